This design comes from an exercise in tuning for small area on the open sky130 flow, not from production work. Where RTL was checked, it was by simulation tests only, not by an equivalence proof against the original. Order is by start time. A run may have started before the one above it ended, and the first run may already hold edits. The series may have gaps, and a smaller design here may also do less where the tests do not look. Function not checked in runs 7 and 8: the RTL went through the layout flow alone. No driver is modelled on the clock port, so clocking that relies on it looks cheaper here than on a real chip. Power figures rest on the tool's default switching activity, not on a simulated workload.

**flow/run.sh**
```bash
#!/bin/bash
# synth_recipe.tcl (not shown) runs the flow's synth.tcl, then flattens the netlist and writes it again
# the make line also repeats each setting of config.mk as NAME=value (left out here)
make -C /OpenROAD-flow-scripts/flow DESIGN_CONFIG=/design/flow/config.mk WORK_HOME=/design/flow/orfs CLKGATE_MAP_FILE= SYNTH_SCRIPT=/design/flow/synth_recipe.tcl finish
```
**flow/design.v**
```verilog
`timescale 1 ps / 1 ps
module OFDM_Symbol_Sync #(
    THRESHOLD=100,
    OFDM_SYMBOL_LENGTH=64
) (
		output  reg        sample_clock_reset,  
		input  wire        clock_clk,              
        input  wire        reset_reset,
		input  wire signed [31:0] asi_in0_data,            
		input  wire        asi_in0_valid,           
		output reg  [31:0] aso_out0_data,           
		output reg         aso_out0_valid,          
		output reg         aso_out0_endofpacket,    
		output reg         aso_out0_startofpacket,  
		output  reg        pre_sampling             
	);
    wire signed [15:0] asiReal;
    wire signed [15:0] asiImag;
    reg signed [31:0]tMA32;
    reg signed [31:0]tMA32C2;
    reg signed [31:0]tMA32Accu;
    reg signed [31:0]tMA32C2Accu;
    reg signed [5:0]tMA32Index;
    reg signed [5:0]tMA32C2Index;
    reg signed [31:0]tMA4;
    reg signed [31:0]tMA4C2;
    reg signed [31:0]tMA4Accu;
    reg signed [31:0]tMA4C2Accu;
    reg signed [5:0]tMA4Index;
    reg signed [5:0]tMA4C2Index;
    reg signed [31:0]tMADifference;
    reg signed [31:0]tMAC2Difference;
    reg [15:0]tMA32Settd;
    reg [15:0]tMA32C2Settd;
    reg [10:0]tIDLECounter;
    reg tSlackState;
    reg tSlackStateC2;
    reg tAccuFlag;
    reg tAccuFlagC2;
    reg [1:0]tInnerState;
    reg tPacketState;
    reg [15:0]tDataCounter;
    wire signed [31:0]tSyncChannelData;
    wire signed [31:0]tSyncChannelDataC2;
    assign tSyncChannelData={{16{asi_in0_data[15]}},asi_in0_data[15:0]};
    assign tSyncChannelDataC2={{16{asi_in0_data[31]}},asi_in0_data[31:16]};
    assign asiReal=asi_in0_data[31:16];
    assign asiImag=asi_in0_data[15:0];
    always @ (posedge clock_clk or posedge reset_reset)begin
        if(reset_reset) begin
            tMA32<=0;
            tMA32C2<=0;
            tMA32Accu<=0;
            tMA32C2Accu<=0;
            tMA32Index<=0;
            tMA32C2Index<=0;
            tMA4<=0;
            tMA4C2<=0;
            tMA4Accu<=0;
            tMA4C2Accu<=0;
            tMA4Index<=0;
            tMA4C2Index<=0;
            tAccuFlag<=0;
            tAccuFlagC2<=0;
            tMA32Settd<=0;
            tMA32C2Settd<=0;
            tMADifference=0;
            tMAC2Difference=0;
            pre_sampling<=1;
            tPacketState<=0;
            tDataCounter<=0;
            tInnerState<=0;
            tIDLECounter<=0;
            tSlackState<=0;
            sample_clock_reset<=0;
            aso_out0_data=0;
            aso_out0_valid<=0;
            aso_out0_endofpacket<=0;
            aso_out0_startofpacket<=0;
        end
        else begin
            case (tInnerState)
                0:begin 
                    if(asi_in0_valid)begin
                        if(tMA4Index==1)begin
                            tMA4<=(tMA4Accu>>>1);
                            tMA4Accu<=tSyncChannelData;
                            tMA4Index<=0;
                            tMADifference=(tMA32-tMA4)>0?(tMA32-tMA4):(tMA4-tMA32);
                            if(tMADifference>THRESHOLD&&tMA32Settd==1)begin
                                pre_sampling<=0;
                                tInnerState<=1;
                                aso_out0_valid<=1;
                                aso_out0_startofpacket<=1;
                            end
                        end else begin
                            tMA4Accu<=tMA4Accu+tSyncChannelData;
                            tMA4Index<=tMA4Index+1;
                        end
                        if (tMA32Index==31)begin
                            tAccuFlag<=1;
                            tMA32<=(tMA32Accu>>>5);
                            tMA32Index<=0;
                            tMA32Accu<=0;
                            tMA32Settd<=1;
                        end else begin
                            tMA32Accu<=tMA32Accu+tSyncChannelData;
                            tMA32Index<=tMA32Index+1;
                        end
                        if(tMA4C2Index==1)begin
                            tMA4C2<=(tMA4C2Accu>>>1);
                            tMA4C2Accu<=tSyncChannelDataC2;
                            tMA4C2Index<=0;
                            tMAC2Difference=(tMA32C2-tMA4C2)>0?(tMA32C2-tMA4C2):(tMA4C2-tMA32C2);
                            if(tMAC2Difference>THRESHOLD&&tMA32C2Settd==1)begin
                                pre_sampling<=0;
                                tInnerState<=1;
                                aso_out0_valid<=1;
                                aso_out0_startofpacket<=1;
                            end
                        end else begin
                            tMA4C2Accu<=tMA4C2Accu+tSyncChannelDataC2;
                            tMA4C2Index<=tMA4C2Index+1;
                        end
                        if (tMA32C2Index==31)begin
                            tAccuFlagC2<=1;
                            tMA32C2<=(tMA32C2Accu>>>5);
                            tMA32C2Index<=0;
                            tMA32C2Accu<=0;
                            tMA32C2Settd<=1;
                        end else begin
                            tMA32C2Accu<=tMA32C2Accu+tSyncChannelDataC2;
                            tMA32C2Index<=tMA32C2Index+1;
                        end
                    end
                end
                1:begin
                    if(aso_out0_valid) begin
                        aso_out0_valid<=0;
                    end
                    else begin
                        if(asi_in0_valid)
                            aso_out0_valid<=1;
                    end
                    if(aso_out0_startofpacket)
                        aso_out0_startofpacket<=0;
                    if(asi_in0_valid)begin
                        if(!tPacketState)begin
                            aso_out0_startofpacket<=1;
                            tPacketState<=1;
                        end
                        aso_out0_data={{16'b0-asiReal},{16'b0-asiImag}};
                        if(tDataCounter==OFDM_SYMBOL_LENGTH-1)begin
                            aso_out0_endofpacket<=1;
                            tDataCounter<=tDataCounter+1;
                        end
                        else if(tDataCounter==OFDM_SYMBOL_LENGTH)begin
                            aso_out0_endofpacket<=0;
                            aso_out0_valid<=0;
                            tPacketState<=0;
                            tMA32<=0;
                            tMA32C2<=0;
                            tMA32Accu<=0;
                            tMA32C2Accu<=0;
                            tMA32Index<=0;
                            tMA32C2Index<=0;
                            tMA4<=0;
                            tMA4C2<=0;
                            tMA4Accu<=0;
                            tMA4C2Accu<=0;
                            tMA4Index<=0;
                            tMA4C2Index<=0;
                            tAccuFlag<=0;
                            tAccuFlagC2<=0;
                            tMA32Settd<=0;
                            tMA32C2Settd<=0;
                            tMADifference=0;
                            tMAC2Difference=0;
                            pre_sampling<=1;
                            tPacketState<=0;
                            tDataCounter<=0;
                            tInnerState<=2;
                            tSlackState<=0;
                            tIDLECounter<=0;
                        end
                        else begin
                            tDataCounter<=tDataCounter+1;
                        end
                    end
                end
                2:begin
                    if(tIDLECounter<512)
                        tIDLECounter<=tIDLECounter+1;
                    else
                        tInnerState<=0;
                end
            endcase
        end
    end
endmodule
```
**flow/constraint.sdc**
```tcl
create_clock -name core_clock -period 5.5 [get_ports {clock_clk}]
set_input_delay 1.1000 -clock core_clock [delete_from_list [all_inputs] [get_ports {clock_clk}]]
set_output_delay 1.1000 -clock core_clock [all_outputs]
set_load 0.01 [all_outputs]
```
**flow/config.mk**
```make
export PLATFORM = sky130hd
export DESIGN_NAME = OFDM_Symbol_Sync
export DESIGN_NICKNAME = OFDM_Symbol_Sync
export VERILOG_FILES = /design/flow/design.v
export SDC_FILE = /design/flow/constraint.sdc
export NUM_CORES = 4
export LEC_CHECK = 0
export CAP_MARGIN = 20
export CORE_MARGIN = 2
export CORE_UTILIZATION = 40
export PLACE_DENSITY = 0.6
export SLEW_MARGIN = 20
```
==> run_results.csv, run 1 <==
group,metric,value,unit
final_layout,syn_to_final_growth,11.6,%
final_layout,drive_gt1_share,5.52,%
final_layout,fill_cells,6718,
flow_run,drv_cap,0,
logic_synthesis,synth.top_cells.by_count,"nand2_1 (386), dfrtp_1 (335), o21ai_0 (307), ha_1 (263), a21oi_1 (261)",
timing,slew_headroom,33.3,%
timing,fin_ws,288,ps
logic_synthesis,synth_area_leaders,"dfrtp_1 (31%), ha_1 (12%), o21ai_0 (5.7%)",
timing,slew_violations,0,
timing,worst_clock_skew,37.8,ps
critical_path,setup.worst_path.start_class,"flip-flop",
logic_synthesis,ys_seq_area_share,30.9,%
logic_synthesis,synthFlopType,"dfrtp_1",
placement,gp_congestion,0.955,
timing,worst_slew_pin_slew,997,ps
critical_path,slowest_delay,550,ps
power,peakVddDrop,292,uV
clock_tree,tritoncts,"built",
logic_synthesis,synthAdderAreaFrac,12.7,%
drt,viasPerCell,5.68,
clock_tree,cts-root-buf,"clkbuf_16",
drt,drt_iter0_drc,1799,
placement,place_hpwl,56.6,mm
placement,detailedPlace.worstSlack,82.7,ps
clock_tree,cts-resized-gates,0,
floorplan,core_area,67300,um^2
timing,finalCritPeriodShare,94.8,%
logic_synthesis,syn-num-nets,3599,
timing,max_freq,0.192,GHz
logic_synthesis,synth_top_family_by_area,"compound AO/OA/AOI/OAI gates",
logic_synthesis,synth.most_common_cell,"nand2_1",
timing,hold_viol,0,
drt,num_vias,24000,
worst_hold_path,hold_class,"reg -> reg",
timing,rsz0062_at_grt,"no",
logic_synthesis,synthArstFlopShare,100,%
grt,grt_pass1_wl,124,mm
floorplan,die-area,70100,um^2
floorplan,start_util,40.4,%
critical_path,worst_path_max_delay_cell,"or4_4",
drt,firstDrtPassIters,5,
logic_synthesis,synth_compound_area_share,26.5,%
critical_path,path_delay_family,"compound AO/OA/AOI/OAI gates",
final_layout,num_antenna_cells,0,
floorplan,pin_count,72,
clock_tree,cts.clk_slew.worst_paths,60,ps
clock_tree,post-cts-setup-buffer-count,0,
critical_path,end_kind,"flip-flop",
grt,grt_usage,21.4,%
timing,final-setup-viol-count,0,
clock_tree,cts-buffers-inserted,39,
logic_synthesis,yosys_register_bits,336,
logic_synthesis,synth-edff-count,0,
grt,grt_pass1_vias,22700,
critical_path,required,5950,ps
logic_synthesis,yosys.area.top_type,"dfrtp_1",
clock_tree,clock_latency,560,ps
critical_path,worstPathCellList,"inv_1, ha_1, nor2b_1, o31a_4, a211oi_4, a21oi_2, or3_1, a2111oi_2, nand4_1, or4_4, o21ai_2, mux4_2, a32oi_1, mux2i_1, o31a_1, o21a_4, a31o_1",
logic_synthesis,yosys_warnings,1,
logic_synthesis,synthMuxAreaShare,1.16,%
placement,io_buffers,70,
critical_path,setup.worst_path.class,"reg -> reg",
logic_synthesis,synth_cells,3293,
timing,period_minus_slack,5210,ps
placement,placed_cell_area,29000,um^2
power,power.leakage,0.0138,uW
grt,antenna_found_initial,0,
grt,grt_max_degree,149,
grt,overflow,0,
logic_synthesis,yosys.area_share.simple,17.5,%
floorplan,fp.dieH,265,um
status,status,"complete, no violations",
clock_tree,cts.sinks,336,
logic_synthesis,synthesis.area,27200,um^2
drt,wl_per_cell,17.9,um
critical_path,critPathBufInv,1,
logic_synthesis,synth_cell_types,94,
floorplan,die_width,265,um
final_layout,nNetsFinal,3631,
critical_path,arrival,5660,ps
clock_tree,cts_hold_buf,0,
power,power.density,734,nW/um^2
logic_synthesis,syn_avg_cell_area,8.25,um^2
drt,drt_wl_total,75.5,mm
logic_synthesis,synthXorXnorAreaFrac,6.54,%
floorplan,std_cell_rows,95,
clock_tree,h-tree-depth,2,
logic_synthesis,synth.top_cell.area_share,30.8,%
final_layout,finalInstanceArea,30300,um^2
drt,drc_errors,0,
clock_tree,cts_buffer_depth,3,
drt,antenna_left,0,
final_layout,final_cells,4227,
placement,place_inst,4157,
timing,hold_slack,472,ps
critical_path,crit_fanout,6,
-- logic make-up (layout without fill, tap and decap cells) --
family,after synthesis,in the layout
compound gates,1105,1105
simple gates,1014,1014
flops,336,336
buf+inv,334,395
fa+ha+maj,271,271
xor+xnor,203,203
mux,29,29
other cells,1,1
-- power by group --
group | internal, uW | switching (uW) | leakage (uW)
registers | 3530 | 1100 | 0.00422
clock network | 1640 | 1110 | 0.000647
logic | 6150 | 8730 | 0.00896
-- per-stage QoR --
| stage | setup TNS (ps) | power (uW) | utilization, % |
|---|---|---|---|
| 2_1_floorplan | -30070 | 15500 | - |
| 3_3_place_gp | 0 | 19200 | 43.1 |
| 3_5_place_dp | 0 | 19300 | 43.1 |
| 4_1_cts | 0 | 22200 | 45.1 |
| 5_1_grt | 0 | 24300 | 45.1 |
| 6_report | 0 | 22300 | 45.1 |
-- worst min-delay path: cells and delay by family (launching register included) --
family,cells,cell delay (ps)
flip-flops,1,370
buffers and inverters,1,60
AO/OA/AOI/OAI,1,50
-- flip-flops by register name, summed over array words and instances (netlist names), 6 cells and up --
signal	count
tIDLECounter	11
tMA32C2	27
tMA32	27
tMA32C2Index	6
tMA32C2Accu	32
aso_out0_data	32
tMA4	31
tMA32Accu	32
tMA4C2Index	6
tDataCounter	16
tMA4C2	31
tMA32Index	6
tMA4Accu	32
tMA4C2Accu	32
tMA4Index	6
-- cell type report --
cell class              count  area [um^2]  share of cell area, %
inverters                 192          724                   2.39
clock inverters            17          246                  0.813
well taps                 873         1090                   3.60
repair buffers            133         1200                   3.96
clock buffers              53         1090                   3.59
multi-input cells        2623        17600                   57.9
flip-flops and latches    336         8410                   27.7
-- final timing paths --
kind                              startpoint               end  slack, ps  depth (start not counted)
worst max-delay path                tMA32[1]    tInnerState[1]        290                         17
worst min-delay path            pre_sampling      pre_sampling        470                          2
worst max register to register      tMA32[1]    tInnerState[1]        290                         17
worst min register to register  pre_sampling      pre_sampling        470                          2
max in group asynchronous        reset_reset        tMA4C2[26]       3300                          3
min in group asynchronous        reset_reset  aso_out0_data[5]        970                          2
-- layout by cell type, fill, tap and decap left out, types with 15 or more instances in the layout --
cell             netlist  routed
a211oi_1              21      20
a21o_1                92      92
a21oi_1              261     258
a22o_1               123     123
a31oi_1               29      28
and2_1                20      20
and3_1                22      22
buf_4                  1      60
clkbuf_16              0      40
clkdlybuf4s50_1        0      68
dfrtp_1              335     335
ha_1                 263     263
inv_1                191     190
mux2i_1               19      19
nand2_1              386     383
nand2b_1              36      36
nand3_1               78      77
nand4_1               45      45
nor2_1               210     209
nor2b_1               32      32
nor3_1                72      72
nor4_1                26      24
o211ai_1              18      18
o21a_1                48      48
o21ai_0              307     307
o21ai_1               18      15
o21bai_1              33      33
o31ai_1               20      20
or3_1                 23      23
or4_1                 16      16
xnor2_1               94      94
xor2_1               109     109
-- metal layers --
metal | global-route usage [%] | vias up | wire length (um)
met5 | 0 | - | 0
li1 | - | 12000 | -
met1 | 31.4 | 11500 | 37700
met2 | 34.8 | 479 | 34000
met4 | 3.66 | 0 | 1050
met3 | 1.99 | 84 | 2730
==> run 2: changes to the inputs <==
==> flow/design.v (replaced) <==
`timescale 1 ps / 1 ps
module OFDM_Symbol_Sync #(
    THRESHOLD=100,
    OFDM_SYMBOL_LENGTH=64
) (
    output wire        sample_clock_reset,
    input  wire        clock_clk,
    input  wire        reset_reset,
    input  wire signed [31:0] asi_in0_data,
    input  wire        asi_in0_valid,
    output reg  [31:0] aso_out0_data,
    output reg         aso_out0_valid,
    output wire        aso_out0_endofpacket,
    output reg         aso_out0_startofpacket,
    output wire        pre_sampling
);
    wire signed [15:0] sI = asi_in0_data[15:0];
    wire signed [15:0] sR = asi_in0_data[31:16];
    wire v = asi_in0_valid;
    reg st_pkt, st_idle;
    wire st_srch = ~st_pkt & ~st_idle;
    reg [9:0] cnt;
    wire [4:0] idx = cnt[4:0];
    wire idx31 = &idx;
    wire idx0  = ~|idx;
    wire settd = cnt[5];
    reg signed [20:0] accR, accI;    
    reg signed [15:0] m32R, m32I;    
    reg signed [15:0] p4R, p4I;      
    reg flag;                         
    wire signed [15:0] mR = idx31 ? accR[20:5] : m32R;
    wire signed [15:0] mI = idx31 ? accI[20:5] : m32I;
    wire signed [16:0] dR = mR - p4R;
    wire signed [16:0] dI = mI - p4I;
    wire bigR = (dR > 17'sd100) | (dR < -17'sd100);
    wire bigI = (dI > 17'sd100) | (dI < -17'sd100);
    wire detect = st_srch & v & idx[0] & flag & settd;
    wire signed [16:0] pairR = p4R + sR;
    wire signed [16:0] pairI = p4I + sI;
    always @(posedge clock_clk) begin
        if (v) begin
            accR <= (idx0 ? 21'sd0 : accR) + sR;
            accI <= (idx0 ? 21'sd0 : accI) + sI;
            p4R  <= idx[0] ? sR : pairR[16:1];
            p4I  <= idx[0] ? sI : pairI[16:1];
        end
        if (idx31) begin
            m32R <= accR[20:5];
            m32I <= accI[20:5];
        end
        if (v & idx[0])
            flag <= bigR | bigI;
    end
    wire pkt_end  = st_pkt & v & cnt[6];
    wire idle_end = st_idle & cnt[9];
    wire cnt_clr  = detect | pkt_end | idle_end;
    wire cnt_inc  = v | st_idle;
    wire c5 = cnt_inc & idx31;
    always @(posedge clock_clk or posedge reset_reset) begin
        if (reset_reset) begin
            st_pkt <= 1'b0;
            st_idle <= 1'b0;
            cnt <= 10'd0;
            aso_out0_data <= 32'd0;
            aso_out0_valid <= 1'b0;
            aso_out0_startofpacket <= 1'b0;
        end else begin
            if (cnt_clr)
                cnt <= 10'd0;
            else if (st_srch) begin
                cnt[4:0] <= idx + {4'd0, cnt_inc};
                cnt[5] <= cnt[5] | c5;
            end else
                cnt <= cnt + {9'd0, cnt_inc};
            if (detect) st_pkt <= 1'b1;
            else if (pkt_end) st_pkt <= 1'b0;
            if (pkt_end) st_idle <= 1'b1;
            else if (idle_end) st_idle <= 1'b0;
            if (st_pkt & v)
                aso_out0_data <= {16'd0 - asi_in0_data[31:16], 16'd0 - asi_in0_data[15:0]};
            aso_out0_valid <= detect | (st_pkt & ~aso_out0_valid & v & ~cnt[6]);
            aso_out0_startofpacket <= detect | (st_pkt & v & ~|cnt[6:0]);
        end
    end
    assign aso_out0_endofpacket = st_pkt & cnt[6];
    assign pre_sampling = ~st_pkt;
    assign sample_clock_reset = 1'b0;
endmodule
==> run 2 against run 1 <==
Effect of this change:
- via count decreased by 63%
- critical path type unchanged
- still clean
- clock power shrank 57%
- sequential power down 63%
- register-to-register slack improved by 720 ps
- cell area down 58%
- utilization rose by 1.4 points
- count of clock-buffer cells in the layout is 31 lower
- sequential cell count down 183
- combinational power is 79% lower
- setup slack gained 720 ps
==> run_results.csv, run 2 <==
group,metric,value,unit
timing,max_freq,0.222,GHz
timing,finalCritPeriodShare,81.8,%
clock_tree,cts_buffer_depth,2,
floorplan,pin_count,72,
logic_synthesis,synth.most_common_cell,"nand2_1",
critical_path,reg2regPathDepth,14,
drt,firstDrtPassIters,5,
floorplan,fp.dieH,171,um
logic_synthesis,synth_cells,1192,
clock_tree,clock_latency,430,ps
floorplan,std_cell_rows,61,
status,status,"complete, no violations",
clock_tree,cts.sinks,153,
drt,drc_errors,0,
grt,grt_pass1_wl,44.4,mm
clock_tree,cts.clk_slew.worst_paths,60,ps
power,pwr-share-comb,52.2,%
logic_synthesis,ys_seq_area_share,36.3,%
timing,hold_viol,0,
final_layout,reg.largest.list,"aso_out0_data: 32 flops, accI: 21 flops, accR: 21 flops",
clock_tree,cts-buffers-inserted,17,
floorplan,die_width,171,um
logic_synthesis,yosys_register_bits,153,
logic_synthesis,yosys_warnings,1,
final_layout,layout_common_cells,"nand2_1 (107), ha_1 (106), o21ai_0 (87)",
timing,rsz0062_at_grt,"no",
final_layout,largest_reg_flops,32,
final_layout,num_antenna_cells,0,
power,swShare,38.6,%
power,p_switching,2340,uW
timing,final-setup-viol-count,0,
clock_tree,h-tree-depth,4,
logic_synthesis,synthArstFlopShare,30.1,%
critical_path,setup.worst_path.start,"cnt[2]",
logic_synthesis,yosys.area.top_type,"edfxtp_1",
placement,place_hpwl,20.4,mm
final_layout,fill_cells,2700,
drt,num_vias,8857,
logic_synthesis,synthFlopType,"edfxtp_1",
critical_path,reg2reg_setup_slack,1000,ps
logic_synthesis,synth-edff-count,75,
timing,slew_headroom,51.1,%
final_layout,nNetsFinal,1409,
timing,period_minus_slack,4500,ps
critical_path,r2r_start,"cnt[2]",
worst_hold_path,min_from,"m32I[0]",
timing,fin_ws,1000,ps
logic_synthesis,syn-num-nets,1339,
placement,gp_congestion,0.878,
timing,worst_slew_pin_slew,732,ps
critical_path,critPathCapture,"flag",
flow_run,drv_cap,0,
clock_tree,cts_hold_buf,0,
timing,worst_clock_skew,9.78,ps
worst_hold_path,hold_class,"reg -> reg",
critical_path,required,5660,ps
final_layout,final_common_cell,"nand2_1",
timing,slew_violations,0,
grt,grt_pass1_vias,8550,
grt,antenna_found_initial,0,
drt,wl_per_cell,16.4,um
logic_synthesis,synth_area_leaders,"edfxtp_1 (20%), ha_1 (12%), dfrtp_1 (10%)",
power,internal-power,3720,uW
critical_path,worstReg2RegEnd,"flag",
floorplan,die-area,29200,um^2
logic_synthesis,synth_cell_types,79,
power,power.density,471,nW/um^2
final_layout,max_flop_register,"aso_out0_data",
critical_path,arrival,4660,ps
critical_path,end_kind,"flip-flop",
grt,grt_max_degree,66,
critical_path,setup.worst_path.class,"reg -> reg",
critical_path,setup.worst_path.start_class,"flip-flop",
power,power.leakage,0.00537,uW
power,power,6060,uW
grt,overflow,0,
floorplan,start_util,40.3,%
logic_synthesis,syn_avg_cell_area,9.34,um^2
final_layout,syn_to_final_growth,15.4,%
drt,viasPerCell,5.36,
clock_tree,tritoncts,"built",
clock_tree,post-cts-setup-buffer-count,0,
placement,detailedPlace.worstSlack,778,ps
logic_synthesis,synth.top_cells.by_count,"nand2_1 (108), ha_1 (106), o21ai_0 (87), edfxtp_1 (75), inv_1 (74)",
drt,drt_iter0_drc,512,
floorplan,core_area,27600,um^2
critical_path,crit_fanout,18,
clock_tree,cts-resized-gates,0,
grt,grt_usage,19.3,%
logic_synthesis,synth.top_cell.area_share,20.2,%
clock_tree,cts-root-buf,"clkbuf_16",
logic_synthesis,synthesis.area,11100,um^2
timing,setup_tns,0,ps
placement,io_buffers,70,
final_layout,drive_gt1_share,7.76,%
drt,drt_wl_total,27.0,mm
drt,antenna_left,0,
power,clockPowerShare,19.5,%
power,peakVddDrop,189,uV
power,p_seq_share,28.3,%
run 2: cell count changes in the layout (fill, tap and decap cells not counted), sizes merged, moves of 65 or more:
| cell | before | now |
|---|---|---|
| dfrtp | 335 | 46 |
| nand2 | 386 | 108 |
| a21o | 92 | 15 |
| o21ai | 325 | 89 |
| edfxtp | 0 | 75 |
| inv | 191 | 75 |
| a22o | 123 | 0 |
| a21oi | 263 | 51 |
| nor2 | 210 | 66 |
| xor2 | 109 | 44 |
| ha | 263 | 106 |
run 2: metrics by stage:
stage          utilization, %  hold slack (ps)  cells  instance area (um^2)
2_1_floorplan               -              435   1192                 11100
3_3_place_gp             44.4              453   1621                 12300
3_5_place_dp             44.4              456   1621                 12300
4_1_cts                  46.5              465   1653                 12900
5_1_grt                  46.5              493   1653                 12900
6_report                 46.5              465   1653                 12900
run 2: cell type report:
cell class              instances  area (um^2)  share of cell area [%]
clock inverters                10         88.8                   0.691
repair buffers                 81          781                    6.07
inverters                      74          278                    2.16
well taps                     378          473                    3.68
multi-input cells             935         6690                    52.1
clock buffers                  22          497                    3.86
flip-flops and latches        153         4050                    31.5
run 2: layer usage:
metal  global-route usage, %  vias up  share of wire (%)
li1                        -     4466                  -
met1                    27.5     4204                 50
met2                    30.3      171                 44
met3                    3.42       16                4.1
met4                    4.72        0                1.2
met5                       0        -                  0
run 2: kinds of logic after synthesis:
family          count (synthesis)  synth area share, %
compound gates                271                 16.3
xor+xnor                      109                 8.57
fa+ha+maj                     112                 13.0
buf+inv                       104                 3.62
flops                         153                 36.3
mux                            40                 3.98
other cells                     1               0.0337
simple gates                  402                 18.2
run 2: worst min-delay path by stage:
stage                      to  slack [ps]  cells past startpoint
2_1_floorplan         m32I[0]         430                      2
3_3_place_gp          m32I[0]         450                      2
3_5_place_dp   aso_out0_valid         460                      1
6_report              m32I[0]         460                      2
4_1_cts        aso_out0_valid         470                      1
5_1_grt               m32R[6]         490                      1
run 2: power by group through the flow:
stage | sequential (uW) | combinational [uW] | clock, uW
floorplan | 1690 | 2530 | 0
global placement | 1740 | 3070 | 0
detailed placement | 1740 | 3120 | 0
CTS | 1720 | 3150 | 1210
global route | 1750 | 3570 | 1250
finish | 1720 | 3160 | 1180
run 2: critical path, cell delays in order (launching register included):
cell and delay (ps):
dfrtp_1 440, nand3_1 100, or2_2 440, buf_4 280
mux2_2 380, ha_1 270, nor2b_1 130, o21a_1 190
o21ai_0 350, a211oi_1 180, or4_1 490, a222oi_1 380
nand4_1 140, nor4_1 350, o211ai_2 120
==> run 3: changes to the inputs <==
==> flow/design.v (replaced) <==
`timescale 1 ps / 1 ps
module OFDM_Symbol_Sync #(
    THRESHOLD=100,
    OFDM_SYMBOL_LENGTH=64
) (
    output wire        sample_clock_reset,
    input  wire        clock_clk,
    input  wire        reset_reset,
    input  wire signed [31:0] asi_in0_data,
    input  wire        asi_in0_valid,
    output reg  [31:0] aso_out0_data,
    output reg         aso_out0_valid,
    output wire        aso_out0_endofpacket,
    output reg         aso_out0_startofpacket,
    output wire        pre_sampling
);
    wire [15:0] sI = asi_in0_data[15:0];
    wire [15:0] sR = asi_in0_data[31:16];
    wire v = asi_in0_valid;
    reg st_pkt, st_idle;
    wire st_srch = ~st_pkt & ~st_idle;
    reg [9:0] cnt;
    wire [4:0] idx = cnt[4:0];
    wire idx31 = &idx;
    wire idx0  = ~|idx;
    wire settd = cnt[5];
    reg [20:0] accR, accI;    
    reg [15:0] m32R, m32I;    
    reg [15:0] p4R, p4I;      
    reg flag;                 
    wire [20:0] aR = accR & {21{~idx0}};
    wire [20:0] aI = accI & {21{~idx0}};
    wire [20:0] bR = {{5{sR[15]}}, sR};
    wire [20:0] bI = {{5{sI[15]}}, sI};
    wire [21:0] caR, caI;
    wire [20:0] sumaR, sumaI;
    assign caR[0] = 1'b0;
    assign caI[0] = 1'b0;
    genvar k;
    generate for (k = 0; k < 21; k = k + 1) begin : g_acc
        assign sumaR[k]  = aR[k] ^ bR[k] ^ caR[k];
        assign caR[k+1]  = (aR[k] & bR[k]) | (caR[k] & (aR[k] ^ bR[k]));
        assign sumaI[k]  = aI[k] ^ bI[k] ^ caI[k];
        assign caI[k+1]  = (aI[k] & bI[k]) | (caI[k] & (aI[k] ^ bI[k]));
    end endgenerate
    wire [16:0] cpR, cpI;
    wire [16:0] sumpR, sumpI;
    assign cpR[0] = 1'b0;
    assign cpI[0] = 1'b0;
    generate for (k = 0; k < 16; k = k + 1) begin : g_pair
        assign sumpR[k]  = p4R[k] ^ sR[k] ^ cpR[k];
        assign cpR[k+1]  = (p4R[k] & sR[k]) | (cpR[k] & (p4R[k] ^ sR[k]));
        assign sumpI[k]  = p4I[k] ^ sI[k] ^ cpI[k];
        assign cpI[k+1]  = (p4I[k] & sI[k]) | (cpI[k] & (p4I[k] ^ sI[k]));
    end endgenerate
    assign sumpR[16] = p4R[15] ^ sR[15] ^ cpR[16];
    assign sumpI[16] = p4I[15] ^ sI[15] ^ cpI[16];
    wire [15:0] mR = idx31 ? accR[20:5] : m32R;
    wire [15:0] mI = idx31 ? accI[20:5] : m32I;
    wire [15:0] npR = ~p4R;
    wire [15:0] npI = ~p4I;
    wire [16:0] cdR, cdI;
    wire [16:0] dR, dI;
    assign cdR[0] = 1'b1;
    assign cdI[0] = 1'b1;
    generate for (k = 0; k < 16; k = k + 1) begin : g_diff
        assign dR[k]     = mR[k] ^ npR[k] ^ cdR[k];
        assign cdR[k+1]  = (mR[k] & npR[k]) | (cdR[k] & (mR[k] ^ npR[k]));
        assign dI[k]     = mI[k] ^ npI[k] ^ cdI[k];
        assign cdI[k+1]  = (mI[k] & npI[k]) | (cdI[k] & (mI[k] ^ npI[k]));
    end endgenerate
    assign dR[16] = mR[15] ^ npR[15] ^ cdR[16];
    assign dI[16] = mI[15] ^ npI[15] ^ cdI[16];
    wire [15:0] eR = dR[15:0] ^ {16{dR[16]}};
    wire [15:0] eI = dI[15:0] ^ {16{dI[16]}};
    wire bigR = (|eR[15:7]) | (eR[6] & eR[5] & (eR[4] | eR[3] | (eR[2] & (dR[16] | eR[1] | eR[0]))));
    wire bigI = (|eI[15:7]) | (eI[6] & eI[5] & (eI[4] | eI[3] | (eI[2] & (dI[16] | eI[1] | eI[0]))));
    wire detect = st_srch & v & idx[0] & flag & settd;
    always @(posedge clock_clk) begin
        if (v) begin
            accR <= sumaR;
            accI <= sumaI;
            p4R  <= idx[0] ? sR : sumpR[16:1];
            p4I  <= idx[0] ? sI : sumpI[16:1];
        end
        if (idx31) begin
            m32R <= accR[20:5];
            m32I <= accI[20:5];
        end
        if (v & idx[0])
            flag <= bigR | bigI;
    end
    wire pkt_end  = st_pkt & v & cnt[6];
    wire idle_end = st_idle & cnt[9];
    wire cnt_clr  = detect | pkt_end | idle_end;
    wire cnt_inc  = v | st_idle;
    wire [10:0] cc;
    assign cc[0] = cnt_inc;
    generate for (k = 0; k < 10; k = k + 1) begin : g_cnt
        assign cc[k+1] = cc[k] & cnt[k];
    end endgenerate
    wire [9:0] cnt_up = cnt ^ cc[9:0];
    wire [15:0] orR, orI;
    assign orR[0] = 1'b0;
    assign orI[0] = 1'b0;
    generate for (k = 1; k < 16; k = k + 1) begin : g_neg
        assign orR[k] = orR[k-1] | sR[k-1];
        assign orI[k] = orI[k-1] | sI[k-1];
    end endgenerate
    always @(posedge clock_clk or posedge reset_reset) begin
        if (reset_reset) begin
            st_pkt <= 1'b0;
            st_idle <= 1'b0;
            cnt <= 10'd0;
            aso_out0_data <= 32'd0;
            aso_out0_valid <= 1'b0;
            aso_out0_startofpacket <= 1'b0;
        end else begin
            if (cnt_clr)
                cnt <= 10'd0;
            else if (st_srch) begin
                cnt[4:0] <= cnt_up[4:0];
                cnt[5] <= cnt[5] | cc[5];
            end else
                cnt <= cnt_up;
            if (detect) st_pkt <= 1'b1;
            else if (pkt_end) st_pkt <= 1'b0;
            if (pkt_end) st_idle <= 1'b1;
            else if (idle_end) st_idle <= 1'b0;
            if (st_pkt & v)
                aso_out0_data <= {sR ^ orR, sI ^ orI};
            aso_out0_valid <= detect | (st_pkt & ~aso_out0_valid & v & ~cnt[6]);
            aso_out0_startofpacket <= detect | (st_pkt & v & ~|cnt[6:0]);
        end
    end
    assign aso_out0_endofpacket = st_pkt & cnt[6];
    assign pre_sampling = ~st_pkt;
    assign sample_clock_reset = 1'b0;
endmodule
==> run 3 against run 2 <==
Effect of this change:
- the layout now fails its checks (setup timing)
- sequential cell count did not move
- routed wire length fell by 35%
- cell area fell by 14%
- die area fell by 21%
- count of clock-buffer cells in the layout rose by 4
- sequential share of layout area rose by 4.9 points
- clock power barely moved
- clock skew fell by 1.2 ps
- utilization rose by 4.9 points
- global-route usage fell by 2.2 points
- largest cell class unchanged
- largest power group unchanged
==> run_results.csv, run 3 <==
group,metric,value,unit
worst_hold_path,hold_class,"reg -> reg",
grt,overflow,0,
logic_synthesis,syn_avg_cell_area,14.2,um^2
clock_tree,cts-root-buf,"clkbuf_16",
logic_synthesis,yosys.area.top_type,"edfxtp_1",
final_layout,fill_cells,1809,
grt,grt_pass1_vias,5734,
power,power.leakage,0.00476,uW
logic_synthesis,synthArstFlopShare,30.1,%
floorplan,pin_count,72,
floorplan,die_width,152,um
drt,antenna_left,0,
final_layout,syn_to_final_growth,27.2,%
final_layout,layout_common_cells,"fa_2 (86), inv_1 (81), mux2_2 (75), edfxtp_1 (75), clkdlybuf4s50_1 (63)",
logic_synthesis,synthFlopType,"edfxtp_1",
placement,place_hpwl,12.8,mm
grt,grt_usage,17.1,%
power,power,4910,uW
grt,grt_pass1_wl,29.6,mm
logic_synthesis,synth_area_leaders,"edfxtp_1 (26%), fa_1 (23%), dfrtp_1 (13%)",
drt,drc_errors,0,
final_layout,nNetsFinal,917,
logic_synthesis,synth.most_common_cell,"fa_1",
status,so_faults,"setup timing",
timing,worst_slew_pin_slew,933,ps
critical_path,setup.worst_path.class,"reg -> reg",
final_layout,finalCoreUtilization,51.4,%
placement,detailedPlace.worstSlack,-3440,ps
clock_tree,cts.clk_slew.worst_paths,60,ps
logic_synthesis,yosys_warnings,1,
timing,slew_headroom,37.7,%
drt,wl_per_cell,17.1,um
logic_synthesis,synth_cell_types,39,
final_layout,largest_reg_flops,32,
power,peakVddDrop,214,uV
timing,hold_slack,472,ps
logic_synthesis,synthesis.area,8740,um^2
logic_synthesis,syn-num-nets,793,
critical_path,slowest_delay,440,ps
logic_synthesis,synth-edff-count,75,
clock_tree,cts-buffers-inserted,17,
final_layout,final_common_cell,"fa_2",
placement,io_buffers,70,
timing,setup_tns,-33910,ps
timing,max_freq,0.123,GHz
critical_path,required,5670,ps
logic_synthesis,yosys_register_bits,153,
clock_tree,cts_buffer_depth,2,
timing,rsz0062_at_grt,"yes",
power,power.density,442,nW/um^2
logic_synthesis,ys_seq_area_share,46.3,%
logic_synthesis,synth.top_cells.by_count,"fa_1 (100), inv_1 (91), mux2_2 (76), edfxtp_1 (75), dfrtp_1 (46)",
drt,firstDrtPassIters,4,
grt,grt_max_degree,69,
final_layout,drive_gt1_share,36.7,%
placement,gp_congestion,0.749,
timing,finalCritPeriodShare,148,%
timing,fin_ws,-2660,ps
timing,slew_violations,0,
timing,final-setup-viol-count,27,
logic_synthesis,synth_cells,616,
drt,drt_wl_total,17.6,mm
floorplan,start_util,40.4,%
critical_path,arrival,8320,ps
floorplan,die-area,23000,um^2
critical_path,path_delay_family,"adder cells",
grt,antenna_found_initial,0,
clock_tree,clock_latency,430,ps
critical_path,end_kind,"flip-flop",
floorplan,std_cell_rows,54,
status,status,"failed layout checks",
drt,num_vias,4921,
logic_synthesis,synth.top_cell.area_share,25.8,%
critical_path,critPathBufInv,2,
timing,hold_viol,0,
drt,viasPerCell,4.76,
timing,worst_clock_skew,8.59,ps
timing,period_minus_slack,8160,ps
clock_tree,h-tree-depth,4,
drt,drt_iter0_drc,162,
final_layout,reg.largest.list,"aso_out0_data: 32 flops, accI: 21 flops, accR: 21 flops",
final_layout,max_flop_register,"aso_out0_data",
floorplan,core_area,21600,um^2
clock_tree,tritoncts,"built",
critical_path,cp_common_cell,"fa_2",
flow_run,drv_cap,0,
floorplan,fp.dieH,152,um
critical_path,crit_fanout,4,
clock_tree,cts.sinks,153,
final_layout,num_antenna_cells,0,
critical_path,worst_path_max_delay_cell,"dfrtp_2",
critical_path,setup.worst_path.start_class,"flip-flop",
==> run 3: worst reg2reg max path: stages (launching register included) <==
cell and delay (ps):
dfrtp_2 440, nor3_4 220, nand2_4 110, and2_4 180
ha_4 150, inv_2 50, fa_2 180, inv_2 40
fa_2 340, fa_2 340, fa_2 350, fa_2 350
fa_2 350, fa_2 340, fa_2 350, fa_2 350
fa_2 350, fa_2 360, fa_2 350, fa_2 350
fa_2 350, fa_2 350, fa_2 350, fa_2 350
fa_2 350, fa_2 340, xor2_1 150, xnor2_1 140
==> run 3: layout make-up <==
class	instances	area, um^2	share of cell area, %
timing repair buffer	121	1160	10.5
tap	280	350	3.15
clock inverter	6	60.1	0.541
multi-input combinational	356	4610	41.5
sequential	153	4050	36.4
inverter	91	350	3.15
clock buffer	26	531	4.77
==> run 3: what timing repair did <==
action	in CTS	in global routing
setup buffers	5	10
setup endpoints to repair	31	29
pin swaps	2	12
resized for setup	36	27
hold buffers	0	0
gates cloned	1	0
==> run 3: stage by stage <==
stage | instances | cell area, um^2
after floorplan | 616 | 9020
after global placement | 989 | 10300
after detailed placement | 989 | 10300
after CTS | 1027 | 11000
after global routing | 1033 | 11100
final | 1033 | 11100
==> run 3: worst paths after layout <==
check | start | cells after the start | to | slack (ps)
max | cnt[0] | 27 | accR[20] | -2660
min | aso_out0_valid | 1 | aso_out0_valid | 470
max reg2reg | cnt[0] | 27 | accR[20] | -2660
min reg2reg | aso_out0_valid | 1 | aso_out0_valid | 470
max in group asynchronous | reset_reset | 2 | cnt[0] | 3740
min in group asynchronous | reset_reset | 2 | aso_out0_data[6] | 1140
==> run 3: power breakdown <==
group / switching [uW] / internal, uW
sequential: 173 / 1670
clock: 464 / 709
combinational: 928 / 969
==> run 3: cell families after synthesis <==
kind of cell	after synthesis	share of synthesized area (%)
compound gates	20	1.49
xor+xnor	7	0.702
fa+ha+maj	142	28.9
buf+inv	107	4.70
flops	153	46.3
mux	92	11.6
other cells	1	0.0429
simple gates	94	6.23
==> run 3: metal layers <==
| metal | part of all wire (%) | track usage [%] |
|---|---|---|
| met4 | 1.4 | 4.72 |
| met2 | 51 | 29.5 |
| met5 | 0 | 0 |
| met3 | 3.0 | 3.68 |
| met1 | 44 | 21.9 |
==> run 4: changes to the inputs <==
==> flow/design.v (replaced) <==
`timescale 1 ps / 1 ps
module ofdm_ss_rca #(parameter W = 8) (
    input  wire [W-1:0] a,
    input  wire [W-1:0] b,
    input  wire         ci,
    output wire [W-1:0] s,
    output wire         co
);
    wire [W:0] c;
    assign c[0] = ci;
    genvar k;
    generate for (k = 0; k < W; k = k + 1) begin : g
        assign s[k]   = a[k] ^ b[k] ^ c[k];
        assign c[k+1] = (a[k] & b[k]) | (c[k] & (a[k] ^ b[k]));
    end endgenerate
    assign co = c[W];
endmodule
module ofdm_ss_chan (
    input  wire        clk,
    input  wire        v,           
    input  wire [15:0] s,           
    input  wire        first,       
    input  wire        last,        
    input  wire        odd,         
    output wire        big          
);
    reg  [4:0] accL;
    reg  [7:0] accM, accH;
    reg        c5, c13;
    wire [4:0] nL;
    wire [7:0] nM, nH;
    wire       n5, n13, nc_unused;
    wire       keep = ~first;
    ofdm_ss_rca #(5) uL (.a(accL & {5{keep}}), .b(s[4:0]),  .ci(1'b0),      .s(nL), .co(n5));
    ofdm_ss_rca #(8) uM (.a(accM & {8{keep}}), .b(s[12:5]), .ci(c5 & keep), .s(nM), .co(n13));
    ofdm_ss_rca #(8) uH (.a(accH & {8{keep}}), .b({{5{s[15]}}, s[15:13]}), .ci(c13 & keep),
                         .s(nH), .co(nc_unused));
    reg [15:0] m32;
    reg        cm0, cm8;
    reg  [16:0] p4;
    reg         pc;
    wire [16:0] pa = p4 & {17{~odd}};
    wire [16:0] pb = {s[15], s};
    wire [16:0] nP;
    wire        n9, np_unused;
    ofdm_ss_rca #(9) uP0 (.a(pa[8:0]),  .b(pb[8:0]),  .ci(1'b0), .s(nP[8:0]),  .co(n9));
    ofdm_ss_rca #(8) uP1 (.a(pa[16:9]), .b(pb[16:9]), .ci(1'b0), .s(nP[16:9]), .co(np_unused));
    always @(posedge clk) begin
        if (v) begin
            accL <= nL;
            accM <= nM;
            accH <= nH;
            c5   <= n5;
            c13  <= n13;
            p4   <= nP;
            pc   <= n9 & ~odd;
        end
        if (v & last) begin
            m32 <= {nH, nM};
            cm0 <= n5;
            cm8 <= n13;
        end
    end
    wire [15:0] X = m32;
    wire [15:0] Y = p4[16:1];
    wire [7:0]  lo;
    wire        cl;
    ofdm_ss_rca #(8) uD0 (.a(X[7:0]), .b(~Y[7:0]), .ci(cm0), .s(lo), .co(cl));
    wire [8:0]  dh;
    ofdm_ss_rca #(9) uD1 (.a({X[15], X[15:8]}), .b(~{Y[15], Y[15:8]}), .ci(cm8), .s(dh), .co());
    wire a1 = &dh[8:1];
    wire z1 = ~|dh[8:1];
    wire dm2 = a1 & ~dh[0];
    wire dm1 = a1 &  dh[0];
    wire d0  = z1 & ~dh[0];
    wire dp1 = z1 &  dh[0];
    wire hz  = (pc == cl) ? d0  : (pc ? dp1 : dm1);
    wire hm1 = (pc == cl) ? dm1 : (pc ? d0  : dm2);
    wire le99  = ~lo[7] & ~(lo[6] & lo[5] & (lo[4] | lo[3] | lo[2]));
    wire ge155 = lo[7] & (lo[6] | lo[5] | (lo[4] & lo[3] & (lo[2] | (lo[1] & lo[0]))));
    assign big = ~((hz & le99) | (hm1 & ge155));
endmodule
module OFDM_Symbol_Sync #(
    THRESHOLD=100,
    OFDM_SYMBOL_LENGTH=64
) (
    output wire        sample_clock_reset,
    input  wire        clock_clk,
    input  wire        reset_reset,
    input  wire signed [31:0] asi_in0_data,
    input  wire        asi_in0_valid,
    output reg  [31:0] aso_out0_data,
    output reg         aso_out0_valid,
    output wire        aso_out0_endofpacket,
    output reg         aso_out0_startofpacket,
    output wire        pre_sampling
);
    wire [15:0] sI = asi_in0_data[15:0];
    wire [15:0] sR = asi_in0_data[31:16];
    wire v = asi_in0_valid;
    reg st_pkt, st_idle;
    wire st_srch = ~st_pkt & ~st_idle;
    reg [9:0] cnt;
    wire [4:0] idx = cnt[4:0];
    wire settd = cnt[5];
    wire bigR, bigI;
    ofdm_ss_chan chR (.clk(clock_clk), .v(v), .s(sR), .first(idx == 5'd0),
                      .last(idx == 5'd30), .odd(idx[0]), .big(bigR));
    ofdm_ss_chan chI (.clk(clock_clk), .v(v), .s(sI), .first(idx == 5'd0),
                      .last(idx == 5'd30), .odd(idx[0]), .big(bigI));
    reg flag;
    always @(posedge clock_clk)
        if (v & idx[0])
            flag <= bigR | bigI;
    wire detect = st_srch & v & idx[0] & flag & settd;
    wire pkt_end  = st_pkt & v & cnt[6];
    wire idle_end = st_idle & cnt[9];
    wire cnt_clr  = detect | pkt_end | idle_end;
    wire cnt_inc  = v | st_idle;
    wire [10:0] cc;
    assign cc[0] = cnt_inc;
    genvar k;
    generate for (k = 0; k < 10; k = k + 1) begin : g_cnt
        assign cc[k+1] = cc[k] & cnt[k];
    end endgenerate
    wire [9:0] cnt_up = cnt ^ cc[9:0];
    wire [15:0] orR, orI;
    assign orR[0] = 1'b0;
    assign orI[0] = 1'b0;
    generate for (k = 1; k < 16; k = k + 1) begin : g_neg
        assign orR[k] = orR[k-1] | sR[k-1];
        assign orI[k] = orI[k-1] | sI[k-1];
    end endgenerate
    always @(posedge clock_clk or posedge reset_reset) begin
        if (reset_reset) begin
            st_pkt <= 1'b0;
            st_idle <= 1'b0;
            cnt <= 10'd0;
            aso_out0_data <= 32'd0;
            aso_out0_valid <= 1'b0;
            aso_out0_startofpacket <= 1'b0;
        end else begin
            if (cnt_clr)
                cnt <= 10'd0;
            else if (st_srch) begin
                cnt[4:0] <= cnt_up[4:0];
                cnt[5] <= cnt[5] | cc[5];
            end else
                cnt <= cnt_up;
            if (detect) st_pkt <= 1'b1;
            else if (pkt_end) st_pkt <= 1'b0;
            if (pkt_end) st_idle <= 1'b1;
            else if (idle_end) st_idle <= 1'b0;
            if (st_pkt & v)
                aso_out0_data <= {sR ^ orR, sI ^ orI};
            aso_out0_valid <= detect | (st_pkt & ~aso_out0_valid & v & ~cnt[6]);
            aso_out0_startofpacket <= detect | (st_pkt & v & ~|cnt[6:0]);
        end
    end
    assign aso_out0_endofpacket = st_pkt & cnt[6];
    assign pre_sampling = ~st_pkt;
    assign sample_clock_reset = 1'b0;
endmodule
==> run 4 against run 3 <==
Effect of this change:
- the run now finishes clean
- clock skew is 4.2 ps higher
- total power is 24% lower
- synthesized cell count is 5.8% higher
- routed wire length is 4.8% lower
- die area is 4.2% higher
- setup slack better by 3100 ps
- sequential share of layout area is 7.3 points higher
- non-clock buffer count is 43 lower
- global-route usage is 1.6 points lower
- combinational power is about 60% lower
- synthesized area is 4.3% higher
- fmax is 62% higher
- critical endpoint is now flag
- largest power group is now registers
==> run_results.csv, run 4 <==
group,metric,value,unit
status,status,"complete, no violations",
floorplan,core_area,22500,um^2
drt,firstDrtPassIters,4,
grt,use_met2,25.8,%
logic_synthesis,ys_seq_area_share,51.8,%
final_layout,layout_common_cells,"edfxtp_1 (119), inv_1 (118), fa_1 (98)",
clock_tree,cts.sinks,165,
timing,hold_slack,483,ps
timing,slew_headroom,43.0,%
clock_tree,clock_latency,430,ps
grt,overflow,0,
logic_synthesis,syn_avg_cell_area,14.0,um^2
drt,drt_wl_total,16.8,mm
critical_path,setup.worst_path.start_class,"flip-flop",
power,power.leakage,0.00468,uW
grt,grt-busiest-layer,"met2",
final_layout,finalCoreUtilization,48.0,%
logic_synthesis,synthArstFlopShare,27.9,%
critical_path,required,5660,ps
timing,rsz0062_at_grt,"no",
clock_tree,cts-buffers-inserted,17,
logic_synthesis,yosys.area.top_type,"edfxtp_1",
logic_synthesis,synth_area_leaders,"edfxtp_1 (39%), fa_1 (22%), dfrtp_1 (13%)",
final_layout,syn_to_final_growth,18.5,%
placement,io_buffers,70,
logic_synthesis,synth_compound_area_share,1.81,%
logic_synthesis,syn-num-nets,829,
placement,place_hpwl,12.4,mm
final_layout,multi_input_area,3880,um^2
grt,grt_max_degree,48,
logic_synthesis,synth.top_cell.area_share,39.2,%
clock_tree,cts.clk_slew.worst_paths,60,ps
timing,final-setup-viol-count,0,
clock_tree,cts-root-buf,"clkbuf_16",
critical_path,r2r_start,"chI.m32[8]",
critical_path,reg2reg_setup_slack,470,ps
logic_synthesis,synth_cells,652,
logic_synthesis,synth_top_family_by_area,"adder cells",
drt,wl_per_cell,16.2,um
floorplan,die-area,24000,um^2
final_layout,fill_cells,1951,
critical_path,worstReg2RegEnd,"flag",
final_layout,max_flop_register,"aso_out0_data",
logic_synthesis,synthAdderAreaFrac,27.6,%
final_layout,drive_gt1_share,7.21,%
final_layout,num_antenna_cells,0,
flow_run,drv_cap,0,
final_layout,final_common_cell,"edfxtp_1",
floorplan,start_util,40.5,%
grt,grt_pass1_wl,28.4,mm
timing,worst_slew_pin_slew,852,ps
clock_tree,cts-resized-gates,0,
final_layout,reg.largest.list,"aso_out0_data: 32 flops, chI.p4: 17 flops, chR.p4: 17 flops",
critical_path,reg2regPathDepth,16,
logic_synthesis,synthXorXnorAreaFrac,1.25,%
power,power.density,344,nW/um^2
timing,finalCritPeriodShare,91.5,%
logic_synthesis,yosys.area_share.simple,8.24,%
grt,use_met3,3.65,%
logic_synthesis,synth-edff-count,119,
logic_synthesis,synth_cell_types,47,
timing,period_minus_slack,5030,ps
drt,drc_errors,0,
timing,max_freq,0.199,GHz
timing,slew_violations,0,
clock_tree,tritoncts,"built",
logic_synthesis,synthesis.area,9110,um^2
clock_tree,post-cts-setup-buffer-count,0,
worst_hold_path,hold_class,"reg -> reg",
final_layout,nNetsFinal,913,
grt,grt_pass1_vias,5562,
logic_synthesis,yosys_register_bits,165,
clock_tree,cts_buffer_depth,2,
final_layout,regArea,4720,um^2
logic_synthesis,synthMuxAreaShare,3.57,%
logic_synthesis,synth.top_cells.by_count,"edfxtp_1 (119), inv_1 (119), fa_1 (98), dfrtp_1 (46), ha_1 (44)",
drt,antenna_left,0,
critical_path,arrival,5200,ps
floorplan,std_cell_rows,55,
drt,num_vias,4914,
floorplan,die_width,155,um
worst_hold_path,hold_end,"aso_out0_valid",
critical_path,setup.worst_path.class,"reg -> reg",
logic_synthesis,yosys_warnings,2,
clock_tree,cts_hold_buf,0,
placement,gp_congestion,0.756,
critical_path,crit_fanout,2,
timing,setup_tns,0,ps
logic_synthesis,synthFlopType,"edfxtp_1",
power,peakVddDrop,206,uV
critical_path,end_kind,"flip-flop",
floorplan,fp.dieH,155,um
clock_tree,h-tree-depth,4,
grt,gr-usage-met1,20.0,%
grt,antenna_found_initial,0,
floorplan,pin_count,72,
worst_hold_path,min_from,"aso_out0_valid",
timing,hold_viol,0,
worst_hold_path,holdPathStages,1,
drt,viasPerCell,4.75,
drt,drt_iter0_drc,250,
grt,grt_usage,15.5,%
final_layout,largest_reg_flops,32,
timing,worst_clock_skew,12.8,ps
==> run 4: changes by cell type after synthesis, moves of 6 or more <==
cell / delta
nor2b_1: +10
nor2_1: +28
mux2_2: -68
edfxtp_1: +44
inv_1: +28
dfxtp_1: -32
mux2_1: +20
nand2_1: +21
mux2i_1: -15
xnor2_1: +6
==> run 4: report_power, final <==
group          internal [uW]  total (uW)  switching (uW)
clock network            739        1230             490
logic                    334         761             427
registers               1680        1720            43.4
==> run 4: kinds of logic (layout without fill, tap and decap cells) <==
family | Yosys count | after routing
AO/OA/AOI/OAI | 23 | 23
buffers and inverters | 132 | 229
multiplexers | 29 | 29
other | 1 | 1
AND/OR/NAND/NOR | 147 | 147
adder cells (fa/ha/maj) | 142 | 142
flip-flops | 165 | 165
XOR/XNOR | 13 | 13
==> run 4: metal layers <==
layer	share of wire, %	up-vias
met5	0	-
met4	1.9	0
met3	2.6	23
met2	50	71
met1	45	2534
li1	-	2286
==> run 4: area by class of cell <==
cell class	count	area share, %
Inverter	119	4.15
Multi-Input combinational cell	355	35.9
Sequential cell	165	43.7
Tap cell	285	3.30
Clock inverter	11	1.39
Timing Repair Buffer	78	7.25
Clock buffer	21	4.26
==> run 4: how the worst max path moves through the flow <==
stage | start | endpoint | slack [ps] | cells past startpoint
final | chI.m32[8] | flag | 470 | 16
after global routing | chI.m32[8] | flag | 230 | 16
after CTS | chI.m32[8] | flag | 450 | 16
after detailed placement | asi_in0_data[16] | chR.pc | 340 | 13
after global placement | asi_in0_data[0] | chI.pc | 390 | 13
after floorplan | chR.m32[8] | flag | 790 | 16
==> run 4: metrics by stage <==
stage / cells / cell area [um^2] / power (uW) / worst slack, ps
after floorplan: 652 / 9110 / 2260 / 790
after global placement: 1002 / 10200 / 2470 / 389
after detailed placement: 1002 / 10200 / 2530 / 336
after CTS: 1034 / 10800 / 3770 / 450
after global routing: 1034 / 10800 / 3980 / 232
final: 1034 / 10800 / 3710 / 465
==> run 4: critical path: stages, from the launching register on <==
cell and delay, ps:
edfxtp_1 370, inv_1 80, fa_1 170, inv_1 50, fa_1 440, fa_1 460
fa_1 480, fa_1 460, fa_1 470, fa_1 430, inv_1 90, fa_1 410
nand4b_1 190, nor2_1 190, nand2_1 80, a22oi_1 270, o22ai_1 130
==> run 5: changes to the inputs <==
--- a/flow/design.v
+++ b/flow/design.v
@@ -31,30 +31,30 @@
     wire [7:0] nM, nH;
     wire       n5, n13, nc_unused;
     wire       keep = ~first;
-    ofdm_ss_rca #(5) uL (.a(accL & {5{keep}}), .b(s[4:0]),  .ci(1'b0),      .s(nL), .co(n5));
-    ofdm_ss_rca #(8) uM (.a(accM & {8{keep}}), .b(s[12:5]), .ci(c5 & keep), .s(nM), .co(n13));
-    ofdm_ss_rca #(8) uH (.a(accH & {8{keep}}), .b({{5{s[15]}}, s[15:13]}), .ci(c13 & keep),
+    wire [15:0] sv = s & {16{v}};
+    ofdm_ss_rca #(5) uL (.a(accL & {5{keep}}), .b(sv[4:0]),  .ci(1'b0),      .s(nL), .co(n5));
+    ofdm_ss_rca #(8) uM (.a(accM & {8{keep}}), .b(sv[12:5]), .ci(c5 & keep), .s(nM), .co(n13));
+    ofdm_ss_rca #(8) uH (.a(accH & {8{keep}}), .b({{5{sv[15]}}, sv[15:13]}), .ci(c13 & keep),
                          .s(nH), .co(nc_unused));
     reg [15:0] m32;
     reg        cm0, cm8;
     reg  [16:0] p4;
     reg         pc;
-    wire [16:0] pa = p4 & {17{~odd}};
-    wire [16:0] pb = {s[15], s};
+    wire [16:0] pa = p4 & {17{~(odd & v)}};
+    wire [16:0] pb = {sv[15], sv};
     wire [16:0] nP;
     wire        n9, np_unused;
     ofdm_ss_rca #(9) uP0 (.a(pa[8:0]),  .b(pb[8:0]),  .ci(1'b0), .s(nP[8:0]),  .co(n9));
     ofdm_ss_rca #(8) uP1 (.a(pa[16:9]), .b(pb[16:9]), .ci(1'b0), .s(nP[16:9]), .co(np_unused));
     always @(posedge clk) begin
-        if (v) begin
-            accL <= nL;
-            accM <= nM;
-            accH <= nH;
-            c5   <= n5;
-            c13  <= n13;
-            p4   <= nP;
-            pc   <= n9 & ~odd;
-        end
+        accL <= nL;
+        accM <= nM;
+        accH <= nH;
+        c5   <= n5;
+        c13  <= n13;
+        p4   <= nP;
+        if (v)
+            pc <= n9 & ~odd;
         if (v & last) begin
             m32 <= {nH, nM};
             cm0 <= n5;
--- a/flow/config.mk
+++ b/flow/config.mk
@@ -8,5 +8,6 @@
 export CAP_MARGIN = 20
 export CORE_MARGIN = 2
 export CORE_UTILIZATION = 40
+export CTS_BUF_LIST = sky130_fd_sc_hd__clkbuf_8
 export PLACE_DENSITY = 0.6
 export SLEW_MARGIN = 20
==> run 5 against run 4 <==
Effect of this change:
- global-route usage decreased by 0.15 points
- cell area decreased by 7.7%
- first-iteration DRC count shrank 29%
- register-to-register slack gained 30 ps
- cell count rose by 4.0%
- critical path type unchanged
- critical endpoint unchanged
- largest power group unchanged
==> run_results.csv, run 5 <==
group,metric,value,unit
worst_hold_path,hold_class,"reg -> reg",
timing,worst_slew_pin_slew,933,ps
clock_tree,h-tree-depth,4,
final_layout,nNetsFinal,964,
power,pwr-share-comb,34.4,%
timing,final-setup-viol-count,0,
power,swShare,32.6,%
clock_tree,cts-buffers-inserted,17,
timing,fin_ws,498,ps
logic_synthesis,yosys.area.top_type,"fa_1",
floorplan,fp.dieH,150,um
logic_synthesis,ys_seq_area_share,45.8,%
timing,slew_headroom,37.6,%
timing,worst_clock_skew,13.4,ps
drt,viasPerCell,4.44,
timing,max_freq,0.200,GHz
logic_synthesis,synth_cell_types,49,
critical_path,arrival,5210,ps
logic_synthesis,synthFlopType,"dfxtp_1",
placement,detailedPlace.worstSlack,137,ps
critical_path,setup.worst_path.start_class,"flip-flop",
final_layout,fill_cells,1927,
clock_tree,cts.clk_slew.worst_paths,90,ps
clock_tree,tritoncts,"built",
logic_synthesis,yosys_register_bits,165,
final_layout,drive_gt1_share,9.25,%
drt,wl_per_cell,14.2,um
floorplan,start_util,40.8,%
power,p_switching,1260,uW
placement,place_hpwl,11.6,mm
timing,finalCritPeriodShare,90.9,%
final_layout,final_common_cell,"inv_1",
floorplan,die_width,150,um
power,clockPowerShare,20.8,%
logic_synthesis,synth-edff-count,39,
clock_tree,cts_buffer_depth,2,
final_layout,max_flop_register,"aso_out0_data",
power,internal-power,2590,uW
critical_path,crit_fanout,2,
grt,grt_pass1_vias,5196,
final_layout,syn_to_final_growth,16.4,%
logic_synthesis,syn_avg_cell_area,12.1,um^2
timing,rsz0062_at_grt,"no",
logic_synthesis,synthesis.area,8570,um^2
drt,drt_iter0_drc,178,
floorplan,die-area,22600,um^2
critical_path,required,5710,ps
critical_path,setup.worst_path.class,"reg -> reg",
power,p_seq_share,44.8,%
clock_tree,post-cts-setup-buffer-count,0,
critical_path,end_kind,"flip-flop",
logic_synthesis,synth_area_leaders,"fa_1 (23%), dfxtp_1 (19%), edfxtp_1 (14%)",
logic_synthesis,syn-num-nets,884,
timing,period_minus_slack,5000,ps
grt,grt_pass1_wl,26.2,mm
power,power.density,386,nW/um^2
drt,antenna_left,0,
drt,firstDrtPassIters,4,
grt,antenna_found_initial,0,
logic_synthesis,synth.top_cells.by_count,"inv_1 (138), fa_1 (98), dfxtp_1 (80), nand2_1 (57), and2_1 (56)",
timing,hold_viol,0,
placement,io_buffers,70,
clock_tree,clock_latency,460,ps
clock_tree,cts.sinks,165,
status,status,"complete, no violations",
timing,slew_violations,0,
logic_synthesis,yosys_warnings,2,
final_layout,num_antenna_cells,0,
logic_synthesis,synth_cells,707,
placement,gp_congestion,0.759,
drt,num_vias,4775,
floorplan,std_cell_rows,53,
clock_tree,cts-root-buf,"clkbuf_8",
power,power.leakage,0.00471,uW
logic_synthesis,synth.most_common_cell,"inv_1",
timing,setup_tns,0,ps
grt,grt_max_degree,48,
final_layout,reg.largest.list,"aso_out0_data: 32 flops, chI.p4: 17 flops, chR.p4: 17 flops",
power,peakVddDrop,180,uV
clock_tree,cts_hold_buf,0,
logic_synthesis,synth.top_cell.area_share,22.9,%
floorplan,pin_count,72,
flow_run,drv_cap,0,
final_layout,largest_reg_flops,32,
drt,drt_wl_total,15.3,mm
critical_path,reg2reg_setup_slack,500,ps
grt,grt_usage,15.4,%
clock_tree,cts-resized-gates,0,
final_layout,layout_common_cells,"inv_1 (140), fa_1 (98), dfxtp_1 (80)",
logic_synthesis,synthArstFlopShare,27.9,%
grt,overflow,0,
drt,drc_errors,0,
floorplan,core_area,21000,um^2
[run 5: changes by cell type after synthesis, sizes merged, moves of 3 or more]
cell | before | now
edfxtp | 119 | 39
buf | 6 | 9
nor2b | 10 | 1
o21ai | 6 | 10
nand2b | 4 | 0
dfxtp | 0 | 80
inv | 119 | 139
and2 | 38 | 56
nand2 | 38 | 58
[run 5: layer usage]
metal  share of wire, %  GRT usage [%]  vias to the layer above  wire length [um]
met2                 47           23.3                       72              7190
met4               0.97           4.67                        0               148
met5                  0              0                        -                 0
li1                   -              -                     2343                 -
met3                3.2           3.85                       11               491
met1                 49           21.9                     2349              7440
[run 5: critical path, cell delays in order, from the launching register on]
cell      delay (ps)
edfxtp_1         360
inv_1             90
fa_1             170
inv_1             50
fa_1             440
fa_1             480
fa_1             470
fa_1             460
fa_1             460
fa_1             420
inv_1             90
fa_1             390
nand4b_1         180
nor2_1           180
o21ai_0          150
a211oi_2         270
o22ai_1          100
[run 5: cells by family (layout without fill, tap and decap cells)]
logic type	Yosys count	after routing	share of synthesized area, %
simple gates	172	172	10.3
mux	29	29	3.80
flops	165	165	45.8
other cells	1	1	0.0438
buf+inv	157	250	7.20
fa+ha+maj	142	142	29.3
xor+xnor	13	13	1.33
compound gates	28	28	2.28
[run 5: cell type report]
type,instances,area [um^2],area share (%)
Tap cell,275,344,3.45
Clock inverter,13,92.6,0.928
Clock buffer,19,262,2.62
Timing Repair Buffer,79,788,7.90
Inverter,139,522,5.23
Sequential cell,165,3920,39.3
Multi-Input combinational cell,385,4040,40.5
[run 5: per-stage QoR]
| stage | hold WS, ps | std cells | utilization (%) | power [uW] | cell area [um^2] |
|---|---|---|---|---|---|
| after CTS | 473 | 1074 | 47.3 | 3920 | 9940 |
| final | 479 | 1075 | 47.4 | 3850 | 9970 |
| after detailed placement | 454 | 1042 | 45.6 | 3100 | 9590 |
| after global routing | 480 | 1075 | 47.4 | 4230 | 9970 |
| after global placement | 454 | 1042 | 45.6 | 3050 | 9590 |
| after floorplan | 459 | 707 | - | 2750 | 8570 |
[run 5: power groups by stage]
stage	Combinational (uW)	Clock (uW)	Sequential, uW
after floorplan	1030	0	1720
after global placement	1310	0	1740
after detailed placement	1360	0	1750
after CTS	1360	833	1730
after global routing	1580	892	1760
final	1330	801	1720
[run 5: worst paths after layout]
path	from	endpoint	cells after the start
max	chR.m32[8]	flag	16
min	aso_out0_valid	aso_out0_valid	1
max reg2reg	chR.m32[8]	flag	16
min reg2reg	aso_out0_valid	aso_out0_valid	1
max in group asynchronous	reset_reset	aso_out0_data[19]	3
min in group asynchronous	reset_reset	aso_out0_data[3]	3
==> run 6: changes to the inputs <==
==> flow/flow/run.sh (new file) <==
#!/bin/bash
set -euo pipefail
export BUFFER_PORTS_ARGS="-buffer_cell sky130_fd_sc_hd__buf_1"
bash standard.sh > standard_flow.log 2>&1
==> flow/standard.sh (new file) <==
#!/bin/bash
# synth_recipe.tcl (not shown) runs the flow's synth.tcl, then flattens the netlist and writes it again
# the make line also repeats each setting of config.mk as NAME=value (left out here)
make -C /OpenROAD-flow-scripts/flow DESIGN_CONFIG=/design/flow/config.mk WORK_HOME=/design/flow/orfs CLKGATE_MAP_FILE= SYNTH_SCRIPT=/design/flow/synth_recipe.tcl "${@:-finish}"
removed: flow/run.sh
==> run 6 against run 5 <==
Effect of this change:
- still clean on timing, DRC and antenna
- clock skew grew 3.2 ps
- cell count about the same
- die area unchanged
- worst hold slack worse by 4.7 ps
- register-to-register slack improved by 120 ps
- cell area shrank 3.6%
- via count fell by 0.23%
- utilization fell by 1.7 points
==> run_results.csv, run 6 <==
group,metric,value,unit
timing,finalCritPeriodShare,88.8,%
critical_path,setup.worst_path.class,"reg -> reg",
logic_synthesis,synthXorXnorAreaFrac,1.33,%
critical_path,slowest_delay,470,ps
logic_synthesis,synth.most_common_cell,"inv_1",
clock_tree,cts-root-buf,"clkbuf_8",
clock_tree,post-cts-setup-buffer-count,0,
logic_synthesis,ys_seq_area_share,45.8,%
power,p_seq_share,43.1,%
critical_path,end_kind,"flip-flop",
timing,hold_viol,0,
floorplan,start_util,40.8,%
critical_path,reg2regPathDepth,16,
logic_synthesis,synthArstFlopShare,27.9,%
critical_path,worst_path_max_delay_cell,"fa_1",
power,swShare,32.1,%
flow_run,drv_cap,0,
clock_tree,tritoncts,"built",
final_layout,max_flop_register,"aso_out0_data",
critical_path,worstPathCellList,"inv_1, fa_1, inv_1, fa_1, fa_1, fa_1, fa_1, fa_1, fa_1, inv_1, fa_1, nand4b_1, nor2_1, o2111ai_1, a21oi_1, o22ai_1",
critical_path,required,5700,ps
clock_tree,cts_hold_buf,0,
worst_hold_path,hold_class,"reg -> reg",
logic_synthesis,synth_cells,707,
logic_synthesis,synth_top_family_by_area,"adder cells",
final_layout,nNetsFinal,963,
logic_synthesis,yosys.area.top_type,"fa_1",
logic_synthesis,syn_avg_cell_area,12.1,um^2
drt,firstDrtPassIters,4,
placement,placed_cell_area,9150,um^2
final_layout,syn_to_final_growth,12.1,%
grt,antenna_found_initial,0,
logic_synthesis,synthAdderAreaFrac,29.3,%
timing,final-setup-viol-count,0,
floorplan,die_width,150,um
timing,worst_clock_skew,16.6,ps
final_layout,num_antenna_cells,0,
clock_tree,cts-resized-gates,0,
final_layout,finalInstanceArea,9610,um^2
final_layout,layout_common_cells,"inv_1 (137), fa_1 (98), dfxtp_1 (80)",
critical_path,critPathBufInv,3,
critical_path,setup.worst_path.start_class,"flip-flop",
final_layout,reg.largest.list,"aso_out0_data: 32 flops, chI.p4: 17 flops, chR.p4: 17 flops",
floorplan,pin_count,72,
logic_synthesis,syn-num-nets,884,
critical_path,path_delay_family,"adder cells",
logic_synthesis,synthMuxAreaShare,3.80,%
power,pwr-share-comb,32.9,%
critical_path,cp_common_cell,"fa_1",
final_layout,drive_gt1_share,10.0,%
timing,period_minus_slack,4890,ps
final_layout,largest_reg_flops,32,
grt,grt_pass1_vias,5091,
power,peakVddDrop,198,uV
drt,drc_errors,0,
logic_synthesis,synthFlopType,"dfxtp_1",
placement,place_hpwl,11.1,mm
clock_tree,clock_latency,460,ps
grt,grt_pass1_wl,25.1,mm
placement,gp_congestion,0.732,
grt,grt_max_degree,48,
critical_path,crit_fanout,2,
clock_tree,cts-buffers-inserted,17,
drt,wl_per_cell,13.7,um
timing,max_freq,0.205,GHz
floorplan,die-area,22600,um^2
logic_synthesis,synthesis.area,8570,um^2
clock_tree,h-tree-depth,4,
drt,viasPerCell,4.44,
worst_hold_path,holdPathStages,1,
floorplan,core_area,21000,um^2
timing,rsz0062_at_grt,"no",
final_layout,fill_cells,1927,
logic_synthesis,synth.top_cell.area_share,22.9,%
power,power.density,415,nW/um^2
logic_synthesis,synth_area_leaders,"fa_1 (23%), dfxtp_1 (19%), edfxtp_1 (14%)",
grt,overflow,0,
timing,setup_tns,0,ps
critical_path,cp.depth,16,
drt,num_vias,4764,
clock_tree,cts.sinks,165,
logic_synthesis,yosys_register_bits,165,
timing,slew_headroom,37.6,%
power,p_switching,1280,uW
placement,io_buffers,70,
status,status,"complete, no violations",
grt,grt_usage,14.7,%
timing,slew_violations,0,
drt,drt_wl_total,14.7,mm
timing,worst_slew_pin_slew,933,ps
logic_synthesis,synth_compound_area_share,2.28,%
logic_synthesis,synth_cell_types,49,
floorplan,std_cell_rows,53,
final_layout,final_common_cell,"inv_1",
power,power.leakage,0.00457,uW
power,clockPowerShare,24.0,%
drt,drt_iter0_drc,137,
clock_tree,cts.clk_slew.worst_paths,90,ps
power,internal-power,2710,uW
logic_synthesis,synth.top_cells.by_count,"inv_1 (138), fa_1 (98), dfxtp_1 (80), nand2_1 (57), and2_1 (56)",
logic_synthesis,yosys.area_share.simple,10.3,%
logic_synthesis,yosys_warnings,2,
logic_synthesis,synth-edff-count,39,
critical_path,arrival,5090,ps
clock_tree,cts_buffer_depth,2,
floorplan,fp.dieH,150,um
drt,antenna_left,0,
run 6: changes by cell type in the layout (fill, tap and decap cells not counted), moves of 2 or more:
cell	previous run	this run
clkbuf_8	19	17
clkinv_1	3	0
clkdlybuf4s50_1	70	0
inv_1	140	137
inv_6	0	4
buf_1	0	69
bufinv_16	1	4
run 6: cell families after synthesis:
logic type,after synthesis
multiplexers,29
XOR/XNOR,13
AND/OR/NAND/NOR,172
other,1
adder cells (fa/ha/maj),142
buffers and inverters,157
AO/OA/AOI/OAI,28
flip-flops,165
run 6: layer usage:
| layer | GRT usage, % | routed length, um | vias to the layer above |
|---|---|---|---|
| met1 | 20.1 | 7060 | 2335 |
| met3 | 3.30 | 529 | 15 |
| li1 | - | - | 2333 |
| met5 | 0 | 0 | - |
| met2 | 23.0 | 6870 | 81 |
| met4 | 5.24 | 223 | 0 |
run 6: worst paths after layout:
check	start	end	slack (ps)
min in group asynchronous	reset_reset	aso_out0_data[3]	780
worst max-delay path	chI.m32[8]	flag	610
worst min-delay path	aso_out0_valid	aso_out0_valid	470
max in group asynchronous	reset_reset	aso_out0_data[26]	4270
worst max register to register	chI.m32[8]	flag	610
worst min register to register	aso_out0_valid	aso_out0_valid	470
run 6: area by class of cell:
class                           count  area, um^2  share of cell area, %
Multi-Input combinational cell    385        4040                   42.0
Clock inverter                     15         201                   2.10
Inverter                          139         522                   5.43
Sequential cell                   165        3920                   40.8
Tap cell                          275         344                   3.58
Timing Repair Buffer               78         344                   3.58
Clock buffer                       17         234                   2.43
run 6: power by group through the flow:
stage | Sequential (uW) | Combinational (uW) | Clock (uW)
floorplan | 1720 | 1030 | 0
global placement | 1740 | 1290 | 0
detailed placement | 1750 | 1340 | 0
CTS | 1720 | 1350 | 987
global route | 1750 | 1570 | 1040
finish | 1720 | 1310 | 958
run 6: per-stage QoR:
step	setup slack [ps]	total power [uW]	utilization (%)	hold slack (ps)	instances
floorplan	624	2750	-	459	707
global placement	515	3030	43.5	461	1041
detailed placement	402	3080	43.5	456	1041
global route	238	4370	45.7	500	1074
CTS	571	4060	45.6	475	1073
finish	614	3990	45.7	474	1074
==> run 7: changes to the inputs <==
--- a/flow/design.v
+++ b/flow/design.v
@@ -45,7 +45,8 @@
     wire [16:0] nP;
     wire        n9, np_unused;
     ofdm_ss_rca #(9) uP0 (.a(pa[8:0]),  .b(pb[8:0]),  .ci(1'b0), .s(nP[8:0]),  .co(n9));
-    ofdm_ss_rca #(8) uP1 (.a(pa[16:9]), .b(pb[16:9]), .ci(1'b0), .s(nP[16:9]), .co(np_unused));
+    ofdm_ss_rca #(8) uP1 (.a(pa[16:9]), .b(pb[16:9]), .ci(pc & ~(odd & v)), .s(nP[16:9]),
+                          .co(np_unused));
     always @(posedge clk) begin
         accL <= nL;
         accM <= nM;
@@ -53,8 +54,7 @@
         c5   <= n5;
         c13  <= n13;
         p4   <= nP;
-        if (v)
-            pc <= n9 & ~odd;
+        pc   <= n9;
         if (v & last) begin
             m32 <= {nH, nM};
             cm0 <= n5;
@@ -127,9 +127,11 @@
     wire [15:0] orR, orI;
     assign orR[0] = 1'b0;
     assign orI[0] = 1'b0;
-    generate for (k = 1; k < 16; k = k + 1) begin : g_neg
-        assign orR[k] = orR[k-1] | sR[k-1];
-        assign orI[k] = orI[k-1] | sI[k-1];
+    assign orR[1] = sR[0];
+    assign orI[1] = sI[0];
+    generate for (k = 2; k < 16; k = k + 1) begin : g_neg
+        assign orR[k] = orR[k-2] | sR[k-2] | sR[k-1];
+        assign orI[k] = orI[k-2] | sI[k-2] | sI[k-1];
     end endgenerate
     always @(posedge clock_clk or posedge reset_reset) begin
         if (reset_reset) begin
==> flow/flow/run.sh (replaced) <==
#!/bin/bash
set -euo pipefail
export SYNTH_ARGS="-noabc"
export BUFFER_PORTS_ARGS="-buffer_cell sky130_fd_sc_hd__buf_1"
bash standard.sh > standard_flow.log 2>&1
==> run 7 against run 6 <==
Effect of this change:
- still clean on timing, DRC and antenna
- via count down 2.0%
- clock power down 3.1%
- register-to-register slack lost 300 ps
- count of clock-buffer cells in the layout is 1 higher
- cell count shrank 5.2%
- global-route usage fell by 0.17 points
- fmax decreased by 5.8%
==> run_results.csv, run 7 <==
group,metric,value,unit
clock_tree,cts-buffers-inserted,17,
logic_synthesis,synth-edff-count,37,
drt,drt_wl_total,14.7,mm
worst_hold_path,hold_class,"reg -> reg",
clock_tree,post-cts-setup-buffer-count,0,
grt,grt_max_degree,47,
logic_synthesis,synth_cells,650,
clock_tree,cts-root-buf,"clkbuf_8",
critical_path,worst_path_max_delay_cell,"fa_1",
timing,worst_slew_pin_slew,862,ps
logic_synthesis,synth_cell_types,44,
final_layout,reg.largest.list,"aso_out0_data: 32 flops, chI.p4: 17 flops, chR.p4: 17 flops",
timing,worst_clock_skew,21.5,ps
status,status,"complete, no violations",
critical_path,end_kind,"flip-flop",
final_layout,largest_reg_flops,32,
logic_synthesis,yosys_register_bits,165,
clock_tree,clock_latency,460,ps
clock_tree,cts.sinks,165,
clock_tree,h-tree-depth,4,
placement,io_buffers,70,
drt,drt_iter0_drc,229,
placement,placed_cell_area,9090,um^2
drt,firstDrtPassIters,4,
critical_path,cp_common_cell,"fa_1",
grt,grt_pass1_vias,5244,
placement,place_hpwl,11.4,mm
clock_tree,tritoncts,"built",
timing,hold_viol,0,
timing,slew_violations,0,
grt,grt_usage,14.5,%
logic_synthesis,yosys_warnings,2,
worst_hold_path,min_from,"aso_out0_valid",
clock_tree,cts_hold_buf,0,
power,power.leakage,0.00428,uW
clock_tree,cts.clk_slew.worst_paths,100,ps
floorplan,start_util,40.5,%
critical_path,reg2reg_setup_slack,310,ps
final_layout,nNetsFinal,907,
floorplan,die_width,150,um
critical_path,setup.worst_path.start,"chI.m32[8]",
floorplan,die-area,22400,um^2
placement,place_inst,986,
final_layout,drive_gt1_share,9.96,%
logic_synthesis,synthFlopType,"dfxtp_1",
final_layout,finalInstanceArea,9520,um^2
drt,drc_errors,0,
logic_synthesis,synth.most_common_cell,"and2_1",
floorplan,pin_count,72,
floorplan,fp.dieH,150,um
final_layout,final_common_cell,"and2_1",
timing,hold_slack,469,ps
critical_path,required,5700,ps
final_layout,num_antenna_cells,0,
worst_hold_path,hold_end,"aso_out0_valid",
logic_synthesis,syn_avg_cell_area,13.1,um^2
timing,final-setup-viol-count,0,
timing,setup_tns,0,ps
logic_synthesis,synthArstFlopShare,27.9,%
timing,period_minus_slack,5190,ps
final_layout,fill_cells,1909,
critical_path,r2r_start,"chI.m32[8]",
floorplan,std_cell_rows,53,
critical_path,crit_fanout,2,
drt,antenna_left,0,
final_layout,syn_to_final_growth,12.2,%
logic_synthesis,synth.top_cells.by_count,"and2_1 (116), fa_1 (100), dfxtp_1 (82), inv_1 (75), dfrtp_1 (46)",
drt,num_vias,4670,
critical_path,setup.worst_path.class,"reg -> reg",
flow_run,drv_cap,0,
grt,overflow,0,
grt,antenna_found_initial,0,
critical_path,worstPathCellList,"inv_1, fa_1, fa_1, fa_1, fa_1, fa_1, fa_1, fa_1, inv_1, fa_1, nand4b_1, nor2_1, nand4_1, a211oi_1, o22ai_1",
critical_path,arrival,5380,ps
logic_synthesis,yosys.area.top_type,"fa_1",
timing,finalCritPeriodShare,94.3,%
power,peakVddDrop,170,uV
critical_path,path_delay_family,"adder cells",
critical_path,critPathBufInv,2,
logic_synthesis,synth.top_cell.area_share,23.6,%
critical_path,setup.worst_path.start_class,"flip-flop",
timing,slew_headroom,42.3,%
drt,viasPerCell,4.59,
final_layout,final_cells,1018,
clock_tree,cts-resized-gates,0,
drt,wl_per_cell,14.5,um
final_layout,layout_common_cells,"and2_1 (116), fa_1 (98), dfxtp_1 (82)",
placement,gp_congestion,0.760,
final_layout,max_flop_register,"aso_out0_data",
critical_path,worstReg2RegEnd,"flag",
clock_tree,cts_buffer_depth,2,
worst_hold_path,holdPathStages,1,
logic_synthesis,syn-num-nets,827,
logic_synthesis,ys_seq_area_share,46.0,%
critical_path,reg2regPathDepth,15,
logic_synthesis,synth_area_leaders,"fa_1 (24%), dfxtp_1 (19%), dfrtp_1 (14%)",
timing,max_freq,0.193,GHz
power,power.density,422,nW/um^2
timing,rsz0062_at_grt,"no",
critical_path,slowest_delay,470,ps
logic_synthesis,synthesis.area,8490,um^2
grt,grt_pass1_wl,25.2,mm
floorplan,core_area,21000,um^2
## run 7: cell types whose count changed in the layout (fill, tap and decap cells not counted), sizes merged, moves of 3 or more
cell / change
and2: +60
inv: -64
buf: +3
nor2: -27
clkinv: +3
nand2: -29
## run 7: area by class of cell
cell class	instances	area [um^2]	area share, %
repair buffers	80	338	3.55
multi-input cells	390	4230	44.4
flip-flops and latches	165	3900	41.0
inverters	76	287	3.01
clock inverters	14	175	1.84
clock buffers	18	248	2.60
well taps	275	344	3.61
## run 7: layer usage
layer | track usage [%] | vias up | share of wire, %
met5 | 0 | - | 0
met4 | 5.05 | 0 | 1.6
met3 | 3.32 | 19 | 3.5
met2 | 23.4 | 72 | 48
met1 | 19.4 | 2347 | 47
li1 | - | 2232 | -
## run 7: logic make-up (layout without fill, tap and decap cells)
group | count (synthesis) | in the layout | synth area share, %
AOI/OAI and AO/OA | 26 | 26 | 1.93
xor gates and xnor gates | 13 | 13 | 1.34
adders and majority gates | 142 | 142 | 29.8
buffers and inverters | 95 | 188 | 4.41
DFF | 165 | 165 | 46.0
muxes | 30 | 30 | 3.95
other | 1 | 1 | 0.0442
and+or+nand+nor | 178 | 178 | 12.5
## run 7: how the worst max path moves through the flow
stage | slack [ps] | depth (start not counted) | endpoint
2_1_floorplan | 20 | 12 | chI.p4[8]
3_3_place_gp | -70 | 12 | chI.p4[8]
3_5_place_dp | -130 | 12 | chI.p4[8]
4_1_cts | 210 | 15 | flag
5_1_grt | 10 | 15 | flag
6_report | 310 | 15 | flag
## run 7: metrics by stage
stage               setup WS, ps  total power, uW  util [%]
finish                       315             4020      45.4
global route                14.9             4370      45.4
CTS                          214             4080      45.4
detailed placement          -130             3130      43.4
global placement           -68.7             3040      43.4
floorplan                   19.3             2790         -
## run 7: power breakdown
group | switching (uW) | internal, uW
Sequential | 140 | 1640
Clock | 461 | 467
Combinational | 680 | 626
Total | 1280 | 2740
==> run 8: changes to the inputs <==
==> flow/flow/run.sh (replaced) <==
#!/bin/bash
set -euo pipefail
export SYNTH_ARGS="-noabc"
export BUFFER_PORTS_ARGS="-buffer_cell sky130_fd_sc_hd__buf_1"
export CTS_ARGS="-sink_clustering_enable -repair_clock_nets -dont_use_dummy_load -buf_list sky130_fd_sc_hd__clkbuf_8"
bash standard.sh > standard_flow.log 2>&1
==> run 8 against run 7 <==
Effect of this change:
- total power decreased by 6.9%
- sequential cell count unchanged
- non-clock buffer count unchanged
- synthesized area is the same
- die area did not move
- sequential share of layout area rose by 0.83 points
- critical endpoint unchanged
- global-route usage fell by 0.064 points
- still clean
- highest routed layer unchanged
==> run_results.csv, run 8 <==
group,metric,value,unit
critical_path,arrival,5400,ps
power,power.leakage,0.00419,uW
clock_tree,cts-root-buf,"clkbuf_8",
drt,firstDrtPassIters,4,
final_layout,num_antenna_cells,0,
clock_tree,h-tree-depth,4,
logic_synthesis,synth_cells,650,
timing,final-setup-viol-count,0,
final_layout,largest_reg_flops,32,
logic_synthesis,syn_avg_cell_area,13.1,um^2
status,status,"complete, no violations",
clock_tree,cts_hold_buf,0,
clock_tree,post-cts-setup-buffer-count,0,
drt,drt_wl_total,14.7,mm
final_layout,drive_gt1_share,8.10,%
critical_path,setup.worst_path.class,"reg -> reg",
logic_synthesis,synthArstFlopShare,27.9,%
logic_synthesis,synth-edff-count,37,
power,peakVddDrop,169,uV
timing,fin_ws,301,ps
placement,io_buffers,70,
logic_synthesis,synth.most_common_cell,"and2_1",
placement,detailedPlace.worstSlack,-130,ps
timing,rsz0062_at_grt,"no",
grt,antenna_found_initial,0,
timing,slew_headroom,41.7,%
drt,wl_per_cell,14.7,um
clock_tree,tritoncts,"built",
logic_synthesis,ys_seq_area_share,46.0,%
logic_synthesis,synth_area_leaders,"fa_1 (24%), dfxtp_1 (19%), dfrtp_1 (14%)",
drt,viasPerCell,4.63,
timing,worst_slew_pin_slew,871,ps
power,power,3740,uW
final_layout,layout_common_cells,"and2_1 (116), fa_1 (98), dfxtp_1 (82)",
flow_run,drv_cap,0,
final_layout,nNetsFinal,907,
final_layout,reg.largest.list,"aso_out0_data: 32 flops, chI.p4: 17 flops, chR.p4: 17 flops",
power,power.density,401,nW/um^2
timing,max_freq,0.192,GHz
power,p_switching,1200,uW
grt,grt_usage,14.5,%
logic_synthesis,syn-num-nets,827,
placement,gp_congestion,0.760,
clock_tree,cts.sinks,165,
logic_synthesis,yosys_warnings,2,
clock_tree,cts_buffer_depth,2,
power,p_seq_share,47.7,%
final_layout,final_common_cell,"and2_1",
floorplan,pin_count,72,
logic_synthesis,synth.top_cell.area_share,23.6,%
final_layout,fill_cells,1930,
grt,grt_pass1_vias,5216,
final_layout,regArea,3900,um^2
placement,place_hpwl,11.4,mm
logic_synthesis,yosys_register_bits,165,
timing,setup_tns,0,ps
logic_synthesis,yosys.area.top_type,"fa_1",
clock_tree,cts-buffers-inserted,17,
worst_hold_path,hold_class,"reg -> reg",
power,swShare,32.0,%
timing,slew_violations,0,
drt,drt_iter0_drc,223,
power,internal-power,2540,uW
final_layout,syn_to_final_growth,9.97,%
logic_synthesis,synthFlopType,"dfxtp_1",
critical_path,reg2regPathDepth,15,
grt,grt_pass1_wl,25.1,mm
logic_synthesis,synth_cell_types,44,
power,clockPowerShare,17.4,%
drt,antenna_left,0,
grt,grt_max_degree,47,
final_layout,multi_input_area,4230,um^2
floorplan,core_area,21000,um^2
timing,finalCritPeriodShare,94.5,%
floorplan,die-area,22400,um^2
clock_tree,clock_latency,460,ps
drt,num_vias,4643,
grt,overflow,0,
floorplan,std_cell_rows,53,
floorplan,fp.dieH,150,um
timing,worst_clock_skew,33.7,ps
critical_path,required,5700,ps
logic_synthesis,synth.top_cells.by_count,"and2_1 (116), fa_1 (100), dfxtp_1 (82), inv_1 (75), dfrtp_1 (46)",
final_layout,max_flop_register,"aso_out0_data",
timing,hold_viol,0,
logic_synthesis,synthesis.area,8490,um^2
power,pwr-share-comb,34.9,%
critical_path,crit_fanout,2,
critical_path,end_kind,"flip-flop",
floorplan,die_width,150,um
worst_hold_path,holdPathStages,1,
timing,period_minus_slack,5200,ps
critical_path,setup.worst_path.start_class,"flip-flop",
floorplan,start_util,40.5,%
clock_tree,cts.clk_slew.worst_paths,100,ps
drt,drc_errors,0,
run 8: timing repair:
| item | CTS | global route |
|---|---|---|
| endpoints found under the setup margin | 0 | 1 |
| gates resized for setup | 0 | 1 |
| hold endpoints to repair | 0 | 0 |
run 8: cell families (layout without fill, tap and decap cells):
kind of cell	count (synthesis)	count (layout)	synth area share (%)
AND/OR/NAND/NOR	178	178	12.5
buffers and inverters	95	173	4.41
AO/OA/AOI/OAI	26	26	1.93
flip-flops	165	165	46.0
adder cells (fa/ha/maj)	142	142	29.8
XOR/XNOR	13	13	1.34
other	1	1	0.0442
multiplexers	30	30	3.95
run 8: path summary, 6_finish.rpt:
check / from / to / slack, ps
worst max-delay path: chR.m32[8] / flag / 300
worst min-delay path: aso_out0_valid / aso_out0_valid / 470
worst max register to register: chR.m32[8] / flag / 300
worst min register to register: aso_out0_valid / aso_out0_valid / 470
max in group asynchronous: reset_reset / aso_out0_data[30] / 4200
min in group asynchronous: reset_reset / aso_out0_data[2] / 760
run 8: power groups by stage:
stage,registers [uW],clock network [uW],logic (uW)
finish,1790,651,1300
global route,1830,725,1540
CTS,1790,672,1340
detailed placement,1810,0,1320
global placement,1810,0,1230
floorplan,1770,0,1020
run 8: area by class of cell:
| cell class | count | share of cell area [%] |
|---|---|---|
| multi-input cells | 390 | 45.3 |
| flip-flops and latches | 165 | 41.8 |
| well taps | 275 | 3.69 |
| repair buffers | 80 | 3.62 |
| inverters | 76 | 3.07 |
| clock buffers | 17 | 2.51 |
run 8: worst max-delay path, stage by stage, from the launching register on:
cell,delay [ps]
edfxtp_1,340
inv_1,60
fa_1,430
fa_1,470
fa_1,460
fa_1,460
fa_1,460
fa_1,460
fa_1,430
inv_1,90
fa_1,420
nand4b_1,190
nor2_1,180
nand4_1,140
a211oi_2,230
o22ai_1,150
run 8: metrics by stage:
step | area, um^2 | hold slack [ps] | std cells | utilization (%)
global route | 9330 | 493 | 1003 | 44.5
finish | 9330 | 468 | 1003 | 44.5
floorplan | 8490 | 460 | 650 | -
CTS | 9330 | 465 | 1003 | 44.5
global placement | 9090 | 451 | 986 | 43.4
detailed placement | 9090 | 455 | 986 | 43.4
run 8: routing by layer:
metal | vias to the layer above | GRT usage (%) | part of all wire, %
met5 | - | 0 | 0
li1 | 2210 | - | -
met4 | 0 | 4.91 | 1.5
met3 | 17 | 3.41 | 3.5
met1 | 2347 | 19.5 | 47
met2 | 69 | 23.1 | 48
==> run 9: changes to the inputs <==
--- a/flow/design.v
+++ b/flow/design.v
@@ -22,6 +22,8 @@
     input  wire        first,       
     input  wire        last,        
     input  wire        odd,         
+    input  wire        count,       
+    output wire        c512,        
     output wire        big          
 );
     reg  [4:0] accL;
@@ -30,12 +32,13 @@
     wire [4:0] nL;
     wire [7:0] nM, nH;
     wire       n5, n13, nc_unused;
-    wire       keep = ~first;
+    wire       keep = ~first | count;
     wire [15:0] sv = s & {16{v}};
-    ofdm_ss_rca #(5) uL (.a(accL & {5{keep}}), .b(sv[4:0]),  .ci(1'b0),      .s(nL), .co(n5));
+    ofdm_ss_rca #(5) uL (.a(accL & {5{keep}}), .b(sv[4:0]),  .ci(count),     .s(nL), .co(n5));
     ofdm_ss_rca #(8) uM (.a(accM & {8{keep}}), .b(sv[12:5]), .ci(c5 & keep), .s(nM), .co(n13));
     ofdm_ss_rca #(8) uH (.a(accH & {8{keep}}), .b({{5{sv[15]}}, sv[15:13]}), .ci(c13 & keep),
                          .s(nH), .co(nc_unused));
+    assign c512 = (&accM[3:0]) & c5;
     reg [15:0] m32;
     reg        cm0, cm8;
     reg  [16:0] p4;
@@ -100,30 +103,32 @@
     wire v = asi_in0_valid;
     reg st_pkt, st_idle;
     wire st_srch = ~st_pkt & ~st_idle;
-    reg [9:0] cnt;
+    reg [6:0] cnt;
     wire [4:0] idx = cnt[4:0];
     wire settd = cnt[5];
-    wire bigR, bigI;
-    ofdm_ss_chan chR (.clk(clock_clk), .v(v), .s(sR), .first(idx == 5'd0),
-                      .last(idx == 5'd30), .odd(idx[0]), .big(bigR));
-    ofdm_ss_chan chI (.clk(clock_clk), .v(v), .s(sI), .first(idx == 5'd0),
-                      .last(idx == 5'd30), .odd(idx[0]), .big(bigI));
+    wire bigR, bigI, c512;
+    wire vs = v & st_srch;
+    ofdm_ss_chan chR (.clk(clock_clk), .v(vs), .s(sR), .first(idx == 5'd0),
+                      .last(idx == 5'd30), .odd(idx[0]), .count(st_idle), .c512(c512),
+                      .big(bigR));
+    ofdm_ss_chan chI (.clk(clock_clk), .v(vs), .s(sI), .first(idx == 5'd0),
+                      .last(idx == 5'd30), .odd(idx[0]), .count(1'b0), .c512(),
+                      .big(bigI));
     reg flag;
     always @(posedge clock_clk)
         if (v & idx[0])
             flag <= bigR | bigI;
     wire detect = st_srch & v & idx[0] & flag & settd;
     wire pkt_end  = st_pkt & v & cnt[6];
-    wire idle_end = st_idle & cnt[9];
+    wire idle_end = st_idle & c512;
     wire cnt_clr  = detect | pkt_end | idle_end;
-    wire cnt_inc  = v | st_idle;
-    wire [10:0] cc;
-    assign cc[0] = cnt_inc;
+    wire [7:0] cc;
+    assign cc[0] = v;
     genvar k;
-    generate for (k = 0; k < 10; k = k + 1) begin : g_cnt
+    generate for (k = 0; k < 7; k = k + 1) begin : g_cnt
         assign cc[k+1] = cc[k] & cnt[k];
     end endgenerate
-    wire [9:0] cnt_up = cnt ^ cc[9:0];
+    wire [6:0] cnt_up = cnt ^ cc[6:0];
     wire [15:0] orR, orI;
     assign orR[0] = 1'b0;
     assign orI[0] = 1'b0;
@@ -137,13 +142,13 @@
         if (reset_reset) begin
             st_pkt <= 1'b0;
             st_idle <= 1'b0;
-            cnt <= 10'd0;
+            cnt <= 7'd0;
             aso_out0_data <= 32'd0;
             aso_out0_valid <= 1'b0;
             aso_out0_startofpacket <= 1'b0;
         end else begin
             if (cnt_clr)
-                cnt <= 10'd0;
+                cnt <= 7'd0;
             else if (st_srch) begin
                 cnt[4:0] <= cnt_up[4:0];
                 cnt[5] <= cnt[5] | cc[5];
==> run 9 against run 8 <==
Effect of this change:
- still clean on timing, DRC and antenna
- via count fell by 1.3%
- critical path depth fell by 2
- combinational power increased by 65%
- synthesized cell count shrank 3.1%
- sequential share of layout area is 0.43 points lower
- count of clock-buffer cells in the layout did not move
- total power grew 30%
- fmax fell by 1.6%
- clock power down 0.8%
- sequential power up 16%
- die area shrank 2.0%
- critical path type unchanged
- critical endpoint unchanged
- highest routed layer unchanged
==> run_results.csv, run 9 <==
group,metric,value,unit
logic_synthesis,syn-num-nets,804,
timing,slew_headroom,39.0,%
placement,gp_congestion,0.782,
final_layout,multi_input_area,4170,um^2
final_layout,finalCoreUtilization,45.6,%
power,clockPowerShare,13.3,%
logic_synthesis,synth.top_cell.area_share,24.3,%
drt,drt_iter0_drc,177,
final_layout,final_common_cell,"and2_1",
floorplan,fp.dieH,148,um
clock_tree,cts.sinks,162,
drt,viasPerCell,4.64,
worst_hold_path,hold_class,"reg -> reg",
timing,hold_viol,0,
clock_tree,post-cts-setup-buffer-count,0,
logic_synthesis,syn_avg_cell_area,13.2,um^2
drt,num_vias,4583,
grt,grt_pass1_wl,26.7,mm
power,swShare,36.2,%
clock_tree,cts.clk_slew.worst_paths,90,ps
placement,place_hpwl,12.4,mm
critical_path,cp_common_cell,"fa_1",
drt,wl_per_cell,15.7,um
timing,max_freq,0.189,GHz
drt,drt_wl_total,15.5,mm
logic_synthesis,yosys_register_bits,162,
critical_path,worst_path_max_delay_cell,"fa_1",
logic_synthesis,synth_area_leaders,"fa_1 (24%), dfxtp_1 (20%), edfxtp_1 (13%)",
logic_synthesis,synthMuxAreaShare,3.91,%
power,power.density,526,nW/um^2
logic_synthesis,synth_compound_area_share,2.05,%
logic_synthesis,synth_cells,630,
final_layout,nNetsFinal,894,
power,power,4860,uW
clock_tree,cts_hold_buf,0,
logic_synthesis,synthesis.area,8310,um^2
timing,finalCritPeriodShare,96.1,%
final_layout,largest_reg_flops,32,
drt,antenna_left,0,
grt,overflow,0,
critical_path,crit_fanout,5,
floorplan,die_width,148,um
floorplan,std_cell_rows,52,
floorplan,core_area,20300,um^2
logic_synthesis,synth_top_family_by_area,"adder cells",
logic_synthesis,yosys_warnings,2,
final_layout,max_flop_register,"aso_out0_data",
critical_path,path_delay_family,"adder cells",
critical_path,worstPathCellList,"fa_1, fa_1, fa_1, fa_1, fa_1, fa_1, fa_1, fa_1, xnor2_1, nor2_1, o211ai_1, a211oi_1, o2bb2ai_1",
final_layout,reg.largest.list,"aso_out0_data: 32 flops, chI.p4: 17 flops, chR.p4: 17 flops",
critical_path,critPathBufInv,0,
final_layout,regArea,3830,um^2
drt,firstDrtPassIters,4,
grt,grt_max_degree,44,
logic_synthesis,synthXorXnorAreaFrac,1.37,%
timing,slew_violations,0,
power,pwr-share-comb,43.9,%
critical_path,setup.worst_path.class,"reg -> reg",
logic_synthesis,ys_seq_area_share,46.0,%
floorplan,die-area,22000,um^2
power,p_switching,1760,uW
timing,period_minus_slack,5280,ps
critical_path,setup.worst_path.start_class,"flip-flop",
timing,rsz0062_at_grt,"no",
logic_synthesis,synthArstFlopShare,26.5,%
timing,final-setup-viol-count,0,
placement,io_buffers,70,
grt,antenna_found_initial,0,
timing,worst_slew_pin_slew,913,ps
clock_tree,cts_buffer_depth,2,
drt,drc_errors,0,
logic_synthesis,synthFlopType,"dfxtp_1",
critical_path,slowest_delay,530,ps
logic_synthesis,yosys.area_share.simple,12.3,%
clock_tree,tritoncts,"built",
flow_run,drv_cap,0,
critical_path,required,5660,ps
logic_synthesis,synth.top_cells.by_count,"fa_1 (101), and2_1 (94), dfxtp_1 (82), inv_1 (74), dfrtp_1 (43)",
floorplan,start_util,41.0,%
final_layout,num_antenna_cells,0,
clock_tree,clock_latency,460,ps
clock_tree,cts-resized-gates,0,
logic_synthesis,synth-edff-count,37,
clock_tree,cts-root-buf,"clkbuf_8",
power,peakVddDrop,234,uV
clock_tree,h-tree-depth,4,
final_layout,layout_common_cells,"and2_1 (94), fa_1 (89), dfxtp_1 (82)",
final_layout,fill_cells,1873,
final_layout,syn_to_final_growth,11.2,%
logic_synthesis,synth_cell_types,44,
logic_synthesis,synth.most_common_cell,"fa_1",
grt,grt_pass1_vias,5305,
status,status,"complete, no violations",
final_layout,drive_gt1_share,11.1,%
floorplan,pin_count,72,
power,p_seq_share,42.8,%
grt,grt_usage,15.7,%
timing,worst_clock_skew,26.3,ps
clock_tree,cts-buffers-inserted,17,
power,power.leakage,0.00406,uW
logic_synthesis,yosys.area.top_type,"fa_1",
critical_path,arrival,5450,ps
logic_synthesis,synthAdderAreaFrac,30.0,%
critical_path,end_kind,"flip-flop",
power,internal-power,3100,uW
-- run 9: power by group through the flow --
stage               Combinational (uW)  Sequential (uW)  Clock, uW
floorplan                         1530             2080          0
global placement                  2020             2080          0
detailed placement                2180             2100          0
CTS                               2200             2090        670
global route                      2510             2140        715
finish                            2140             2080        646
-- run 9: kinds of logic (layout without fill, tap and decap cells) --
family                     Yosys count  count (layout)
DFF                                162             162
other                                1               1
AOI/OAI and AO/OA                   26              26
and+or+nand+nor                    170             170
xor gates and xnor gates            13              13
muxes                               29              29
buffers and inverters               90             178
adders and majority gates          139             139
-- run 9: final timing paths --
check / from / depth (start not counted) / slack [ps] / endpoint
worst max-delay path: chI.p4[1] / 13 / 220 / flag
worst min-delay path: aso_out0_valid / 1 / 490 / aso_out0_valid
worst max register to register: chI.p4[1] / 13 / 220 / flag
worst min register to register: aso_out0_valid / 1 / 490 / aso_out0_valid
max in group asynchronous: reset_reset / 2 / 4080 / cnt[5]
min in group asynchronous: reset_reset / 2 / 820 / aso_out0_data[1]
-- run 9: routing by layer --
| layer | up-vias | routed length, um | track usage (%) |
|---|---|---|---|
| met4 | 0 | 275 | 5.71 |
| met2 | 59 | 7570 | 25.8 |
| met5 | - | 0 | 0 |
| li1 | 2178 | - | - |
| met3 | 20 | 341 | 2.73 |
| met1 | 2326 | 7360 | 21.1 |
-- run 9: through the flow --
stage	setup TNS (ps)	cells	instance area (um^2)	hold slack, ps	setup slack (ps)
after floorplan	0	630	8360	460	9.18
after global placement	-95.2	971	9010	458	-51.8
after detailed placement	-473	971	9010	453	-110
after CTS	0	988	9250	476	208
after global routing	0	988	9250	510	10.6
final	0	988	9250	485	216
-- run 9: area by class of cell --
type,count,area share (%)
Multi-Input combinational cell,378,45.1
Sequential cell,162,41.4
Timing Repair Buffer,87,4.36
Tap cell,270,3.65
Inverter,74,3.00
Clock buffer,17,2.53
==> run 10: changes to the inputs <==
==> flow/flow/run.sh (replaced) <==
#!/bin/bash
set -euo pipefail
export SYNTH_ARGS="-noabc"
export BUFFER_PORTS_ARGS="-buffer_cell sky130_fd_sc_hd__buf_1"
export CTS_ARGS="-sink_clustering_enable -repair_clock_nets -dont_use_dummy_load -buf_list {sky130_fd_sc_hd__clkbuf_4 sky130_fd_sc_hd__clkbuf_8} -root_buf sky130_fd_sc_hd__clkbuf_8"
bash standard.sh > standard_flow.log 2>&1
==> run 10 against run 9 <==
Effect of this change:
- still clean
- utilization stayed put
- clock power about the same
- critical path depth did not move
- worst hold slack is the same
- fmax is the same
- synthesized area unchanged
- combinational power hardly changed
- sequential share of layout area did not move
- critical path type unchanged
- largest power group unchanged
==> run_results.csv, run 10 <==
group,metric,value,unit
timing,slew_violations,0,
final_layout,reg.largest.list,"aso_out0_data: 32 flops, chI.p4: 17 flops, chR.p4: 17 flops",
power,power.leakage,0.00406,uW
power,p_seq_share,42.8,%
critical_path,crit_fanout,5,
grt,grt_max_degree,44,
clock_tree,cts-root-buf,"clkbuf_8",
worst_hold_path,hold_class,"reg -> reg",
timing,worst_slew_pin_slew,913,ps
timing,period_minus_slack,5280,ps
timing,hold_viol,0,
status,status,"complete, no violations",
clock_tree,post-cts-setup-buffer-count,0,
drt,viasPerCell,4.64,
critical_path,cp_common_cell,"fa_1",
drt,num_vias,4583,
logic_synthesis,synth_cells,630,
floorplan,die-area,22000,um^2
timing,final-setup-viol-count,0,
timing,worst_clock_skew,26.3,ps
grt,grt_usage,15.7,%
floorplan,start_util,41.0,%
drt,drc_errors,0,
floorplan,core_area,20300,um^2
final_layout,drive_gt1_share,11.1,%
floorplan,std_cell_rows,52,
power,p_switching,1760,uW
critical_path,reg2reg_setup_slack,220,ps
logic_synthesis,synth.top_cells.by_count,"fa_1 (101), and2_1 (94), dfxtp_1 (82), inv_1 (74), dfrtp_1 (43)",
logic_synthesis,synth_cell_types,44,
critical_path,required,5660,ps
flow_run,drv_cap,0,
critical_path,end_kind,"flip-flop",
timing,rsz0062_at_grt,"no",
timing,finalCritPeriodShare,96.1,%
final_layout,final_cells,988,
logic_synthesis,syn-num-nets,804,
final_layout,nNetsFinal,894,
critical_path,path_delay_family,"adder cells",
grt,antenna_found_initial,0,
drt,wl_per_cell,15.7,um
logic_synthesis,yosys.area.top_type,"fa_1",
drt,antenna_left,0,
logic_synthesis,synthFlopType,"dfxtp_1",
logic_synthesis,synthesis.area,8310,um^2
placement,detailedPlace.worstSlack,-110,ps
floorplan,die_width,148,um
final_layout,layout_common_cells,"and2_1 (94), fa_1 (89), dfxtp_1 (82)",
power,peakVddDrop,234,uV
timing,max_freq,0.189,GHz
critical_path,setup.worst_path.start_class,"flip-flop",
placement,place_inst,971,
power,clockPowerShare,13.3,%
logic_synthesis,synth.top_cell.area_share,24.3,%
placement,gp_congestion,0.782,
floorplan,fp.dieH,148,um
final_layout,fill_cells,1873,
logic_synthesis,synth.most_common_cell,"fa_1",
critical_path,worst_path_max_delay_cell,"fa_1",
drt,drt_wl_total,15.5,mm
grt,overflow,0,
critical_path,arrival,5450,ps
final_layout,syn_to_final_growth,11.2,%
grt,grt_pass1_vias,5305,
power,swShare,36.2,%
critical_path,critPathBufInv,0,
clock_tree,cts-resized-gates,0,
clock_tree,cts-buffers-inserted,17,
drt,drt_iter0_drc,177,
timing,slew_headroom,39.0,%
placement,place_hpwl,12.4,mm
power,power.density,526,nW/um^2
final_layout,largest_reg_flops,32,
clock_tree,cts.sinks,162,
clock_tree,cts_buffer_depth,2,
clock_tree,h-tree-depth,4,
logic_synthesis,syn_avg_cell_area,13.2,um^2
clock_tree,cts_hold_buf,0,
final_layout,num_antenna_cells,0,
logic_synthesis,synth-edff-count,37,
critical_path,worstPathCellList,"fa_1, fa_1, fa_1, fa_1, fa_1, fa_1, fa_1, fa_1, xnor2_1, nor2_1, o211ai_1, a211oi_1, o2bb2ai_1",
clock_tree,clock_latency,460,ps
critical_path,setup.worst_path.class,"reg -> reg",
power,pwr-share-comb,43.9,%
clock_tree,cts.clk_slew.worst_paths,90,ps
logic_synthesis,yosys_register_bits,162,
timing,fin_ws,216,ps
placement,io_buffers,70,
power,internal-power,3100,uW
grt,grt_pass1_wl,26.7,mm
logic_synthesis,synth_area_leaders,"fa_1 (24%), dfxtp_1 (20%), edfxtp_1 (13%)",
clock_tree,tritoncts,"built",
floorplan,pin_count,72,
final_layout,final_common_cell,"and2_1",
logic_synthesis,synthArstFlopShare,26.5,%
critical_path,slowest_delay,530,ps
logic_synthesis,ys_seq_area_share,46.0,%
drt,firstDrtPassIters,4,
final_layout,max_flop_register,"aso_out0_data",
logic_synthesis,yosys_warnings,2,
## run 10: cell counts after synthesis
Identical to the previous run, type by type.
## run 10: logic make-up after synthesis
family,share of synthesized area [%]
and+or+nand+nor,12.3
adders and majority gates,30.0
AOI/OAI and AO/OA,2.05
xor gates and xnor gates,1.37
muxes,3.91
other,0.0451
buffers and inverters,4.20
DFF,46.0
## run 10: per-stage QoR
stage / TNS (ps) / hold slack [ps] / utilization [%] / instance area, um^2 / total power, uW
2_1_floorplan: 0 / 460 / - / 8360 / 3610
5_1_grt: 0 / 510 / 45.6 / 9250 / 5370
3_5_place_dp: -473 / 453 / 44.4 / 9010 / 4290
3_3_place_gp: -95.2 / 458 / 44.4 / 9010 / 4110
4_1_cts: 0 / 476 / 45.6 / 9250 / 4950
6_report: 0 / 485 / 45.6 / 9250 / 4860
## run 10: power by group through the flow
stage / combinational, uW / clock [uW] / sequential (uW)
finish: 2140 / 646 / 2080
global route: 2510 / 715 / 2140
CTS: 2200 / 670 / 2090
detailed placement: 2180 / 0 / 2100
global placement: 2020 / 0 / 2080
floorplan: 1530 / 0 / 2080
## run 10: cell type report
| class | instances | area [um^2] | area share [%] |
|---|---|---|---|
| well taps | 270 | 338 | 3.65 |
| flip-flops and latches | 162 | 3830 | 41.4 |
| inverters | 74 | 278 | 3.00 |
| clock buffers | 17 | 234 | 2.53 |
| multi-input cells | 378 | 4170 | 45.1 |
| repair buffers | 87 | 403 | 4.36 |
## run 10: final timing paths
path	startpoint	endpoint	cells past startpoint
max in group asynchronous	reset_reset	cnt[5]	2
setup / recovery	chI.p4[1]	flag	13
min in group asynchronous	reset_reset	aso_out0_data[1]	2
hold reg to reg	aso_out0_valid	aso_out0_valid	1
setup reg to reg	chI.p4[1]	flag	13
hold / removal	aso_out0_valid	aso_out0_valid	1
## run 10: layer usage
metal  global-route usage, %  vias up  wire length [um]
li1                        -     2178                 -
met1                    21.1     2326              7360
met2                    25.8       59              7570
met3                    2.73       20               341
met4                    5.71        0               275
met5                       0        -                 0
## run 10: worst reg2reg max path: stages, from the launching register on
cell and delay (ps):
dfxtp_1 360, fa_1 460, fa_1 470, fa_1 460, fa_1 460, fa_1 460
fa_1 460, fa_1 460, fa_1 530, xnor2_1 180, nor2_1 100, o211ai_1 110
a211oi_1 370, o2bb2ai_1 140
==> run 11: changes to the inputs <==
==> flow/flow/run.sh (replaced) <==
#!/bin/bash
set -euo pipefail
export SYNTH_ARGS="-noabc"
export BUFFER_PORTS_ARGS="-buffer_cell sky130_fd_sc_hd__buf_1"
export CTS_ARGS="-sink_clustering_enable -repair_clock_nets -dont_use_dummy_load -buf_list sky130_fd_sc_hd__clkbuf_4 -root_buf sky130_fd_sc_hd__clkbuf_8"
export POST_CTS_TCL="$(pwd)/flow/post_cts.tcl"
bash standard.sh > standard_flow.log 2>&1
==> flow/flow/post_cts.tcl (new file) <==
# After clock tree synthesis: a clkbuf_4 leaf buffer that drives many
# flip-flops gives them too slow a clock edge, so upsize those to clkbuf_8.
set upsized 0
foreach inst [get_cells -filter "ref_name == sky130_fd_sc_hd__clkbuf_4"] {
  set out [get_pins -of_objects $inst -filter "direction == output"]
  set net [get_nets -of_objects $out]
  set loads [llength [get_pins -of_objects $net -filter "direction == input"]]
  if { $loads >= 12 } {
    replace_cell $inst sky130_fd_sc_hd__clkbuf_8
    incr upsized
  }
}
puts "post_cts: upsized $upsized clock buffers"
if { $upsized > 0 } {
  detailed_placement
  estimate_parasitics -placement
}
==> run 11 against run 10 <==
Effect of this change:
- still clean on timing, DRC and antenna
- fmax rose by 0.38%
- first-iteration DRC count grew 5.1%
- cell area down 0.74%
- total power decreased by 2.3%
==> run_results.csv, run 11 <==
group,metric,value,unit
status,status,"complete, no violations",
critical_path,path_delay_family,"adder cells",
logic_synthesis,synthFlopType,"dfxtp_1",
final_layout,finalInstanceArea,9180,um^2
floorplan,std_cell_rows,52,
floorplan,start_util,41.0,%
logic_synthesis,synthAdderAreaFrac,30.0,%
critical_path,end_kind,"flip-flop",
timing,worst_slew_pin_slew,916,ps
logic_synthesis,yosys.area_share.simple,12.3,%
timing,slew_headroom,38.8,%
floorplan,die-area,22000,um^2
clock_tree,cts.clk_slew.worst_paths,100,ps
power,power.density,518,nW/um^2
grt,grt_usage,15.6,%
clock_tree,tritoncts,"built",
placement,gp_congestion,0.782,
timing,hold_viol,0,
placement,io_buffers,70,
final_layout,syn_to_final_growth,10.4,%
final_layout,reg.largest.list,"aso_out0_data: 32 flops, chI.p4: 17 flops, chR.p4: 17 flops",
power,swShare,36.5,%
logic_synthesis,yosys.area.top_type,"fa_1",
critical_path,worstPathCellList,"fa_1, fa_1, fa_1, fa_1, fa_1, fa_1, fa_1, fa_1, xnor2_1, nor2_1, o211ai_1, a211oi_1, o2bb2ai_1",
placement,detailedPlace.worstSlack,-110,ps
critical_path,required,5660,ps
logic_synthesis,synth.most_common_cell,"fa_1",
final_layout,largest_reg_flops,32,
logic_synthesis,synthesis.area,8310,um^2
drt,highest_layer,"met4",
logic_synthesis,synthMuxAreaShare,3.91,%
critical_path,slowest_delay,520,ps
drt,wl_met2,7.59,mm
final_layout,nNetsFinal,894,
flow_run,drv_cap,0,
grt,grt_max_degree,44,
logic_synthesis,syn_avg_cell_area,13.2,um^2
logic_synthesis,synth_cells,630,
drt,met1Wirelength,7.30,mm
drt,firstDrtPassIters,4,
final_layout,num_antenna_cells,0,
power,power,4750,uW
clock_tree,cts.sinks,162,
final_layout,layout_common_cells,"and2_1 (94), fa_1 (89), dfxtp_1 (82)",
timing,hold_slack,481,ps
final_layout,regArea,3830,um^2
floorplan,core_area,20300,um^2
drt,antenna_left,0,
logic_synthesis,synth_cell_types,44,
clock_tree,clock_latency,440,ps
logic_synthesis,synthXorXnorAreaFrac,1.37,%
critical_path,worst_path_max_delay_cell,"fa_1",
power,peakVddDrop,216,uV
worst_hold_path,hold_class,"reg -> reg",
grt,grt_pass1_wl,26.6,mm
logic_synthesis,synth.top_cells.by_count,"fa_1 (101), and2_1 (94), dfxtp_1 (82), inv_1 (74), dfrtp_1 (43)",
logic_synthesis,synth-edff-count,37,
power,clockPowerShare,11.5,%
final_layout,multi_input_area,4170,um^2
floorplan,fp.dieH,148,um
critical_path,critPathBufInv,0,
timing,slew_violations,0,
critical_path,arrival,5430,ps
drt,wl_per_cell,15.6,um
drt,drc_errors,0,
final_layout,drive_gt1_share,11.1,%
final_layout,final_common_cell,"and2_1",
timing,finalCritPeriodShare,95.7,%
logic_synthesis,synth_compound_area_share,2.05,%
logic_synthesis,yosys_warnings,2,
logic_synthesis,yosys_register_bits,162,
power,p_switching,1740,uW
critical_path,setup.worst_path.class,"reg -> reg",
floorplan,die_width,148,um
logic_synthesis,synth_top_family_by_area,"adder cells",
final_layout,max_flop_register,"aso_out0_data",
power,internal-power,3020,uW
grt,overflow,0,
timing,period_minus_slack,5260,ps
drt,num_vias,4569,
power,p_seq_share,43.7,%
drt,drt_wl_total,15.4,mm
timing,setup_tns,0,ps
timing,worst_clock_skew,38.4,ps
drt,drt_iter0_drc,186,
timing,max_freq,0.190,GHz
logic_synthesis,syn-num-nets,804,
grt,antenna_found_initial,0,
critical_path,setup.worst_path.start_class,"flip-flop",
drt,viasPerCell,4.62,
logic_synthesis,synth.top_cell.area_share,24.3,%
floorplan,pin_count,72,
power,pwr-share-comb,44.8,%
grt,grt_pass1_vias,5285,
placement,placed_cell_area,9010,um^2
logic_synthesis,synthArstFlopShare,26.5,%
logic_synthesis,ys_seq_area_share,46.0,%
placement,place_hpwl,12.4,mm
critical_path,cp_common_cell,"fa_1",
timing,final-setup-viol-count,0,
drt,met3WireLength,348,um
critical_path,crit_fanout,5,
power,power.leakage,0.00403,uW
timing,rsz0062_at_grt,"no",
logic_synthesis,synth_area_leaders,"fa_1 (24%), dfxtp_1 (20%), edfxtp_1 (13%)",
final_layout,fill_cells,1880,
timing,fin_ws,236,ps
-- run 11: final timing paths --
path,from,endpoint,slack (ps),depth (start not counted)
min,aso_out0_valid,aso_out0_valid,480,1
min in group asynchronous,reset_reset,aso_out0_data[8],840,2
max reg2reg,chI.p4[1],flag,240,13
max,chI.p4[1],flag,240,13
max in group asynchronous,reset_reset,aso_out0_data[28],4060,2
min reg2reg,aso_out0_valid,aso_out0_valid,480,1
-- run 11: layout make-up --
| cell class | count | area share (%) |
|---|---|---|
| Multi-Input combinational cell | 378 | 45.4 |
| Timing Repair Buffer | 87 | 4.39 |
| Inverter | 74 | 3.03 |
| Sequential cell | 162 | 41.7 |
| Clock buffer | 17 | 1.80 |
| Tap cell | 270 | 3.68 |
-- run 11: cell families after synthesis --
family	after synthesis
compound gates	26
xor+xnor	13
fa+ha+maj	139
buf+inv	90
flops	162
mux	29
other cells	1
simple gates	170
-- run 11: power groups by stage --
stage / logic (uW) / registers (uW) / clock network (uW)
3_5_place_dp: 2180 / 2100 / 0
3_3_place_gp: 2020 / 2080 / 0
6_report: 2130 / 2080 / 546
5_1_grt: 2500 / 2140 / 619
2_1_floorplan: 1530 / 2080 / 0
-- run 11: worst reg2reg max path, cell delays in order, from the launching register on --
cell and delay, ps:
dfxtp_1 370, fa_1 460, fa_1 470, fa_1 460
fa_1 460, fa_1 460, fa_1 460, fa_1 460
fa_1 520, xnor2_1 180, nor2_1 100, o211ai_1 110
a211oi_1 360, o2bb2ai_1 130
-- run 11: layer usage --
metal	up-vias	track usage, %
met4	0	5.43
met5	-	0
met3	14	2.64
met2	66	25.7
li1	2182	-
met1	2307	21.1
-- run 11: through the flow --
step                      util [%]  instances
after floorplan                  -        630
after global placement        44.4        971
after detailed placement      44.4        971
after global routing          45.2        988
final                         45.2        988
==> run 12: changes to the inputs <==
--- a/flow/flow/post_cts.tcl
+++ b/flow/flow/post_cts.tcl
@@ -5,7 +5,7 @@
   set out [get_pins -of_objects $inst -filter "direction == output"]
   set net [get_nets -of_objects $out]
   set loads [llength [get_pins -of_objects $net -filter "direction == input"]]
-  if { $loads >= 12 } {
+  if { $loads >= 11 } {
     replace_cell $inst sky130_fd_sc_hd__clkbuf_8
     incr upsized
   }
==> run 12 against run 11 <==
Effect of this change:
- synthesized area is the same
- first-iteration DRC count rose by 8.1%
- total power up 0.81%
- sequential cell count stayed put
- highest routed layer unchanged
==> run_results.csv, run 12 <==
group,metric,value,unit
status,status,"complete, no violations",
final_layout,num_antenna_cells,0,
logic_synthesis,syn-num-nets,804,
critical_path,required,5680,ps
timing,rsz0062_at_grt,"no",
logic_synthesis,synth-edff-count,37,
drt,antenna_left,0,
grt,grt_usage,15.6,%
timing,period_minus_slack,5260,ps
critical_path,worstPathCellList,"fa_1, fa_1, fa_1, fa_1, fa_1, fa_1, fa_1, fa_1, xnor2_1, nor2_1, o211ai_1, a211oi_1, o2bb2ai_1",
power,swShare,36.4,%
final_layout,regArea,3830,um^2
drt,drc_errors,0,
logic_synthesis,yosys.area.top_type,"fa_1",
drt,drt_wl_total,15.5,mm
power,clockPowerShare,12.2,%
placement,place_hpwl,12.4,mm
floorplan,std_cell_rows,52,
final_layout,nNetsFinal,894,
power,peakVddDrop,233,uV
logic_synthesis,yosys_register_bits,162,
timing,max_freq,0.190,GHz
drt,firstDrtPassIters,4,
final_layout,reg.largest.list,"aso_out0_data: 32 flops, chI.p4: 17 flops, chR.p4: 17 flops",
timing,worst_slew_pin_slew,915,ps
power,power.leakage,0.00405,uW
logic_synthesis,synthesis.area,8310,um^2
clock_tree,tritoncts,"built",
worst_hold_path,holdPathStages,1,
critical_path,r2r_start,"chI.p4[1]",
final_layout,final_common_cell,"and2_1",
logic_synthesis,synth.most_common_cell,"fa_1",
final_layout,layout_common_cells,"and2_1 (94), fa_1 (89), dfxtp_1 (82)",
drt,num_vias,4560,
grt,antenna_found_initial,0,
final_layout,multi_input_area,4170,um^2
placement,io_buffers,70,
grt,grt_max_degree,44,
critical_path,worstReg2RegEnd,"flag",
logic_synthesis,synth_area_leaders,"fa_1 (24%), dfxtp_1 (20%), edfxtp_1 (13%)",
timing,final-setup-viol-count,0,
power,p_switching,1740,uW
clock_tree,clock_latency,450,ps
drt,met1Wirelength,7.34,mm
timing,finalCritPeriodShare,95.7,%
floorplan,fp.dieH,148,um
critical_path,slowest_delay,520,ps
grt,grt_pass1_vias,5288,
critical_path,end_kind,"flip-flop",
drt,viasPerCell,4.62,
drt,drt_iter0_drc,201,
critical_path,reg2regPathDepth,13,
floorplan,die_width,148,um
critical_path,reg2reg_setup_slack,240,ps
power,p_seq_share,43.4,%
logic_synthesis,synth_cells,630,
critical_path,setup.worst_path.start_class,"flip-flop",
drt,highest_layer,"met4",
clock_tree,cts.clk_slew.worst_paths,100,ps
final_layout,largest_reg_flops,32,
drt,met3WireLength,326,um
grt,overflow,0,
power,power.density,520,nW/um^2
clock_tree,cts.sinks,162,
grt,grt_pass1_wl,26.6,mm
timing,slew_headroom,38.9,%
floorplan,core_area,20300,um^2
critical_path,worst_path_max_delay_cell,"fa_1",
logic_synthesis,ys_seq_area_share,46.0,%
placement,placed_cell_area,9010,um^2
power,pwr-share-comb,44.5,%
final_layout,max_flop_register,"aso_out0_data",
placement,gp_congestion,0.782,
logic_synthesis,synth.top_cells.by_count,"fa_1 (101), and2_1 (94), dfxtp_1 (82), inv_1 (74), dfrtp_1 (43)",
final_layout,finalInstanceArea,9200,um^2
floorplan,die-area,22000,um^2
drt,wl_met2,7.56,mm
power,internal-power,3050,uW
logic_synthesis,synth_cell_types,44,
placement,detailedPlace.worstSlack,-110,ps
final_layout,fill_cells,1875,
worst_hold_path,hold_class,"reg -> reg",
timing,slew_violations,0,
logic_synthesis,syn_avg_cell_area,13.2,um^2
final_layout,syn_to_final_growth,10.7,%
drt,wl_per_cell,15.6,um
worst_hold_path,min_from,"aso_out0_valid",
logic_synthesis,synth.top_cell.area_share,24.3,%
critical_path,cp_common_cell,"fa_1",
worst_hold_path,hold_end,"aso_out0_valid",
logic_synthesis,synthArstFlopShare,26.5,%
timing,worst_clock_skew,32.4,ps
logic_synthesis,yosys_warnings,2,
floorplan,start_util,41.0,%
timing,fin_ws,236,ps
critical_path,setup.worst_path.class,"reg -> reg",
floorplan,pin_count,72,
flow_run,drv_cap,0,
critical_path,arrival,5440,ps
logic_synthesis,synthFlopType,"dfxtp_1",
critical_path,crit_fanout,5,
timing,hold_viol,0,
final_layout,drive_gt1_share,11.1,%
## run 12: cell counts after synthesis
No cell type changed its count.
## run 12: critical path, delay by kind of cell, from the launching register on
family	cells	cell delay (ps)
adders and majority gates	8	3750
AOI/OAI and AO/OA	3	600
DFF	1	370
xor gates and xnor gates	1	180
and+or+nand+nor	1	100
## run 12: per-layer routing
layer	up-vias	track usage, %
met5	-	0
met4	0	5.57
met3	18	2.55
met2	58	25.7
met1	2302	21.2
li1	2182	-
## run 12: kinds of logic after synthesis
logic type	count (synthesis)	share of synthesized area [%]
xor gates and xnor gates	13	1.37
other	1	0.0451
muxes	29	3.91
AOI/OAI and AO/OA	26	2.05
buffers and inverters	90	4.20
adders and majority gates	139	30.0
DFF	162	46.0
and+or+nand+nor	170	12.3
## run 12: final cells by class
type                       count  area share [%]
clock buffer                  17            2.07
inverter                      74            3.02
multi-input combinational    378            45.3
sequential                   162            41.6
tap                          270            3.67
timing repair buffer          87            4.38
## run 12: power by group through the flow
stage	Clock, uW	Combinational (uW)	Sequential (uW)
2_1_floorplan	0	1530	2080
3_3_place_gp	0	2020	2080
3_5_place_dp	0	2180	2100
5_1_grt	654	2500	2140
6_report	584	2130	2080
## run 12: worst max-delay path by stage
stage	from	endpoint	depth (start not counted)
final	chI.p4[1]	flag	13
after global routing	cnt[0]	chR.m32[15]	14
after detailed placement	asi_in0_valid	chR.p4[8]	14
after global placement	asi_in0_valid	chI.p4[8]	14
after floorplan	asi_in0_valid	chI.p4[8]	13
## run 12: through the flow
step                hold WS (ps)  power (uW)  setup TNS, ps  utilization (%)  cells
global placement             458        4110          -95.2             44.4    971
finish                       481        4790              0             45.3    988
floorplan                    460        3610              0                -    630
detailed placement           453        4290           -473             44.4    971
global route                 510        5300              0             45.3    988
==> run 13: changes to the inputs <==
--- a/flow/config.mk
+++ b/flow/config.mk
@@ -7,7 +7,7 @@
 export LEC_CHECK = 0
 export CAP_MARGIN = 20
 export CORE_MARGIN = 2
-export CORE_UTILIZATION = 40
+export CORE_UTILIZATION = 60
 export CTS_BUF_LIST = sky130_fd_sc_hd__clkbuf_8
-export PLACE_DENSITY = 0.6
+export PLACE_DENSITY = 0.7
 export SLEW_MARGIN = 20
==> run 13 against run 12 <==
Effect of this change:
- fmax up 0.85%
- global-route usage up 6.7 points
- synthesized area unchanged
- non-clock buffer count down 6
- cell area down 1.8%
- combinational power about the same
- critical path type unchanged
==> run_results.csv, run 13 <==
group,metric,value,unit
status,status,"complete, no violations",
final_layout,final_common_cell,"and2_1",
floorplan,fp.dieH,122,um
logic_synthesis,synth_compound_area_share,2.05,%
critical_path,required,5700,ps
drt,met1Wirelength,6.79,mm
logic_synthesis,synth.top_cells.by_count,"fa_1 (101), and2_1 (94), dfxtp_1 (82), inv_1 (74), dfrtp_1 (43)",
timing,slew_headroom,34.2,%
floorplan,core_area,13700,um^2
timing,hold_viol,0,
final_layout,layout_common_cells,"and2_1 (94), fa_1 (89), dfxtp_1 (82)",
drt,met3WireLength,530,um
logic_synthesis,synthXorXnorAreaFrac,1.37,%
logic_synthesis,yosys.area.top_type,"fa_1",
placement,gp_congestion,0.825,
grt,overflow,0,
timing,rsz0062_at_grt,"no",
logic_synthesis,syn_avg_cell_area,13.2,um^2
clock_tree,clock_latency,460,ps
critical_path,setup.worst_path.start_class,"flip-flop",
floorplan,die_width,122,um
critical_path,end_kind,"flip-flop",
clock_tree,cts.sinks,162,
timing,max_freq,0.192,GHz
grt,grt_usage,22.4,%
timing,finalCritPeriodShare,94.9,%
grt,grt_max_degree,44,
final_layout,syn_to_final_growth,8.74,%
floorplan,std_cell_rows,43,
logic_synthesis,synth-edff-count,37,
power,power.leakage,0.00401,uW
final_layout,largest_reg_flops,32,
drt,antenna_left,0,
grt,grt_pass1_vias,4950,
timing,slew_violations,0,
final_layout,num_antenna_cells,0,
clock_tree,tritoncts,"built",
final_layout,reg.largest.list,"aso_out0_data: 32 flops, chI.p4: 17 flops, chR.p4: 17 flops",
placement,place_hpwl,11.2,mm
drt,drt_wl_total,14.6,mm
logic_synthesis,synthMuxAreaShare,3.91,%
logic_synthesis,synth_area_leaders,"fa_1 (24%), dfxtp_1 (20%), edfxtp_1 (13%)",
drt,firstDrtPassIters,5,
drt,highest_layer,"met4",
final_layout,finalCoreUtilization,65.9,%
critical_path,setup.worst_path.start,"chR.m32[8]",
power,power,4740,uW
power,power.density,524,nW/um^2
placement,io_buffers,70,
logic_synthesis,synth_cell_types,44,
drt,num_vias,4540,
floorplan,start_util,60.6,%
drt,wl_per_cell,16.4,um
logic_synthesis,synthAdderAreaFrac,30.0,%
critical_path,setup.worst_path.class,"reg -> reg",
drt,viasPerCell,5.09,
logic_synthesis,synth.most_common_cell,"fa_1",
final_layout,max_flop_register,"aso_out0_data",
critical_path,r2r_start,"chR.m32[8]",
clock_tree,cts.clk_slew.worst_paths,100,ps
logic_synthesis,yosys.area_share.simple,12.3,%
drt,wl_met2,7.08,mm
worst_hold_path,hold_class,"reg -> reg",
power,peakVddDrop,278,uV
logic_synthesis,yosys_register_bits,162,
floorplan,die-area,14800,um^2
timing,hold_slack,472,ps
critical_path,arrival,5420,ps
logic_synthesis,synthArstFlopShare,26.5,%
timing,setup_tns,0,ps
logic_synthesis,syn-num-nets,804,
logic_synthesis,synthFlopType,"dfxtp_1",
timing,final-setup-viol-count,0,
logic_synthesis,ys_seq_area_share,46.0,%
critical_path,crit_fanout,2,
logic_synthesis,yosys_warnings,2,
timing,worst_slew_pin_slew,987,ps
logic_synthesis,synth_top_family_by_area,"adder cells",
final_layout,fill_cells,1076,
final_layout,nNetsFinal,888,
logic_synthesis,synthesis.area,8310,um^2
flow_run,drv_cap,0,
final_layout,drive_gt1_share,10.4,%
grt,antenna_found_initial,0,
floorplan,pin_count,72,
logic_synthesis,synth.top_cell.area_share,24.3,%
timing,worst_clock_skew,39.2,ps
grt,grt_pass1_wl,24.8,mm
logic_synthesis,synth_cells,630,
timing,period_minus_slack,5220,ps
worst_hold_path,min_from,"aso_out0_valid",
drt,drt_iter0_drc,224,
drt,drc_errors,0,
[run 13: critical path, stage by stage, from the launching register on]
cell and delay, ps:
edfxtp_1 350, inv_1 60, fa_1 410, fa_1 460, fa_1 460, fa_1 460
fa_1 460, fa_1 470, fa_1 440, inv_1 90, fa_1 390, nand4b_1 220
o32ai_1 360, nand3_1 130, o2bb2ai_1 190
[run 13: kinds of logic (layout without fill, tap and decap cells)]
kind of cell,after synthesis,count (layout)
compound gates,26,26
flops,162,162
fa+ha+maj,139,139
buf+inv,90,172
mux,29,29
xor+xnor,13,13
other cells,1,1
simple gates,170,170
[run 13: routing by layer]
metal	vias up	GRT usage (%)
met1	2284	31.3
met4	0	6.47
li1	2166	-
met5	-	0
met2	69	35.3
met3	21	5.48
[run 13: final cells by class]
| type | instances | area, um^2 | area share (%) |
|---|---|---|---|
| multi-input cells | 378 | 4170 | 46.1 |
| flip-flops and latches | 162 | 3830 | 42.3 |
| inverters | 74 | 279 | 3.09 |
| well taps | 180 | 225 | 2.49 |
| repair buffers | 81 | 370 | 4.10 |
| clock buffers | 17 | 171 | 1.90 |
[run 13: final timing paths]
path | to | slack [ps] | cells after the start
setup / recovery | flag | 280 | 14
hold / removal | aso_out0_valid | 470 | 1
setup reg to reg | flag | 280 | 14
hold reg to reg | aso_out0_valid | 470 | 1
max in group asynchronous | aso_out0_data[21] | 4240 | 2
min in group asynchronous | aso_out0_data[24] | 750 | 2
[run 13: stage by stage]
step | cells | area, um^2 | setup WS [ps]
2_1_floorplan | 630 | 8360 | 9.18
3_3_place_gp | 875 | 8870 | -35.0
3_5_place_dp | 875 | 8870 | -111
5_1_grt | 892 | 9040 | 59.6
6_report | 892 | 9040 | 280
[run 13: power breakdown]
| group | internal [uW] | switching [uW] | total [uW] | leakage (uW) |
|---|---|---|---|---|
| Clock | 197 | 360 | 557 | 0.0000963 |
| Sequential | 1820 | 249 | 2070 | 0.00154 |
| Combinational | 995 | 1120 | 2110 | 0.00237 |
==> run 14: changes to the inputs <==
--- a/flow/config.mk
+++ b/flow/config.mk
@@ -7,7 +7,7 @@
 export LEC_CHECK = 0
 export CAP_MARGIN = 20
 export CORE_MARGIN = 2
-export CORE_UTILIZATION = 60
+export CORE_UTILIZATION = 75
 export CTS_BUF_LIST = sky130_fd_sc_hd__clkbuf_8
-export PLACE_DENSITY = 0.7
+export PLACE_DENSITY = 0.85
 export SLEW_MARGIN = 20
==> run 14 against run 13 <==
Effect of this change:
- register-to-register slack got worse by 60 ps
- routed wire length increased by 4.5%
- clock power decreased by 2%
- critical endpoint unchanged
- utilization increased by 17 points
- cell area decreased by 0.65%
- first-iteration DRC count decreased by 13%
- sequential share of layout area increased by 0.28 points
- count of clock-buffer cells in the layout unchanged
- global-route usage increased by 6.8 points
- clock skew decreased by 1.8 ps
- critical path depth increased by 1
==> run_results.csv, run 14 <==
group,metric,value,unit
logic_synthesis,synth_cell_types,44,
critical_path,crit_fanout,2,
logic_synthesis,synth_area_leaders,"fa_1 (24%), dfxtp_1 (20%), edfxtp_1 (13%)",
power,internal-power,3020,uW
logic_synthesis,yosys_register_bits,162,
clock_tree,tritoncts,"built",
grt,overflow,0,
power,p_switching,1780,uW
drt,num_vias,4705,
final_layout,syn_to_final_growth,8.04,%
critical_path,setup.worst_path.class,"reg -> reg",
critical_path,required,5710,ps
timing,slew_violations,0,
logic_synthesis,synth-edff-count,37,
drt,wl_per_cell,17.8,um
power,power.leakage,0.00401,uW
final_layout,layout_common_cells,"and2_1 (94), fa_1 (89), dfxtp_1 (82)",
logic_synthesis,synth_cells,630,
final_layout,num_antenna_cells,0,
final_layout,finalInstanceArea,8980,um^2
placement,place_hpwl,11.8,mm
drt,drc_errors,0,
timing,finalCritPeriodShare,96.0,%
floorplan,core_area,10800,um^2
drt,drt_wl_total,15.3,mm
timing,final-setup-viol-count,0,
logic_synthesis,synthArstFlopShare,26.5,%
grt,grt_usage,29.2,%
floorplan,die-area,11900,um^2
grt,antenna_found_initial,0,
clock_tree,cts.sinks,162,
placement,placed_cell_area,8820,um^2
status,status,"complete, no violations",
power,p_seq_share,43.3,%
logic_synthesis,synth.most_common_cell,"fa_1",
floorplan,start_util,76.7,%
timing,period_minus_slack,5280,ps
grt,grt_pass1_wl,25.2,mm
floorplan,die_width,109,um
logic_synthesis,synth.top_cell.area_share,24.3,%
final_layout,largest_reg_flops,32,
logic_synthesis,syn_avg_cell_area,13.2,um^2
critical_path,end_kind,"flip-flop",
final_layout,drive_gt1_share,10.8,%
drt,drt_iter0_drc,195,
floorplan,std_cell_rows,38,
critical_path,worstReg2RegEnd,"flag",
flow_run,drv_cap,0,
critical_path,arrival,5490,ps
critical_path,reg2reg_setup_slack,220,ps
drt,antenna_left,0,
placement,io_buffers,70,
critical_path,reg2regPathDepth,15,
worst_hold_path,holdPathStages,1,
power,power.density,534,nW/um^2
grt,grt_max_degree,44,
power,peakVddDrop,367,uV
final_layout,max_flop_register,"aso_out0_data",
final_layout,nNetsFinal,891,
worst_hold_path,hold_end,"aso_out0_valid",
power,pwr-share-comb,45.3,%
logic_synthesis,syn-num-nets,804,
timing,hold_slack,475,ps
timing,hold_viol,0,
logic_synthesis,synthFlopType,"dfxtp_1",
worst_hold_path,min_from,"aso_out0_valid",
logic_synthesis,ys_seq_area_share,46.0,%
drt,firstDrtPassIters,5,
final_layout,reg.largest.list,"aso_out0_data: 32 flops, chI.p4: 17 flops, chR.p4: 17 flops",
power,swShare,37.1,%
placement,gp_congestion,0.865,
floorplan,fp.dieH,109,um
timing,worst_clock_skew,37.3,ps
timing,fin_ws,219,ps
logic_synthesis,yosys_warnings,2,
timing,worst_slew_pin_slew,1020,ps
logic_synthesis,yosys.area.top_type,"fa_1",
grt,grt_pass1_vias,5089,
critical_path,setup.worst_path.start_class,"flip-flop",
floorplan,pin_count,72,
logic_synthesis,synth.top_cells.by_count,"fa_1 (101), and2_1 (94), dfxtp_1 (82), inv_1 (74), dfrtp_1 (43)",
placement,detailedPlace.worstSlack,-224,ps
timing,rsz0062_at_grt,"no",
timing,max_freq,0.189,GHz
timing,slew_headroom,31.7,%
critical_path,r2r_start,"chI.m32[8]",
final_layout,final_common_cell,"and2_1",
worst_hold_path,hold_class,"reg -> reg",
clock_tree,cts.clk_slew.worst_paths,110,ps
power,clockPowerShare,11.4,%
clock_tree,clock_latency,460,ps
drt,viasPerCell,5.50,
logic_synthesis,synthesis.area,8310,um^2
==> run 14: worst max path at each step <==
| stage | from | endpoint | slack [ps] | depth (start not counted) |
|---|---|---|---|---|
| after floorplan | asi_in0_valid | chI.p4[8] | 9 | 13 |
| after global placement | asi_in0_valid | chI.p4[8] | -80 | 13 |
| after global routing | chI.m32[8] | flag | 10 | 15 |
| after detailed placement | asi_in0_valid | chI.p4[8] | -220 | 13 |
| final | chI.m32[8] | flag | 220 | 15 |
==> run 14: worst max-delay path, stage by stage, from the launching register on <==
cell	delay (ps)
edfxtp_1	340
inv_1	50
fa_1	430
fa_1	460
fa_1	460
fa_1	460
fa_1	470
fa_1	470
fa_1	420
inv_1	90
fa_1	390
nand4b_1	190
nor2_1	230
nand4_1	130
a211oi_1	320
o2bb2ai_1	110
==> run 14: metal layers <==
layer | up-vias | global-route usage (%) | routed length [um]
met5 | - | 0 | 0
met4 | 0 | 9.86 | 347
met3 | 28 | 8.24 | 899
met2 | 130 | 46.1 | 7360
met1 | 2374 | 39.8 | 6650
li1 | 2173 | - | -
==> run 14: cells by family after synthesis <==
family / synth area share (%)
AOI/OAI and AO/OA: 2.05
xor gates and xnor gates: 1.37
adders and majority gates: 30.0
buffers and inverters: 4.20
DFF: 46.0
muxes: 3.91
other: 0.0451
and+or+nand+nor: 12.3
==> run 14: through the flow <==
step                total power, uW  setup TNS [ps]  util [%]  instances
finish                         4790               0      82.9        855
global route                   5220               0      82.9        855
detailed placement             4280           -1220      81.3        838
global placement               4060            -215      81.3        838
floorplan                      3610               0         -        630
==> run 14: power groups by stage <==
stage / combinational (uW) / clock, uW / sequential [uW]
floorplan: 1530 / 0 / 2080
global placement: 1980 / 0 / 2080
detailed placement: 2180 / 0 / 2100
global route: 2490 / 600 / 2130
finish: 2170 / 547 / 2080
==> run 14: final cells by class <==
type	instances	area, um^2
repair buffers	84	368
well taps	140	175
multi-input cells	378	4170
fillers	596	1860
flip-flops and latches	162	3830
inverters	74	279
clock buffers	17	165
==> run 15: changes to the inputs <==
--- a/flow/flow/post_cts.tcl
+++ b/flow/flow/post_cts.tcl
@@ -5,7 +5,7 @@
   set out [get_pins -of_objects $inst -filter "direction == output"]
   set net [get_nets -of_objects $out]
   set loads [llength [get_pins -of_objects $net -filter "direction == input"]]
-  if { $loads >= 11 } {
+  if { $loads >= 12 } {
     replace_cell $inst sky130_fd_sc_hd__clkbuf_8
     incr upsized
   }
==> run 15 against run 14 <==
Effect of this change:
- sequential share of layout area did not move
- critical path depth unchanged
- global-route usage down 0.13 points
- via count barely moved
- total power decreased by 0.59%
- setup slack worse by 3.2 ps
- register-to-register slack hardly changed
- highest routed layer unchanged
==> run_results.csv, run 15 <==
group,metric,value,unit
status,status,"complete, no violations",
final_layout,nNetsFinal,892,
logic_synthesis,ys_seq_area_share,46.0,%
logic_synthesis,yosys_register_bits,162,
floorplan,fp.dieH,109,um
flow_run,drv_cap,0,
placement,gp_congestion,0.865,
grt,overflow,0,
power,clockPowerShare,10.9,%
critical_path,setup.worst_path.start_class,"flip-flop",
power,p_switching,1770,uW
floorplan,die-area,11900,um^2
final_layout,largest_reg_flops,32,
logic_synthesis,synth.most_common_cell,"fa_1",
logic_synthesis,synth-edff-count,37,
critical_path,path_delay_family,"adder cells",
timing,worst_clock_skew,38.0,ps
drt,wl_per_cell,17.8,um
logic_synthesis,syn_avg_cell_area,13.2,um^2
power,power.density,531,nW/um^2
logic_synthesis,synth.top_cells.by_count,"fa_1 (101), and2_1 (94), dfxtp_1 (82), inv_1 (74), dfrtp_1 (43)",
critical_path,arrival,5480,ps
worst_hold_path,hold_class,"reg -> reg",
critical_path,critPathBufInv,2,
timing,hold_viol,0,
critical_path,cp_common_cell,"fa_1",
clock_tree,clock_latency,450,ps
final_layout,drive_gt1_share,10.9,%
power,peakVddDrop,367,uV
floorplan,start_util,76.7,%
timing,period_minus_slack,5280,ps
clock_tree,tritoncts,"built",
final_layout,reg.largest.list,"aso_out0_data: 32 flops, chI.p4: 17 flops, chR.p4: 17 flops",
placement,place_hpwl,11.8,mm
floorplan,std_cell_rows,38,
power,p_seq_share,43.6,%
timing,slew_violations,0,
drt,viasPerCell,5.50,
logic_synthesis,synthArstFlopShare,26.5,%
logic_synthesis,synth_cell_types,44,
logic_synthesis,synth_area_leaders,"fa_1 (24%), dfxtp_1 (20%), edfxtp_1 (13%)",
final_layout,syn_to_final_growth,8.04,%
timing,finalCritPeriodShare,96.1,%
critical_path,worstPathCellList,"inv_1, fa_1, fa_1, fa_1, fa_1, fa_1, fa_1, fa_1, inv_1, fa_1, nand4b_1, nor2_1, nand4_1, a211oi_1, o2bb2ai_1",
placement,detailedPlace.worstSlack,-224,ps
floorplan,die_width,109,um
final_layout,layout_common_cells,"and2_1 (94), fa_1 (89), dfxtp_1 (82)",
power,swShare,37.2,%
grt,grt_pass1_wl,25.1,mm
critical_path,crit_fanout,2,
timing,rsz0062_at_grt,"no",
critical_path,cp.depth,15,
final_layout,max_flop_register,"aso_out0_data",
final_layout,num_antenna_cells,0,
critical_path,r2r_start,"chI.m32[8]",
timing,final-setup-viol-count,0,
grt,grt_pass1_vias,5078,
worst_hold_path,hold_end,"aso_out0_valid",
critical_path,reg2reg_setup_slack,220,ps
logic_synthesis,synth.top_cell.area_share,24.3,%
power,internal-power,2990,uW
final_layout,finalCoreUtilization,82.9,%
power,power,4770,uW
worst_hold_path,min_from,"aso_out0_valid",
floorplan,core_area,10800,um^2
logic_synthesis,yosys.area.top_type,"fa_1",
grt,antenna_found_initial,0,
grt,grt_usage,29.1,%
drt,antenna_left,0,
clock_tree,cts.sinks,162,
critical_path,reg2regPathDepth,15,
logic_synthesis,syn-num-nets,804,
placement,io_buffers,70,
logic_synthesis,synthFlopType,"dfxtp_1",
logic_synthesis,synth_cells,630,
drt,drc_errors,0,
clock_tree,cts.clk_slew.worst_paths,110,ps
timing,slew_headroom,31.2,%
worst_hold_path,holdPathStages,1,
critical_path,worst_path_max_delay_cell,"fa_1",
critical_path,required,5690,ps
critical_path,slowest_delay,470,ps
critical_path,setup.worst_path.class,"reg -> reg",
timing,fin_ws,216,ps
drt,drt_wl_total,15.2,mm
floorplan,pin_count,72,
grt,grt_max_degree,44,
logic_synthesis,synthesis.area,8310,um^2
drt,drt_iter0_drc,225,
logic_synthesis,yosys_warnings,2,
critical_path,setup.worst_path.start,"chI.m32[8]",
critical_path,worstReg2RegEnd,"flag",
drt,firstDrtPassIters,5,
power,pwr-share-comb,45.5,%
critical_path,end_kind,"flip-flop",
drt,num_vias,4707,
final_layout,final_common_cell,"and2_1",
timing,max_freq,0.189,GHz
power,power.leakage,0.00401,uW
timing,worst_slew_pin_slew,1030,ps
[run 15: cell families after synthesis]
group | count (synthesis) | share of synthesized area [%]
AOI/OAI and AO/OA | 26 | 2.05
buffers and inverters | 90 | 4.20
other | 1 | 0.0451
adders and majority gates | 139 | 30.0
muxes | 29 | 3.91
DFF | 162 | 46.0
xor gates and xnor gates | 13 | 1.37
and+or+nand+nor | 170 | 12.3
[run 15: layout make-up]
cell class / instances / area (um^2)
Clock buffer: 17 / 146
Timing Repair Buffer: 85 / 388
Multi-Input combinational cell: 378 / 4170
Fill cell: 595 / 1860
Inverter: 74 / 278
Tap cell: 140 / 175
Sequential cell: 162 / 3830
[run 15: worst register-to-register path: stages (launching register included)]
cell and delay, ps:
edfxtp_1 340, inv_1 50, fa_1 430, fa_1 460, fa_1 460, fa_1 460
fa_1 470, fa_1 470, fa_1 420, inv_1 90, fa_1 390, nand4b_1 190
nor2_1 230, nand4_1 130, a211oi_1 330, o2bb2ai_1 110
[run 15: power by group through the flow]
stage / Sequential (uW) / Combinational, uW / Clock (uW)
floorplan: 2080 / 1530 / 0
global placement: 2080 / 1980 / 0
detailed placement: 2100 / 2180 / 0
global route: 2130 / 2490 / 572
finish: 2080 / 2170 / 520
[run 15: worst max path at each step]
stage / end
finish: flag
global route: flag
detailed placement: chI.p4[8]
global placement: chI.p4[8]
floorplan: chI.p4[8]
[run 15: metrics by stage]
step / TNS, ps / instance area [um^2] / instances / hold WS, ps
floorplan: 0 / 8360 / 630 / 460
global placement: -215 / 8820 / 838 / 449
detailed placement: -1220 / 8820 / 838 / 458
global route: 0 / 8980 / 856 / 481
finish: 0 / 8980 / 856 / 478
[run 15: routing by layer]
layer	routed length [um]	GRT usage, %	vias to the layer above
met5	0	0	-
met4	381	10.9	0
met3	799	7.17	27
met2	7450	46.1	127
met1	6590	39.7	2376
li1	-	-	2177
==> run 16: changes to the inputs <==
--- a/flow/flow/post_cts.tcl
+++ b/flow/flow/post_cts.tcl
@@ -5,7 +5,7 @@
   set out [get_pins -of_objects $inst -filter "direction == output"]
   set net [get_nets -of_objects $out]
   set loads [llength [get_pins -of_objects $net -filter "direction == input"]]
-  if { $loads >= 12 } {
+  if { $loads >= 11 } {
     replace_cell $inst sky130_fd_sc_hd__clkbuf_8
     incr upsized
   }
--- a/flow/config.mk
+++ b/flow/config.mk
@@ -9,5 +9,7 @@
 export CORE_MARGIN = 2
 export CORE_UTILIZATION = 75
 export CTS_BUF_LIST = sky130_fd_sc_hd__clkbuf_8
+export GPL_ROUTABILITY_DRIVEN = 0
+export GPL_TIMING_DRIVEN = 0
 export PLACE_DENSITY = 0.85
 export SLEW_MARGIN = 20
==> run 16 against run 15 <==
Effect of this change:
- still clean on timing, DRC and antenna
- clock skew shrank 7.2 ps
- cell count increased by 0.47%
- synthesized area stayed put
- setup slack worse by 130 ps
- via count up 2.0%
- non-clock buffer count up 4
- first-iteration DRC count rose by 27%
- combinational power rose by 3%
- critical path type is now in -> reg
- largest cell class unchanged
==> run_results.csv, run 16 <==
group,metric,value,unit
final_layout,nNetsFinal,896,
drt,viasPerCell,5.58,
logic_synthesis,syn_avg_cell_area,13.2,um^2
logic_synthesis,yosys.area.top_type,"fa_1",
placement,detailedPlace.worstSlack,-754,ps
drt,drc_errors,0,
logic_synthesis,synth.most_common_cell,"fa_1",
power,pwr-share-comb,46.2,%
logic_synthesis,yosys_register_bits,162,
timing,final-setup-viol-count,0,
placement,place_hpwl,12.6,mm
timing,fin_ws,83.4,ps
power,power.leakage,0.00405,uW
timing,worst_slew_pin_slew,554,ps
final_layout,largest_reg_flops,32,
grt,grt_pass1_wl,26.4,mm
logic_synthesis,syn-num-nets,804,
logic_synthesis,ys_seq_area_share,46.0,%
clock_tree,cts.clk_slew.worst_paths,90,ps
logic_synthesis,synth_cells,630,
floorplan,std_cell_rows,38,
timing,finalCritPeriodShare,98.5,%
logic_synthesis,synth_cell_types,44,
power,peakVddDrop,366,uV
worst_hold_path,hold_class,"reg -> reg",
timing,worst_clock_skew,30.8,ps
floorplan,die-area,11900,um^2
logic_synthesis,synth.top_cells.by_count,"fa_1 (101), and2_1 (94), dfxtp_1 (82), inv_1 (74), dfrtp_1 (43)",
power,swShare,37.4,%
logic_synthesis,synth.top_cell.area_share,24.3,%
timing,hold_viol,0,
timing,max_freq,0.185,GHz
logic_synthesis,synthesis.area,8310,um^2
grt,overflow,0,
final_layout,num_antenna_cells,0,
floorplan,die_width,109,um
critical_path,setup.worst_path.start_class,"primary input",
floorplan,start_util,76.7,%
placement,io_buffers,70,
power,internal-power,3040,uW
critical_path,worstReg2RegEnd,"chI.m32[7]",
final_layout,syn_to_final_growth,9.00,%
floorplan,core_area,10800,um^2
timing,period_minus_slack,5420,ps
power,p_seq_share,42.6,%
floorplan,fp.dieH,109,um
final_layout,max_flop_register,"aso_out0_data",
status,status,"complete, no violations",
final_layout,reg.largest.list,"aso_out0_data: 32 flops, chI.p4: 17 flops, chR.p4: 17 flops",
critical_path,reg2reg_setup_slack,120,ps
logic_synthesis,yosys_warnings,2,
drt,antenna_left,0,
power,clockPowerShare,11.2,%
drt,wl_per_cell,18.6,um
drt,drt_iter0_drc,286,
critical_path,setup.worst_path.class,"in -> reg",
critical_path,reg2regPathDepth,12,
power,power.density,536,nW/um^2
grt,antenna_found_initial,0,
timing,slew_violations,0,
final_layout,layout_common_cells,"and2_1 (94), fa_1 (89), dfxtp_1 (82)",
clock_tree,cts.sinks,162,
critical_path,critPathCapture,"chR.m32[7]",
floorplan,pin_count,72,
logic_synthesis,synthFlopType,"dfxtp_1",
logic_synthesis,synth-edff-count,37,
logic_synthesis,synth_area_leaders,"fa_1 (24%), dfxtp_1 (20%), edfxtp_1 (13%)",
critical_path,end_kind,"flip-flop",
critical_path,setup.worst_path.start,"asi_in0_valid",
grt,grt_usage,30.8,%
grt,grt_max_degree,34,
logic_synthesis,synthArstFlopShare,26.5,%
drt,num_vias,4800,
critical_path,r2r_start,"cnt[0]",
clock_tree,clock_latency,450,ps
clock_tree,tritoncts,"built",
timing,slew_headroom,63.1,%
drt,firstDrtPassIters,4,
critical_path,arrival,5600,ps
timing,setup_tns,0,ps
drt,drt_wl_total,16.0,mm
critical_path,crit_fanout,10,
critical_path,required,5680,ps
final_layout,drive_gt1_share,11.7,%
flow_run,drv_cap,0,
grt,grt_pass1_vias,5288,
final_layout,final_common_cell,"and2_1",
power,p_switching,1820,uW
## run 16: worst min-delay path by stage
stage	start	depth (start not counted)	endpoint
3_5_place_dp	aso_out0_valid	1	aso_out0_valid
6_report	aso_out0_valid	1	aso_out0_valid
2_1_floorplan	chI.accH[7]	2	chI.accH[7]
3_3_place_gp	aso_out0_data[16]	2	aso_out0_data[16]
5_1_grt	aso_out0_valid	1	aso_out0_valid
## run 16: final cells by class
class	instances	area, um^2
Multi-Input combinational cell	378	4190
Sequential cell	162	3830
Fill cell	616	1780
Timing Repair Buffer	73	319
Inverter	74	278
Tap cell	140	175
Clock buffer	17	171
Buffer	16	100
## run 16: power groups by stage
stage	Sequential (uW)	Clock, uW	Combinational (uW)
floorplan	2080	0	1530
global placement	2050	0	2010
detailed placement	2090	0	2220
global route	2130	597	2560
finish	2070	546	2240
## run 16: kinds of logic after synthesis
| kind of cell | after synthesis | share of synthesized area, % |
|---|---|---|
| XOR/XNOR | 13 | 1.37 |
| flip-flops | 162 | 46.0 |
| buffers and inverters | 90 | 4.20 |
| AO/OA/AOI/OAI | 26 | 2.05 |
| multiplexers | 29 | 3.91 |
| other | 1 | 0.0451 |
| AND/OR/NAND/NOR | 170 | 12.3 |
| adder cells (fa/ha/maj) | 139 | 30.0 |
## run 16: critical path, cell delays in order
cell and delay [ps]:
clkbuf_2 130, nor3b_4 180, buf_4 180, buf_2 200, and2_1 230, fa_1 400, fa_1 450, fa_1 430
fa_1 440, fa_1 440, fa_1 450, fa_1 450, fa_1 520
## run 16: layer usage
metal	track usage [%]	wire length [um]	vias up
li1	-	-	2180
met1	42.3	6740	2417
met2	50.2	8020	171
met3	6.40	914	32
met4	10.1	286	0
met5	0	0	-
## run 16: through the flow
stage	cells	cell area, um^2	power [uW]	hold slack, ps	util, %
after floorplan	630	8360	3610	460	-
after global placement	840	8800	4070	466	81.2
after detailed placement	842	8850	4310	455	81.6
after global routing	860	9060	5280	503	83.6
final	860	9060	4860	480	83.6
==> run 17: changes to the inputs <==
--- a/flow/config.mk
+++ b/flow/config.mk
@@ -7,9 +7,7 @@
 export LEC_CHECK = 0
 export CAP_MARGIN = 20
 export CORE_MARGIN = 2
-export CORE_UTILIZATION = 75
+export CORE_UTILIZATION = 80
 export CTS_BUF_LIST = sky130_fd_sc_hd__clkbuf_8
-export GPL_ROUTABILITY_DRIVEN = 0
-export GPL_TIMING_DRIVEN = 0
-export PLACE_DENSITY = 0.85
+export PLACE_DENSITY = 0.9
 export SLEW_MARGIN = 20
==> run 17 against run 16 <==
Effect of this change:
- still clean on timing, DRC and antenna
- largest power group unchanged
- via count up 3.5%
- total power is 2.1% higher
- first-iteration DRC count shrank 13%
==> run_results.csv, run 17 <==
group,metric,value,unit
logic_synthesis,yosys_warnings,2,
timing,slew_violations,0,
placement,place_hpwl,12.4,mm
clock_tree,cts.clk_slew.worst_paths,110,ps
floorplan,start_util,81.6,%
logic_synthesis,yosys.area_share.simple,12.3,%
grt,grt_pass1_wl,28.3,mm
placement,gp_congestion,0.845,
critical_path,worstPathCellList,"inv_1, fa_1, fa_1, fa_1, fa_1, fa_1, fa_1, fa_1, inv_1, fa_1, nand4b_1, nor2_2, nand4_1, a211oi_2, o2bb2ai_1",
logic_synthesis,synth_cells,630,
floorplan,pin_count,72,
timing,period_minus_slack,5360,ps
timing,finalCritPeriodShare,97.5,%
drt,wl_per_cell,20.4,um
logic_synthesis,synth_area_leaders,"fa_1 (24%), dfxtp_1 (20%), edfxtp_1 (13%)",
timing,worst_clock_skew,31.7,ps
placement,detailedPlace.worstSlack,-306,ps
timing,slew_headroom,32.9,%
clock_tree,cts.sinks,162,
logic_synthesis,synthArstFlopShare,26.5,%
final_layout,layout_common_cells,"and2_1 (94), fa_1 (89), dfxtp_1 (82)",
clock_tree,clock_latency,440,ps
logic_synthesis,synthMuxAreaShare,3.91,%
logic_synthesis,yosys_register_bits,162,
critical_path,worst_path_max_delay_cell,"fa_1",
critical_path,required,5690,ps
timing,final-setup-viol-count,0,
flow_run,drv_cap,0,
drt,drt_wl_total,17.3,mm
timing,hold_viol,0,
placement,placed_cell_area,8810,um^2
logic_synthesis,synth-edff-count,37,
logic_synthesis,ys_seq_area_share,46.0,%
final_layout,drive_gt1_share,11.2,%
power,power.density,552,nW/um^2
drt,viasPerCell,5.84,
logic_synthesis,yosys.area.top_type,"fa_1",
floorplan,die_width,106,um
final_layout,largest_reg_flops,32,
critical_path,setup.worst_path.start_class,"flip-flop",
floorplan,fp.dieH,106,um
final_layout,finalInstanceArea,9000,um^2
logic_synthesis,synth_top_family_by_area,"adder cells",
critical_path,arrival,5550,ps
critical_path,end_kind,"flip-flop",
critical_path,cp_common_cell,"fa_1",
grt,antenna_found_initial,0,
drt,antenna_left,0,
final_layout,max_flop_register,"aso_out0_data",
logic_synthesis,synthFlopType,"dfxtp_1",
final_layout,syn_to_final_growth,8.23,%
final_layout,reg.largest.list,"aso_out0_data: 32 flops, chI.p4: 17 flops, chR.p4: 17 flops",
floorplan,die-area,11200,um^2
logic_synthesis,synth.top_cell.area_share,24.3,%
critical_path,slowest_delay,480,ps
final_layout,num_antenna_cells,0,
worst_hold_path,hold_class,"reg -> reg",
logic_synthesis,syn_avg_cell_area,13.2,um^2
logic_synthesis,synthAdderAreaFrac,30.0,%
logic_synthesis,synthesis.area,8310,um^2
critical_path,crit_fanout,2,
logic_synthesis,synth.most_common_cell,"fa_1",
logic_synthesis,synthXorXnorAreaFrac,1.37,%
power,power,4960,uW
grt,overflow,0,
final_layout,nNetsFinal,891,
floorplan,core_area,10200,um^2
logic_synthesis,synth_cell_types,44,
placement,io_buffers,70,
critical_path,setup.worst_path.class,"reg -> reg",
timing,rsz0062_at_grt,"no",
logic_synthesis,synth.top_cells.by_count,"fa_1 (101), and2_1 (94), dfxtp_1 (82), inv_1 (74), dfrtp_1 (43)",
clock_tree,tritoncts,"built",
final_layout,final_common_cell,"and2_1",
timing,fin_ws,139,ps
drt,drt_iter0_drc,249,
logic_synthesis,synth_compound_area_share,2.05,%
timing,max_freq,0.187,GHz
grt,grt_max_degree,44,
grt,grt_pass1_vias,5594,
timing,worst_slew_pin_slew,1010,ps
drt,firstDrtPassIters,7,
drt,num_vias,4968,
power,peakVddDrop,333,uV
floorplan,std_cell_rows,37,
logic_synthesis,syn-num-nets,804,
status,status,"complete, no violations",
drt,drc_errors,0,
grt,grt_usage,34.5,%
power,power.leakage,0.00402,uW
## run 17: path summary, 6_finish.rpt
path / start / endpoint / slack (ps) / cells past startpoint
min reg2reg: aso_out0_valid / aso_out0_valid / 480 / 1
max: chI.cm8 / flag / 140 / 15
min: aso_out0_valid / aso_out0_valid / 480 / 1
max reg2reg: chI.cm8 / flag / 140 / 15
max in group asynchronous: reset_reset / aso_out0_data[12] / 4220 / 2
min in group asynchronous: reset_reset / aso_out0_data[6] / 770 / 2
## run 17: per-layer routing
metal / up-vias / global-route usage, % / part of all wire [%]
met1: 2523 / 43.6 / 39
met5: - / 0 / 0
li1: 2169 / - / -
met4: 0 / 15.6 / 3.3
met3: 55 / 8.71 / 7.0
met2: 221 / 57.3 / 51
## run 17: per-stage QoR
| stage | cells | TNS [ps] | hold slack [ps] | util [%] |
|---|---|---|---|---|
| after floorplan | 630 | 0 | 460 | - |
| after global placement | 834 | -346 | 465 | 86.5 |
| after detailed placement | 834 | -1660 | 453 | 86.5 |
| after global routing | 851 | 0 | 491 | 88.4 |
| final | 851 | 0 | 477 | 88.4 |
## run 17: layout make-up
type / count / area, um^2
Fill cell: 446 / 1190
Clock buffer: 17 / 171
Inverter: 74 / 279
Timing Repair Buffer: 84 / 368
Tap cell: 136 / 170
Sequential cell: 162 / 3830
Multi-Input combinational cell: 378 / 4180
## run 17: where the power goes
| group | switching (uW) | internal [uW] | leakage [uW] |
|---|---|---|---|
| registers | 292 | 1820 | 0.00154 |
| clock network | 362 | 198 | 0.0000963 |
| logic | 1260 | 1040 | 0.00238 |
| total | 1910 | 3050 | 0.00402 |
## run 17: critical path, delay by kind of cell, from the launching register on
| family | cells | cell delay (ps) |
|---|---|---|
| adder cells (fa/ha/maj) | 8 | 3620 |
| AND/OR/NAND/NOR | 3 | 570 |
| AO/OA/AOI/OAI | 2 | 380 |
| flip-flops | 1 | 340 |
| buffers and inverters | 2 | 180 |
## run 17: logic make-up after synthesis
group                    after synthesis
buffers and inverters                 90
adder cells (fa/ha/maj)              139
other                                  1
multiplexers                          29
AND/OR/NAND/NOR                      170
AO/OA/AOI/OAI                         26
flip-flops                           162
XOR/XNOR                              13

[port drivers added, routing unchanged]
No port has a modelled driver above. Below, the same layouts with a new extraction and two added sets of constraints. Step 1 assumes that a clkbuf_16 drives the clock port and a buf_2 every other input. Step 2, shift: input delay + t, output delay - t, t = (earliest + latest rising clock arrival at the registers) / 2. This alone moves slack from input paths to output paths. Slacks: ideal / step 1 / step 2; pairs: ideal / step 1.
run	t, ns	setup slack, ns	worst hold slack (ns)	worst setup path after step 2	latest minus earliest clock arrival (ns)
run 1	0.599	0.288 / 0.288 / 0.059	0.472 / 0.472 / 0.472	input to register	0.038 / 0.038
run 2	0.471	1.004 / 1.004 / 0.732	0.465 / 0.465 / 0.465	input to register	0.010 / 0.011
run 3	0.463	-2.656 / -2.656 / -3.088	0.472 / 0.472 / 0.472	input to register	0.009 / 0.009
run 4	0.472	0.465 / 0.465 / 0.336	0.483 / 0.483 / 0.483	input to register	0.016 / 0.016
run 5	0.490	0.498 / 0.498 / 0.128	0.479 / 0.479 / 0.479	input to register	0.014 / 0.014
run 6	0.487	0.614 / 0.614 / 0.380	0.474 / 0.474 / 0.474	input to register	0.017 / 0.017
run 7	0.487	0.315 / 0.315 / -0.145	0.469 / 0.469 / 0.469	input to register	0.021 / 0.021
run 8	0.479	0.301 / 0.301 / -0.123	0.468 / 0.468 / 0.468	input to register	0.034 / 0.034
run 9	0.478	0.216 / 0.216 / -0.090	0.485 / 0.485 / 0.485	input to register	0.026 / 0.026
run 10	0.478	0.216 / 0.216 / -0.090	0.485 / 0.485 / 0.485	input to register	0.026 / 0.026
run 11	0.460	0.236 / 0.236 / -0.089	0.481 / 0.481 / 0.481	input to register	0.040 / 0.039
run 12	0.470	0.236 / 0.236 / -0.116	0.481 / 0.481 / 0.481	input to register	0.033 / 0.033
run 13	0.479	0.280 / 0.280 / -0.067	0.472 / 0.472 / 0.472	input to register	0.040 / 0.040
run 14	0.478	0.219 / 0.219 / -0.214	0.475 / 0.475 / 0.475	input to register	0.038 / 0.038
run 15	0.473	0.216 / 0.216 / -0.214	0.478 / 0.478 / 0.478	input to register	0.039 / 0.040
run 16	0.474	0.083 / 0.097 / -0.376	0.480 / 0.480 / 0.480	input to register	0.035 / 0.035
run 17	0.463	0.139 / 0.139 / -0.212	0.477 / 0.477 / 0.477	input to register	0.037 / 0.036
With both steps, setup timing fails in 11 of these runs, where it was met with ideal ports. The setup slack of run 7, which loses most, moves by 0.000 ns with the drivers and by -0.460 ns with both steps.
